From an optimization exercise on the open Yosys and OpenROAD flow, aimed at small area, a short achievable clock period and few clock cycles; shortcuts taken in it are not production practice.
At most, simulation tests tie the RTL to the original design; equivalence was not proved.
Order is by start time. A run may have started before the one above it ended, and the first run may already hold edits.
Some runs may be left out. An edit can pass the tests and still lose a function that they never use.
No functional check of the RTL was part of runs 3 to 13 and 18.
Power is estimated from default activity; no workload was simulated.

==> design.v <==
module MyDesign(
      output reg        dut_busy                   ,
      input  wire       dut_run                    , 
      input  wire       reset_b                    ,  
      input  wire       clk                        ,
      output            input_sram_write_enable    ,
      output     [11:0] input_sram_write_addresss  ,
      output     [15:0] input_sram_write_data      ,
      output     [11:0] input_sram_read_address    ,
      input wire [15:0] input_sram_read_data       ,
      output reg        output_sram_write_enable    ,
      output reg [11:0] output_sram_write_addresss  ,
      output reg [15:0] output_sram_write_data      ,
      output     [11:0] output_sram_read_address    ,
      input wire [15:0] output_sram_read_data       ,
      output            scratchpad_sram_write_enable    ,
      output     [11:0] scratchpad_sram_write_addresss  ,
      output     [15:0] scratchpad_sram_write_data      ,
      output     [11:0] scratchpad_sram_read_address    ,
      input wire [15:0] scratchpad_sram_read_data       ,
      output            weights_sram_write_enable    ,
      output     [11:0] weights_sram_write_addresss  ,
      output     [15:0] weights_sram_write_data      ,
      output reg [11:0] weights_sram_read_address    ,
      input wire [15:0] weights_sram_read_data       
);
  localparam reset_state              = 'd0;
  localparam pre_data_fetch_state     = 'd1;
  localparam initial_data_fetch_state = 'd2;
  localparam inter_conv1_state        = 'd3;
  localparam inter_conv2_state        = 'd4;
  localparam inter_conv3_state        = 'd5;
  localparam inter_conv4_state        = 'd6;
  localparam inter_conv5_state        = 'd7;
  localparam inter_conv6_state        = 'd8;
  localparam conv_compare_state       = 'd9;
  localparam max_pool1_state          = 'd10;
  localparam max_pool2_state          = 'd11;
  localparam write_to_output_sram     = 'd12;
  localparam next_data_fetch_state    = 'd13;
  localparam stop_state               = 'd14;
  reg               ip_end_reg, 
                    even_max_pool_valid_bit, 
                    odd_max_pool_valid_bit;
  reg        [3:0]  current_state;
  reg        [3:0]  kernel_counter;
  reg        [7:0]  current_size_reg;
  reg        [5:0]  input_row_index;
  reg        [5:0]  input_col_index;
  reg        [5:0]  conv_row_index;
  reg        [5:0]  conv_even_col_index;
  reg        [5:0]  conv_odd_col_index;
  reg        [5:0]  max_pool_reg_write_ind;
  reg        [5:0]  max_pool_reg_read_ind;
  reg signed [7:0]  temp_even_max_pool_reg;
  reg signed [7:0]  temp_odd_max_pool_reg;
  reg signed [7:0]  k_reg_array             [9:0];  
  reg signed [7:0]  temp_max_pool_reg_array [30:0];  
  reg        [11:0] static_base_addr;
  reg        [11:0] output_sram_addr;
  reg        [11:0] dynamic_base_addr;
  reg signed [15:0] multiplier_1_reg;
  reg signed [15:0] multiplier_2_reg;
  reg signed [15:0] multiplier_3_reg;
  reg signed [15:0] multiplier_4_reg;
  reg signed [19:0] mac0_reg;
  reg signed [19:0] mac1_reg;
  reg signed [19:0] temp_conv_mac0_output;
  reg signed [19:0] temp_conv_mac1_output;
  wire status_k_fetch_complete, status_last_index_arrived;
  wire signed [7:0]  temp_even_max_pool_out;
  wire signed [7:0]  temp_odd_max_pool_out;
  wire signed [7:0]  max_pool_out;
  wire signed [7:0]  ip_sram_read_msb_out;
  wire signed [7:0]  ip_sram_read_lsb_out;
  wire signed [7:0]  relued_max_out;
  wire signed [7:0]  temp_max_out;
  wire signed [19:0] max_feature_out;
  assign input_sram_write_enable = 1'd0;
  assign scratchpad_sram_write_enable = 1'd0;
  assign input_sram_write_addresss      = 12'd0;
  assign input_sram_write_data          = 16'd0;
  assign output_sram_read_address       = 12'd0;
  assign scratchpad_sram_write_addresss = 12'd0;
  assign scratchpad_sram_write_data     = 16'd0;
  assign scratchpad_sram_read_address   = 12'd0;
  assign weights_sram_write_enable      = 1'd0;
  assign weights_sram_write_addresss    = 12'd0;
  assign weights_sram_write_data        = 16'd0;
  assign input_sram_read_address = ( (current_state == inter_conv6_state) && 
                                    (conv_row_index == current_size_reg - 3) && 
                                    (conv_odd_col_index == current_size_reg - 3) ) ? static_base_addr : dynamic_base_addr ;
  assign ip_sram_read_lsb_out = input_sram_read_data[7:0];
  assign ip_sram_read_msb_out = input_sram_read_data[15:8];
  assign status_k_fetch_complete = kernel_counter[3];
  assign status_last_index_arrived = (input_row_index == current_size_reg - 1 && input_col_index    == current_size_reg - 2);
  assign max_feature_out   = (mac0_reg > mac1_reg)      ? mac0_reg : mac1_reg;
  assign max_pool_out      = temp_max_pool_reg_array[max_pool_reg_read_ind];
  assign temp_max_out      = (max_feature_out < 0)      ? 'd0      : max_feature_out;
  assign relued_max_out    = (max_feature_out > 'sd127) ? 'd127    : temp_max_out;
  assign temp_odd_max_pool_out  = (max_pool_out > relued_max_out) ? max_pool_out : relued_max_out;
  assign temp_even_max_pool_out = (max_pool_out > relued_max_out) ? max_pool_out : relued_max_out;
  always @(posedge clk) begin
    if(!reset_b) begin
      current_state <= 'd0;
    end
    else begin
      casex(current_state)
        reset_state: begin
          if(dut_run == 1)
            current_state <=  pre_data_fetch_state;
          else
            current_state <=  reset_state;
        end
        pre_data_fetch_state: begin
          current_state <=  initial_data_fetch_state;
        end
        initial_data_fetch_state: begin
          if(status_k_fetch_complete == 1'd1)
            current_state <=  inter_conv1_state;
          else
            current_state <=  initial_data_fetch_state;
        end
        inter_conv1_state: begin
          if(current_size_reg != 'hff)
            current_state <=  inter_conv2_state;
          else
            current_state <=  stop_state;
        end
        inter_conv2_state: begin
          current_state <=  inter_conv3_state;
        end
        inter_conv3_state: begin
          current_state <=  inter_conv4_state;
        end
        inter_conv4_state: begin
          current_state <=  inter_conv5_state;
        end
        inter_conv5_state: begin
          current_state <=  inter_conv6_state;
        end
        inter_conv6_state: begin
          if(conv_row_index[0] == 0)
            current_state <=  conv_compare_state;
          else if(even_max_pool_valid_bit == 1'd0)
            current_state <=  max_pool1_state;
          else if(even_max_pool_valid_bit == 1'd1) 
            current_state <=  max_pool2_state;
        end
        conv_compare_state: begin
          current_state <=  inter_conv1_state;
        end
        max_pool1_state: begin
          if(conv_row_index == current_size_reg - 3 && conv_odd_col_index == current_size_reg - 3)
            current_state <=  write_to_output_sram;
          else
            current_state <=  inter_conv1_state;
        end
        max_pool2_state: begin
          current_state <=  write_to_output_sram;
        end
        write_to_output_sram: begin
          if(ip_end_reg == 1'd1)
            current_state <=  next_data_fetch_state;
          else
            current_state <=  inter_conv1_state;
        end
        next_data_fetch_state: begin
          if(current_size_reg != 'd63) 
            current_state <=  inter_conv1_state;
          else
            current_state <=  stop_state;
        end
        stop_state: begin
          if(dut_run == 1'd0)
            current_state <=  reset_state;
          else
            current_state <=  stop_state;
        end
        default: begin
            current_state <=  reset_state;
        end
      endcase
    end
  end
  always @(posedge clk) begin
    casex(current_state)
      reset_state: begin
        weights_sram_read_address   <= 'd0;
        kernel_counter              <= 'd0;
        mac0_reg                    <= 'd0;
        mac1_reg                    <= 'd0;
        static_base_addr            <= 'd0;
        conv_row_index              <= 'd0;
        conv_even_col_index         <= 'd0;
        conv_odd_col_index          <= 'd1;
        max_pool_reg_write_ind      <= 'd0;
        max_pool_reg_read_ind       <= 'd0;
        output_sram_addr            <= 'd0;
        dut_busy                    <= 'd0;
        even_max_pool_valid_bit     <= 'd0;
        odd_max_pool_valid_bit      <= 'd0;
      end
      pre_data_fetch_state: begin
        weights_sram_read_address <= weights_sram_read_address + 1'd1;
      end
      initial_data_fetch_state: begin
        k_reg_array[kernel_counter     ] <= weights_sram_read_data[15:8];
        k_reg_array[kernel_counter + 1 ] <= weights_sram_read_data[7:0];
        kernel_counter <= kernel_counter + 2;
        current_size_reg <= input_sram_read_data[7:0];
        dut_busy <= 'd1;
        if (kernel_counter <= 8) begin
          weights_sram_read_address <= weights_sram_read_address + 1'd1;
        end
      end
      inter_conv1_state,
      inter_conv2_state,
      inter_conv3_state,
      inter_conv4_state,
      inter_conv6_state: begin 
        mac1_reg <= temp_conv_mac1_output;
        mac0_reg <= temp_conv_mac0_output;
      end
      inter_conv5_state: begin
        mac1_reg <= temp_conv_mac1_output;
        mac0_reg <= temp_conv_mac0_output;
        if(status_last_index_arrived == 1) begin
          static_base_addr <= dynamic_base_addr + 1'd1;
        end
      end
      conv_compare_state: begin
        temp_max_pool_reg_array[max_pool_reg_write_ind] <= relued_max_out; 
        if(max_pool_reg_write_ind == 'd30) begin
          max_pool_reg_write_ind <= 'd0;
        end
        else begin
          max_pool_reg_write_ind <= max_pool_reg_write_ind + 1'd1;
        end
        if (conv_odd_col_index == current_size_reg - 3) begin
          conv_row_index <= conv_row_index + 1'd1;
          conv_even_col_index <= 'd0;
          conv_odd_col_index <= 'd1;
        end
        else begin
          conv_row_index <= conv_row_index;
          conv_even_col_index <= conv_even_col_index + 'd2;
          conv_odd_col_index <= conv_odd_col_index + 'd2;
        end
      end
      max_pool1_state: begin
        temp_even_max_pool_reg <= temp_even_max_pool_out;
        even_max_pool_valid_bit <= 1'd1;
        ip_end_reg <= (conv_row_index  == current_size_reg - 3 && conv_odd_col_index == current_size_reg - 3);  
        if(max_pool_reg_read_ind == 'd30) begin
          max_pool_reg_read_ind <= 'd0;
        end
        else begin
          max_pool_reg_read_ind <= max_pool_reg_read_ind + 1'd1;
        end
        if(conv_row_index == current_size_reg - 3 && conv_odd_col_index == current_size_reg -3) begin
          current_size_reg <= input_sram_read_data[07:00];
        end
        if(conv_row_index != current_size_reg - 2 && conv_odd_col_index != current_size_reg - 2) begin
          if (conv_odd_col_index == current_size_reg - 3) begin
            conv_row_index <= conv_row_index + 1'd1;
            conv_even_col_index <= 'd0;
            conv_odd_col_index <= 'd1;
          end
          else begin
            conv_row_index <= conv_row_index;
            conv_even_col_index <= conv_even_col_index + 'd2;
            conv_odd_col_index <= conv_odd_col_index + 'd2;
          end
        end
      end
      max_pool2_state: begin
        temp_odd_max_pool_reg <= temp_odd_max_pool_out;
        odd_max_pool_valid_bit <= 1'd1;
        if(max_pool_reg_read_ind == 'd30) begin  
          max_pool_reg_read_ind <= 'd0;
        end
        else begin
          max_pool_reg_read_ind <= max_pool_reg_read_ind + 1'd1;
        end
      end
      write_to_output_sram: begin
        output_sram_write_addresss <= output_sram_addr;
        output_sram_addr <= output_sram_addr + 1'd1;
        output_sram_write_data <= { 
                                    (even_max_pool_valid_bit ? (temp_even_max_pool_reg) : 8'd0), 
                                    (odd_max_pool_valid_bit  ? (temp_odd_max_pool_reg ) : 8'd0) 
                                  };
        if(conv_row_index != current_size_reg - 2 && conv_odd_col_index != current_size_reg - 2) begin
          if(conv_odd_col_index == current_size_reg - 3) begin
            conv_row_index <= conv_row_index + 1'd1;
            conv_even_col_index <= 'd0;
            conv_odd_col_index <= 'd1;
          end
          else begin
            conv_row_index <= conv_row_index;
            conv_even_col_index <= conv_even_col_index + 'd2;
            conv_odd_col_index <= conv_odd_col_index + 'd2;
          end
        end
        if(ip_end_reg == 1'd1) begin
          conv_row_index <= 1'd0;
          conv_even_col_index <= 1'd0;
          conv_odd_col_index <= 1'd1;
        end
        even_max_pool_valid_bit <= 'd0;
        odd_max_pool_valid_bit <= 'd0;
      end
      next_data_fetch_state: begin
        max_pool_reg_write_ind <= 'd0;
        max_pool_reg_read_ind <= 'd0;
        ip_end_reg <= 0;
      end
      stop_state: begin
        dut_busy <= 'd0;
      end
    endcase
  end
  always @(posedge clk) begin
    output_sram_write_enable <= (current_state == write_to_output_sram);
  end
  always@(*) begin
    casex(current_state)
      inter_conv1_state: begin
        input_row_index = conv_row_index;
        input_col_index = conv_even_col_index + 2;
      end
      inter_conv2_state: begin
        input_row_index = conv_row_index + 1;
        input_col_index = conv_even_col_index;
      end
      inter_conv3_state: begin
        input_row_index = conv_row_index + 1;
        input_col_index = conv_even_col_index + 2;
      end
      inter_conv4_state: begin
        input_row_index = conv_row_index + 2;
        input_col_index = conv_even_col_index;
      end
      inter_conv5_state: begin
        input_row_index = conv_row_index  + 2;
        input_col_index = conv_even_col_index + 2;    
      end
      inter_conv6_state: begin
        if (conv_odd_col_index == current_size_reg - 3)
          begin
            input_row_index = conv_row_index + 1; 
            input_col_index = 0;
          end
        else
          begin
            input_row_index = conv_row_index;
            input_col_index = conv_odd_col_index + 1;
          end
      end
      conv_compare_state: begin
        if (conv_odd_col_index == current_size_reg - 3)
          begin
            input_row_index = conv_row_index + 1; 
            input_col_index = 0;
          end
        else
          begin
            input_row_index = conv_row_index;
            input_col_index = conv_odd_col_index + 1;
          end
      end
      default: begin
        input_row_index = conv_row_index;
        input_col_index = conv_even_col_index;
      end
    endcase
  end
  always @(*) begin
    casex(current_state)
      reset_state: begin
        dynamic_base_addr = 'd0;
      end
      pre_data_fetch_state: begin
        dynamic_base_addr = 'd0;
      end
      initial_data_fetch_state: begin
        if(status_k_fetch_complete)
          dynamic_base_addr = 'd1;
        else
          dynamic_base_addr = 'd0;
      end
      inter_conv1_state,
      inter_conv2_state,
      inter_conv3_state,
      inter_conv4_state,
      inter_conv5_state: begin
        dynamic_base_addr   = static_base_addr + (((input_row_index*current_size_reg) + input_col_index ) >> 1 ) + 1;
      end
      inter_conv6_state,
      conv_compare_state,
      max_pool2_state,
      write_to_output_sram: begin 
        if(conv_odd_col_index == current_size_reg - 3)
          dynamic_base_addr = static_base_addr + (((conv_row_index+1)*current_size_reg)>>1) + 1'd1;
        else
          dynamic_base_addr = static_base_addr + ((conv_row_index*current_size_reg + conv_odd_col_index + 1'd1)>>1) + 1'd1;
      end
      max_pool1_state: begin
        if(conv_row_index == current_size_reg - 3 && conv_odd_col_index == current_size_reg - 3)
          dynamic_base_addr = static_base_addr + 1'd1;
        else begin
          if(conv_odd_col_index == current_size_reg - 3)
            dynamic_base_addr = static_base_addr + (((conv_row_index+1)*current_size_reg)>>1) + 1'd1;
          else
            dynamic_base_addr = static_base_addr + ((conv_row_index*current_size_reg + conv_odd_col_index + 1'd1)>>1) + 1'd1;
        end
      end
      next_data_fetch_state: begin
        dynamic_base_addr = static_base_addr + 1'd1;
      end
      stop_state: begin
        dynamic_base_addr = 'd0;
      end
      default: begin
        dynamic_base_addr = 'd0;
      end
    endcase
  end
  always@(*) begin
    casex(current_state)
    inter_conv2_state: begin
      multiplier_1_reg = (k_reg_array[2] * ip_sram_read_msb_out);
      multiplier_2_reg = 0;
      multiplier_3_reg = (k_reg_array[1] * ip_sram_read_msb_out);
      multiplier_4_reg = (k_reg_array[2] * ip_sram_read_lsb_out);
    end
    inter_conv3_state: begin
      multiplier_1_reg = (k_reg_array[3] * ip_sram_read_msb_out);
      multiplier_2_reg = (k_reg_array[4] * ip_sram_read_lsb_out);
      multiplier_3_reg = 0;
      multiplier_4_reg = (k_reg_array[3] * ip_sram_read_lsb_out);
    end
    inter_conv4_state: begin
      multiplier_1_reg = (k_reg_array[5] * ip_sram_read_msb_out);
      multiplier_2_reg = 0;
      multiplier_3_reg = (k_reg_array[4] * ip_sram_read_msb_out);
      multiplier_4_reg = (k_reg_array[5] * ip_sram_read_lsb_out);
    end
    inter_conv5_state: begin
      multiplier_1_reg = (k_reg_array[6] * ip_sram_read_msb_out);
      multiplier_2_reg = (k_reg_array[7] * ip_sram_read_lsb_out);
      multiplier_3_reg = 0;
      multiplier_4_reg = (k_reg_array[6] * ip_sram_read_lsb_out);
    end
    inter_conv6_state: begin
      multiplier_1_reg = (k_reg_array[8] * ip_sram_read_msb_out);
      multiplier_2_reg = 0;
      multiplier_3_reg = (k_reg_array[7] * ip_sram_read_msb_out);
      multiplier_4_reg = (k_reg_array[8] * ip_sram_read_lsb_out);
    end
    default: begin
        multiplier_1_reg = (k_reg_array[0] * ip_sram_read_msb_out);
        multiplier_2_reg = (k_reg_array[1] * ip_sram_read_lsb_out);
        multiplier_3_reg = 0;
        multiplier_4_reg = (k_reg_array[0] * ip_sram_read_lsb_out);
    end
    endcase
  end
  always @(*) begin
    if((current_state == reset_state) ||
      (current_state == pre_data_fetch_state) ||
      (current_state == initial_data_fetch_state))  begin
      temp_conv_mac0_output = 0;
      temp_conv_mac1_output = 0;
    end
    else if (current_state == inter_conv1_state)  begin
      temp_conv_mac0_output = multiplier_1_reg + multiplier_2_reg;
      temp_conv_mac1_output = multiplier_3_reg + multiplier_4_reg;
    end
    else begin
      temp_conv_mac0_output = mac0_reg + multiplier_1_reg + multiplier_2_reg;
      temp_conv_mac1_output = mac1_reg + multiplier_3_reg + multiplier_4_reg;
    end
  end
endmodule
==> run.sh <==
#!/bin/bash
# synth_recipe.tcl (not shown) runs the flow's synth.tcl, then flattens the netlist and writes it again
# the make line also repeats each setting of config.mk as NAME=value (left out here)
make -C /OpenROAD-flow-scripts/flow DESIGN_CONFIG=/design/flow/config.mk WORK_HOME=/design/flow/orfs CLKGATE_MAP_FILE= SYNTH_SCRIPT=/design/flow/synth_recipe.tcl finish
==> config.mk <==
export PLATFORM = sky130hd
export DESIGN_NAME = MyDesign
export DESIGN_NICKNAME = MyDesign
export VERILOG_FILES = /design/flow/design.v
export SDC_FILE = /design/flow/constraint.sdc
export NUM_CORES = 4
export LEC_CHECK = 0
export CAP_MARGIN = 20
export CORE_MARGIN = 2
export CORE_UTILIZATION = 40
export SLEW_MARGIN = 20
==> constraint.sdc <==
create_clock -name core_clock -period 13.0 [get_ports {clk}]
set_input_delay 2.6000 -clock core_clock [delete_from_list [all_inputs] [get_ports {clk}]]
set_output_delay 2.6000 -clock core_clock [all_outputs]
set_load 0.01 [all_outputs]
==> run summary, run 1 <==
status=timing/DRC/antenna clean; CTS buffer count=57; ys async rst share=0; Final Hold Fails=0; placed insts=10300; CTS root buf=clkbuf_16; Tot GR Track Use=0.216; total number of vias=54600; Reg2Reg Depth=31; crit start category=register; top cells by count, synth=inv_1 (1444), fa_1 (1118), ha_1 (759), and2_1 (724), nand2_1 (617); top cell type by total area after synthesis=fa_1; RSZ-0062 raised after global routing=false; Final HPWL DP=163000 um; Pins Over Slew Limit=0; Residual DRC=0; reg2reg setup slack=4.05 ns; Die W=445 um; P_leak=37.0 nW; crit path DAT=9.67 ns; Final Instance Count excl. Fillers=10500; setup violators final=0; clock latency on the worst-skew pair=0.67 ns; area grow syn2layout=6.64%; max-cap viol count=0; setup repair bufs after CTS=0; initial antenna violation count=16; clock buffer depth=3; Synth Register Bits=495; Crit. path cell count=30; mapped cell area=0.0779 mm^2; Worst Path Required=10.40 ns; via/cell ratio=5.23; hold path start=output_sram_addr[11]; Worst VDD drop=0.000360 V; worst-margin pin slew=1.20 ns; number of flip-flops in the largest register=248; top-count cell post-synth=inv_1; total negative slack=0 ns; minimum clock period=12.27 ns; final WL=212000 um; vias in the first global route=56600; Area contributors post-synth=fa_1 (29%), edfxtp_1 (19%), ha_1 (12%), inv_1 (7.0%), and2_1 (5.8%); grt ovf=0; worst r2r dst=mac0_reg[19]; synth unique cells=95; Crit path max-delay family=compound AO/OA/AOI/OAI gates; drt wl/cell=20.3 um; synth warn=1; Setup crit end kind=output port; fin nets=9815; CTS tree=done; worst path buffer plus inverter count=2; DRT antenna net count=0; port buffer count=88; Worst-path clk slew=0.06 ns; Crit-path slowest cell=or2_1; die area=0.198 mm^2; hold path endpoint=output_sram_write_addresss[11]; Slew headroom=0.190; hold crit path type=reg2reg; Die H=445 um; Post-synth EDFFs=485; drt pass-1 iters=6; clk_skew=0.0381 ns; Largest Register=temp_max_pool_reg_array; Initial Util=0.403; CTS H-tree lvls=2; power density over the cells=194 mW/mm^2; synthesized instance count=7926; syn avg cell area=9.82 um^2; RePlAce Congestion=0.901; R2R Path Start=k_reg_array[2][7]; layout filler cell count=18400; most used flip-flop cell after synthesis=edfxtp_1; first-pass GRT wire length=333000 um; Hold Path Depth=0; Tcrit/Tclk final=0.944; largest net degree at the start of global routing=74; CP max stage delay=0.75 ns; crit path kind=reg2out; top flop regs=temp_max_pool_reg_array (248), k_reg_array (72); row cnt=161; cts repair resizes=0; I/O pin count=232; Max Fanout on Critical Path=17; ratio of cells with drive above 1 in the final layout=0.0467; FMAX=81.5 MHz; Core Area=0.193 mm^2; post-synthesis sequential area ratio=0.190; hold_buf cts=0; CTS Sinks=495; Iter 0 DRT Violations=3782; Yosys top cell area share=0.287
==> final cells by class <==
type                            instances  area (um^2)  area share
Antenna cell                            6         15.0    0.000181
Sequential cell                       495        14800       0.178
Clock buffer                           64         1450      0.0175
Multi-Input combinational cell       5694        56200       0.677
Timing Repair Buffer                  177         1530      0.0184
Inverter                             1446         5430      0.0654
Tap cell                             2526         3160      0.0381
Clock inverter                         43          483     0.00582
==> cell usage in the layout (no fill, tap or decap), drive strengths merged, types with 171 or more instances in the layout <==
master / netlist / final
nand2b: 171 / 171
nor2: 306 / 306
fa: 1118 / 1118
ha: 759 / 759
inv: 1444 / 1453
o21ai: 197 / 197
and2: 725 / 725
nand2: 618 / 618
xnor2: 383 / 383
a21oi: 261 / 261
edfxtp: 485 / 485
==> where the power goes <==
group	switching, mW	internal [mW]	leakage, nW	total (mW)
sequential	0.208	2.21	4.66	2.42
clock	0.728	0.956	0.939	1.68
combinational	7.03	4.97	31.4	12.0
==> logic make-up after synthesis <==
family          Yosys count  synth area share
mux                     139            0.0309
flops                   495             0.190
buf+inv                1878            0.0965
fa+ha+maj              1877             0.409
compound gates          901            0.0749
other cells               2         0.0000965
simple gates           2110             0.140
xor+xnor                524            0.0589
==> worst max-delay path by stage <==
stage,start,slack [ns],end
floorplan,current_size_reg[1],2.95,input_sram_read_address[10]
detailed placement,input_sram_read_data[8],1.35,mac0_reg[19]
CTS,current_size_reg[1],0.69,input_sram_read_address[11]
global route,current_size_reg[1],0.22,input_sram_read_address[11]
global placement,input_sram_read_data[8],1.46,mac0_reg[19]
finish,current_size_reg[1],0.73,input_sram_read_address[11]
==> per-stage QoR <==
step           hold slack (ns)   util  cell area, um^2  total power [mW]  setup WS (ns)
6_report                 0.479  0.430            83000              16.1          0.725
5_1_grt                  0.492  0.430            83000              17.7          0.218
4_1_cts                  0.479  0.430            83000              16.1          0.689
3_5_place_dp             0.462  0.420            81100              14.4           1.35
3_3_place_gp             0.457  0.420            81100              14.1           1.46
2_1_floorplan            0.448      -            78400              11.3           2.95
==> per-layer routing <==
metal / GRT usage / wire length (um)
met1: 0.295 / 91800
met3: 0.0357 / 14600
met4: 0.0592 / 6170
met2: 0.355 / 99400
met5: 0 / 39
Testbench counts, summed over its fixed seeds: cycles 246,724.
## Run 2: large edit since run 1, in outline
design.v: 486 -> 2113 lines; modules unchanged: 0
  MyDesign: edited, 486 -> 204 lines
  conv_tree: new, 1909 lines, shown in part
==> module MyDesign as of run 2 <==
module MyDesign(
      output reg        dut_busy                   ,
      input  wire       dut_run                    ,
      input  wire       reset_b                    ,
      input  wire       clk                        ,
      output            input_sram_write_enable    ,
      output     [11:0] input_sram_write_addresss  ,
      output     [15:0] input_sram_write_data      ,
      output     [11:0] input_sram_read_address    ,
      input wire [15:0] input_sram_read_data       ,
      output reg        output_sram_write_enable    ,
      output reg [11:0] output_sram_write_addresss  ,
      output reg [15:0] output_sram_write_data      ,
      output     [11:0] output_sram_read_address    ,
      input wire [15:0] output_sram_read_data       ,
      output            scratchpad_sram_write_enable    ,
      output     [11:0] scratchpad_sram_write_addresss  ,
      output     [15:0] scratchpad_sram_write_data      ,
      output     [11:0] scratchpad_sram_read_address    ,
      input wire [15:0] scratchpad_sram_read_data       ,
      output            weights_sram_write_enable    ,
      output     [11:0] weights_sram_write_addresss  ,
      output     [15:0] weights_sram_write_data      ,
      output reg [11:0] weights_sram_read_address    ,
      input wire [15:0] weights_sram_read_data
);
  assign input_sram_write_enable        = 1'b0;
  assign input_sram_write_addresss      = 12'd0;
  assign input_sram_write_data          = 16'd0;
  assign output_sram_read_address       = 12'd0;
  assign scratchpad_sram_write_enable   = 1'b0;
  assign scratchpad_sram_write_addresss = 12'd0;
  assign scratchpad_sram_write_data     = 16'd0;
  assign scratchpad_sram_read_address   = 12'd0;
  assign weights_sram_write_enable      = 1'b0;
  assign weights_sram_write_addresss    = 12'd0;
  assign weights_sram_write_data        = 16'd0;
  localparam S_IDLE = 3'd0,    
             S_HDR  = 3'd1,    
             S_RUN  = 3'd2,    
             S_HW   = 3'd3,    
             S_DONE = 3'd4;    
  reg  [2:0]  state;
  reg  [11:0] addr;            
  reg  [11:0] cb;              
  reg  [5:0]  half;            
  reg  [1:0]  j;               
  reg  [4:0]  s;               
  reg  [4:0]  a;               
  reg  [2:0]  dcnt;            
  wire last_s = (s == half[4:0] - 5'd1);
  wire last_a = (a == half[4:0] - 5'd2);
  wire hdr_end = (input_sram_read_data[7:0] == 8'hFF);
  wire        use_cb  = (j == 2'd3) && !(last_s && last_a);
  wire [11:0] abase   = use_cb ? cb : addr;
  wire [5:0]  ainc    = (j != 2'd3) ? half : 6'd0;
  wire        acin    = (j == 2'd3);
  wire [5:0]  ainc2   = (j == 2'd3 && last_s && !last_a) ? half : ainc;
  wire [11:0] addr_nx = abase + {6'd0, ainc2} + {11'd0, acin};
  always @(posedge clk) begin
    if (!reset_b) begin
      state <= S_IDLE;
      addr  <= 12'd0;
      dut_busy <= 1'b0;
      j <= 2'd0; s <= 5'd0; a <= 5'd0;
      dcnt <= 3'd0;
    end else begin
      case (state)
        S_IDLE: begin
          addr <= 12'd0;
          if (dut_run) begin
            state    <= S_HDR;
            dut_busy <= 1'b1;
          end
        end
        S_HDR: begin
          half <= input_sram_read_data[6:1];
          j <= 2'd0; s <= 5'd0; a <= 5'd0;
          addr <= addr + 12'd1;
          cb   <= addr + 12'd1;
          dcnt <= 3'd0;
          state <= hdr_end ? S_DONE : S_RUN;
        end
        S_RUN: begin
          addr <= addr_nx;
          j <= j + 2'd1;
          if (j == 2'd3) begin
            cb <= addr_nx;
            if (last_s) begin
              s <= 5'd0;
              a <= a + 5'd1;
              if (last_a) state <= S_HW;
            end else begin
              s <= s + 5'd1;
            end
          end
        end
        S_HW: begin
          state <= S_HDR;
        end
        S_DONE: begin
          dcnt <= dcnt + 3'd1;
          if (dcnt == 3'd5) begin
            dut_busy <= 1'b0;
            state    <= S_IDLE;
            addr     <= 12'd0;
          end
        end
        default: state <= S_IDLE;
      endcase
    end
  end
  assign input_sram_read_address = addr;
  reg  [2:0]  waddr;
  reg  [7:0]  kr [0:8];
  always @(posedge clk) begin
    if (!reset_b) begin
      waddr <= 3'd0;
    end else if (state == S_IDLE && dut_run) begin
      waddr <= 3'd1;
    end else if (waddr != 3'd0) begin
      waddr <= (waddr == 3'd5) ? 3'd0 : waddr + 3'd1;
    end
    case (waddr)
      3'd1: begin kr[0] <= weights_sram_read_data[15:8]; kr[1] <= weights_sram_read_data[7:0]; end
      3'd2: begin kr[2] <= weights_sram_read_data[15:8]; kr[3] <= weights_sram_read_data[7:0]; end
      3'd3: begin kr[4] <= weights_sram_read_data[15:8]; kr[5] <= weights_sram_read_data[7:0]; end
      3'd4: begin kr[6] <= weights_sram_read_data[15:8]; kr[7] <= weights_sram_read_data[7:0]; end
      3'd5: begin kr[8] <= weights_sram_read_data[15:8]; end
      default: ;
    endcase
  end
  always @(*) weights_sram_read_address = {9'd0, waddr};
  reg [15:0] sr0, sr1, sr2, sr3, sr4, sr5, sr6;
  reg [7:0]  sr7, sr8;        
  always @(posedge clk) begin
    sr0 <= input_sram_read_data;
    sr1 <= sr0; sr2 <= sr1; sr3 <= sr2; sr4 <= sr3; sr5 <= sr4; sr6 <= sr5;
    sr7 <= sr6[7:0]; sr8 <= sr7;
  end
  wire tag_start = (state == S_RUN) && (j == 2'd2) && (s != 5'd0);
  wire tag_last  = tag_start && last_s && last_a;
  reg  [8:1] tg, lt;
  reg        sel_a;
  always @(posedge clk) begin
    if (!reset_b) begin
      tg <= 8'd0; lt <= 8'd0; sel_a <= 1'b0;
    end else begin
      tg <= {tg[7:1], tag_start};
      lt <= {lt[7:1], tag_last};
      sel_a <= tg[1] | tg[2];
    end
  end
  wire [7:0] x00 = sel_a ? sr6[15:8] : sr8;
  wire [7:0] x01 = sel_a ? sr6[7:0]  : sr4[15:8];
  wire [7:0] x02 = sel_a ? sr2[15:8] : sr4[7:0];
  wire [7:0] x10 = sel_a ? sr5[15:8] : sr7;
  wire [7:0] x11 = sel_a ? sr5[7:0]  : sr3[15:8];
  wire [7:0] x12 = sel_a ? sr1[15:8] : sr3[7:0];
  wire [7:0] x20 = sel_a ? sr4[15:8] : sr6[7:0];
  wire [7:0] x21 = sel_a ? sr4[7:0]  : sr2[15:8];
  wire [7:0] x22 = sel_a ? sr0[15:8] : sr2[7:0];
  wire [18:0] ra, rb;
  conv_tree u_tree (
    .clk(clk),
    .k({kr[8], kr[7], kr[6], kr[5], kr[4], kr[3], kr[2], kr[1], kr[0]}),
    .x({x22, x21, x20, x12, x11, x10, x02, x01, x00}),
    .ra(ra), .rb(rb)
  );
  wire [18:0] conv = ra + rb;
  wire [6:0]  cl   = conv[18] ? 7'd0 : ((|conv[17:7]) ? 7'd127 : conv[6:0]);
  reg  [6:0]  pool;
  always @(posedge clk) begin
    if (tg[4] || cl > pool) pool <= cl;
  end
  reg hi_full;
  always @(posedge clk) begin
    if (!reset_b) begin
      output_sram_write_enable <= 1'b0;
      output_sram_write_addresss <= 12'd0;
      hi_full <= 1'b0;
    end else begin
      output_sram_write_enable <= 1'b0;
      if (output_sram_write_enable)
        output_sram_write_addresss <= output_sram_write_addresss + 12'd1;
      if (state == S_IDLE) begin
        output_sram_write_addresss <= 12'd0;
        hi_full <= 1'b0;
      end
      if (tg[8]) begin
        if (!hi_full) begin
          output_sram_write_data[15:8] <= {1'b0, pool};
          output_sram_write_data[7:0]  <= 8'd0;
          if (lt[8]) output_sram_write_enable <= 1'b1;
          else       hi_full <= 1'b1;
        end else begin
          output_sram_write_data[7:0] <= {1'b0, pool};
          output_sram_write_enable <= 1'b1;
          hi_full <= 1'b0;
        end
      end
    end
  end
endmodule
==> module conv_tree as of run 2, first 65 of 1909 lines <==
module conv_tree(input clk, input [71:0] k, input [71:0] x, output reg [18:0] ra, output reg [18:0] rb);
  reg [195:0] mid;
  wire p1 = x[0] & k[0];
  wire p2 = x[0] & k[1];
  wire p3 = x[0] & k[2];
  wire p4 = x[0] & k[3];
  wire p5 = x[0] & k[4];
  wire p6 = x[0] & k[5];
  wire p7 = x[0] & k[6];
  wire p8 = ~(x[0] & k[7]);
  wire p9 = x[1] & k[0];
  wire p10 = x[1] & k[1];
  wire p11 = x[1] & k[2];
  wire p12 = x[1] & k[3];
  wire p13 = x[1] & k[4];
  wire p14 = x[1] & k[5];
  wire p15 = x[1] & k[6];
  wire p16 = ~(x[1] & k[7]);
  wire p17 = x[2] & k[0];
  wire p18 = x[2] & k[1];
  wire p19 = x[2] & k[2];
  wire p20 = x[2] & k[3];
  wire p21 = x[2] & k[4];
  wire p22 = x[2] & k[5];
  wire p23 = x[2] & k[6];
  wire p24 = ~(x[2] & k[7]);
  wire p25 = x[3] & k[0];
  wire p26 = x[3] & k[1];
  wire p27 = x[3] & k[2];
  wire p28 = x[3] & k[3];
  wire p29 = x[3] & k[4];
  wire p30 = x[3] & k[5];
  wire p31 = x[3] & k[6];
  wire p32 = ~(x[3] & k[7]);
  wire p33 = x[4] & k[0];
  wire p34 = x[4] & k[1];
  wire p35 = x[4] & k[2];
  wire p36 = x[4] & k[3];
  wire p37 = x[4] & k[4];
  wire p38 = x[4] & k[5];
  wire p39 = x[4] & k[6];
  wire p40 = ~(x[4] & k[7]);
  wire p41 = x[5] & k[0];
  wire p42 = x[5] & k[1];
  wire p43 = x[5] & k[2];
  wire p44 = x[5] & k[3];
  wire p45 = x[5] & k[4];
  wire p46 = x[5] & k[5];
  wire p47 = x[5] & k[6];
  wire p48 = ~(x[5] & k[7]);
  wire p49 = x[6] & k[0];
  wire p50 = x[6] & k[1];
  wire p51 = x[6] & k[2];
  wire p52 = x[6] & k[3];
  wire p53 = x[6] & k[4];
  wire p54 = x[6] & k[5];
  wire p55 = x[6] & k[6];
  wire p56 = ~(x[6] & k[7]);
  wire p57 = ~(x[7] & k[0]);
  wire p58 = ~(x[7] & k[1]);
  wire p59 = ~(x[7] & k[2]);
  wire p60 = ~(x[7] & k[3]);
  wire p61 = ~(x[7] & k[4]);
  wire p62 = ~(x[7] & k[5]);
  wire p63 = ~(x[7] & k[6]);
==> run summary, run 2 <==
Die H=293 um (-34%); Crit path max-delay family=compound AO/OA/AOI/OAI gates; power density over the cells=241 mW/mm^2 (+24%); CTS Sinks=538 (+8.7%); drt wl/cell=21.3 um (+4.9%); grt ovf=0 (unchanged); CP max stage delay=0.60 ns (-0.15 ns); number of flip-flops in the largest register=196 (-21%); CTS H-tree lvls=2 (unchanged); I/O pin count=232 (unchanged); area grow syn2layout=11.0%; worst-margin pin slew=1.18 ns (-0.0182 ns); synthesized instance count=2971 (-63%); Reg2Reg Depth=19 (-39%); reg2reg setup slack=7.56 ns (+3.51 ns); synth warn=3 (+2); Worst VDD drop=0.000370 V (+2.8%); total number of vias=20100 (-63%); RePlAce Congestion=0.991 (+10%); worst path buffer plus inverter count=0 (-2); cts repair resizes=0 (unchanged); Max Fanout on Critical Path=8 (-9); synth unique cells=64 (-33%); minimum clock period=5.44 ns (-6.83 ns); Antenna Cells=0 (-6); Crit-path slowest cell=or4_1; via/cell ratio=4.78 (-8.6%); crit path setup slack, layout=7.56 ns (+6.83 ns); RSZ-0062 raised after global routing=false; CTS tree=done; total negative slack=0 ns (unchanged); R2R Path Start=u_tree.ra[0]; drt pass-1 iters=5 (-1); CP Cell Sequence=ha_1 -> fa_1 -> a211oi_1 -> o21ai_1 -> a211o_1 -> o32ai_1 -> a31oi_1 -> or4_1 -> or4_1 -> o31a_1 -> ha_1 -> nor2b_1 -> o21a_1 -> o21a_1 -> o21a_1 -> o21ai_0 -> nand2b_1 -> a21oi_1 -> o21bai_1; Final Instance Count excl. Fillers=4218 (-60%); FMAX=184 MHz (+130%); Final Hold Fails=0 (unchanged); Largest Register=u_tree.mid; Post-synth EDFFs=111 (-77%); status=timing/DRC/antenna clean; crit path kind=reg2reg; CP startpoint=u_tree.ra[0]; initial antenna violation count=3 (-13); Yosys top cell area share=0.325 (+0.0371); max-cap viol count=0 (unchanged); Core Area=0.0833 mm^2 (-57%); DRT antenna net count=0 (unchanged); Tot GR Track Use=0.215 (-0.00139); top cell type by total area after synthesis=fa_1; Residual DRC=0 (unchanged); top flop regs=u_tree.mid (196), kr (72); final WL=89800 um (-58%); placed insts=4112 (-60%); Final HPWL DP=70700 um (-57%); commonest cells after routing, fill and taps aside=fa_1 (543), inv_1 (533), dfxtp_1 (426), nand2_1 (278), and2_1 (253); post-synthesis sequential area ratio=0.355 (+0.165); setup violators final=0 (unchanged); top-count cell post-synth=fa_1; Total Power=8.95 mW (-44%); worst r2r dst=pool[5]; Worst-path clk slew=0.06 ns (about the same); vias in the first global route=21400 (-62%); most used flip-flop cell after synthesis=dfxtp_1; pre-CTS setup slack=7.54 ns (+6.19 ns); crit path DAT=5.70 ns (-3.97 ns); Initial Util=0.402 (-0.00138); Iter 0 DRT Violations=1367 (-64%); ratio of cells with drive above 1 in the final layout=0.0625 (+0.0157); row cnt=106 (-34%); Worst Path Required=13.26 ns (+2.86 ns); fin nets=3768 (-62%); largest net degree at the start of global routing=63 (-15%); clock latency on the worst-skew pair=0.65 ns (-0.02 ns); Slew headroom=0.187 (-0.00200); clk_skew=0.0387 ns (+0.000583 ns); CTS root buf=clkbuf_16; top cells by count, synth=fa_1 (543), inv_1 (533), dfxtp_1 (427), nand2_1 (278), and2_1 (253); CTS buffer count=58 (+1.8%); crit start category=register; Pins Over Slew Limit=0 (unchanged); CP most frequent cell=o21a_1; Crit. path cell count=19 (-37%); Worst setup endpoint=pool[5]; Area contributors post-synth=fa_1 (32%), dfxtp_1 (26%), edfxtp_1 (10%), inv_1 (6.0%), and2_1 (4.7%); port buffer count=77 (-13%); Tcrit/Tclk final=0.419 (-0.526); setup repair bufs after CTS=0 (unchanged); syn avg cell area=11.3 um^2 (+15%); Setup crit end kind=register; P_leak=16.4 nW (-56%); hold_buf cts=0 (unchanged); Die W=293 um (-34%); mapped cell area=0.0335 mm^2 (-57%); die area=0.0861 mm^2 (-57%); first-pass GRT wire length=134000 um (-60%); commonest non-fill, non-tap cell in the layout=fa_1; hold crit path type=reg2reg; ys async rst share=0 (unchanged); Synth Register Bits=538 (+8.7%); clock buffer depth=3 (unchanged)
==> run 2: changes by cell type after synthesis, sizes merged, moves of 110 or more <==
cell,change
a21oi,-220
and2,-472
clkbuf,-264
dfxtp,+417
edfxtp,-374
fa,-575
ha,-693
inv,-911
nand2,-340
nand2b,-133
nor2,-244
o21ai,-157
xnor2,-351
xor2,-110
==> run 2: area by class of cell <==
| cell class | instances | area [um^2] |
|---|---|---|
| clock buffers | 84 | 1710 |
| clock inverters | 22 | 245 |
| fillers | 7774 | 46100 |
| inverters | 533 | 2000 |
| multi-input cells | 1862 | 19000 |
| flip-flops and latches | 538 | 11900 |
| well taps | 1080 | 1350 |
| repair buffers | 99 | 936 |
==> run 2: worst min path at each step <==
stage / startpoint / to / slack (ns) / depth (start not counted)
finish: sr1[2] / sr2[2] / 0.32 / 0
global route: sr0[2] / sr1[2] / 0.33 / 0
CTS: sr1[2] / sr2[2] / 0.32 / 0
detailed placement: sr1[0] / sr2[0] / 0.31 / 0
global placement: sr0[0] / sr1[0] / 0.31 / 0
floorplan: sr0[0] / sr1[0] / 0.31 / 0
==> run 2: layer usage <==
metal | vias to the layer above | part of all wire | track usage
li1 | 9046 | - | -
met1 | 10200 | 0.40 | 0.273
met2 | 739 | 0.46 | 0.349
met3 | 174 | 0.081 | 0.0506
met4 | 0 | 0.051 | 0.0974
met5 | - | 0 | 0
==> run 2: logic make-up (layout without fill, tap and decap cells) <==
| group | Yosys count | in the layout | synth area share |
|---|---|---|---|
| compound gates | 170 | 170 | 0.0339 |
| xor+xnor | 63 | 63 | 0.0165 |
| fa+ha+maj | 609 | 609 | 0.349 |
| buf+inv | 692 | 738 | 0.0914 |
| flops | 538 | 538 | 0.355 |
| mux | 88 | 88 | 0.0287 |
| other cells | 1 | 122 | 0.000112 |
| simple gates | 810 | 810 | 0.125 |
==> run 2: power by group <==
part           leakage, nW  internal [mW]  total [mW]  switching, mW
logic                 10.8           2.07        4.96           2.89
registers             4.60           2.15        2.32          0.176
clock network        0.953          0.963        1.66          0.701
==> run 2: per-stage QoR <==
step                      instance area, um^2  hold WS [ns]  utilization
after global routing                    37200         0.328        0.446
after floorplan                         33900         0.310            -
final                                   37200         0.323        0.446
after detailed placement                35200         0.312        0.423
after CTS                               37200         0.322        0.446
after global placement                  35200         0.313        0.423
Testbench counts for the RTL of run 2, summed over its fixed seeds: cycles 72,122.
==> run 3: changes to the inputs <==
--- a/design.v
+++ b/design.v
@@ -48,8 +48,11 @@
   reg  [4:0]  s;               
   reg  [4:0]  a;               
   reg  [2:0]  dcnt;            
-  wire last_s = (s == half[4:0] - 5'd1);
-  wire last_a = (a == half[4:0] - 5'd2);
+  reg  last_s, last_a;
+  always @(posedge clk) begin
+    last_s <= (s == half[4:0] - 5'd1);
+    last_a <= (a == half[4:0] - 5'd2);
+  end
   wire hdr_end = (input_sram_read_data[7:0] == 8'hFF);
   wire        use_cb  = (j == 2'd3) && !(last_s && last_a);
   wire [11:0] abase   = use_cb ? cb : addr;
@@ -100,7 +103,7 @@
         end
         S_DONE: begin
           dcnt <= dcnt + 3'd1;
-          if (dcnt == 3'd5) begin
+          if (dcnt == 3'd6) begin
             dut_busy <= 1'b0;
             state    <= S_IDLE;
             addr     <= 12'd0;
@@ -140,26 +143,27 @@
   end
   wire tag_start = (state == S_RUN) && (j == 2'd2) && (s != 5'd0);
   wire tag_last  = tag_start && last_s && last_a;
-  reg  [8:1] tg, lt;
-  reg        sel_a;
+  reg  [9:1] tg, lt;
+  reg        sel_a, sel_b;
   always @(posedge clk) begin
     if (!reset_b) begin
-      tg <= 8'd0; lt <= 8'd0; sel_a <= 1'b0;
+      tg <= 9'd0; lt <= 9'd0; sel_a <= 1'b0; sel_b <= 1'b0;
     end else begin
-      tg <= {tg[7:1], tag_start};
-      lt <= {lt[7:1], tag_last};
+      tg <= {tg[8:1], tag_start};
+      lt <= {lt[8:1], tag_last};
       sel_a <= tg[1] | tg[2];
+      sel_b <= tg[3] | tg[4];
     end
   end
   wire [7:0] x00 = sel_a ? sr6[15:8] : sr8;
   wire [7:0] x01 = sel_a ? sr6[7:0]  : sr4[15:8];
   wire [7:0] x02 = sel_a ? sr2[15:8] : sr4[7:0];
-  wire [7:0] x10 = sel_a ? sr5[15:8] : sr7;
-  wire [7:0] x11 = sel_a ? sr5[7:0]  : sr3[15:8];
-  wire [7:0] x12 = sel_a ? sr1[15:8] : sr3[7:0];
-  wire [7:0] x20 = sel_a ? sr4[15:8] : sr6[7:0];
-  wire [7:0] x21 = sel_a ? sr4[7:0]  : sr2[15:8];
-  wire [7:0] x22 = sel_a ? sr0[15:8] : sr2[7:0];
+  wire [7:0] x10 = sel_b ? sr7 : sr5[15:8];
+  wire [7:0] x11 = sel_b ? sr3[15:8] : sr5[7:0];
+  wire [7:0] x12 = sel_b ? sr3[7:0] : sr1[15:8];
+  wire [7:0] x20 = sel_b ? sr6[7:0] : sr4[15:8];
+  wire [7:0] x21 = sel_b ? sr2[15:8] : sr4[7:0];
+  wire [7:0] x22 = sel_b ? sr2[7:0] : sr0[15:8];
   wire [18:0] ra, rb;
   conv_tree u_tree (
     .clk(clk),
@@ -169,9 +173,11 @@
   );
   wire [18:0] conv = ra + rb;
   wire [6:0]  cl   = conv[18] ? 7'd0 : ((|conv[17:7]) ? 7'd127 : conv[6:0]);
+  reg  [6:0]  clr;
   reg  [6:0]  pool;
   always @(posedge clk) begin
-    if (tg[4] || cl > pool) pool <= cl;
+    clr <= cl;
+    if (tg[5] || clr > pool) pool <= clr;
   end
   reg hi_full;
   always @(posedge clk) begin
@@ -187,11 +193,11 @@
         output_sram_write_addresss <= 12'd0;
         hi_full <= 1'b0;
       end
-      if (tg[8]) begin
+      if (tg[9]) begin
         if (!hi_full) begin
           output_sram_write_data[15:8] <= {1'b0, pool};
           output_sram_write_data[7:0]  <= 8'd0;
-          if (lt[8]) output_sram_write_enable <= 1'b1;
+          if (lt[9]) output_sram_write_enable <= 1'b1;
           else       hi_full <= 1'b1;
         end else begin
           output_sram_write_data[7:0] <= {1'b0, pool};
==> run summary, run 3 <==
CP startpoint=sel_b; Worst VDD drop=0.000305 V (-18%); Slew headroom=0.155 (-0.0321); first-pass GRT wire length=137000 um (+2.0%); port buffer count=77 (unchanged); Tcrit/Tclk final=0.359 (-0.0598); FMAX=214 MHz (+17%); initial antenna violation count=4 (+1); P_leak=16.8 nW (+2.5%); CTS H-tree lvls=2 (unchanged); Area contributors post-synth=fa_1 (32%), dfxtp_1 (26%), edfxtp_1 (9.9%), inv_1 (6.4%), and2_1 (4.3%); top flop regs=u_tree.mid (196), kr (72); ys async rst share=0 (unchanged); CP Cell Sequence=buf_4 -> mux2i_1 -> nor2b_1 -> fa_1 -> inv_1 -> fa_1 -> inv_1 -> fa_1 -> fa_1; synth warn=3 (unchanged); top-count cell post-synth=inv_1; Setup crit end kind=register; status=timing/DRC/antenna clean; I/O pin count=232 (unchanged); final WL=91200 um (+1.6%); placed insts=4254 (+3.5%); sequential cell fraction of total power=0.267 (+0.007); Worst setup endpoint=u_tree.mid[89]; RSZ-0062 raised after global routing=false; die area=0.0869 mm^2 (+1.0%); mapped cell area=0.0338 mm^2 (+1.0%); Net Sw Power=3.69 mW (-2.0%); commonest cells after routing, fill and taps aside=inv_1 (579), fa_1 (543), dfxtp_1 (438), nand2_1 (316), and2_1 (234); Synth Register Bits=550 (+2.2%); minimum clock period=4.66 ns (-0.778 ns); synthesized instance count=3050 (+2.7%); Die H=295 um (+0.51%); Max Fanout on Critical Path=48 (+40); reg2reg setup slack=8.34 ns (+0.78 ns); Residual DRC=0 (unchanged); top cell type by total area after synthesis=fa_1; crit path DAT=5.14 ns (-0.56 ns); setup violators final=0 (unchanged); ratio of cells with drive above 1 in the final layout=0.0620 (-0.000483); placed cell area=0.0357 mm^2 (+1.3%); DRT antenna net count=0 (unchanged); max-cap viol count=0 (unchanged); Pins Over Slew Limit=0 (unchanged); cts repair resizes=0 (unchanged); hold_buf cts=0 (unchanged); crit start category=register; CTS tree=done; layout filler cell count=7875 (+1.3%); total number of vias=20700 (+2.9%); grt ovf=0 (unchanged); internal power=5.06 mW (-2.4%); Final Util=0.450 (+0.00398); clk_skew=0.0608 ns (+0.0221 ns); setup repair bufs after CTS=0 (unchanged); CP max stage delay=1.07 ns (+0.47 ns); crit path kind=reg2reg; Core Area=0.0837 mm^2 (+0.48%); CTS buffer count=58 (unchanged); Final Hold Fails=0 (unchanged); top cells by count, synth=inv_1 (579), fa_1 (543), dfxtp_1 (439), nand2_1 (316), and2_1 (234); Clk pwr share=0.195 (+0.009); clock latency on the worst-skew pair=0.66 ns (about the same); power density over the cells=232 mW/mm^2 (-3.5%); post-synthesis sequential area ratio=0.358 (+0.00343); worst r2r dst=u_tree.mid[89]; Reg2Reg Depth=9 (-10); vias in the first global route=21900 (+2.4%); Iter 0 DRT Violations=1510 (+10%); clock buffer depth=3 (unchanged); syn avg cell area=11.1 um^2 (-1.6%); Final HPWL DP=71600 um (+1.4%); Initial Util=0.404 (+0.00227); via/cell ratio=4.75 (-0.51%); number of flip-flops in the largest register=196 (unchanged); largest net degree at the start of global routing=49 (-22%); CTS root buf=clkbuf_16; drt pass-1 iters=5 (unchanged); Post-synth EDFFs=111 (unchanged); CTS Sinks=550 (+2.2%); RePlAce Congestion=0.972 (-1.9%); Total Power=8.75 mW (-2.2%); fin nets=3856 (+2.3%); Worst Path Required=13.48 ns (+0.22 ns); commonest non-fill, non-tap cell in the layout=inv_1; most used flip-flop cell after synthesis=dfxtp_1; worst-margin pin slew=1.23 ns (+0.0468 ns); synth unique cells=65 (+1.6%); Final Cell Area=0.0377 mm^2 (+1.4%); Tot GR Track Use=0.218 (+0.00296); Largest Register=u_tree.mid; total negative slack=0 ns (unchanged); combinational share of power=0.539 (-0.015); hold crit path type=reg2reg; area grow syn2layout=11.3%; Worst-path clk slew=0.06 ns (about the same); Final Instance Count excl. Fillers=4364 (+3.5%); CP most frequent cell=fa_1; switch share=0.422 (+0.000977); area of the multi-input gates=0.0190 mm^2 (-0.23%); Die W=295 um (+0.51%); sequential cell area=0.0121 mm^2 (+2.0%); drt wl/cell=20.9 um (-1.8%); Yosys top cell area share=0.321 (-0.00336); R2R Path Start=sel_b; Crit-path slowest cell=mux2i_1; row cnt=106 (unchanged)
run 3: changes by cell type in the layout (fill, tap and decap cells not counted), sizes merged, moves of 9 or more:
cell   before  now
nand2     278  316
dfxtp     427  439
nand3      13   24
nor2b     106  125
and2      253  234
xnor2      32   22
inv       541  585
nor2       62   86
xor2       31   40
run 3: how the worst min path moves through the flow:
stage,from,to,cells after the start
after floorplan,sr0[0],sr1[0],0
after global placement,sr1[0],sr2[0],0
after global routing,sr1[5],sr2[5],0
final,sr1[0],sr2[0],0
after detailed placement,sr1[0],sr2[0],0
after CTS,sr1[3],sr2[3],0
run 3: logic make-up after synthesis:
kind of cell / Yosys count / synth area share
xor gates and xnor gates: 62 / 0.0160
muxes: 82 / 0.0264
other: 1 / 0.000111
DFF: 550 / 0.358
and+or+nand+nor: 864 / 0.130
AOI/OAI and AO/OA: 149 / 0.0291
adders and majority gates: 609 / 0.346
buffers and inverters: 733 / 0.0950
run 3: final cells by class:
class,count,area share
inverter,579,0.0577
sequential,550,0.322
clock buffer,81,0.0451
multi-input combinational,1888,0.504
clock inverter,26,0.00800
tap,1134,0.0377
antenna,3,0.000199
timing repair buffer,103,0.0255
run 3: power by group through the flow:
stage | sequential (mW) | clock [mW] | combinational, mW
after CTS | 2.34 | 1.75 | 4.88
after floorplan | 2.31 | 0 | 3.09
after detailed placement | 2.38 | 0 | 4.86
after global routing | 2.37 | 1.81 | 5.53
final | 2.33 | 1.70 | 4.72
after global placement | 2.37 | 0 | 4.74
run 3: through the flow:
| stage | hold WS [ns] | setup slack, ns |
|---|---|---|
| 4_1_cts | 0.326 | 8.40 |
| 6_report | 0.327 | 8.34 |
| 2_1_floorplan | 0.310 | 9.05 |
| 3_5_place_dp | 0.312 | 8.44 |
| 3_3_place_gp | 0.314 | 8.48 |
| 5_1_grt | 0.331 | 8.25 |
run 3: per-layer routing:
layer / part of all wire / vias to the layer above / GRT usage
li1: - / 9220 / -
met3: 0.079 / 199 / 0.0483
met4: 0.047 / 0 / 0.0887
met2: 0.47 / 776 / 0.358
met5: 0 / - / 0
met1: 0.41 / 10500 / 0.279
run 3: worst max-delay path: cells and delay by family, from the launching register on:
kind                     cells  cell delay [ns]
AND/OR/NAND/NOR              1             0.17
buffers and inverters        3             0.70
multiplexers                 1             1.07
flip-flops                   1             0.31
adder cells (fa/ha/maj)      4             2.15
==> run 4: changes to the inputs <==
--- a/design.v
+++ b/design.v
@@ -54,12 +54,14 @@
     last_a <= (a == half[4:0] - 5'd2);
   end
   wire hdr_end = (input_sram_read_data[7:0] == 8'hFF);
-  wire        use_cb  = (j == 2'd3) && !(last_s && last_a);
+  reg         use_cb, inc_half, inc_one;
   wire [11:0] abase   = use_cb ? cb : addr;
-  wire [5:0]  ainc    = (j != 2'd3) ? half : 6'd0;
-  wire        acin    = (j == 2'd3);
-  wire [5:0]  ainc2   = (j == 2'd3 && last_s && !last_a) ? half : ainc;
-  wire [11:0] addr_nx = abase + {6'd0, ainc2} + {11'd0, acin};
+  wire [11:0] addr_nx = abase + {6'd0, inc_half ? half : 6'd0} + {11'd0, inc_one};
+  always @(posedge clk) begin
+    use_cb   <= (j == 2'd2) && !(last_s && last_a);
+    inc_half <= (j != 2'd2) || (last_s && !last_a);
+    inc_one  <= (j == 2'd2);
+  end
   always @(posedge clk) begin
     if (!reset_b) begin
       state <= S_IDLE;
@@ -103,7 +105,7 @@
         end
         S_DONE: begin
           dcnt <= dcnt + 3'd1;
-          if (dcnt == 3'd6) begin
+          if (dcnt == 3'd5) begin
             dut_busy <= 1'b0;
             state    <= S_IDLE;
             addr     <= 12'd0;
@@ -143,14 +145,14 @@
   end
   wire tag_start = (state == S_RUN) && (j == 2'd2) && (s != 5'd0);
   wire tag_last  = tag_start && last_s && last_a;
-  reg  [9:1] tg, lt;
+  reg  [8:1] tg, lt;
   reg        sel_a, sel_b;
   always @(posedge clk) begin
     if (!reset_b) begin
-      tg <= 9'd0; lt <= 9'd0; sel_a <= 1'b0; sel_b <= 1'b0;
+      tg <= 8'd0; lt <= 8'd0; sel_a <= 1'b0; sel_b <= 1'b0;
     end else begin
-      tg <= {tg[8:1], tag_start};
-      lt <= {lt[8:1], tag_last};
+      tg <= {tg[7:1], tag_start};
+      lt <= {lt[7:1], tag_last};
       sel_a <= tg[1] | tg[2];
       sel_b <= tg[3] | tg[4];
     end
@@ -164,20 +166,17 @@
   wire [7:0] x20 = sel_b ? sr6[7:0] : sr4[15:8];
   wire [7:0] x21 = sel_b ? sr2[15:8] : sr4[7:0];
   wire [7:0] x22 = sel_b ? sr2[7:0] : sr0[15:8];
-  wire [18:0] ra, rb;
+  wire [18:0] conv;
   conv_tree u_tree (
     .clk(clk),
     .k({kr[8], kr[7], kr[6], kr[5], kr[4], kr[3], kr[2], kr[1], kr[0]}),
     .x({x22, x21, x20, x12, x11, x10, x02, x01, x00}),
-    .ra(ra), .rb(rb)
+    .conv(conv)
   );
-  wire [18:0] conv = ra + rb;
   wire [6:0]  cl   = conv[18] ? 7'd0 : ((|conv[17:7]) ? 7'd127 : conv[6:0]);
-  reg  [6:0]  clr;
   reg  [6:0]  pool;
   always @(posedge clk) begin
-    clr <= cl;
-    if (tg[5] || clr > pool) pool <= clr;
+    if (tg[4] || cl > pool) pool <= cl;
   end
   reg hi_full;
   always @(posedge clk) begin
@@ -193,11 +192,11 @@
         output_sram_write_addresss <= 12'd0;
         hi_full <= 1'b0;
       end
-      if (tg[9]) begin
+      if (tg[8]) begin
         if (!hi_full) begin
           output_sram_write_data[15:8] <= {1'b0, pool};
           output_sram_write_data[7:0]  <= 8'd0;
-          if (lt[9]) output_sram_write_enable <= 1'b1;
+          if (lt[8]) output_sram_write_enable <= 1'b1;
           else       hi_full <= 1'b1;
         end else begin
           output_sram_write_data[7:0] <= {1'b0, pool};
@@ -208,8 +207,8 @@
     end
   end
 endmodule
-module conv_tree(input clk, input [71:0] k, input [71:0] x, output reg [18:0] ra, output reg [18:0] rb);
-  reg [195:0] mid;
+module conv_tree(input clk, input [71:0] k, input [71:0] x, output reg [18:0] conv);
+  reg [144:0] mid;
   wire p1 = x[0] & k[0];
   wire p2 = x[0] & k[1];
   wire p3 = x[0] & k[2];
@@ -1576,212 +1575,212 @@
   wire c1364 = (c1194 & c1196) | (c1194 & c1198) | (c1196 & c1198);
   wire s1365 = c1200 ^ c1202 ^ c1204;
   wire c1366 = (c1200 & c1202) | (c1200 & c1204) | (c1202 & c1204);
-  wire s1367 = mid[9] ^ mid[10] ^ mid[11];
-  wire c1368 = (mid[9] & mid[10]) | (mid[9] & mid[11]) | (mid[10] & mid[11]);
-  wire s1369 = mid[12] ^ mid[13] ^ mid[14];
-  wire c1370 = (mid[12] & mid[13]) | (mid[12] & mid[14]) | (mid[13] & mid[14]);
-  wire s1371 = mid[22] ^ mid[23] ^ mid[24];
-  wire c1372 = (mid[22] & mid[23]) | (mid[22] & mid[24]) | (mid[23] & mid[24]);
-  wire s1373 = mid[25] ^ mid[26] ^ mid[27];
-  wire c1374 = (mid[25] & mid[26]) | (mid[25] & mid[27]) | (mid[26] & mid[27]);
-  wire s1375 = mid[28] ^ mid[29] ^ mid[30];
-  wire c1376 = (mid[28] & mid[29]) | (mid[28] & mid[30]) | (mid[29] & mid[30]);
-  wire s1377 = mid[35] ^ mid[36] ^ mid[37];
-  wire c1378 = (mid[35] & mid[36]) | (mid[35] & mid[37]) | (mid[36] & mid[37]);
-  wire s1379 = mid[38] ^ mid[39] ^ mid[40];
-  wire c1380 = (mid[38] & mid[39]) | (mid[38] & mid[40]) | (mid[39] & mid[40]);
-  wire s1381 = mid[41] ^ mid[42] ^ mid[43];
-  wire c1382 = (mid[41] & mid[42]) | (mid[41] & mid[43]) | (mid[42] & mid[43]);
-  wire s1383 = mid[44] ^ mid[45];
-  wire c1384 = mid[44] & mid[45];
-  wire s1385 = mid[48] ^ mid[49] ^ mid[50];
-  wire c1386 = (mid[48] & mid[49]) | (mid[48] & mid[50]) | (mid[49] & mid[50]);
-  wire s1387 = mid[51] ^ mid[52] ^ mid[53];
-  wire c1388 = (mid[51] & mid[52]) | (mid[51] & mid[53]) | (mid[52] & mid[53]);
-  wire s1389 = mid[54] ^ mid[55] ^ mid[56];
-  wire c1390 = (mid[54] & mid[55]) | (mid[54] & mid[56]) | (mid[55] & mid[56]);
-  wire s1391 = mid[57] ^ mid[58] ^ mid[59];
-  wire c1392 = (mid[57] & mid[58]) | (mid[57] & mid[59]) | (mid[58] & mid[59]);
-  wire s1393 = mid[61] ^ mid[62] ^ mid[63];
-  wire c1394 = (mid[61] & mid[62]) | (mid[61] & mid[63]) | (mid[62] & mid[63]);
-  wire s1395 = mid[64] ^ mid[65] ^ mid[66];
-  wire c1396 = (mid[64] & mid[65]) | (mid[64] & mid[66]) | (mid[65] & mid[66]);
-  wire s1397 = mid[67] ^ mid[68] ^ mid[69];
-  wire c1398 = (mid[67] & mid[68]) | (mid[67] & mid[69]) | (mid[68] & mid[69]);
-  wire s1399 = mid[70] ^ mid[71] ^ mid[72];
-  wire c1400 = (mid[70] & mid[71]) | (mid[70] & mid[72]) | (mid[71] & mid[72]);
-  wire s1401 = mid[74] ^ mid[75] ^ mid[76];
-  wire c1402 = (mid[74] & mid[75]) | (mid[74] & mid[76]) | (mid[75] & mid[76]);
-  wire s1403 = mid[77] ^ mid[78] ^ mid[79];
-  wire c1404 = (mid[77] & mid[78]) | (mid[77] & mid[79]) | (mid[78] & mid[79]);
-  wire s1405 = mid[80] ^ mid[81] ^ mid[82];
-  wire c1406 = (mid[80] & mid[81]) | (mid[80] & mid[82]) | (mid[81] & mid[82]);
-  wire s1407 = mid[83] ^ mid[84] ^ mid[85];
-  wire c1408 = (mid[83] & mid[84]) | (mid[83] & mid[85]) | (mid[84] & mid[85]);
-  wire s1409 = mid[87] ^ mid[88] ^ mid[89];
-  wire c1410 = (mid[87] & mid[88]) | (mid[87] & mid[89]) | (mid[88] & mid[89]);
-  wire s1411 = mid[90] ^ mid[91] ^ mid[92];
-  wire c1412 = (mid[90] & mid[91]) | (mid[90] & mid[92]) | (mid[91] & mid[92]);
-  wire s1413 = mid[93] ^ mid[94] ^ mid[95];
-  wire c1414 = (mid[93] & mid[94]) | (mid[93] & mid[95]) | (mid[94] & mid[95]);
-  wire s1415 = mid[96] ^ mid[97] ^ mid[98];
-  wire c1416 = (mid[96] & mid[97]) | (mid[96] & mid[98]) | (mid[97] & mid[98]);
-  wire s1417 = mid[100] ^ mid[101] ^ mid[102];
-  wire c1418 = (mid[100] & mid[101]) | (mid[100] & mid[102]) | (mid[101] & mid[102]);
-  wire s1419 = mid[103] ^ mid[104] ^ mid[105];
-  wire c1420 = (mid[103] & mid[104]) | (mid[103] & mid[105]) | (mid[104] & mid[105]);
-  wire s1421 = mid[106] ^ mid[107] ^ mid[108];
-  wire c1422 = (mid[106] & mid[107]) | (mid[106] & mid[108]) | (mid[107] & mid[108]);
-  wire s1423 = mid[109] ^ mid[110] ^ mid[111];
-  wire c1424 = (mid[109] & mid[110]) | (mid[109] & mid[111]) | (mid[110] & mid[111]);
-  wire s1425 = mid[113] ^ mid[114] ^ mid[115];
-  wire c1426 = (mid[113] & mid[114]) | (mid[113] & mid[115]) | (mid[114] & mid[115]);
-  wire s1427 = mid[116] ^ mid[117] ^ mid[118];
-  wire c1428 = (mid[116] & mid[117]) | (mid[116] & mid[118]) | (mid[117] & mid[118]);
-  wire s1429 = mid[119] ^ mid[120] ^ mid[121];
-  wire c1430 = (mid[119] & mid[120]) | (mid[119] & mid[121]) | (mid[120] & mid[121]);
-  wire s1431 = mid[122] ^ mid[123] ^ mid[124];
-  wire c1432 = (mid[122] & mid[123]) | (mid[122] & mid[124]) | (mid[123] & mid[124]);
-  wire s1433 = mid[126] ^ mid[127] ^ mid[128];
-  wire c1434 = (mid[126] & mid[127]) | (mid[126] & mid[128]) | (mid[127] & mid[128]);
-  wire s1435 = mid[129] ^ mid[130] ^ mid[131];
-  wire c1436 = (mid[129] & mid[130]) | (mid[129] & mid[131]) | (mid[130] & mid[131]);
-  wire s1437 = mid[132] ^ mid[133] ^ mid[134];
-  wire c1438 = (mid[132] & mid[133]) | (mid[132] & mid[134]) | (mid[133] & mid[134]);
-  wire s1439 = mid[135] ^ mid[136] ^ mid[137];
-  wire c1440 = (mid[135] & mid[136]) | (mid[135] & mid[137]) | (mid[136] & mid[137]);
-  wire s1441 = mid[139] ^ mid[140] ^ mid[141];
-  wire c1442 = (mid[139] & mid[140]) | (mid[139] & mid[141]) | (mid[140] & mid[141]);
-  wire s1443 = mid[142] ^ mid[143] ^ mid[144];
-  wire c1444 = (mid[142] & mid[143]) | (mid[142] & mid[144]) | (mid[143] & mid[144]);
-  wire s1445 = mid[145] ^ mid[146] ^ mid[147];
-  wire c1446 = (mid[145] & mid[146]) | (mid[145] & mid[147]) | (mid[146] & mid[147]);
-  wire s1447 = mid[148] ^ mid[149] ^ mid[150];
-  wire c1448 = (mid[148] & mid[149]) | (mid[148] & mid[150]) | (mid[149] & mid[150]);
-  wire s1449 = mid[152] ^ mid[153] ^ mid[154];
-  wire c1450 = (mid[152] & mid[153]) | (mid[152] & mid[154]) | (mid[153] & mid[154]);
-  wire s1451 = mid[155] ^ mid[156] ^ mid[157];
-  wire c1452 = (mid[155] & mid[156]) | (mid[155] & mid[157]) | (mid[156] & mid[157]);
-  wire s1453 = mid[158] ^ mid[159] ^ mid[160];
-  wire c1454 = (mid[158] & mid[159]) | (mid[158] & mid[160]) | (mid[159] & mid[160]);
-  wire s1455 = mid[161] ^ mid[162] ^ mid[163];
-  wire c1456 = (mid[161] & mid[162]) | (mid[161] & mid[163]) | (mid[162] & mid[163]);
-  wire s1457 = mid[165] ^ mid[166] ^ mid[167];
-  wire c1458 = (mid[165] & mid[166]) | (mid[165] & mid[167]) | (mid[166] & mid[167]);
-  wire s1459 = mid[168] ^ mid[169] ^ mid[170];
-  wire c1460 = (mid[168] & mid[169]) | (mid[168] & mid[170]) | (mid[169] & mid[170]);
-  wire s1461 = mid[171] ^ mid[172] ^ mid[173];
-  wire c1462 = (mid[171] & mid[172]) | (mid[171] & mid[173]) | (mid[172] & mid[173]);
-  wire s1463 = mid[174] ^ mid[175] ^ mid[176];
-  wire c1464 = (mid[174] & mid[175]) | (mid[174] & mid[176]) | (mid[175] & mid[176]);
-  wire s1465 = mid[178] ^ mid[179] ^ mid[180];
-  wire c1466 = (mid[178] & mid[179]) | (mid[178] & mid[180]) | (mid[179] & mid[180]);
-  wire s1467 = mid[181] ^ mid[182] ^ mid[183];
-  wire c1468 = (mid[181] & mid[182]) | (mid[181] & mid[183]) | (mid[182] & mid[183]);
-  wire s1469 = mid[184] ^ mid[185] ^ mid[186];
-  wire c1470 = (mid[184] & mid[185]) | (mid[184] & mid[186]) | (mid[185] & mid[186]);
-  wire s1471 = mid[187] ^ mid[188] ^ mid[189];
-  wire c1472 = (mid[187] & mid[188]) | (mid[187] & mid[189]) | (mid[188] & mid[189]);
-  wire s1473 = 1'b1 ^ mid[191];
-  wire c1474 = 1'b1 & mid[191];
+  wire s1367 = p258 ^ p265 ^ p322;
+  wire c1368 = (p258 & p265) | (p258 & p322) | (p265 & p322);
+  wire s1369 = p329 ^ p386 ^ p393;
+  wire c1370 = (p329 & p386) | (p329 & p393) | (p386 & p393);
+  wire s1371 = p529 ^ s1011 ^ s1013;
+  wire c1372 = (p529 & s1011) | (p529 & s1013) | (s1011 & s1013);
+  wire s1373 = s1015 ^ s1017 ^ s1215;
+  wire c1374 = (s1015 & s1017) | (s1015 & s1215) | (s1017 & s1215);
+  wire s1375 = s1217 ^ s1219 ^ s1221;
+  wire c1376 = (s1217 & s1219) | (s1217 & s1221) | (s1219 & s1221);
+  wire s1377 = c1016 ^ c1018 ^ s1225;
+  wire c1378 = (c1016 & c1018) | (c1016 & s1225) | (c1018 & s1225);
+  wire s1379 = s1227 ^ s1229 ^ s1231;
+  wire c1380 = (s1227 & s1229) | (s1227 & s1231) | (s1229 & s1231);
+  wire s1381 = s1233 ^ s1235 ^ c1216;
+  wire c1382 = (s1233 & s1235) | (s1233 & c1216) | (s1235 & c1216);
+  wire s1383 = c1218 ^ c1220;
+  wire c1384 = c1218 & c1220;
+  wire s1385 = c1032 ^ s1237 ^ s1239;
+  wire c1386 = (c1032 & s1237) | (c1032 & s1239) | (s1237 & s1239);
+  wire s1387 = s1241 ^ s1243 ^ s1245;
+  wire c1388 = (s1241 & s1243) | (s1241 & s1245) | (s1243 & s1245);
+  wire s1389 = s1247 ^ c1226 ^ c1228;
+  wire c1390 = (s1247 & c1226) | (s1247 & c1228) | (c1226 & c1228);
+  wire s1391 = c1230 ^ c1232 ^ c1234;
+  wire c1392 = (c1230 & c1232) | (c1230 & c1234) | (c1232 & c1234);
+  wire s1393 = c1048 ^ s1249 ^ s1251;
+  wire c1394 = (c1048 & s1249) | (c1048 & s1251) | (s1249 & s1251);
+  wire s1395 = s1253 ^ s1255 ^ s1257;
+  wire c1396 = (s1253 & s1255) | (s1253 & s1257) | (s1255 & s1257);
+  wire s1397 = s1259 ^ c1238 ^ c1240;
+  wire c1398 = (s1259 & c1238) | (s1259 & c1240) | (c1238 & c1240);
+  wire s1399 = c1242 ^ c1244 ^ c1246;
+  wire c1400 = (c1242 & c1244) | (c1242 & c1246) | (c1244 & c1246);
+  wire s1401 = c1066 ^ s1261 ^ s1263;
+  wire c1402 = (c1066 & s1261) | (c1066 & s1263) | (s1261 & s1263);
+  wire s1403 = s1265 ^ s1267 ^ s1269;
+  wire c1404 = (s1265 & s1267) | (s1265 & s1269) | (s1267 & s1269);
+  wire s1405 = s1271 ^ c1250 ^ c1252;
+  wire c1406 = (s1271 & c1250) | (s1271 & c1252) | (c1250 & c1252);
+  wire s1407 = c1254 ^ c1256 ^ c1258;
+  wire c1408 = (c1254 & c1256) | (c1254 & c1258) | (c1256 & c1258);
+  wire s1409 = c1084 ^ s1273 ^ s1275;
+  wire c1410 = (c1084 & s1273) | (c1084 & s1275) | (s1273 & s1275);
+  wire s1411 = s1277 ^ s1279 ^ s1281;
+  wire c1412 = (s1277 & s1279) | (s1277 & s1281) | (s1279 & s1281);
+  wire s1413 = s1283 ^ c1262 ^ c1264;
+  wire c1414 = (s1283 & c1262) | (s1283 & c1264) | (c1262 & c1264);
+  wire s1415 = c1266 ^ c1268 ^ c1270;
+  wire c1416 = (c1266 & c1268) | (c1266 & c1270) | (c1268 & c1270);
+  wire s1417 = c1102 ^ s1285 ^ s1287;
+  wire c1418 = (c1102 & s1285) | (c1102 & s1287) | (s1285 & s1287);
+  wire s1419 = s1289 ^ s1291 ^ s1293;
+  wire c1420 = (s1289 & s1291) | (s1289 & s1293) | (s1291 & s1293);
+  wire s1421 = s1295 ^ c1274 ^ c1276;
+  wire c1422 = (s1295 & c1274) | (s1295 & c1276) | (c1274 & c1276);
+  wire s1423 = c1278 ^ c1280 ^ c1282;
+  wire c1424 = (c1278 & c1280) | (c1278 & c1282) | (c1280 & c1282);
+  wire s1425 = c1120 ^ s1297 ^ s1299;
+  wire c1426 = (c1120 & s1297) | (c1120 & s1299) | (s1297 & s1299);
+  wire s1427 = s1301 ^ s1303 ^ s1305;
+  wire c1428 = (s1301 & s1303) | (s1301 & s1305) | (s1303 & s1305);
+  wire s1429 = s1307 ^ c1286 ^ c1288;
+  wire c1430 = (s1307 & c1286) | (s1307 & c1288) | (c1286 & c1288);
+  wire s1431 = c1290 ^ c1292 ^ c1294;
+  wire c1432 = (c1290 & c1292) | (c1290 & c1294) | (c1292 & c1294);
+  wire s1433 = c1138 ^ s1309 ^ s1311;
+  wire c1434 = (c1138 & s1309) | (c1138 & s1311) | (s1309 & s1311);
+  wire s1435 = s1313 ^ s1315 ^ s1317;
+  wire c1436 = (s1313 & s1315) | (s1313 & s1317) | (s1315 & s1317);
+  wire s1437 = s1319 ^ c1298 ^ c1300;
+  wire c1438 = (s1319 & c1298) | (s1319 & c1300) | (c1298 & c1300);
+  wire s1439 = c1302 ^ c1304 ^ c1306;
+  wire c1440 = (c1302 & c1304) | (c1302 & c1306) | (c1304 & c1306);
+  wire s1441 = c1156 ^ s1321 ^ s1323;
+  wire c1442 = (c1156 & s1321) | (c1156 & s1323) | (s1321 & s1323);
+  wire s1443 = s1325 ^ s1327 ^ s1329;
+  wire c1444 = (s1325 & s1327) | (s1325 & s1329) | (s1327 & s1329);
+  wire s1445 = s1331 ^ c1310 ^ c1312;
+  wire c1446 = (s1331 & c1310) | (s1331 & c1312) | (c1310 & c1312);
+  wire s1447 = c1314 ^ c1316 ^ c1318;
+  wire c1448 = (c1314 & c1316) | (c1314 & c1318) | (c1316 & c1318);
+  wire s1449 = c1174 ^ s1333 ^ s1335;
+  wire c1450 = (c1174 & s1333) | (c1174 & s1335) | (s1333 & s1335);
+  wire s1451 = s1337 ^ s1339 ^ s1341;
+  wire c1452 = (s1337 & s1339) | (s1337 & s1341) | (s1339 & s1341);
+  wire s1453 = s1343 ^ c1322 ^ c1324;
+  wire c1454 = (s1343 & c1322) | (s1343 & c1324) | (c1322 & c1324);
+  wire s1455 = c1326 ^ c1328 ^ c1330;
+  wire c1456 = (c1326 & c1328) | (c1326 & c1330) | (c1328 & c1330);
+  wire s1457 = c1192 ^ s1345 ^ s1347;
+  wire c1458 = (c1192 & s1345) | (c1192 & s1347) | (s1345 & s1347);
+  wire s1459 = s1349 ^ s1351 ^ s1353;
+  wire c1460 = (s1349 & s1351) | (s1349 & s1353) | (s1351 & s1353);
+  wire s1461 = s1355 ^ c1334 ^ c1336;
+  wire c1462 = (s1355 & c1334) | (s1355 & c1336) | (c1334 & c1336);
+  wire s1463 = c1338 ^ c1340 ^ c1342;
+  wire c1464 = (c1338 & c1340) | (c1338 & c1342) | (c1340 & c1342);
+  wire s1465 = c1206 ^ c1208 ^ s1357;
+  wire c1466 = (c1206 & c1208) | (c1206 & s1357) | (c1208 & s1357);
+  wire s1467 = s1359 ^ s1361 ^ s1363;
+  wire c1468 = (s1359 & s1361) | (s1359 & s1363) | (s1361 & s1363);
+  wire s1469 = s1365 ^ c1346 ^ c1348;
+  wire c1470 = (s1365 & c1346) | (s1365 & c1348) | (c1346 & c1348);
+  wire s1471 = c1350 ^ c1352 ^ c1354;
+  wire c1472 = (c1350 & c1352) | (c1350 & c1354) | (c1352 & c1354);
+  wire s1473 = 1'b1 ^ c1358;
+  wire c1474 = 1'b1 & c1358;
   wire s1475 = mid[0] ^ mid[1] ^ mid[2];
   wire c1476 = (mid[0] & mid[1]) | (mid[0] & mid[2]) | (mid[1] & mid[2]);
   wire s1477 = mid[3] ^ mid[4];
   wire c1478 = mid[3] & mid[4];
-  wire s1479 = mid[15] ^ mid[16] ^ mid[17];
-  wire c1480 = (mid[15] & mid[16]) | (mid[15] & mid[17]) | (mid[16] & mid[17]);
-  wire s1481 = mid[18] ^ mid[19] ^ mid[20];
-  wire c1482 = (mid[18] & mid[19]) | (mid[18] & mid[20]) | (mid[19] & mid[20]);
-  wire s1483 = mid[21] ^ s1367;
-  wire c1484 = mid[21] & s1367;
-  wire s1485 = mid[31] ^ mid[32] ^ mid[33];
-  wire c1486 = (mid[31] & mid[32]) | (mid[31] & mid[33]) | (mid[32] & mid[33]);
-  wire s1487 = mid[34] ^ s1371 ^ s1373;
-  wire c1488 = (mid[34] & s1371) | (mid[34] & s1373) | (s1371 & s1373);
-  wire s1489 = s1375 ^ c1368 ^ c1370;
-  wire c1490 = (s1375 & c1368) | (s1375 & c1370) | (c1368 & c1370);
-  wire s1491 = mid[46] ^ mid[47] ^ s1377;
-  wire c1492 = (mid[46] & mid[47]) | (mid[46] & s1377) | (mid[47] & s1377);
-  wire s1493 = s1379 ^ s1381 ^ s1383;
-  wire c1494 = (s1379 & s1381) | (s1379 & s1383) | (s1381 & s1383);
-  wire s1495 = c1372 ^ c1374 ^ c1376;
-  wire c1496 = (c1372 & c1374) | (c1372 & c1376) | (c1374 & c1376);
-  wire s1497 = mid[60] ^ s1385 ^ s1387;
-  wire c1498 = (mid[60] & s1385) | (mid[60] & s1387) | (s1385 & s1387);
-  wire s1499 = s1389 ^ s1391 ^ c1378;
-  wire c1500 = (s1389 & s1391) | (s1389 & c1378) | (s1391 & c1378);
-  wire s1501 = c1380 ^ c1382 ^ c1384;
-  wire c1502 = (c1380 & c1382) | (c1380 & c1384) | (c1382 & c1384);
-  wire s1503 = mid[73] ^ s1393 ^ s1395;
-  wire c1504 = (mid[73] & s1393) | (mid[73] & s1395) | (s1393 & s1395);
-  wire s1505 = s1397 ^ s1399 ^ c1386;
-  wire c1506 = (s1397 & s1399) | (s1397 & c1386) | (s1399 & c1386);
-  wire s1507 = c1388 ^ c1390 ^ c1392;
-  wire c1508 = (c1388 & c1390) | (c1388 & c1392) | (c1390 & c1392);
-  wire s1509 = mid[86] ^ s1401 ^ s1403;
-  wire c1510 = (mid[86] & s1401) | (mid[86] & s1403) | (s1401 & s1403);
-  wire s1511 = s1405 ^ s1407 ^ c1394;
-  wire c1512 = (s1405 & s1407) | (s1405 & c1394) | (s1407 & c1394);
-  wire s1513 = c1396 ^ c1398 ^ c1400;
-  wire c1514 = (c1396 & c1398) | (c1396 & c1400) | (c1398 & c1400);
-  wire s1515 = mid[99] ^ s1409 ^ s1411;
-  wire c1516 = (mid[99] & s1409) | (mid[99] & s1411) | (s1409 & s1411);
-  wire s1517 = s1413 ^ s1415 ^ c1402;
-  wire c1518 = (s1413 & s1415) | (s1413 & c1402) | (s1415 & c1402);
-  wire s1519 = c1404 ^ c1406 ^ c1408;
-  wire c1520 = (c1404 & c1406) | (c1404 & c1408) | (c1406 & c1408);
-  wire s1521 = mid[112] ^ s1417 ^ s1419;
-  wire c1522 = (mid[112] & s1417) | (mid[112] & s1419) | (s1417 & s1419);
-  wire s1523 = s1421 ^ s1423 ^ c1410;
-  wire c1524 = (s1421 & s1423) | (s1421 & c1410) | (s1423 & c1410);
-  wire s1525 = c1412 ^ c1414 ^ c1416;
-  wire c1526 = (c1412 & c1414) | (c1412 & c1416) | (c1414 & c1416);
-  wire s1527 = mid[125] ^ s1425 ^ s1427;
-  wire c1528 = (mid[125] & s1425) | (mid[125] & s1427) | (s1425 & s1427);
-  wire s1529 = s1429 ^ s1431 ^ c1418;
-  wire c1530 = (s1429 & s1431) | (s1429 & c1418) | (s1431 & c1418);
-  wire s1531 = c1420 ^ c1422 ^ c1424;
-  wire c1532 = (c1420 & c1422) | (c1420 & c1424) | (c1422 & c1424);
-  wire s1533 = mid[138] ^ s1433 ^ s1435;
-  wire c1534 = (mid[138] & s1433) | (mid[138] & s1435) | (s1433 & s1435);
-  wire s1535 = s1437 ^ s1439 ^ c1426;
-  wire c1536 = (s1437 & s1439) | (s1437 & c1426) | (s1439 & c1426);
-  wire s1537 = c1428 ^ c1430 ^ c1432;
-  wire c1538 = (c1428 & c1430) | (c1428 & c1432) | (c1430 & c1432);
-  wire s1539 = mid[151] ^ s1441 ^ s1443;
-  wire c1540 = (mid[151] & s1441) | (mid[151] & s1443) | (s1441 & s1443);
-  wire s1541 = s1445 ^ s1447 ^ c1434;
-  wire c1542 = (s1445 & s1447) | (s1445 & c1434) | (s1447 & c1434);
-  wire s1543 = c1436 ^ c1438 ^ c1440;
-  wire c1544 = (c1436 & c1438) | (c1436 & c1440) | (c1438 & c1440);
-  wire s1545 = mid[164] ^ s1449 ^ s1451;
-  wire c1546 = (mid[164] & s1449) | (mid[164] & s1451) | (s1449 & s1451);
-  wire s1547 = s1453 ^ s1455 ^ c1442;
-  wire c1548 = (s1453 & s1455) | (s1453 & c1442) | (s1455 & c1442);
-  wire s1549 = c1444 ^ c1446 ^ c1448;
-  wire c1550 = (c1444 & c1446) | (c1444 & c1448) | (c1446 & c1448);
-  wire s1551 = mid[177] ^ s1457 ^ s1459;
-  wire c1552 = (mid[177] & s1457) | (mid[177] & s1459) | (s1457 & s1459);
-  wire s1553 = s1461 ^ s1463 ^ c1450;
-  wire c1554 = (s1461 & s1463) | (s1461 & c1450) | (s1463 & c1450);
-  wire s1555 = c1452 ^ c1454 ^ c1456;
-  wire c1556 = (c1452 & c1454) | (c1452 & c1456) | (c1454 & c1456);
-  wire s1557 = mid[190] ^ s1465 ^ s1467;
-  wire c1558 = (mid[190] & s1465) | (mid[190] & s1467) | (s1465 & s1467);
-  wire s1559 = s1469 ^ s1471 ^ c1458;
-  wire c1560 = (s1469 & s1471) | (s1469 & c1458) | (s1471 & c1458);
-  wire s1561 = c1460 ^ c1462 ^ c1464;
-  wire c1562 = (c1460 & c1462) | (c1460 & c1464) | (c1462 & c1464);
-  wire s1563 = mid[192] ^ mid[193] ^ mid[194];
-  wire c1564 = (mid[192] & mid[193]) | (mid[192] & mid[194]) | (mid[193] & mid[194]);
-  wire s1565 = mid[195] ^ s1473 ^ c1466;
-  wire c1566 = (mid[195] & s1473) | (mid[195] & c1466) | (s1473 & c1466);
-  wire s1567 = c1468 ^ c1470 ^ c1472;
-  wire c1568 = (c1468 & c1470) | (c1468 & c1472) | (c1470 & c1472);
+  wire s1479 = mid[9] ^ mid[10] ^ mid[11];
+  wire c1480 = (mid[9] & mid[10]) | (mid[9] & mid[11]) | (mid[10] & mid[11]);
+  wire s1481 = mid[12] ^ mid[13] ^ mid[14];
+  wire c1482 = (mid[12] & mid[13]) | (mid[12] & mid[14]) | (mid[13] & mid[14]);
+  wire s1483 = mid[15] ^ mid[16];
+  wire c1484 = mid[15] & mid[16];
+  wire s1485 = mid[18] ^ mid[19] ^ mid[20];
+  wire c1486 = (mid[18] & mid[19]) | (mid[18] & mid[20]) | (mid[19] & mid[20]);
+  wire s1487 = mid[21] ^ mid[22] ^ mid[23];
+  wire c1488 = (mid[21] & mid[22]) | (mid[21] & mid[23]) | (mid[22] & mid[23]);
+  wire s1489 = mid[24] ^ mid[25] ^ mid[26];
+  wire c1490 = (mid[24] & mid[25]) | (mid[24] & mid[26]) | (mid[25] & mid[26]);
+  wire s1491 = mid[27] ^ mid[28] ^ mid[29];
+  wire c1492 = (mid[27] & mid[28]) | (mid[27] & mid[29]) | (mid[28] & mid[29]);
+  wire s1493 = mid[30] ^ mid[31] ^ mid[32];
+  wire c1494 = (mid[30] & mid[31]) | (mid[30] & mid[32]) | (mid[31] & mid[32]);
+  wire s1495 = mid[33] ^ mid[34] ^ mid[35];
+  wire c1496 = (mid[33] & mid[34]) | (mid[33] & mid[35]) | (mid[34] & mid[35]);
+  wire s1497 = mid[36] ^ mid[37] ^ mid[38];
+  wire c1498 = (mid[36] & mid[37]) | (mid[36] & mid[38]) | (mid[37] & mid[38]);
+  wire s1499 = mid[39] ^ mid[40] ^ mid[41];
+  wire c1500 = (mid[39] & mid[40]) | (mid[39] & mid[41]) | (mid[40] & mid[41]);
+  wire s1501 = mid[42] ^ mid[43] ^ mid[44];
+  wire c1502 = (mid[42] & mid[43]) | (mid[42] & mid[44]) | (mid[43] & mid[44]);
+  wire s1503 = mid[45] ^ mid[46] ^ mid[47];
+  wire c1504 = (mid[45] & mid[46]) | (mid[45] & mid[47]) | (mid[46] & mid[47]);
+  wire s1505 = mid[48] ^ mid[49] ^ mid[50];
+  wire c1506 = (mid[48] & mid[49]) | (mid[48] & mid[50]) | (mid[49] & mid[50]);
+  wire s1507 = mid[51] ^ mid[52] ^ mid[53];
+  wire c1508 = (mid[51] & mid[52]) | (mid[51] & mid[53]) | (mid[52] & mid[53]);
+  wire s1509 = mid[54] ^ mid[55] ^ mid[56];
+  wire c1510 = (mid[54] & mid[55]) | (mid[54] & mid[56]) | (mid[55] & mid[56]);
+  wire s1511 = mid[57] ^ mid[58] ^ mid[59];
+  wire c1512 = (mid[57] & mid[58]) | (mid[57] & mid[59]) | (mid[58] & mid[59]);
+  wire s1513 = mid[60] ^ mid[61] ^ mid[62];
+  wire c1514 = (mid[60] & mid[61]) | (mid[60] & mid[62]) | (mid[61] & mid[62]);
+  wire s1515 = mid[63] ^ mid[64] ^ mid[65];
+  wire c1516 = (mid[63] & mid[64]) | (mid[63] & mid[65]) | (mid[64] & mid[65]);
+  wire s1517 = mid[66] ^ mid[67] ^ mid[68];
+  wire c1518 = (mid[66] & mid[67]) | (mid[66] & mid[68]) | (mid[67] & mid[68]);
+  wire s1519 = mid[69] ^ mid[70] ^ mid[71];
+  wire c1520 = (mid[69] & mid[70]) | (mid[69] & mid[71]) | (mid[70] & mid[71]);
+  wire s1521 = mid[72] ^ mid[73] ^ mid[74];
+  wire c1522 = (mid[72] & mid[73]) | (mid[72] & mid[74]) | (mid[73] & mid[74]);
+  wire s1523 = mid[75] ^ mid[76] ^ mid[77];
+  wire c1524 = (mid[75] & mid[76]) | (mid[75] & mid[77]) | (mid[76] & mid[77]);
+  wire s1525 = mid[78] ^ mid[79] ^ mid[80];
+  wire c1526 = (mid[78] & mid[79]) | (mid[78] & mid[80]) | (mid[79] & mid[80]);
+  wire s1527 = mid[81] ^ mid[82] ^ mid[83];
+  wire c1528 = (mid[81] & mid[82]) | (mid[81] & mid[83]) | (mid[82] & mid[83]);
+  wire s1529 = mid[84] ^ mid[85] ^ mid[86];
+  wire c1530 = (mid[84] & mid[85]) | (mid[84] & mid[86]) | (mid[85] & mid[86]);
+  wire s1531 = mid[87] ^ mid[88] ^ mid[89];
+  wire c1532 = (mid[87] & mid[88]) | (mid[87] & mid[89]) | (mid[88] & mid[89]);
+  wire s1533 = mid[90] ^ mid[91] ^ mid[92];
+  wire c1534 = (mid[90] & mid[91]) | (mid[90] & mid[92]) | (mid[91] & mid[92]);
+  wire s1535 = mid[93] ^ mid[94] ^ mid[95];
+  wire c1536 = (mid[93] & mid[94]) | (mid[93] & mid[95]) | (mid[94] & mid[95]);
+  wire s1537 = mid[96] ^ mid[97] ^ mid[98];
+  wire c1538 = (mid[96] & mid[97]) | (mid[96] & mid[98]) | (mid[97] & mid[98]);
+  wire s1539 = mid[99] ^ mid[100] ^ mid[101];
+  wire c1540 = (mid[99] & mid[100]) | (mid[99] & mid[101]) | (mid[100] & mid[101]);
+  wire s1541 = mid[102] ^ mid[103] ^ mid[104];
+  wire c1542 = (mid[102] & mid[103]) | (mid[102] & mid[104]) | (mid[103] & mid[104]);
+  wire s1543 = mid[105] ^ mid[106] ^ mid[107];
+  wire c1544 = (mid[105] & mid[106]) | (mid[105] & mid[107]) | (mid[106] & mid[107]);
+  wire s1545 = mid[108] ^ mid[109] ^ mid[110];
+  wire c1546 = (mid[108] & mid[109]) | (mid[108] & mid[110]) | (mid[109] & mid[110]);
+  wire s1547 = mid[111] ^ mid[112] ^ mid[113];
+  wire c1548 = (mid[111] & mid[112]) | (mid[111] & mid[113]) | (mid[112] & mid[113]);
+  wire s1549 = mid[114] ^ mid[115] ^ mid[116];
+  wire c1550 = (mid[114] & mid[115]) | (mid[114] & mid[116]) | (mid[115] & mid[116]);
+  wire s1551 = mid[117] ^ mid[118] ^ mid[119];
+  wire c1552 = (mid[117] & mid[118]) | (mid[117] & mid[119]) | (mid[118] & mid[119]);
+  wire s1553 = mid[120] ^ mid[121] ^ mid[122];
+  wire c1554 = (mid[120] & mid[121]) | (mid[120] & mid[122]) | (mid[121] & mid[122]);
+  wire s1555 = mid[123] ^ mid[124] ^ mid[125];
+  wire c1556 = (mid[123] & mid[124]) | (mid[123] & mid[125]) | (mid[124] & mid[125]);
+  wire s1557 = mid[126] ^ mid[127] ^ mid[128];
+  wire c1558 = (mid[126] & mid[127]) | (mid[126] & mid[128]) | (mid[127] & mid[128]);
+  wire s1559 = mid[129] ^ mid[130] ^ mid[131];
+  wire c1560 = (mid[129] & mid[130]) | (mid[129] & mid[131]) | (mid[130] & mid[131]);
+  wire s1561 = mid[132] ^ mid[133] ^ mid[134];
+  wire c1562 = (mid[132] & mid[133]) | (mid[132] & mid[134]) | (mid[133] & mid[134]);
+  wire s1563 = mid[135] ^ mid[136] ^ mid[137];
+  wire c1564 = (mid[135] & mid[136]) | (mid[135] & mid[137]) | (mid[136] & mid[137]);
+  wire s1565 = mid[138] ^ mid[139] ^ mid[140];
+  wire c1566 = (mid[138] & mid[139]) | (mid[138] & mid[140]) | (mid[139] & mid[140]);
+  wire s1567 = mid[141] ^ mid[142] ^ mid[143];
+  wire c1568 = (mid[141] & mid[142]) | (mid[141] & mid[143]) | (mid[142] & mid[143]);
   wire s1569 = mid[5] ^ mid[6] ^ mid[7];
   wire c1570 = (mid[5] & mid[6]) | (mid[5] & mid[7]) | (mid[6] & mid[7]);
-  wire s1571 = s1369 ^ s1479 ^ s1481;
-  wire c1572 = (s1369 & s1479) | (s1369 & s1481) | (s1479 & s1481);
+  wire s1571 = mid[17] ^ s1479 ^ s1481;
+  wire c1572 = (mid[17] & s1479) | (mid[17] & s1481) | (s1479 & s1481);
   wire s1573 = s1483 ^ c1476;
   wire c1574 = s1483 & c1476;
   wire s1575 = s1485 ^ s1487 ^ s1489;
@@ -1840,8 +1839,8 @@
   wire c1628 = (s1563 & s1565) | (s1563 & s1567) | (s1565 & s1567);
   wire s1629 = c1558 ^ c1560 ^ c1562;
   wire c1630 = (c1558 & c1560) | (c1558 & c1562) | (c1560 & c1562);
-  wire s1631 = 1'b1 ^ c1474 ^ c1564;
-  wire c1632 = (1'b1 & c1474) | (1'b1 & c1564) | (c1474 & c1564);
+  wire s1631 = 1'b1 ^ mid[144] ^ c1564;
+  wire c1632 = (1'b1 & mid[144]) | (1'b1 & c1564) | (mid[144] & c1564);
   wire s1633 = c1566 ^ c1568;
   wire c1634 = c1566 & c1568;
   wire s1635 = mid[8] ^ s1475;
@@ -1926,194 +1925,142 @@
     mid[6] <= p385;
     mid[7] <= p449;
     mid[8] <= p513;
-    mid[9] <= p258;
-    mid[10] <= p265;
-    mid[11] <= p322;
-    mid[12] <= p329;
-    mid[13] <= p386;
-    mid[14] <= p393;
-    mid[15] <= p450;
-    mid[16] <= p457;
-    mid[17] <= p514;
-    mid[18] <= p521;
-    mid[19] <= s1209;
-    mid[20] <= s1211;
-    mid[21] <= s1213;
-    mid[22] <= p529;
-    mid[23] <= s1011;
-    mid[24] <= s1013;
-    mid[25] <= s1015;
-    mid[26] <= s1017;
-    mid[27] <= s1215;
-    mid[28] <= s1217;
-    mid[29] <= s1219;
-    mid[30] <= s1221;
-    mid[31] <= s1223;
-    mid[32] <= c1210;
-    mid[33] <= c1212;
-    mid[34] <= c1214;
-    mid[35] <= c1016;
-    mid[36] <= c1018;
-    mid[37] <= s1225;
-    mid[38] <= s1227;
-    mid[39] <= s1229;
-    mid[40] <= s1231;
-    mid[41] <= s1233;
-    mid[42] <= s1235;
-    mid[43] <= c1216;
-    mid[44] <= c1218;
-    mid[45] <= c1220;
-    mid[46] <= c1222;
-    mid[47] <= c1224;
-    mid[48] <= c1032;
-    mid[49] <= s1237;
-    mid[50] <= s1239;
-    mid[51] <= s1241;
-    mid[52] <= s1243;
-    mid[53] <= s1245;
-    mid[54] <= s1247;
-    mid[55] <= c1226;
-    mid[56] <= c1228;
-    mid[57] <= c1230;
-    mid[58] <= c1232;
-    mid[59] <= c1234;
-    mid[60] <= c1236;
-    mid[61] <= c1048;
-    mid[62] <= s1249;
-    mid[63] <= s1251;
-    mid[64] <= s1253;
-    mid[65] <= s1255;
-    mid[66] <= s1257;
-    mid[67] <= s1259;
-    mid[68] <= c1238;
-    mid[69] <= c1240;
-    mid[70] <= c1242;
-    mid[71] <= c1244;
-    mid[72] <= c1246;
-    mid[73] <= c1248;
-    mid[74] <= c1066;
-    mid[75] <= s1261;
-    mid[76] <= s1263;
-    mid[77] <= s1265;
-    mid[78] <= s1267;
-    mid[79] <= s1269;
-    mid[80] <= s1271;
-    mid[81] <= c1250;
-    mid[82] <= c1252;
-    mid[83] <= c1254;
-    mid[84] <= c1256;
-    mid[85] <= c1258;
-    mid[86] <= c1260;
-    mid[87] <= c1084;
-    mid[88] <= s1273;
-    mid[89] <= s1275;
-    mid[90] <= s1277;
-    mid[91] <= s1279;
-    mid[92] <= s1281;
-    mid[93] <= s1283;
-    mid[94] <= c1262;
-    mid[95] <= c1264;
-    mid[96] <= c1266;
-    mid[97] <= c1268;
-    mid[98] <= c1270;
-    mid[99] <= c1272;
-    mid[100] <= c1102;
-    mid[101] <= s1285;
-    mid[102] <= s1287;
-    mid[103] <= s1289;
-    mid[104] <= s1291;
-    mid[105] <= s1293;
-    mid[106] <= s1295;
-    mid[107] <= c1274;
-    mid[108] <= c1276;
-    mid[109] <= c1278;
-    mid[110] <= c1280;
-    mid[111] <= c1282;
-    mid[112] <= c1284;
-    mid[113] <= c1120;
-    mid[114] <= s1297;
-    mid[115] <= s1299;
-    mid[116] <= s1301;
-    mid[117] <= s1303;
-    mid[118] <= s1305;
-    mid[119] <= s1307;
-    mid[120] <= c1286;
-    mid[121] <= c1288;
-    mid[122] <= c1290;
-    mid[123] <= c1292;
-    mid[124] <= c1294;
-    mid[125] <= c1296;
-    mid[126] <= c1138;
-    mid[127] <= s1309;
-    mid[128] <= s1311;
-    mid[129] <= s1313;
-    mid[130] <= s1315;
-    mid[131] <= s1317;
-    mid[132] <= s1319;
-    mid[133] <= c1298;
-    mid[134] <= c1300;
-    mid[135] <= c1302;
-    mid[136] <= c1304;
-    mid[137] <= c1306;
-    mid[138] <= c1308;
-    mid[139] <= c1156;
-    mid[140] <= s1321;
-    mid[141] <= s1323;
-    mid[142] <= s1325;
-    mid[143] <= s1327;
-    mid[144] <= s1329;
-    mid[145] <= s1331;
-    mid[146] <= c1310;
-    mid[147] <= c1312;
-    mid[148] <= c1314;
-    mid[149] <= c1316;
-    mid[150] <= c1318;
-    mid[151] <= c1320;
-    mid[152] <= c1174;
-    mid[153] <= s1333;
-    mid[154] <= s1335;
-    mid[155] <= s1337;
-    mid[156] <= s1339;
-    mid[157] <= s1341;
-    mid[158] <= s1343;
-    mid[159] <= c1322;
-    mid[160] <= c1324;
-    mid[161] <= c1326;
-    mid[162] <= c1328;
-    mid[163] <= c1330;
-    mid[164] <= c1332;
-    mid[165] <= c1192;
-    mid[166] <= s1345;
-    mid[167] <= s1347;
-    mid[168] <= s1349;
-    mid[169] <= s1351;
-    mid[170] <= s1353;
-    mid[171] <= s1355;
-    mid[172] <= c1334;
-    mid[173] <= c1336;
-    mid[174] <= c1338;
-    mid[175] <= c1340;
-    mid[176] <= c1342;
-    mid[177] <= c1344;
-    mid[178] <= c1206;
-    mid[179] <= c1208;
-    mid[180] <= s1357;
-    mid[181] <= s1359;
-    mid[182] <= s1361;
-    mid[183] <= s1363;
-    mid[184] <= s1365;
-    mid[185] <= c1346;
-    mid[186] <= c1348;
-    mid[187] <= c1350;
-    mid[188] <= c1352;
-    mid[189] <= c1354;
-    mid[190] <= c1356;
-    mid[191] <= c1358;
-    mid[192] <= c1360;
-    mid[193] <= c1362;
-    mid[194] <= c1364;
-    mid[195] <= c1366;
-    ra <= {c1670, s1705, s1703, s1701, s1699, s1697, s1695, s1693, s1691, s1689, s1687, s1685, s1683, s1681, s1679, s1677, s1675, s1673, s1635};
-    rb <= {c1706, c1704, c1702, c1700, c1698, c1696, c1694, c1692, c1690, c1688, c1686, c1684, c1682, c1680, c1678, c1676, c1674, c1672, s1671};
+    mid[9] <= p450;
+    mid[10] <= p457;
+    mid[11] <= p514;
+    mid[12] <= p521;
+    mid[13] <= s1209;
+    mid[14] <= s1211;
+    mid[15] <= s1213;
+    mid[16] <= s1367;
+    mid[17] <= s1369;
+    mid[18] <= s1223;
+    mid[19] <= c1210;
+    mid[20] <= c1212;
+    mid[21] <= c1214;
+    mid[22] <= s1371;
+    mid[23] <= s1373;
+    mid[24] <= s1375;
+    mid[25] <= c1368;
+    mid[26] <= c1370;
+    mid[27] <= c1222;
+    mid[28] <= c1224;
+    mid[29] <= s1377;
+    mid[30] <= s1379;
+    mid[31] <= s1381;
+    mid[32] <= s1383;
+    mid[33] <= c1372;
+    mid[34] <= c1374;
+    mid[35] <= c1376;
+    mid[36] <= c1236;
+    mid[37] <= s1385;
+    mid[38] <= s1387;
+    mid[39] <= s1389;
+    mid[40] <= s1391;
+    mid[41] <= c1378;
+    mid[42] <= c1380;
+    mid[43] <= c1382;
+    mid[44] <= c1384;
+    mid[45] <= c1248;
+    mid[46] <= s1393;
+    mid[47] <= s1395;
+    mid[48] <= s1397;
+    mid[49] <= s1399;
+    mid[50] <= c1386;
+    mid[51] <= c1388;
+    mid[52] <= c1390;
+    mid[53] <= c1392;
+    mid[54] <= c1260;
+    mid[55] <= s1401;
+    mid[56] <= s1403;
+    mid[57] <= s1405;
+    mid[58] <= s1407;
+    mid[59] <= c1394;
+    mid[60] <= c1396;
+    mid[61] <= c1398;
+    mid[62] <= c1400;
+    mid[63] <= c1272;
+    mid[64] <= s1409;
+    mid[65] <= s1411;
+    mid[66] <= s1413;
+    mid[67] <= s1415;
+    mid[68] <= c1402;
+    mid[69] <= c1404;
+    mid[70] <= c1406;
+    mid[71] <= c1408;
+    mid[72] <= c1284;
+    mid[73] <= s1417;
+    mid[74] <= s1419;
+    mid[75] <= s1421;
+    mid[76] <= s1423;
+    mid[77] <= c1410;
+    mid[78] <= c1412;
+    mid[79] <= c1414;
+    mid[80] <= c1416;
+    mid[81] <= c1296;
+    mid[82] <= s1425;
+    mid[83] <= s1427;
+    mid[84] <= s1429;
+    mid[85] <= s1431;
+    mid[86] <= c1418;
+    mid[87] <= c1420;
+    mid[88] <= c1422;
+    mid[89] <= c1424;
+    mid[90] <= c1308;
+    mid[91] <= s1433;
+    mid[92] <= s1435;
+    mid[93] <= s1437;
+    mid[94] <= s1439;
+    mid[95] <= c1426;
+    mid[96] <= c1428;
+    mid[97] <= c1430;
+    mid[98] <= c1432;
+    mid[99] <= c1320;
+    mid[100] <= s1441;
+    mid[101] <= s1443;
+    mid[102] <= s1445;
+    mid[103] <= s1447;
+    mid[104] <= c1434;
+    mid[105] <= c1436;
+    mid[106] <= c1438;
+    mid[107] <= c1440;
+    mid[108] <= c1332;
+    mid[109] <= s1449;
+    mid[110] <= s1451;
+    mid[111] <= s1453;
+    mid[112] <= s1455;
+    mid[113] <= c1442;
+    mid[114] <= c1444;
+    mid[115] <= c1446;
+    mid[116] <= c1448;
+    mid[117] <= c1344;
+    mid[118] <= s1457;
+    mid[119] <= s1459;
+    mid[120] <= s1461;
+    mid[121] <= s1463;
+    mid[122] <= c1450;
+    mid[123] <= c1452;
+    mid[124] <= c1454;
+    mid[125] <= c1456;
+    mid[126] <= c1356;
+    mid[127] <= s1465;
+    mid[128] <= s1467;
+    mid[129] <= s1469;
+    mid[130] <= s1471;
+    mid[131] <= c1458;
+    mid[132] <= c1460;
+    mid[133] <= c1462;
+    mid[134] <= c1464;
+    mid[135] <= c1360;
+    mid[136] <= c1362;
+    mid[137] <= c1364;
+    mid[138] <= c1366;
+    mid[139] <= s1473;
+    mid[140] <= c1466;
+    mid[141] <= c1468;
+    mid[142] <= c1470;
+    mid[143] <= c1472;
+    mid[144] <= c1474;
+    conv <= {c1670, s1705, s1703, s1701, s1699, s1697, s1695, s1693, s1691, s1689, s1687, s1685, s1683, s1681, s1679, s1677, s1675, s1673, s1635} + {c1706, c1704, c1702, c1700, c1698, c1696, c1694, c1692, c1690, c1688, c1686, c1684, c1682, c1680, c1678, c1676, c1674, c1672, s1671};
   end
 endmodule
==> run summary, run 4 <==
status=timing/DRC/antenna clean; hold_buf cts=0 (unchanged); clock latency on the worst-skew pair=0.65 ns (about the same); Max Fanout on Critical Path=48 (unchanged); hold path endpoint=sr2[0]; max-cap viol count=0 (unchanged); CTS buffer count=50 (-14%); port buffer count=77 (unchanged); initial antenna violation count=2 (-2); ys async rst share=0 (unchanged); clk_skew=0.0714 ns (+0.0106 ns); post-synthesis sequential area ratio=0.327 (-0.0314); Die W=289 um (-2.1%); drt wl/cell=21.4 um (+2.3%); Residual DRC=0 (unchanged); crit start category=register; commonest cells after routing, fill and taps aside=inv_1 (554), fa_1 (543), dfxtp_1 (362), nand2_1 (208), nor2b_1 (205); CTS root buf=clkbuf_16; final WL=88800 um (-2.6%); CTS H-tree lvls=2 (unchanged); row cnt=104 (-1.9%); Largest Register=u_tree.mid; total negative slack=0 ns (unchanged); Initial Util=0.403 (-0.00101); Final HPWL DP=70900 um (-1.0%); fin nets=3727 (-3.3%); top cells by count, synth=inv_1 (554), fa_1 (543), dfxtp_1 (363), nand2_1 (208), nor2b_1 (205); via/cell ratio=4.77 (+0.44%); drt pass-1 iters=5 (unchanged); DRT antenna net count=0 (unchanged); largest net degree at the start of global routing=49 (unchanged); total number of vias=19800 (-4.4%); ratio of cells with drive above 1 in the final layout=0.0640 (+0.00206); Setup crit end kind=register; Reg2Reg Depth=9 (unchanged); synth warn=3 (unchanged); Iter 0 DRT Violations=1331 (-12%); synthesized instance count=2919 (-4.3%); mapped cell area=0.0324 mm^2 (-4.1%); grt ovf=0 (unchanged); number of flip-flops in the largest register=145 (-26%); commonest non-fill, non-tap cell in the layout=inv_1; Die H=289 um (-2.1%); setup violators final=0 (unchanged); CTS tree=done; RePlAce Congestion=0.967 (-0.51%); Tcrit/Tclk final=0.390 (+0.0308); hold crit path type=reg2reg; clock buffer depth=3 (unchanged); R2R Path Start=sel_b; reg2reg setup slack=7.94 ns (-0.40 ns); crit path DAT=5.51 ns (+0.37 ns); top-count cell post-synth=inv_1; setup repair bufs after CTS=0 (unchanged); crit path kind=reg2reg; cts repair resizes=0 (unchanged); Area contributors post-synth=fa_1 (34%), dfxtp_1 (22%), edfxtp_1 (10%), inv_1 (6.4%), nor2b_1 (4.0%); Yosys top cell area share=0.335 (+0.0139); Synth Register Bits=474 (-14%); syn avg cell area=11.1 um^2 (+0.15%); RSZ-0062 raised after global routing=false; Tot GR Track Use=0.223 (+0.00502); Pins Over Slew Limit=0 (unchanged); Worst-path clk slew=0.06 ns (about the same); minimum clock period=5.06 ns (+0.400 ns); die area=0.0834 mm^2 (-4.1%); top cell type by total area after synthesis=fa_1; synth unique cells=76 (+17%); Core Area=0.0804 mm^2 (-3.9%); top flop regs=u_tree.mid (145), kr (72), u_tree.conv (19); worst r2r dst=u_tree.mid[91]; worst-margin pin slew=1.17 ns (-0.0658 ns); CTS Sinks=474 (-14%); Post-synth EDFFs=111 (unchanged); first-pass GRT wire length=134000 um (-1.7%); vias in the first global route=21500 (-1.6%); Worst Path Required=13.45 ns (-0.03 ns); Final Hold Fails=0 (unchanged); Hold Path Depth=0 (unchanged); Slew headroom=0.207 (+0.0520); area grow syn2layout=10.6%; hold path start=sr1[0]; most used flip-flop cell after synthesis=dfxtp_1; I/O pin count=232 (unchanged); FMAX=197 MHz (-7.9%)
## run 4: cell count changes in the layout (fill, tap and decap cells not counted), sizes merged, moves of 13 or more
cell    before  now
and2       234  196
a21oi       36   65
nor2b      125  205
xor2        40   26
clkbuf      81   62
mux2i       27   40
inv        585  560
o21ai       44   29
dfxtp      439  363
nand2      316  208
nor2        86   63
nand2b      37   58
## run 4: kinds of logic after synthesis
logic type / count (synthesis) / share of synthesized area
other: 1 / 0.000116
DFF: 474 / 0.327
AOI/OAI and AO/OA: 164 / 0.0323
buffers and inverters: 709 / 0.0971
adders and majority gates: 609 / 0.361
xor gates and xnor gates: 60 / 0.0162
muxes: 88 / 0.0294
and+or+nand+nor: 814 / 0.138
## run 4: how the worst max path moves through the flow
stage	cells past startpoint	start	endpoint	slack, ns
after global routing	9	sel_b	u_tree.mid[91]	7.76
after global placement	10	sel_b	u_tree.mid[73]	8.00
final	9	sel_b	u_tree.mid[91]	7.94
after floorplan	14	sel_a	u_tree.mid[73]	8.70
after CTS	9	sel_b	u_tree.mid[91]	7.94
after detailed placement	10	sel_b	u_tree.mid[55]	8.00
## run 4: routing by layer
metal,share of wire,GRT usage
met2,0.47,0.364
met4,0.047,0.0927
met5,0,0
met1,0.40,0.282
met3,0.087,0.0573
## run 4: worst max-delay path, stage by stage, from the launching register on
cell and delay (ns):
dfxtp_2 0.31, buf_4 0.60, mux2i_1 0.95, nor2b_1 0.19, fa_1 0.55, fa_1 0.59
fa_1 0.55, fa_1 0.57, inv_1 0.06, fa_1 0.45
## run 4: area by class of cell
type,count,area [um^2]
well taps,1060,1330
multi-input cells,1857,19200
fillers,7721,44600
flip-flops and latches,474,10600
diodes,1,2.50
clock buffers,62,1320
clock inverters,31,315
inverters,555,2080
repair buffers,113,1040
## run 4: stage by stage
stage / setup WS, ns / std cells / cell area, um^2 / util / hold slack (ns)
after floorplan: 8.70 / 3040 / 32900 / - / 0.310
after global placement: 8.00 / 4059 / 34200 / 0.426 / 0.312
after detailed placement: 8.00 / 4059 / 34200 / 0.426 / 0.313
after CTS: 7.94 / 4152 / 35900 / 0.446 / 0.328
after global routing: 7.76 / 4152 / 35900 / 0.446 / 0.333
final: 7.94 / 4153 / 35900 / 0.446 / 0.327
Power of run 4 is not shown: the default activity estimate is doubtful for this run.
==> run 5: changes to the inputs <==
--- a/design.v
+++ b/design.v
@@ -105,7 +105,7 @@
         end
         S_DONE: begin
           dcnt <= dcnt + 3'd1;
-          if (dcnt == 3'd5) begin
+          if (dcnt == 3'd6) begin
             dut_busy <= 1'b0;
             state    <= S_IDLE;
             addr     <= 12'd0;
@@ -136,47 +136,51 @@
     endcase
   end
   always @(*) weights_sram_read_address = {9'd0, waddr};
-  reg [15:0] sr0, sr1, sr2, sr3, sr4, sr5, sr6;
-  reg [7:0]  sr7, sr8;        
+  reg [15:0] sr0, sr1, sr2, sr3, sr4, sr5;
+  reg [7:0]  sr6, sr7;        
   always @(posedge clk) begin
     sr0 <= input_sram_read_data;
-    sr1 <= sr0; sr2 <= sr1; sr3 <= sr2; sr4 <= sr3; sr5 <= sr4; sr6 <= sr5;
-    sr7 <= sr6[7:0]; sr8 <= sr7;
+    sr1 <= sr0; sr2 <= sr1; sr3 <= sr2; sr4 <= sr3; sr5 <= sr4;
+    sr6 <= sr5[7:0]; sr7 <= sr6;
   end
   wire tag_start = (state == S_RUN) && (j == 2'd2) && (s != 5'd0);
   wire tag_last  = tag_start && last_s && last_a;
-  reg  [8:1] tg, lt;
-  reg        sel_a, sel_b;
+  reg  [9:1] tg, lt;
   always @(posedge clk) begin
     if (!reset_b) begin
-      tg <= 8'd0; lt <= 8'd0; sel_a <= 1'b0; sel_b <= 1'b0;
+      tg <= 9'd0; lt <= 9'd0;
     end else begin
-      tg <= {tg[7:1], tag_start};
-      lt <= {lt[7:1], tag_last};
-      sel_a <= tg[1] | tg[2];
-      sel_b <= tg[3] | tg[4];
+      tg <= {tg[8:1], tag_start};
+      lt <= {lt[8:1], tag_last};
     end
   end
-  wire [7:0] x00 = sel_a ? sr6[15:8] : sr8;
-  wire [7:0] x01 = sel_a ? sr6[7:0]  : sr4[15:8];
-  wire [7:0] x02 = sel_a ? sr2[15:8] : sr4[7:0];
-  wire [7:0] x10 = sel_b ? sr7 : sr5[15:8];
-  wire [7:0] x11 = sel_b ? sr3[15:8] : sr5[7:0];
-  wire [7:0] x12 = sel_b ? sr3[7:0] : sr1[15:8];
-  wire [7:0] x20 = sel_b ? sr6[7:0] : sr4[15:8];
-  wire [7:0] x21 = sel_b ? sr2[15:8] : sr4[7:0];
-  wire [7:0] x22 = sel_b ? sr2[7:0] : sr0[15:8];
-  wire [18:0] conv;
+  wire sel_a = tg[1] | tg[2];
+  reg  [7:0] x00, x01, x02, x10, x11, x12, x20, x21, x22;
+  always @(posedge clk) begin
+    x00 <= sel_a ? sr5[15:8] : sr7;
+    x01 <= sel_a ? sr5[7:0]  : sr3[15:8];
+    x02 <= sel_a ? sr1[15:8] : sr3[7:0];
+    x10 <= sel_a ? sr4[15:8] : sr6;
+    x11 <= sel_a ? sr4[7:0]  : sr2[15:8];
+    x12 <= sel_a ? sr0[15:8] : sr2[7:0];
+    x20 <= sel_a ? sr3[15:8] : sr5[7:0];
+    x21 <= sel_a ? sr3[7:0]  : sr1[15:8];
+    x22 <= sel_a ? input_sram_read_data[15:8] : sr1[7:0];
+  end
+  wire [18:0] ra, rb;
   conv_tree u_tree (
     .clk(clk),
     .k({kr[8], kr[7], kr[6], kr[5], kr[4], kr[3], kr[2], kr[1], kr[0]}),
     .x({x22, x21, x20, x12, x11, x10, x02, x01, x00}),
-    .conv(conv)
+    .ra(ra), .rb(rb)
   );
+  wire [18:0] conv = ra + rb;
   wire [6:0]  cl   = conv[18] ? 7'd0 : ((|conv[17:7]) ? 7'd127 : conv[6:0]);
+  reg  [6:0]  clr;
   reg  [6:0]  pool;
   always @(posedge clk) begin
-    if (tg[4] || cl > pool) pool <= cl;
+    clr <= cl;
+    if (tg[5] || clr > pool) pool <= clr;
   end
   reg hi_full;
   always @(posedge clk) begin
@@ -192,11 +196,11 @@
         output_sram_write_addresss <= 12'd0;
         hi_full <= 1'b0;
       end
-      if (tg[8]) begin
+      if (tg[9]) begin
         if (!hi_full) begin
           output_sram_write_data[15:8] <= {1'b0, pool};
           output_sram_write_data[7:0]  <= 8'd0;
-          if (lt[8]) output_sram_write_enable <= 1'b1;
+          if (lt[9]) output_sram_write_enable <= 1'b1;
           else       hi_full <= 1'b1;
         end else begin
           output_sram_write_data[7:0] <= {1'b0, pool};
@@ -207,7 +211,7 @@
     end
   end
 endmodule
-module conv_tree(input clk, input [71:0] k, input [71:0] x, output reg [18:0] conv);
+module conv_tree(input clk, input [71:0] k, input [71:0] x, output reg [18:0] ra, output reg [18:0] rb);
   reg [144:0] mid;
   wire p1 = x[0] & k[0];
   wire p2 = x[0] & k[1];
@@ -2061,6 +2065,7 @@
     mid[142] <= c1470;
     mid[143] <= c1472;
     mid[144] <= c1474;
-    conv <= {c1670, s1705, s1703, s1701, s1699, s1697, s1695, s1693, s1691, s1689, s1687, s1685, s1683, s1681, s1679, s1677, s1675, s1673, s1635} + {c1706, c1704, c1702, c1700, c1698, c1696, c1694, c1692, c1690, c1688, c1686, c1684, c1682, c1680, c1678, c1676, c1674, c1672, s1671};
+    ra <= {c1670, s1705, s1703, s1701, s1699, s1697, s1695, s1693, s1691, s1689, s1687, s1685, s1683, s1681, s1679, s1677, s1675, s1673, s1635};
+    rb <= {c1706, c1704, c1702, c1700, c1698, c1696, c1694, c1692, c1690, c1688, c1686, c1684, c1682, c1680, c1678, c1676, c1674, c1672, s1671};
   end
 endmodule
==> run summary, run 5 <==
top cells by count, synth=fa_1 (543), inv_1 (533), dfxtp_1 (445), and2_1 (379), nand2_1 (282); Die W=294 um (+1.9%); CTS Sinks=556 (+17%); Worst VDD drop=0.000214 V; Adder-Cell Fraction of Synth Area=0.347 (-0.0135); setup violators final=0 (unchanged); clk_skew=0.0636 ns (-0.00781 ns); Crit path max-delay family=buffers and inverters; worst path buffer plus inverter count=1 (-1); clock buffer depth=3 (unchanged); CTS H-tree lvls=2 (unchanged); placed insts=4115 (+1.4%); minimum clock period=4.35 ns (-0.715 ns); Final Cell Area=0.0374 mm^2 (+4.3%); layout filler cell count=7847 (+1.6%); commonest cells after routing, fill and taps aside=fa_1 (543), inv_1 (533), dfxtp_1 (445), and2_1 (379), nand2_1 (282); synthesized instance count=2976 (+2.0%); port buffer count=77 (unchanged); mapped cell area=0.0337 mm^2 (+3.9%); Total Power=7.68 mW; DRT antenna net count=0 (unchanged); Final HPWL DP=69100 um (-2.5%); largest family of logic cells by synthesized area=adder cells; CP max stage delay=0.61 ns (-0.34 ns); Post-synth EDFFs=111 (unchanged); Final Hold Fails=0 (unchanged); RePlAce Congestion=0.956 (-1.2%); commonest non-fill, non-tap cell in the layout=fa_1; FMAX=230 MHz (+16%); Slew headroom=0.305 (+0.0978); post-synthesis sequential area ratio=0.363 (+0.0364); Crit-path slowest cell=clkdlybuf4s50_1; Area contributors post-synth=fa_1 (32%), dfxtp_1 (26%), edfxtp_1 (9.9%), and2_1 (7.0%), inv_1 (5.9%); xor-xnor portion of the synthesized cell area=0.0164 (+0.000171); Worst-path clk slew=0.06 ns (about the same); initial antenna violation count=3 (+1); power density over the cells=205 mW/mm^2; drt wl/cell=20.6 um (-3.6%); synth unique cells=53 (-30%); final WL=87200 um (-1.9%); Max Fanout on Critical Path=8 (-83%); crit path kind=reg2out; Simple-Gate Fraction of Synth Area=0.125 (-0.0121); Largest Register=u_tree.mid; area grow syn2layout=11.0%; first-pass GRT wire length=132000 um (-2.1%); worst-margin pin slew=1.04 ns (-0.124 ns); via/cell ratio=4.80 (+0.48%); P_leak=16.6 nW; cts repair resizes=0 (unchanged); top flop regs=u_tree.mid (145), kr (72); Initial Util=0.403 (about the same); mux cell area share after synthesis=0.0293 (-0.0000649); drt pass-1 iters=6 (+1); Tot GR Track Use=0.208 (-0.0151); Final Instance Count excl. Fillers=4228 (+1.8%); die area=0.0866 mm^2 (+3.8%); ratio of cells with drive above 1 in the final layout=0.0637 (-0.000342); setup repair bufs after CTS=0 (unchanged); placed cell area=0.0354 mm^2 (+3.4%); sequential cell area=0.0122 mm^2 (+15%); total number of vias=20300 (+2.3%); Die H=294 um (+1.9%); status=timing/DRC/antenna clean; top-count cell post-synth=fa_1; vias in the first global route=21300 (-1.3%); Tcrit/Tclk final=0.335 (-0.0550); WHS=0.327 ns (+0.000239 ns); crit start category=register; row cnt=106 (+1.9%); Setup crit end kind=output port; CTS tree=done; fin nets=3770 (+1.2%); crit path setup slack, layout=8.65 ns (+0.715 ns); Pins Over Slew Limit=0 (unchanged); RSZ-0062 raised after global routing=false; Yosys top cell area share=0.323 (-0.0126); synth warn=3 (unchanged); CP Cell Sequence=clkdlybuf4s50_1; max-cap viol count=0 (unchanged); pre-CTS setup slack=8.45 ns (+0.449 ns); Synth Register Bits=556 (+17%); clock latency on the worst-skew pair=0.64 ns (about the same); largest net degree at the start of global routing=73 (+49%); syn avg cell area=11.3 um^2 (+1.9%); most used flip-flop cell after synthesis=dfxtp_1; Residual DRC=0 (unchanged); Final Util=0.448 (+0.00167); area of the multi-input gates=0.0189 mm^2 (-1.5%); total negative slack=0 ns (unchanged); Worst Path Required=10.40 ns (-3.05 ns); hold crit path type=reg2reg; Iter 0 DRT Violations=1398 (+5.0%); I/O pin count=232 (unchanged); top cell type by total area after synthesis=fa_1; CTS buffer count=57 (+14%); hold_buf cts=0 (unchanged); grt ovf=0 (unchanged); Core Area=0.0836 mm^2 (+3.9%); crit path DAT=1.75 ns (-3.76 ns); Synth Area in Compound Gates=0.0281 (-0.00418); number of flip-flops in the largest register=145 (unchanged); CTS root buf=clkbuf_16; ys async rst share=0 (unchanged)
run 5: changes by cell type after synthesis, sizes merged, moves of 29 or more:
cell    change
mux2       +30
dfxtp      +82
nand2      +74
and2      +183
nor2b     -199
mux2i      -29
nand2b     -53
run 5: cells by family after synthesis:
group                      after synthesis
and+or+nand+nor                        819
buffers and inverters                  689
adders and majority gates              609
DFF                                    556
AOI/OAI and AO/OA                      150
muxes                                   89
xor gates and xnor gates                63
other                                    1
run 5: cell type report:
class,instances,area share
clock inverter,32,0.0105
antenna,8,0.000535
multi-input combinational,1852,0.505
inverter,533,0.0535
clock buffer,73,0.0430
timing repair buffer,94,0.0240
sequential,556,0.327
tap,1080,0.0361
run 5: final timing paths:
path | from | endpoint | slack [ns] | depth (start not counted)
max | addr[6] | input_sram_read_address[6] | 8.65 | 1
min | sr0[2] | sr1[2] | 0.33 | 0
max reg2reg | kr[0][4] | u_tree.mid[73] | 8.92 | 11
min reg2reg | sr0[2] | sr1[2] | 0.33 | 0
run 5: per-layer routing:
layer	track usage	vias to the layer above	share of wire
li1	-	9006	-
met1	0.274	10300	0.42
met2	0.340	740	0.47
met3	0.0362	184	0.071
met4	0.0836	0	0.043
met5	0	-	0
run 5: where the power goes:
part	switching [mW]	internal, mW
combinational	2.12	1.52
sequential	0.184	2.14
clock	0.707	1.00
==> run 6: changes to the inputs <==
--- a/config.mk
+++ b/config.mk
@@ -7,5 +7,7 @@
 export LEC_CHECK = 0
 export CAP_MARGIN = 20
 export CORE_MARGIN = 2
-export CORE_UTILIZATION = 40
+export CORE_UTILIZATION = 60
+export CTS_BUF_LIST = sky130_fd_sc_hd__clkbuf_4 sky130_fd_sc_hd__clkbuf_8
+export PLACE_DENSITY = 0.75
 export SLEW_MARGIN = 20
==> run summary, run 6 <==
die area=0.0581 mm^2 (-33%); total number of vias=20900 (+3.2%); total negative slack=0 ns (unchanged); CTS Sinks=556 (unchanged); RSZ-0062 raised after global routing=false; Worst Path Required=10.40 ns (about the same); hold_buf cts=0 (unchanged); setup violators final=0 (unchanged); top flop regs=u_tree.mid (145), kr (72); sequential cell fraction of total power=0.304 (about the same); Core Area=0.0553 mm^2 (-34%); largest net degree at the start of global routing=73 (unchanged); final WL=90800 um (+4.2%); clk_skew=0.0268 ns (-0.0369 ns); Slew headroom=0.262 (-0.0432); Area contributors post-synth=fa_1 (32%), dfxtp_1 (26%), edfxtp_1 (9.9%), and2_1 (7.0%), inv_1 (5.9%); Die H=241 um (-18%); worst r2r dst=u_tree.mid[73]; row cnt=86 (-19%); top cells by count, synth=fa_1 (543), inv_1 (533), dfxtp_1 (445), and2_1 (379), nand2_1 (282); largest family of logic cells by synthesized area=adder cells; Worst-path clk slew=0.06 ns (about the same); met2 Usage GRT=0.539 (+0.198); layout filler cell count=4233 (-46%); synth unique cells=53 (unchanged); number of flip-flops in the largest register=145 (unchanged); Iter 0 DRT Violations=1721 (+23%); fin nets=3790 (+0.53%); minimum clock period=4.41 ns (+0.0582 ns); Tot GR Track Use=0.329 (+0.121); clock latency on the worst-skew pair=0.70 ns (+0.06 ns); hold crit path type=reg2reg; drt wl/cell=23.1 um (+12%); placed insts=3774 (-8.3%); Initial Util=0.609 (+0.206); CP max stage delay=0.61 ns (about the same); grt met3 use=0.0750 (+0.0388); Worst VDD drop=0.000315 V (+47%); mux cell area share after synthesis=0.0293 (unchanged); initial antenna violation count=5 (+2); commonest cells after routing, fill and taps aside=fa_1 (543), inv_1 (533), dfxtp_1 (445), and2_1 (379), nand2_1 (282); Max Fanout on Critical Path=8 (unchanged); CTS buffer count=86 (+51%); area grow syn2layout=8.94%; Tcrit/Tclk final=0.339 (+0.00448); Clk pwr share=0.195 (-0.028); Crit. path cell count=1 (unchanged); top-count cell post-synth=fa_1; status=timing/DRC/antenna clean; I/O pin count=232 (unchanged); reg2reg setup slack=8.89 ns (-0.03 ns); Post-synth EDFFs=111 (unchanged); ys async rst share=0 (unchanged); most used flip-flop cell after synthesis=dfxtp_1; worst-margin pin slew=1.11 ns (+0.0647 ns); Largest Register=u_tree.mid; mapped cell area=0.0337 mm^2 (unchanged); worst path buffer plus inverter count=1 (unchanged); xor-xnor portion of the synthesized cell area=0.0164 (unchanged); Yosys top cell area share=0.323 (unchanged); CTS tree=done; P_leak=16.6 nW (-0.44%); Crit path max-delay family=buffers and inverters; Die W=241 um (-18%); R2R Path Start=kr[0][3]; synth warn=3 (unchanged); top cell type by total area after synthesis=fa_1; Setup crit end kind=output port; Synth Area in Compound Gates=0.0281 (unchanged); cts repair resizes=0 (unchanged); internal power=4.54 mW (-2.7%); Reg2Reg Depth=11 (unchanged); clock buffer depth=3 (unchanged); crit path kind=reg2out; CTS root buf=clkbuf_8; ratio of cells with drive above 1 in the final layout=0.0771 (+0.0134); Crit-path slowest cell=clkdlybuf4s50_1; Adder-Cell Fraction of Synth Area=0.347 (unchanged); CTS H-tree lvls=3 (+1); Final Hold Fails=0 (unchanged); synthesized instance count=2976 (unchanged); post-synthesis sequential area ratio=0.363 (unchanged); Worst setup endpoint=input_sram_read_address[8]; RePlAce Congestion=1.01 (+6.1%); setup repair bufs after CTS=0 (unchanged); vias in the first global route=22700 (+6.7%); crit start category=register; drt pass-1 iters=5 (-1); Pins Over Slew Limit=0 (unchanged); commonest non-fill, non-tap cell in the layout=fa_1; Final HPWL DP=71900 um (+4.0%); DRT antenna net count=0 (unchanged); combinational share of power=0.501 (+0.027); Synth Register Bits=556 (unchanged); crit path DAT=1.81 ns (+0.06 ns); grt ovf=0 (unchanged); Simple-Gate Fraction of Synth Area=0.125 (unchanged); grt peak-use layer=met2; via/cell ratio=5.32 (+11%); Total Power=7.71 mW (+0.51%); power density over the cells=210 mW/mm^2 (+2.4%); CP startpoint=addr[8]; Final Instance Count excl. Fillers=3932 (-7.0%); met1 usage=0.413 (+0.139); max-cap viol count=0 (unchanged); first-pass GRT wire length=136000 um (+3.3%); CP Cell Sequence=clkdlybuf4s50_1; Residual DRC=0 (unchanged); FMAX=227 MHz (-1.3%); port buffer count=77 (unchanged); switch share=0.411 (+0.0193); syn avg cell area=11.3 um^2 (unchanged); Net Sw Power=3.17 mW (+5.4%)
## run 6: changes by cell type in the layout (fill, tap and decap cells not counted), moves of 2 or more
| cell | change |
|---|---|
| inv_4 | -4 |
| bufinv_16 | -6 |
| clkbuf_16 | -58 |
| clkbuf_8 | +94 |
| clkbuf_1 | -5 |
| inv_12 | +2 |
| inv_8 | -2 |
| clkbuf_4 | +33 |
| diode_2 | -3 |
| buf_4 | -9 |
## run 6: cell families after synthesis
family	after synthesis
muxes	89
buffers and inverters	689
other	1
AOI/OAI and AO/OA	150
adders and majority gates	609
and+or+nand+nor	819
xor gates and xnor gates	63
DFF	556
## run 6: power by group through the flow
| stage | Combinational (mW) | Clock (mW) | Sequential (mW) |
|---|---|---|---|
| 3_5_place_dp | 3.91 | 0 | 2.38 |
| 6_report | 3.86 | 1.50 | 2.35 |
| 3_3_place_gp | 3.77 | 0 | 2.37 |
| 4_1_cts | 3.93 | 1.54 | 2.34 |
| 5_1_grt | 4.41 | 1.61 | 2.37 |
| 2_1_floorplan | 2.37 | 0 | 2.29 |
## run 6: worst min path at each step
stage | slack (ns) | depth (start not counted) | from | endpoint
after floorplan | 0.31 | 0 | sr0[0] | sr1[0]
after global placement | 0.31 | 0 | sr0[3] | sr1[3]
after detailed placement | 0.31 | 0 | sr0[2] | sr1[2]
after CTS | 0.33 | 0 | sr0[4] | sr1[4]
after global routing | 0.34 | 0 | sr0[1] | sr1[1]
final | 0.33 | 0 | sr0[4] | sr1[4]
## run 6: final cells by class
type / instances / area, um^2 / share of cell area
repair buffers: 85 / 831 / 0.0226
diodes: 5 / 12.5 / 0.000341
flip-flops and latches: 556 / 12200 / 0.333
inverters: 533 / 2000 / 0.0545
multi-input cells: 1852 / 18900 / 0.515
clock buffers: 137 / 1680 / 0.0457
clock inverters: 16 / 123 / 0.00334
well taps: 748 / 936 / 0.0255
## run 6: stage by stage
stage | hold slack [ns] | setup slack, ns | util | area (um^2)
finish | 0.325 | 8.59 | 0.664 | 36700
global route | 0.339 | 8.52 | 0.664 | 36700
CTS | 0.329 | 8.54 | 0.664 | 36700
detailed placement | 0.313 | 8.11 | 0.631 | 34900
global placement | 0.313 | 7.76 | 0.631 | 34900
floorplan | 0.310 | 8.91 | - | 34200
## run 6: routing by layer
metal / up-vias / wire, um
met3: 268 / 7510
li1: 9046 / -
met4: 0 / 5130
met1: 10600 / 35100
met2: 954 / 43100
met5: - / 0
==> run 7: changes to the inputs <==
==> flow/run.sh (new file) <==
#!/bin/bash
# Own layout flow: the standard flow (standard.sh) with two changes.
#  1. After the standard synthesis, fa_polarity.py chooses each full adder's polarity (a full
#     adder is self-dual) and swaps simple gates for their complements, so that most of the
#     inverters Yosys leaves between the adders of the multiplier tree go away. Registers and
#     their cells are untouched; the netlist computes the same function.
#  2. Ports are buffered with sky130_fd_sc_hd__buf_4 (one buffer per port, as the standard
#     flow does) instead of the buffer buffer_ports picks by itself.
# Each step's full output goes to a log file in the work folder.
set -euo pipefail
W=$PWD
RES=$W/orfs/results/${FLOW_PLATFORM}/MyDesign/base
bash standard.sh synth > 1_std_synth.log 2>&1
cp "$RES/1_2_yosys.v" 1_2_yosys.standard.v
python3 flow/fa_polarity.py 1_2_yosys.standard.v 1_2_yosys.polarity.v > 2_fa_polarity.log 2>&1
cp 1_2_yosys.polarity.v "$RES/1_2_yosys.v"
rm -f "$RES/1_synth.odb" "$RES/1_synth.sdc"
bash standard.sh synth > 3_std_synth_odb.log 2>&1
bash standard.sh "BUFFER_PORTS_ARGS=-buffer_cell sky130_fd_sc_hd__buf_4" finish > 4_std_layout.log 2>&1
==> flow/fa_polarity.py (new file) <==
#!/usr/bin/env python3
"""Remove inverters around full adders in a Yosys/ORFS gate netlist by choosing each full
adder's polarity. A full adder is self-dual: FA(~a, ~b, ~c) = (~sum, ~cout), so an FA cell may
compute on complemented inputs and produce complemented outputs. This picks, per FA cell, the
polarity that needs the fewest inverters, then rebuilds the inverters: for each signal at most one
inverter feeds every pin that needs its complement. Flip-flops and all other cells keep their
connections and function; nets connected to ports are left as they are.

usage: fa_polarity.py in.v out.v
"""
import re
import sys
import random

src = open(sys.argv[1]).read()
cell_re = re.compile(r'^(\s*)(sky130_fd_sc_hd__\w+)\s+(\S+)\s*\((.*?)\);\n', re.S | re.M)
pin_re = re.compile(r'\.(\w+)\(\s*(.*?)\s*\)\s*(?:,|$)', re.S)

cells = []          # [type, name, {pin: net}, order]
spans = []
for m in cell_re.finditer(src):
    typ, name, body = m.group(2), m.group(3), m.group(4)
    pins = [(p, n.strip()) for p, n in pin_re.findall(body)]
    cells.append([typ, name, dict(pins), [p for p, _ in pins]])
    spans.append((m.start(), m.end()))

OUTPINS = {'X', 'Y', 'Q', 'Q_N', 'SUM', 'COUT', 'HI', 'LO'}
# complement pairs with the same inputs: (cell, output pin, area)
PAIRS = [("and2_1", "X", 6.256, "nand2_1", "Y", 3.7536), ("and2_0", "X", 6.256, "nand2_1", "Y", 3.7536),
         ("or2_1", "X", 6.256, "nor2_1", "Y", 3.7536), ("xor2_1", "X", 8.7584, "xnor2_1", "Y", 8.7584),
         ("or2b_1", "X", 7.5072, "nor2b_1", "Y", 6.256), ("and2b_1", "X", 7.5072, "nand2b_1", "Y", 6.256),
         ("a21o_1", "X", 7.5072, "a21oi_1", "Y", 5.0048), ("o21a_1", "X", 7.5072, "o21ai_0", "Y", 5.0048),
         ("a22o_1", "X", 8.7584, "a22oi_1", "Y", 7.5072), ("o22a_1", "X", 8.7584, "o22ai_1", "Y", 6.256),
         ("mux2_1", "X", 11.2608, "mux2i_1", "Y", 10.0096), ("and3_1", "X", 6.256, "nand3_1", "Y", 5.0048),
         ("or3_1", "X", 6.256, "nor3_1", "Y", 5.0048), ("a211o_1", "X", 8.7584, "a211oi_1", "Y", 7.5072),
         ("o211a_1", "X", 10.0096, "o211ai_1", "Y", 7.5072), ("a31o_1", "X", 8.7584, "a31oi_1", "Y", 6.256),
         ("o31a_1", "X", 8.7584, "o31ai_1", "Y", 7.5072), ("or3b_1", "X", 8.7584, "nor3b_1", "Y", 7.5072),
         ("and3b_1", "X", 8.7584, "nand3b_1", "Y", 7.5072), ("xor3_1", "X", 23.7728, "xnor3_1", "X", 22.5216),
         ("a2bb2o_1", "X", 10.0096, "a2bb2oi_1", "Y", 8.7584), ("o2bb2a_1", "X", 10.0096, "o2bb2ai_1", "Y", 8.7584),
         ("a32o_1", "X", 10.0096, "a32oi_1", "Y", 8.7584), ("and4_1", "X", 8.7584, "nand4_1", "Y", 6.256),
         ("or4_1", "X", 7.5072, "nor4_1", "Y", 6.256), ("a21bo_1", "X", 10.0096, "a21boi_0", "Y", 7.5072),
         ("o21ba_1", "X", 10.0096, "o21bai_1", "Y", 7.5072)]
COMP = {}
for a, ap, aa, b, bp, ba in PAIRS:
    COMP["sky130_fd_sc_hd__" + a] = ("sky130_fd_sc_hd__" + b, ap, bp, ba - aa)
    if "sky130_fd_sc_hd__" + b not in COMP:
        COMP["sky130_fd_sc_hd__" + b] = ("sky130_fd_sc_hd__" + a, bp, ap, aa - ba)
INV_AREA = 3.7536
def is_inv(t): return re.search(r'__(clk)?inv_\d+$', t) is not None
def is_fa(t): return re.search(r'__fa_\d+$', t) is not None

# port nets: anything declared input/output (bus bits written as name[i])
ports = set()
for m in re.finditer(r'^\s*(input|output)\s+(\[(\d+):(\d+)\]\s+)?(\S+?)\s*;', src, re.M):
    nm = m.group(5)
    if m.group(2):
        hi, lo = int(m.group(3)), int(m.group(4))
        for i in range(min(hi, lo), max(hi, lo) + 1):
            ports.add(f"{nm}[{i}]")
    ports.add(nm)

driver = {}
loads = {}
for ci, (typ, name, pins, order) in enumerate(cells):
    for p, n in pins.items():
        if p in OUTPINS:
            driver[n] = (ci, p)
        else:
            loads.setdefault(n, []).append((ci, p))

# root and parity through inverter chains
def root_of(n):
    par = 0
    seen = 0
    while n in driver and is_inv(cells[driver[n][0]][0]) and seen < 50:
        n = cells[driver[n][0]][2]['A']
        par ^= 1
        seen += 1
    return n, par

inv_cells = [ci for ci, c in enumerate(cells) if is_inv(c[0])]
fa_cells = [ci for ci, c in enumerate(cells) if is_fa(c[0])]
gate_cells = [ci for ci, c in enumerate(cells) if c[0] in COMP]
fa_index = {ci: k for k, ci in enumerate(fa_cells)}

# terminal loads of each root: (cell, pin, parity), over the root's inverter tree
term = {}
tree_nets = {}
def collect(r):
    res = []
    nets = []
    stack = [(r, 0)]
    while stack:
        n, par = stack.pop()
        nets.append(n)
        for (ci, p) in loads.get(n, []):
            if is_inv(cells[ci][0]):
                stack.append((cells[ci][2]['Y'], par ^ 1))
            else:
                res.append((ci, p, par))
    return res, nets

roots = set()
for ci in inv_cells:
    roots.add(root_of(cells[ci][2]['A'])[0])
for ci in fa_cells:
    for p in ('COUT', 'SUM'):
        roots.add(cells[ci][2][p])
    for p in ('A', 'B', 'CIN'):
        roots.add(root_of(cells[ci][2][p])[0])
for ci in gate_cells:
    roots.add(cells[ci][2][COMP[cells[ci][0]][1]])
frozen = set()
for r in roots:
    t, nets = collect(r)
    term[r] = t
    tree_nets[r] = nets
    if any(n in ports for n in nets) or r.startswith("1'"):
        frozen.add(r)

src_fa = {}
for ci in fa_cells:
    for p in ('COUT', 'SUM'):
        src_fa[cells[ci][2][p]] = fa_index[ci]
NF = len(fa_cells)
gate_var = {}
for k, ci in enumerate(gate_cells):
    gate_var[ci] = NF + k
    src_fa[cells[ci][2][COMP[cells[ci][0]][1]]] = NF + k
var_cell = fa_cells + gate_cells
fixed = set()
for r in frozen:
    if r in src_fa:
        fixed.add(src_fa[r])

# roots touched by each FA (its output roots and the roots feeding its inputs)
fa_roots = [set() for _ in var_cell]
for r in roots:
    if r in src_fa:
        fa_roots[src_fa[r]].add(r)
    for (ci, p, par) in term[r]:
        if ci in fa_index:
            fa_roots[fa_index[ci]].add(r)

pol = [0] * len(var_cell)
def var_cost(k):
    if k < NF or not pol[k]:
        return 0.0
    return COMP[cells[var_cell[k]][0]][3]

def cost_root(r):
    if r in frozen:
        return INV_AREA if any(par for (ci, p, par) in term[r]) else 0.0
    ps = pol[src_fa[r]] if r in src_fa else 0
    need = False
    for (ci, p, par) in term[r]:
        pl = pol[fa_index[ci]] if ci in fa_index else 0
        if par ^ pl ^ ps:
            need = True
            break
    return INV_AREA if need else 0.0

def total():
    return sum(cost_root(r) for r in roots) + sum(var_cost(k) for k in range(len(var_cell)))

before = sum(1 for _ in inv_cells)
start = total()
improved = True
it = 0
order = list(range(len(var_cell)))
rng = random.Random(1)
while improved and it < 50:
    improved = False
    it += 1
    rng.shuffle(order)
    for k in order:
        if k in fixed:
            continue
        rs = fa_roots[k]
        c0 = sum(cost_root(r) for r in rs) + var_cost(k)
        pol[k] ^= 1
        c1 = sum(cost_root(r) for r in rs) + var_cost(k)
        if c1 < c0 - 1e-9:
            improved = True
        else:
            pol[k] ^= 1
# simulated annealing on top of the greedy result
import math
cur = total()
best = cur
best_pol = pol[:]
free = [k for k in range(len(var_cell)) if k not in fixed]
T0, T1, STEPS = 4.0, 0.05, 400000
for step in range(STEPS):
    T = T0 * (T1 / T0) ** (step / STEPS)
    k = free[rng.randrange(len(free))]
    rs = fa_roots[k]
    c0 = sum(cost_root(r) for r in rs) + var_cost(k)
    pol[k] ^= 1
    c1 = sum(cost_root(r) for r in rs) + var_cost(k)
    d = c1 - c0
    if d <= 0 or rng.random() < math.exp(-d / T):
        cur += d
        if cur < best - 1e-9:
            best = cur
            best_pol = pol[:]
    else:
        pol[k] ^= 1
pol = best_pol
end = total()
sys.stderr.write(f"inverters before {before}, cost (um2) before {start:.1f}, after {end:.1f}, "
                 f"fa {len(fa_cells)} flipped {sum(pol[:NF])}, gates {len(gate_cells)} flipped {sum(pol[NF:])}, iterations {it}\n")

# rebuild: drop tree inverters of non-frozen roots, add one inverter per root that needs it
drop = set()
newcells = []
newwires = []
k = 0
for r in roots:
    if r in frozen:
        continue
    tr = term[r]
    ps = pol[src_fa[r]] if r in src_fa else 0
    for n in tree_nets[r]:
        if n in driver and is_inv(cells[driver[n][0]][0]):
            drop.add(driver[n][0])
    inv_net = None
    for (ci, p, par) in tr:
        pl = pol[fa_index[ci]] if ci in fa_index else 0
        if par ^ pl ^ ps:
            if inv_net is None:
                inv_net = f"_polfix_n{k}_"
                newwires.append(inv_net)
                newcells.append(("sky130_fd_sc_hd__inv_1", f"_polfix_i{k}_", {'A': r, 'Y': inv_net}, ['A', 'Y']))
                k += 1
            cells[ci][2][p] = inv_net
        else:
            cells[ci][2][p] = r

for ci, k in gate_var.items():
    if pol[k]:
        typ, name, pins, order = cells[ci]
        nt, op, np_, _ = COMP[typ]
        pins[np_] = pins.pop(op)
        cells[ci] = [nt, name, pins, [np_ if q == op else q for q in order]]
out = []
pos = 0
first = spans[0][0] if spans else len(src)
head = src[:first]
# declare new wires after the last wire declaration of the header
idx = head.rfind('\n  wire ')
idx = head.index('\n', idx + 1) + 1 if idx >= 0 else len(head)
head = head[:idx] + ''.join(f"  wire {w};\n" for w in newwires) + head[idx:]
out.append(head)
def fmt(typ, name, pins, order):
    body = ",\n".join(f"    .{p}({pins[p]}{' ' if pins[p].startswith(chr(92)) else ''})" for p in order)
    return f"  {typ} {name} (\n{body}\n  );\n"
for ci, (typ, name, pins, order) in enumerate(cells):
    if ci in drop:
        continue
    out.append(fmt(typ, name, pins, order))
for c in newcells:
    out.append(fmt(*c))
out.append(src[spans[-1][1]:] if spans else "")
open(sys.argv[2], 'w').write(''.join(out))
sys.stderr.write(f"dropped {len(drop)} inverters, added {len(newcells)}\n")
==> standard.sh (new file) <==
#!/bin/bash
# synth_recipe.tcl (not shown) runs the flow's synth.tcl, then flattens the netlist and writes it again
# the make line also repeats each setting of config.mk as NAME=value (left out here)
make -C /OpenROAD-flow-scripts/flow DESIGN_CONFIG=/design/flow/config.mk WORK_HOME=/design/flow/orfs CLKGATE_MAP_FILE= SYNTH_SCRIPT=/design/flow/synth_recipe.tcl "${@:-finish}"
--- a/config.mk
+++ b/config.mk
@@ -7,7 +7,5 @@
 export LEC_CHECK = 0
 export CAP_MARGIN = 20
 export CORE_MARGIN = 2
-export CORE_UTILIZATION = 60
-export CTS_BUF_LIST = sky130_fd_sc_hd__clkbuf_4 sky130_fd_sc_hd__clkbuf_8
-export PLACE_DENSITY = 0.75
+export CORE_UTILIZATION = 40
 export SLEW_MARGIN = 20
removed: run.sh
==> run summary, run 7 <==
status=timing/DRC/antenna clean; clock buffer depth=3 (unchanged); port buffer count=77 (unchanged); final WL=92200 um (+1.6%); RSZ-0062 raised after global routing=false; hold_buf cts=0 (unchanged); Hold Path Depth=0 (unchanged); Reg2Reg Depth=8 (-3); CP max stage delay=0.93 ns (+0.32 ns); Total Power=7.65 mW (-0.88%); Tot GR Track Use=0.230 (-0.0982); reg2reg setup slack=8.84 ns (-0.05 ns); area grow syn2layout=10.4%; die area=0.0824 mm^2 (+42%); vias in the first global route=20900 (-7.8%); Tcrit/Tclk final=0.320 (-0.0190); max-cap viol count=0 (unchanged); Residual DRC=0 (unchanged); crit path setup slack, layout=8.84 ns (+0.248 ns); clock latency on the worst-skew pair=0.63 ns (-0.07 ns); hold crit path type=reg2reg; Core Area=0.0791 mm^2 (+43%); clk_skew=0.0522 ns (+0.0255 ns); DRT antenna net count=0 (unchanged); Initial Util=0.405 (-0.204); via/cell ratio=5.03 (-5.5%); Iter 0 DRT Violations=1313 (-24%); setup violators final=0 (unchanged); CTS H-tree lvls=2 (-1); CTS root buf=clkbuf_16; drt wl/cell=24.5 um (+6.0%); commonest cells after routing, fill and taps aside=fa_1 (543), dfxtp_1 (445), and2_1 (342), nand2_1 (319), conb_1 (122); CTS buffer count=55 (-36%); syn avg cell area=12.5 um^2 (+11%); R2R Path Start=x00[4]; hold path start=sr0[3]; layout filler cell count=7261 (+72%); total negative slack=0 ns (unchanged); WHS=0.326 ns (+0.000763 ns); FMAX=240 MHz (+6.0%); Largest Register=u_tree.mid; Die H=287 um (+19%); initial antenna violation count=5 (unchanged); largest net degree at the start of global routing=73 (unchanged); cts repair resizes=0 (unchanged); first-pass GRT wire length=137000 um (+0.65%); top flop regs=u_tree.mid (145), kr (72); mapped cell area=0.0321 mm^2 (-4.9%); crit path DAT=4.62 ns (+2.81 ns); setup repair bufs after CTS=0 (unchanged); crit path kind=reg2reg; CTS tree=done; grt ovf=0 (unchanged); CP Cell Sequence=nand2_1 -> fa_1 -> ha_1 -> inv_1 -> fa_1 -> fa_1 -> fa_1 -> fa_1; crit start category=register; fin nets=3349 (-12%); P_leak=14.6 nW (-12%); Crit-path slowest cell=dfxtp_1; Worst VDD drop=0.000345 V (+9.6%); Setup crit end kind=register; worst r2r dst=u_tree.mid[73]; commonest non-fill, non-tap cell in the layout=fa_1; synth warn=3 (unchanged); I/O pin count=232 (unchanged); power density over the cells=216 mW/mm^2 (+2.9%); drt pass-1 iters=5 (unchanged); row cnt=103 (+20%); Final Hold Fails=0 (unchanged); Worst Path Required=13.46 ns (+3.06 ns); Die W=287 um (+19%); CTS Sinks=556 (unchanged); Max Fanout on Critical Path=8 (unchanged); Worst-path clk slew=0.06 ns (about the same); synthesized instance count=2561 (-14%); minimum clock period=4.16 ns (-0.248 ns); ratio of cells with drive above 1 in the final layout=0.0990 (+0.0219); pre-CTS setup slack=8.76 ns (+0.652 ns); worst-margin pin slew=0.981 ns (-0.126 ns); CP most frequent cell=fa_1; Final HPWL DP=73700 um (+2.6%); Pins Over Slew Limit=0 (unchanged); total number of vias=18900 (-9.4%); Slew headroom=0.345 (+0.0831); RePlAce Congestion=0.938 (-7.6%); hold path endpoint=sr1[3]; number of flip-flops in the largest register=145 (unchanged)
run 7: how the worst max path moves through the flow:
| stage | from | end | slack, ns | cells after the start |
|---|---|---|---|---|
| finish | x00[4] | u_tree.mid[73] | 8.84 | 8 |
| global route | x00[4] | u_tree.mid[73] | 8.85 | 8 |
| detailed placement | reset_b | cb[4] | 8.76 | 4 |
| floorplan | reset_b | cb[0] | 8.91 | 4 |
| CTS | kr[0][3] | u_tree.mid[73] | 8.88 | 8 |
| global placement | reset_b | cb[11] | 8.41 | 4 |
run 7: power by group:
group          internal (mW)  switching, mW
Combinational           1.60           2.06
Sequential              2.14          0.210
Clock                  0.949          0.684
run 7: worst max-delay path: cells and delay by family (launching register included):
family / cells / cell delay [ns]
adder cells (fa/ha/maj): 6 / 2.84
flip-flops: 1 / 0.93
AND/OR/NAND/NOR: 1 / 0.19
buffers and inverters: 1 / 0.05
run 7: area by class of cell:
type	instances	area, um^2	area share
multi-input cells	1852	18800	0.532
flip-flops and latches	556	12200	0.346
clock buffers	68	1550	0.0438
well taps	1050	1310	0.0371
repair buffers	90	683	0.0193
inverters	118	443	0.0125
clock inverters	34	339	0.00959
diodes	1	2.50	0.0000707
run 7: through the flow:
step           utilization  std cells  cell area (um^2)
2_1_floorplan            -       2682             32500
3_3_place_gp         0.423       3665             33500
5_1_grt              0.447       3768             35400
6_report             0.447       3769             35400
3_5_place_dp         0.423       3665             33500
4_1_cts              0.447       3767             35400
run 7: layer usage:
| layer | part of all wire | track usage | vias to the layer above |
|---|---|---|---|
| met5 | 0 | 0 | - |
| met4 | 0.047 | 0.0961 | 0 |
| met2 | 0.48 | 0.382 | 669 |
| met3 | 0.064 | 0.0409 | 205 |
| met1 | 0.41 | 0.299 | 9915 |
| li1 | - | - | 8153 |
==> run 8: changes to the inputs <==
--- a/config.mk
+++ b/config.mk
@@ -5,7 +5,7 @@
 export SDC_FILE = /design/flow/constraint.sdc
 export NUM_CORES = 4
 export LEC_CHECK = 0
-export CAP_MARGIN = 20
+export CAP_MARGIN = 60
 export CORE_MARGIN = 2
 export CORE_UTILIZATION = 40
-export SLEW_MARGIN = 20
+export SLEW_MARGIN = 60
==> run summary, run 8 <==
Final HPWL DP=75300 um (+2.1%); initial antenna violation count=6 (+1); port buffer count=77 (unchanged); mapped cell area=0.0321 mm^2 (unchanged); RSZ-0062 raised after global routing=false; Residual DRC=0 (unchanged); CP Cell Sequence=buf_4; minimum clock period=3.94 ns (-0.225 ns); top flop regs=u_tree.mid (145), kr (72); Iter 0 DRT Violations=1569 (+19%); commonest cells after routing, fill and taps aside=fa_1 (543), dfxtp_1 (419), and2_1 (341), nand2_1 (318), conb_1 (122); crit start category=register; synthesized instance count=2561 (unchanged); power density over the cells=218 mW/mm^2 (+0.87%); sequential cell area=0.0123 mm^2 (+0.27%); commonest non-fill, non-tap cell in the layout=fa_1; Setup crit end kind=output port; row cnt=103 (unchanged); vias in the first global route=21000 (+0.49%); fin nets=3360 (+0.33%); CP max stage delay=0.52 ns (-0.41 ns); CTS H-tree lvls=2 (unchanged); clock buffer depth=3 (unchanged); Tot GR Track Use=0.233 (+0.00223); RePlAce Congestion=0.970 (+3.5%); clk_skew=0.0348 ns (-0.0174 ns); DRT antenna net count=0 (unchanged); die area=0.0824 mm^2 (unchanged); crit path DAT=1.34 ns (-3.28 ns); largest net degree at the start of global routing=73 (unchanged); CTS root buf=clkbuf_16; P_leak=14.7 nW (+0.48%); Slew headroom=0.578 (+0.233); worst-margin pin slew=0.632 ns (-0.349 ns); layout filler cell count=7254 (-0.096%); synth warn=3 (unchanged); CTS Sinks=556 (unchanged); setup repair bufs after CTS=0 (unchanged); Tcrit/Tclk final=0.303 (-0.0173); placed insts=3673 (+0.22%); max-cap viol count=0 (unchanged); ratio of cells with drive above 1 in the final layout=0.115 (+0.0164); area grow syn2layout=11.1%; Crit path max-delay family=flip-flops; drt wl/cell=24.6 um (+0.56%); total number of vias=19100 (+0.79%); Max Fanout on Critical Path=8 (unchanged); Initial Util=0.405 (unchanged); Largest Register=u_tree.mid; Final Instance Count excl. Fillers=3785 (+0.42%); worst path buffer plus inverter count=1 (unchanged); I/O pin count=232 (unchanged); syn avg cell area=12.5 um^2 (unchanged); Worst VDD drop=0.000315 V (-8.6%); Worst-path clk slew=0.06 ns (about the same); area of the multi-input gates=0.0189 mm^2 (+0.31%); hold crit path type=reg2reg; Crit-path slowest cell=dfxtp_1; grt ovf=0 (unchanged); total negative slack=0 ns (unchanged); cts repair resizes=0 (unchanged); FMAX=254 MHz (+5.7%); crit path kind=reg2out; drt pass-1 iters=7 (+2); clock latency on the worst-skew pair=0.63 ns (about the same); number of flip-flops in the largest register=145 (unchanged); Pins Over Slew Limit=0 (unchanged); Die W=287 um (unchanged); Core Area=0.0791 mm^2 (unchanged); status=timing/DRC/antenna clean; CTS tree=done; setup violators final=0 (unchanged); CTS buffer count=56 (+1.8%); Die H=287 um (unchanged); via/cell ratio=5.04 (+0.36%); Final Hold Fails=0 (unchanged); final WL=93200 um (+0.99%); Worst Path Required=10.40 ns (-3.06 ns); hold_buf cts=0 (unchanged); first-pass GRT wire length=138000 um (+0.97%)
[run 8: cell types whose count changed in the layout (fill, tap and decap cells not counted), moves of 2 or more]
cell,change
diode_2,+3
inv_8,+2
clkinv_2,-3
clkbuf_1,+4
dfxtp_2,+26
clkinvlp_4,+5
clkbuf_8,-4
buf_4,+6
buf_6,+3
inv_6,-3
dfxtp_1,-26
[run 8: report_power, final]
group	internal, mW	leakage [nW]	total (mW)	switching (mW)
Clock	0.968	0.934	1.67	0.703
Sequential	2.15	4.72	2.35	0.208
Combinational	1.63	9.04	3.74	2.11
Total	4.75	14.7	7.77	3.02
[run 8: cell type report]
cell class / count / share of cell area
multi-input cells: 1852 / 0.529
flip-flops and latches: 556 / 0.345
repair buffers: 100 / 0.0220
well taps: 1050 / 0.0369
inverters: 118 / 0.0124
clock inverters: 36 / 0.0113
diodes: 4 / 0.000281
clock buffers: 69 / 0.0431
[run 8: layer usage]
layer | global-route usage | routed length (um)
met4 | 0.0883 | 3770
met5 | 0 | 11
met1 | 0.306 | 38100
met3 | 0.0417 | 6590
met2 | 0.384 | 44700
[run 8: worst reg2reg max path: cells and delay by family (launching register included)]
kind / cells / cell delay, ns
buffers and inverters: 2 / 0.32
and+or+nand+nor: 1 / 0.11
DFF: 1 / 0.54
adders and majority gates: 6 / 2.80
[run 8: worst paths after layout]
check	startpoint	endpoint	slack [ns]	cells past startpoint
hold reg to reg	sr0[4]	sr1[4]	0.32	0
setup / recovery	addr[7]	input_sram_read_address[7]	9.06	1
setup reg to reg	kr[0][3]	u_tree.mid[73]	9.09	9
hold / removal	sr0[4]	sr1[4]	0.32	0
[run 8: metrics by stage]
| step | utilization | worst slack [ns] | power, mW | hold slack [ns] | cell area, um^2 |
|---|---|---|---|---|---|
| 6_report | 0.450 | 9.06 | 7.77 | 0.318 | 35600 |
| 5_1_grt | 0.450 | 9.00 | 8.36 | 0.321 | 35600 |
| 4_1_cts | 0.449 | 9.03 | 7.91 | 0.313 | 35600 |
| 3_5_place_dp | 0.425 | 8.98 | 6.22 | 0.312 | 33600 |
| 3_3_place_gp | 0.422 | 8.42 | 6.05 | 0.311 | 33400 |
| 2_1_floorplan | - | 8.91 | 4.55 | 0.310 | 32500 |
==> run 9: changes to the inputs <==
--- a/config.mk
+++ b/config.mk
@@ -8,4 +8,5 @@
 export CAP_MARGIN = 60
 export CORE_MARGIN = 2
 export CORE_UTILIZATION = 40
+export CTS_BUF_LIST = sky130_fd_sc_hd__clkbuf_8
 export SLEW_MARGIN = 60
==> run summary, run 9 <==
P_leak=14.9 nW (+1.1%); WHS=0.320 ns (+0.00133 ns); Die W=287 um (unchanged); Max Fanout on Critical Path=8 (unchanged); FMAX=248 MHz (-2.5%); CTS H-tree lvls=3 (+1); Largest Register=u_tree.mid; hold path endpoint=sr1[2]; I/O pin count=232 (unchanged); initial antenna violation count=5 (-1); port buffer count=77 (unchanged); ratio of cells with drive above 1 in the final layout=0.129 (+0.0136); clk_skew=0.0495 ns (+0.0146 ns); CP max stage delay=0.52 ns (about the same); status=timing/DRC/antenna clean; crit path kind=reg2out; hold path start=sr0[2]; Die H=287 um (unchanged); syn avg cell area=12.5 um^2 (unchanged); commonest cells after routing, fill and taps aside=fa_1 (543), dfxtp_1 (423), and2_1 (341), nand2_1 (318), inv_1 (142); CTS tree=done; largest net degree at the start of global routing=73 (unchanged); power density over the cells=214 mW/mm^2 (-1.7%); crit path DAT=1.44 ns (+0.10 ns); minimum clock period=4.04 ns (+0.102 ns); fin nets=3398 (+1.1%); CTS buffer count=88 (+57%); drt pass-1 iters=6 (-1); RSZ-0062 raised after global routing=false; Crit-path slowest cell=dfxtp_1; Crit path max-delay family=flip-flops; Residual DRC=0 (unchanged); Slew headroom=0.564 (-0.0142); met3 WL=6580 um (-0.15%); mapped cell area=0.0321 mm^2 (unchanged); synth warn=3 (unchanged); crit start category=register; hold_buf cts=0 (unchanged); layout filler cell count=7375 (+1.7%); clock buffer depth=3 (unchanged); cts repair resizes=0 (unchanged); DRT antenna net count=0 (unchanged); top flop regs=u_tree.mid (145), kr (72); CTS root buf=clkbuf_8; hold crit path type=reg2reg; Core Area=0.0791 mm^2 (unchanged); total number of vias=19300 (+1.3%); worst path buffer plus inverter count=1 (unchanged); CTS Sinks=556 (unchanged); drt wl/cell=24.6 um (about the same); Final Hold Fails=0 (unchanged); synthesized instance count=2561 (unchanged); Tcrit/Tclk final=0.311 (+0.00785); Initial Util=0.405 (unchanged); total negative slack=0 ns (unchanged); die area=0.0824 mm^2 (unchanged); Final HPWL DP=75700 um (+0.60%); reg2reg setup slack=9.16 ns (+0.07 ns); area grow syn2layout=11.1% (about the same); CP Cell Sequence=buf_4; first-pass GRT wire length=139000 um (+0.42%); Worst VDD drop=0.000333 V (+5.8%); Worst Path Required=10.40 ns (about the same); Tot GR Track Use=0.236 (+0.00295); Top Layer Used=met5; commonest non-fill, non-tap cell in the layout=fa_1; Worst-path clk slew=0.07 ns (about the same); metal2 WL=45400 um (+1.5%); Hold Path Depth=0 (unchanged); Reg2Reg Depth=7 (-2); M1 WL=38900 um (+2.1%); RePlAce Congestion=0.952 (-1.9%); via/cell ratio=5.03 (-0.25%); Pins Over Slew Limit=0 (unchanged); final WL=94700 um (+1.7%); worst r2r dst=u_tree.mid[73]; clock latency on the worst-skew pair=0.72 ns (+0.09 ns); setup repair bufs after CTS=0 (unchanged); vias in the first global route=21300 (+1.2%); grt ovf=0 (unchanged); Setup crit end kind=output port; row cnt=103 (unchanged); max-cap viol count=0 (unchanged); Iter 0 DRT Violations=1274 (-19%); number of flip-flops in the largest register=145 (unchanged); R2R Path Start=x01[1]; setup violators final=0 (unchanged); worst-margin pin slew=0.654 ns (+0.0213 ns)
run 9: cell count changes in the layout (fill, tap and decap cells not counted), moves of 5 or more:
cell	previous run	this run
clkbuf_8	2	109
clkbuf_16	59	0
inv_1	117	142
clkbuf_1	8	0
clkinvlp_4	7	1
buf_4	95	100
clkinv_1	5	0
run 9: per-stage QoR:
step	utilization	instance area [um^2]	total power [mW]	std cells	worst slack, ns
3_3_place_gp	0.423	33500	5.99	3665	8.42
6_report	0.450	35600	7.64	3845	8.96
5_1_grt	0.450	35600	8.26	3842	8.90
2_1_floorplan	-	32500	4.55	2682	8.91
4_1_cts	0.449	35500	7.74	3836	8.90
3_5_place_dp	0.425	33600	6.17	3677	9.00
run 9: worst max-delay path by stage:
stage / from / end / slack (ns) / cells past startpoint
after detailed placement: reset_b / half[4] / 9.00 / 4
after floorplan: reset_b / cb[0] / 8.91 / 4
final: addr[6] / input_sram_read_address[6] / 8.96 / 1
after global routing: addr[7] / input_sram_read_address[7] / 8.90 / 1
after global placement: reset_b / cb[4] / 8.42 / 4
after CTS: addr[6] / input_sram_read_address[6] / 8.90 / 1
run 9: cell type report:
| cell class | instances | area [um^2] | area share |
|---|---|---|---|
| Multi-Input combinational cell | 1852 | 18900 | 0.530 |
| Sequential cell | 556 | 12300 | 0.344 |
| Clock buffer | 109 | 1500 | 0.0421 |
| Tap cell | 1050 | 1310 | 0.0369 |
| Timing Repair Buffer | 106 | 831 | 0.0233 |
| Inverter | 118 | 443 | 0.0124 |
| Clock inverter | 50 | 378 | 0.0106 |
| Antenna cell | 4 | 10.0 | 0.000281 |
run 9: layer usage:
metal  track usage  vias up
met1         0.301    10100
met2         0.390      745
li1              -     8276
met3        0.0514      186
met4        0.0936        2
met5             0        -
run 9: power by group:
part / internal, mW / leakage, nW / switching (mW)
Clock: 0.832 / 1.07 / 0.717
Combinational: 1.62 / 9.08 / 2.12
Sequential: 2.15 / 4.72 / 0.206
Total: 4.60 / 14.9 / 3.04
==> run 10: changes to the inputs <==
--- a/flow/run.sh
+++ b/flow/run.sh
@@ -12,7 +12,7 @@
 RES=$W/orfs/results/${FLOW_PLATFORM}/MyDesign/base
 bash standard.sh synth > 1_std_synth.log 2>&1
 cp "$RES/1_2_yosys.v" 1_2_yosys.standard.v
-python3 flow/fa_polarity.py 1_2_yosys.standard.v 1_2_yosys.polarity.v > 2_fa_polarity.log 2>&1
+python3 flow/fa_polarity.py 1_2_yosys.standard.v 1_2_yosys.polarity.v --size '^\\x[0-2][0-2]\[=sky130_fd_sc_hd__dfxtp_2' '^\\(addr|output_sram_write|dut_busy)=sky130_fd_sc_hd__dfxtp_2' > 2_fa_polarity.log 2>&1
 cp 1_2_yosys.polarity.v "$RES/1_2_yosys.v"
 rm -f "$RES/1_synth.odb" "$RES/1_synth.sdc"
 bash standard.sh synth > 3_std_synth_odb.log 2>&1
--- a/flow/fa_polarity.py
+++ b/flow/fa_polarity.py
@@ -6,13 +6,22 @@
 inverter feeds every pin that needs its complement. Flip-flops and all other cells keep their
 connections and function; nets connected to ports are left as they are.
 
-usage: fa_polarity.py in.v out.v
+Optionally also changes the drive strength of the cells whose instance names match a regular
+expression (--size REGEX=CELL, e.g. to give registers that drive many loads a stronger cell).
+
+usage: fa_polarity.py in.v out.v [--size REGEX=CELL ...]
 """
 import re
 import sys
 import random
 
 src = open(sys.argv[1]).read()
+SIZES = []
+for a in sys.argv[3:]:
+    if a.startswith('--size'):
+        continue
+    rx, cell = a.rsplit('=', 1)
+    SIZES.append((re.compile(rx), cell))
 cell_re = re.compile(r'^(\s*)(sky130_fd_sc_hd__\w+)\s+(\S+)\s*\((.*?)\);\n', re.S | re.M)
 pin_re = re.compile(r'\.(\w+)\(\s*(.*?)\s*\)\s*(?:,|$)', re.S)
 
@@ -255,10 +264,17 @@
 def fmt(typ, name, pins, order):
     body = ",\n".join(f"    .{p}({pins[p]}{' ' if pins[p].startswith(chr(92)) else ''})" for p in order)
     return f"  {typ} {name} (\n{body}\n  );\n"
+nsized = 0
 for ci, (typ, name, pins, order) in enumerate(cells):
     if ci in drop:
         continue
+    for rx, cell in SIZES:
+        if rx.search(name) and re.sub(r'_\d+$', '', typ) == re.sub(r'_\d+$', '', cell):
+            typ = cell
+            nsized += 1
+            break
     out.append(fmt(typ, name, pins, order))
+sys.stderr.write(f"resized {nsized} cells\n")
 for c in newcells:
     out.append(fmt(*c))
 out.append(src[spans[-1][1]:] if spans else "")
--- a/config.mk
+++ b/config.mk
@@ -8,5 +8,4 @@
 export CAP_MARGIN = 60
 export CORE_MARGIN = 2
 export CORE_UTILIZATION = 40
-export CTS_BUF_LIST = sky130_fd_sc_hd__clkbuf_8
 export SLEW_MARGIN = 60
==> run summary, run 10 <==
Pins Over Slew Limit=0 (unchanged); crit path DAT=4.37 ns (+2.93 ns); first-pass GRT wire length=135000 um (-2.4%); FMAX=256 MHz (+3.5%); hold_buf cts=0 (unchanged); Core Area=0.0800 mm^2 (+1.1%); port buffer count=77 (unchanged); drt pass-1 iters=5 (-1); Worst Path Required=13.47 ns (+3.07 ns); Max Fanout on Critical Path=8 (unchanged); mapped cell area=0.0322 mm^2 (+0.38%); Final HPWL DP=73600 um (-2.8%); via/cell ratio=5.02 (-0.28%); Reg2Reg Depth=8 (+1); largest net degree at the start of global routing=73 (unchanged); Die H=288 um (+0.19%); commonest non-fill, non-tap cell in the layout=fa_1; CTS buffer count=56 (-36%); Slew headroom=0.582 (+0.0184); ratio of cells with drive above 1 in the final layout=0.140 (+0.0110); CTS root buf=clkbuf_16; vias in the first global route=20900 (-1.8%); layout filler cell count=7247 (-1.7%); row cnt=104 (+0.97%); Tcrit/Tclk final=0.300 (-0.0105); Iter 0 DRT Violations=1396 (+9.6%); clock buffer depth=3 (unchanged); DRT antenna net count=0 (unchanged); synthesized instance count=2561 (unchanged); max-cap viol count=0 (unchanged); power density over the cells=216 mW/mm^2 (+0.67%); status=timing/DRC/antenna clean; area grow syn2layout=10.6%; initial antenna violation count=4 (-1); area of the multi-input gates=0.0189 mm^2 (-0.12%); Tot GR Track Use=0.227 (-0.00846); die area=0.0827 mm^2 (+0.38%); Hold Path Depth=0 (unchanged); Final Util=0.445 (-0.00538); total number of vias=19000 (-1.8%); synth warn=3 (unchanged); P_leak=14.6 nW (-1.6%); clock latency on the worst-skew pair=0.64 ns (-0.08 ns); I/O pin count=232 (unchanged); final WL=91000 um (-3.9%); reg2reg setup slack=9.10 ns (-0.06 ns); hold path start=sr0[12]; RSZ-0062 raised after global routing=false; setup violators final=0 (unchanged); grt ovf=0 (unchanged); commonest cells after routing, fill and taps aside=fa_1 (543), dfxtp_1 (346), and2_1 (341), nand2_1 (318), conb_1 (122); minimum clock period=3.90 ns (-0.137 ns); Worst-path clk slew=0.06 ns (about the same); syn avg cell area=12.6 um^2 (+0.38%); Final Cell Area=0.0356 mm^2 (about the same); worst-margin pin slew=0.627 ns (-0.0266 ns); clk_skew=0.0494 ns (-0.0000793 ns); Total Power=7.68 mW (+0.60%); worst r2r dst=u_tree.mid[73]; sequential cell area=0.0124 mm^2 (+0.78%); Largest Register=u_tree.mid; Die W=288 um (+0.19%); placed cell area=0.0337 mm^2 (about the same); crit path kind=reg2reg; Residual DRC=0 (unchanged); Worst VDD drop=0.000355 V (+6.3%); total negative slack=0 ns (unchanged); hold crit path type=reg2reg; setup repair bufs after CTS=0 (unchanged); RePlAce Congestion=0.951 (about the same); CTS H-tree lvls=2 (-1); fin nets=3351 (-1.4%); Final Hold Fails=0 (unchanged); crit start category=register; Setup crit end kind=register; top flop regs=u_tree.mid (145), kr (72); drt wl/cell=24.0 um (-2.4%); CTS tree=done; number of flip-flops in the largest register=145 (unchanged); hold path endpoint=sr1[12]; Initial Util=0.402 (-0.00301); R2R Path Start=kr[0][4]; cts repair resizes=0 (unchanged); CTS Sinks=556 (unchanged)
[run 10: layer usage]
layer  up-vias  global-route usage  part of all wire
met4         2              0.0939             0.044
met3       203              0.0444             0.066
met2       731               0.378              0.48
met5         -                   0           0.00016
li1       8177                   -                 -
met1      9883               0.290              0.41
[run 10: where the power goes]
group,leakage (nW),total (mW),switching [mW],internal (mW)
registers,4.73,2.36,0.212,2.15
clock network,0.908,1.64,0.711,0.927
logic,8.99,3.69,2.07,1.62
[run 10: worst max-delay path by stage]
stage                                    to      from  slack (ns)  depth (start not counted)
4_1_cts        weights_sram_read_address[0]  waddr[0]        9.07                          1
3_5_place_dp                         cb[10]   reset_b        8.95                          4
6_report                     u_tree.mid[73]  kr[0][4]        9.10                          8
5_1_grt        weights_sram_read_address[0]  waddr[0]        9.03                          1
2_1_floorplan                         cb[0]   reset_b        8.91                          4
3_3_place_gp                         cb[10]   reset_b        8.74                          4
[run 10: area by class of cell]
type | instances | area share
clock buffer | 70 | 0.0429
clock inverter | 35 | 0.0106
multi-input combinational | 1852 | 0.530
tap | 1060 | 0.0373
sequential | 556 | 0.347
antenna | 4 | 0.000281
inverter | 118 | 0.0124
timing repair buffer | 91 | 0.0194
[run 10: critical path, cell delays in order, from the launching register on]
cell and delay (ns):
edfxtp_1 0.69, nand2_1 0.16, fa_1 0.51, ha_1 0.29, inv_1 0.05, fa_1 0.54
fa_1 0.45, fa_1 0.62, fa_1 0.43
[run 10: through the flow]
step / hold slack, ns / worst slack (ns) / instances
5_1_grt: 0.325 / 9.03 / 3782
2_1_floorplan: 0.310 / 8.91 / 2682
3_3_place_gp: 0.311 / 8.74 / 3668
3_5_place_dp: 0.312 / 8.95 / 3674
4_1_cts: 0.325 / 9.07 / 3779
6_report: 0.325 / 9.10 / 3786
==> run 11: changes to the inputs <==
--- a/config.mk
+++ b/config.mk
@@ -5,7 +5,7 @@
 export SDC_FILE = /design/flow/constraint.sdc
 export NUM_CORES = 4
 export LEC_CHECK = 0
-export CAP_MARGIN = 60
+export CAP_MARGIN = 80
 export CORE_MARGIN = 2
 export CORE_UTILIZATION = 40
-export SLEW_MARGIN = 60
+export SLEW_MARGIN = 80
==> run summary, run 11 <==
status=timing/DRC/antenna clean; Final HPWL DP=76100 um (+3.4%); worst r2r dst=u_tree.mid[73]; cts repair resizes=0 (unchanged); FMAX=241 MHz (-6.0%); synthesized instance count=2561 (unchanged); total number of vias=19200 (+1.3%); Clk pwr share=0.223 (+0.010); grt peak-use layer=met2; Core Area=0.0800 mm^2 (unchanged); row cnt=104 (unchanged); first-pass GRT wire length=137000 um (+0.89%); via/cell ratio=4.90 (-2.3%); area of the multi-input gates=0.0191 mm^2 (+1.3%); grt met3 use=0.0422 (-0.00222); initial antenna violation count=2 (-2); Net Sw Power=2.99 mW (-0.15%); CTS buffer count=58 (+3.6%); Die W=288 um (unchanged); syn avg cell area=12.6 um^2 (unchanged); Initial Util=0.402 (unchanged); Die H=288 um (unchanged); CTS root buf=clkbuf_16; I/O pin count=232 (unchanged); Setup crit end kind=register; clock buffer depth=3 (unchanged); final WL=91400 um (+0.36%); met1 usage=0.290 (about the same); WHS=0.326 ns (+0.000457 ns); crit path kind=reg2reg; P_leak=15.4 nW (+5.4%); switch share=0.381 (-0.00806); number of flip-flops in the largest register=145 (unchanged); layout filler cell count=7227 (-0.28%); Final Hold Fails=0 (unchanged); clk_skew=0.0378 ns (-0.0116 ns); commonest non-fill, non-tap cell in the layout=fa_1; sequential cell fraction of total power=0.299 (-0.008); fin nets=3492 (+4.2%); DRT antenna net count=0 (unchanged); power density over the cells=210 mW/mm^2 (-2.5%); RePlAce Congestion=0.932 (-2.0%); ratio of cells with drive above 1 in the final layout=0.195 (+0.0551); top flop regs=u_tree.mid (145), kr (72); R2R Path Start=kr[0][2]; CTS Sinks=556 (unchanged); Iter 0 DRT Violations=1212 (-13%); die area=0.0827 mm^2 (unchanged); Max Fanout on Critical Path=4 (-4); Worst-path clk slew=0.06 ns (about the same); RSZ-0062 raised after global routing=false; drt pass-1 iters=8 (+3); max-cap viol count=0 (unchanged); hold_buf cts=0 (unchanged); internal power=4.85 mW (+3.3%); clock latency on the worst-skew pair=0.63 ns (about the same); largest net degree at the start of global routing=28 (-62%); hold path endpoint=sr7[4]; crit path DAT=4.61 ns (+0.24 ns); vias in the first global route=21500 (+2.9%); crit start category=register; setup repair bufs after CTS=0 (unchanged); reg2reg setup slack=8.85 ns (-0.25 ns); hold path start=sr6[4]; Tot GR Track Use=0.227 (about the same); port buffer count=77 (unchanged); Worst VDD drop=0.000222 V (-37%); hold crit path type=reg2reg; Reg2Reg Depth=11 (+3); Tcrit/Tclk final=0.319 (+0.0193); synth warn=3 (unchanged); Hold Path Depth=0 (unchanged); setup violators final=0 (unchanged); commonest cells after routing, fill and taps aside=fa_1 (541), and2_1 (341), dfxtp_1 (340), nand2_1 (317), conb_1 (122); Worst Path Required=13.46 ns (about the same); minimum clock period=4.15 ns (+0.250 ns); area grow syn2layout=15.7%; CTS H-tree lvls=2 (unchanged); grt ovf=0 (unchanged); combinational share of power=0.479 (about the same); sequential cell area=0.0125 mm^2 (+0.79%); total negative slack=0 ns (unchanged); mapped cell area=0.0322 mm^2 (unchanged); Pins Over Slew Limit=0 (unchanged); CTS tree=done; Residual DRC=0 (unchanged); met2 Usage GRT=0.380 (+0.00210); drt wl/cell=23.3 um (-3.2%); Largest Register=u_tree.mid
[run 11: how the worst max path moves through the flow]
stage,from,to,cells past startpoint
final,kr[0][2],u_tree.mid[73],11
after global routing,kr[0][7],u_tree.mid[73],10
after CTS,kr[0][2],u_tree.mid[73],11
after detailed placement,reset_b,cb[0],6
after global placement,reset_b,cb[0],4
after floorplan,reset_b,cb[0],4
[run 11: layer usage]
metal | vias up | part of all wire | wire length [um]
met5 | - | 0 | 0
met4 | 0 | 0.046 | 4210
met3 | 177 | 0.055 | 5060
met2 | 620 | 0.48 | 44000
met1 | 9992 | 0.42 | 38100
li1 | 8453 | - | -
[run 11: per-stage QoR]
stage                     total power, mW  cells  worst slack (ns)   util  cell area [um^2]
after floorplan                      4.55   2682              8.91      -             32600
after global placement               6.01   3670              8.46  0.419             33600
after detailed placement             6.20   3814              8.90  0.438             35100
after CTS                            7.96   3924              8.87  0.464             37100
after global routing                 8.44   3926              8.77  0.465             37200
final                                7.83   3927              8.85  0.465             37200
[run 11: cell type report]
| type | count | area share |
|---|---|---|
| Antenna cell | 1 | 0.0000672 |
| Clock buffer | 79 | 0.0446 |
| Clock inverter | 31 | 0.0106 |
| Inverter | 118 | 0.0120 |
| Multi-Input combinational cell | 1852 | 0.513 |
| Sequential cell | 556 | 0.335 |
| Tap cell | 1060 | 0.0356 |
| Timing Repair Buffer | 230 | 0.0494 |
[run 11: worst max-delay path, stage by stage (launching register included)]
cell and delay, ns:
edfxtp_1 0.33, buf_2 0.19, clkdlybuf4s18_2 0.28, clkdlybuf4s15_2 0.28
nand2_1 0.08, fa_1 0.44, ha_1 0.28, inv_1 0.05
fa_1 0.54, fa_1 0.45, fa_1 0.60, fa_1 0.46
[run 11: power groups by stage]
stage	Combinational, mW	Sequential [mW]	Clock [mW]
global placement	3.62	2.39	0
detailed placement	3.83	2.38	0
CTS	3.83	2.34	1.79
floorplan	2.25	2.30	0
finish	3.75	2.34	1.75
global route	4.21	2.37	1.86
==> run 12: changes to the inputs <==
--- a/design.v
+++ b/design.v
@@ -212,7 +212,7 @@
   end
 endmodule
 module conv_tree(input clk, input [71:0] k, input [71:0] x, output reg [18:0] ra, output reg [18:0] rb);
-  reg [144:0] mid;
+  reg [195:0] mid;
   wire p1 = x[0] & k[0];
   wire p2 = x[0] & k[1];
   wire p3 = x[0] & k[2];
@@ -1579,212 +1579,212 @@
   wire c1364 = (c1194 & c1196) | (c1194 & c1198) | (c1196 & c1198);
   wire s1365 = c1200 ^ c1202 ^ c1204;
   wire c1366 = (c1200 & c1202) | (c1200 & c1204) | (c1202 & c1204);
-  wire s1367 = p258 ^ p265 ^ p322;
-  wire c1368 = (p258 & p265) | (p258 & p322) | (p265 & p322);
-  wire s1369 = p329 ^ p386 ^ p393;
-  wire c1370 = (p329 & p386) | (p329 & p393) | (p386 & p393);
-  wire s1371 = p529 ^ s1011 ^ s1013;
-  wire c1372 = (p529 & s1011) | (p529 & s1013) | (s1011 & s1013);
-  wire s1373 = s1015 ^ s1017 ^ s1215;
-  wire c1374 = (s1015 & s1017) | (s1015 & s1215) | (s1017 & s1215);
-  wire s1375 = s1217 ^ s1219 ^ s1221;
-  wire c1376 = (s1217 & s1219) | (s1217 & s1221) | (s1219 & s1221);
-  wire s1377 = c1016 ^ c1018 ^ s1225;
-  wire c1378 = (c1016 & c1018) | (c1016 & s1225) | (c1018 & s1225);
-  wire s1379 = s1227 ^ s1229 ^ s1231;
-  wire c1380 = (s1227 & s1229) | (s1227 & s1231) | (s1229 & s1231);
-  wire s1381 = s1233 ^ s1235 ^ c1216;
-  wire c1382 = (s1233 & s1235) | (s1233 & c1216) | (s1235 & c1216);
-  wire s1383 = c1218 ^ c1220;
-  wire c1384 = c1218 & c1220;
-  wire s1385 = c1032 ^ s1237 ^ s1239;
-  wire c1386 = (c1032 & s1237) | (c1032 & s1239) | (s1237 & s1239);
-  wire s1387 = s1241 ^ s1243 ^ s1245;
-  wire c1388 = (s1241 & s1243) | (s1241 & s1245) | (s1243 & s1245);
-  wire s1389 = s1247 ^ c1226 ^ c1228;
-  wire c1390 = (s1247 & c1226) | (s1247 & c1228) | (c1226 & c1228);
-  wire s1391 = c1230 ^ c1232 ^ c1234;
-  wire c1392 = (c1230 & c1232) | (c1230 & c1234) | (c1232 & c1234);
-  wire s1393 = c1048 ^ s1249 ^ s1251;
-  wire c1394 = (c1048 & s1249) | (c1048 & s1251) | (s1249 & s1251);
-  wire s1395 = s1253 ^ s1255 ^ s1257;
-  wire c1396 = (s1253 & s1255) | (s1253 & s1257) | (s1255 & s1257);
-  wire s1397 = s1259 ^ c1238 ^ c1240;
-  wire c1398 = (s1259 & c1238) | (s1259 & c1240) | (c1238 & c1240);
-  wire s1399 = c1242 ^ c1244 ^ c1246;
-  wire c1400 = (c1242 & c1244) | (c1242 & c1246) | (c1244 & c1246);
-  wire s1401 = c1066 ^ s1261 ^ s1263;
-  wire c1402 = (c1066 & s1261) | (c1066 & s1263) | (s1261 & s1263);
-  wire s1403 = s1265 ^ s1267 ^ s1269;
-  wire c1404 = (s1265 & s1267) | (s1265 & s1269) | (s1267 & s1269);
-  wire s1405 = s1271 ^ c1250 ^ c1252;
-  wire c1406 = (s1271 & c1250) | (s1271 & c1252) | (c1250 & c1252);
-  wire s1407 = c1254 ^ c1256 ^ c1258;
-  wire c1408 = (c1254 & c1256) | (c1254 & c1258) | (c1256 & c1258);
-  wire s1409 = c1084 ^ s1273 ^ s1275;
-  wire c1410 = (c1084 & s1273) | (c1084 & s1275) | (s1273 & s1275);
-  wire s1411 = s1277 ^ s1279 ^ s1281;
-  wire c1412 = (s1277 & s1279) | (s1277 & s1281) | (s1279 & s1281);
-  wire s1413 = s1283 ^ c1262 ^ c1264;
-  wire c1414 = (s1283 & c1262) | (s1283 & c1264) | (c1262 & c1264);
-  wire s1415 = c1266 ^ c1268 ^ c1270;
-  wire c1416 = (c1266 & c1268) | (c1266 & c1270) | (c1268 & c1270);
-  wire s1417 = c1102 ^ s1285 ^ s1287;
-  wire c1418 = (c1102 & s1285) | (c1102 & s1287) | (s1285 & s1287);
-  wire s1419 = s1289 ^ s1291 ^ s1293;
-  wire c1420 = (s1289 & s1291) | (s1289 & s1293) | (s1291 & s1293);
-  wire s1421 = s1295 ^ c1274 ^ c1276;
-  wire c1422 = (s1295 & c1274) | (s1295 & c1276) | (c1274 & c1276);
-  wire s1423 = c1278 ^ c1280 ^ c1282;
-  wire c1424 = (c1278 & c1280) | (c1278 & c1282) | (c1280 & c1282);
-  wire s1425 = c1120 ^ s1297 ^ s1299;
-  wire c1426 = (c1120 & s1297) | (c1120 & s1299) | (s1297 & s1299);
-  wire s1427 = s1301 ^ s1303 ^ s1305;
-  wire c1428 = (s1301 & s1303) | (s1301 & s1305) | (s1303 & s1305);
-  wire s1429 = s1307 ^ c1286 ^ c1288;
-  wire c1430 = (s1307 & c1286) | (s1307 & c1288) | (c1286 & c1288);
-  wire s1431 = c1290 ^ c1292 ^ c1294;
-  wire c1432 = (c1290 & c1292) | (c1290 & c1294) | (c1292 & c1294);
-  wire s1433 = c1138 ^ s1309 ^ s1311;
-  wire c1434 = (c1138 & s1309) | (c1138 & s1311) | (s1309 & s1311);
-  wire s1435 = s1313 ^ s1315 ^ s1317;
-  wire c1436 = (s1313 & s1315) | (s1313 & s1317) | (s1315 & s1317);
-  wire s1437 = s1319 ^ c1298 ^ c1300;
-  wire c1438 = (s1319 & c1298) | (s1319 & c1300) | (c1298 & c1300);
-  wire s1439 = c1302 ^ c1304 ^ c1306;
-  wire c1440 = (c1302 & c1304) | (c1302 & c1306) | (c1304 & c1306);
-  wire s1441 = c1156 ^ s1321 ^ s1323;
-  wire c1442 = (c1156 & s1321) | (c1156 & s1323) | (s1321 & s1323);
-  wire s1443 = s1325 ^ s1327 ^ s1329;
-  wire c1444 = (s1325 & s1327) | (s1325 & s1329) | (s1327 & s1329);
-  wire s1445 = s1331 ^ c1310 ^ c1312;
-  wire c1446 = (s1331 & c1310) | (s1331 & c1312) | (c1310 & c1312);
-  wire s1447 = c1314 ^ c1316 ^ c1318;
-  wire c1448 = (c1314 & c1316) | (c1314 & c1318) | (c1316 & c1318);
-  wire s1449 = c1174 ^ s1333 ^ s1335;
-  wire c1450 = (c1174 & s1333) | (c1174 & s1335) | (s1333 & s1335);
-  wire s1451 = s1337 ^ s1339 ^ s1341;
-  wire c1452 = (s1337 & s1339) | (s1337 & s1341) | (s1339 & s1341);
-  wire s1453 = s1343 ^ c1322 ^ c1324;
-  wire c1454 = (s1343 & c1322) | (s1343 & c1324) | (c1322 & c1324);
-  wire s1455 = c1326 ^ c1328 ^ c1330;
-  wire c1456 = (c1326 & c1328) | (c1326 & c1330) | (c1328 & c1330);
-  wire s1457 = c1192 ^ s1345 ^ s1347;
-  wire c1458 = (c1192 & s1345) | (c1192 & s1347) | (s1345 & s1347);
-  wire s1459 = s1349 ^ s1351 ^ s1353;
-  wire c1460 = (s1349 & s1351) | (s1349 & s1353) | (s1351 & s1353);
-  wire s1461 = s1355 ^ c1334 ^ c1336;
-  wire c1462 = (s1355 & c1334) | (s1355 & c1336) | (c1334 & c1336);
-  wire s1463 = c1338 ^ c1340 ^ c1342;
-  wire c1464 = (c1338 & c1340) | (c1338 & c1342) | (c1340 & c1342);
-  wire s1465 = c1206 ^ c1208 ^ s1357;
-  wire c1466 = (c1206 & c1208) | (c1206 & s1357) | (c1208 & s1357);
-  wire s1467 = s1359 ^ s1361 ^ s1363;
-  wire c1468 = (s1359 & s1361) | (s1359 & s1363) | (s1361 & s1363);
-  wire s1469 = s1365 ^ c1346 ^ c1348;
-  wire c1470 = (s1365 & c1346) | (s1365 & c1348) | (c1346 & c1348);
-  wire s1471 = c1350 ^ c1352 ^ c1354;
-  wire c1472 = (c1350 & c1352) | (c1350 & c1354) | (c1352 & c1354);
-  wire s1473 = 1'b1 ^ c1358;
-  wire c1474 = 1'b1 & c1358;
+  wire s1367 = mid[9] ^ mid[10] ^ mid[11];
+  wire c1368 = (mid[9] & mid[10]) | (mid[9] & mid[11]) | (mid[10] & mid[11]);
+  wire s1369 = mid[12] ^ mid[13] ^ mid[14];
+  wire c1370 = (mid[12] & mid[13]) | (mid[12] & mid[14]) | (mid[13] & mid[14]);
+  wire s1371 = mid[22] ^ mid[23] ^ mid[24];
+  wire c1372 = (mid[22] & mid[23]) | (mid[22] & mid[24]) | (mid[23] & mid[24]);
+  wire s1373 = mid[25] ^ mid[26] ^ mid[27];
+  wire c1374 = (mid[25] & mid[26]) | (mid[25] & mid[27]) | (mid[26] & mid[27]);
+  wire s1375 = mid[28] ^ mid[29] ^ mid[30];
+  wire c1376 = (mid[28] & mid[29]) | (mid[28] & mid[30]) | (mid[29] & mid[30]);
+  wire s1377 = mid[35] ^ mid[36] ^ mid[37];
+  wire c1378 = (mid[35] & mid[36]) | (mid[35] & mid[37]) | (mid[36] & mid[37]);
+  wire s1379 = mid[38] ^ mid[39] ^ mid[40];
+  wire c1380 = (mid[38] & mid[39]) | (mid[38] & mid[40]) | (mid[39] & mid[40]);
+  wire s1381 = mid[41] ^ mid[42] ^ mid[43];
+  wire c1382 = (mid[41] & mid[42]) | (mid[41] & mid[43]) | (mid[42] & mid[43]);
+  wire s1383 = mid[44] ^ mid[45];
+  wire c1384 = mid[44] & mid[45];
+  wire s1385 = mid[48] ^ mid[49] ^ mid[50];
+  wire c1386 = (mid[48] & mid[49]) | (mid[48] & mid[50]) | (mid[49] & mid[50]);
+  wire s1387 = mid[51] ^ mid[52] ^ mid[53];
+  wire c1388 = (mid[51] & mid[52]) | (mid[51] & mid[53]) | (mid[52] & mid[53]);
+  wire s1389 = mid[54] ^ mid[55] ^ mid[56];
+  wire c1390 = (mid[54] & mid[55]) | (mid[54] & mid[56]) | (mid[55] & mid[56]);
+  wire s1391 = mid[57] ^ mid[58] ^ mid[59];
+  wire c1392 = (mid[57] & mid[58]) | (mid[57] & mid[59]) | (mid[58] & mid[59]);
+  wire s1393 = mid[61] ^ mid[62] ^ mid[63];
+  wire c1394 = (mid[61] & mid[62]) | (mid[61] & mid[63]) | (mid[62] & mid[63]);
+  wire s1395 = mid[64] ^ mid[65] ^ mid[66];
+  wire c1396 = (mid[64] & mid[65]) | (mid[64] & mid[66]) | (mid[65] & mid[66]);
+  wire s1397 = mid[67] ^ mid[68] ^ mid[69];
+  wire c1398 = (mid[67] & mid[68]) | (mid[67] & mid[69]) | (mid[68] & mid[69]);
+  wire s1399 = mid[70] ^ mid[71] ^ mid[72];
+  wire c1400 = (mid[70] & mid[71]) | (mid[70] & mid[72]) | (mid[71] & mid[72]);
+  wire s1401 = mid[74] ^ mid[75] ^ mid[76];
+  wire c1402 = (mid[74] & mid[75]) | (mid[74] & mid[76]) | (mid[75] & mid[76]);
+  wire s1403 = mid[77] ^ mid[78] ^ mid[79];
+  wire c1404 = (mid[77] & mid[78]) | (mid[77] & mid[79]) | (mid[78] & mid[79]);
+  wire s1405 = mid[80] ^ mid[81] ^ mid[82];
+  wire c1406 = (mid[80] & mid[81]) | (mid[80] & mid[82]) | (mid[81] & mid[82]);
+  wire s1407 = mid[83] ^ mid[84] ^ mid[85];
+  wire c1408 = (mid[83] & mid[84]) | (mid[83] & mid[85]) | (mid[84] & mid[85]);
+  wire s1409 = mid[87] ^ mid[88] ^ mid[89];
+  wire c1410 = (mid[87] & mid[88]) | (mid[87] & mid[89]) | (mid[88] & mid[89]);
+  wire s1411 = mid[90] ^ mid[91] ^ mid[92];
+  wire c1412 = (mid[90] & mid[91]) | (mid[90] & mid[92]) | (mid[91] & mid[92]);
+  wire s1413 = mid[93] ^ mid[94] ^ mid[95];
+  wire c1414 = (mid[93] & mid[94]) | (mid[93] & mid[95]) | (mid[94] & mid[95]);
+  wire s1415 = mid[96] ^ mid[97] ^ mid[98];
+  wire c1416 = (mid[96] & mid[97]) | (mid[96] & mid[98]) | (mid[97] & mid[98]);
+  wire s1417 = mid[100] ^ mid[101] ^ mid[102];
+  wire c1418 = (mid[100] & mid[101]) | (mid[100] & mid[102]) | (mid[101] & mid[102]);
+  wire s1419 = mid[103] ^ mid[104] ^ mid[105];
+  wire c1420 = (mid[103] & mid[104]) | (mid[103] & mid[105]) | (mid[104] & mid[105]);
+  wire s1421 = mid[106] ^ mid[107] ^ mid[108];
+  wire c1422 = (mid[106] & mid[107]) | (mid[106] & mid[108]) | (mid[107] & mid[108]);
+  wire s1423 = mid[109] ^ mid[110] ^ mid[111];
+  wire c1424 = (mid[109] & mid[110]) | (mid[109] & mid[111]) | (mid[110] & mid[111]);
+  wire s1425 = mid[113] ^ mid[114] ^ mid[115];
+  wire c1426 = (mid[113] & mid[114]) | (mid[113] & mid[115]) | (mid[114] & mid[115]);
+  wire s1427 = mid[116] ^ mid[117] ^ mid[118];
+  wire c1428 = (mid[116] & mid[117]) | (mid[116] & mid[118]) | (mid[117] & mid[118]);
+  wire s1429 = mid[119] ^ mid[120] ^ mid[121];
+  wire c1430 = (mid[119] & mid[120]) | (mid[119] & mid[121]) | (mid[120] & mid[121]);
+  wire s1431 = mid[122] ^ mid[123] ^ mid[124];
+  wire c1432 = (mid[122] & mid[123]) | (mid[122] & mid[124]) | (mid[123] & mid[124]);
+  wire s1433 = mid[126] ^ mid[127] ^ mid[128];
+  wire c1434 = (mid[126] & mid[127]) | (mid[126] & mid[128]) | (mid[127] & mid[128]);
+  wire s1435 = mid[129] ^ mid[130] ^ mid[131];
+  wire c1436 = (mid[129] & mid[130]) | (mid[129] & mid[131]) | (mid[130] & mid[131]);
+  wire s1437 = mid[132] ^ mid[133] ^ mid[134];
+  wire c1438 = (mid[132] & mid[133]) | (mid[132] & mid[134]) | (mid[133] & mid[134]);
+  wire s1439 = mid[135] ^ mid[136] ^ mid[137];
+  wire c1440 = (mid[135] & mid[136]) | (mid[135] & mid[137]) | (mid[136] & mid[137]);
+  wire s1441 = mid[139] ^ mid[140] ^ mid[141];
+  wire c1442 = (mid[139] & mid[140]) | (mid[139] & mid[141]) | (mid[140] & mid[141]);
+  wire s1443 = mid[142] ^ mid[143] ^ mid[144];
+  wire c1444 = (mid[142] & mid[143]) | (mid[142] & mid[144]) | (mid[143] & mid[144]);
+  wire s1445 = mid[145] ^ mid[146] ^ mid[147];
+  wire c1446 = (mid[145] & mid[146]) | (mid[145] & mid[147]) | (mid[146] & mid[147]);
+  wire s1447 = mid[148] ^ mid[149] ^ mid[150];
+  wire c1448 = (mid[148] & mid[149]) | (mid[148] & mid[150]) | (mid[149] & mid[150]);
+  wire s1449 = mid[152] ^ mid[153] ^ mid[154];
+  wire c1450 = (mid[152] & mid[153]) | (mid[152] & mid[154]) | (mid[153] & mid[154]);
+  wire s1451 = mid[155] ^ mid[156] ^ mid[157];
+  wire c1452 = (mid[155] & mid[156]) | (mid[155] & mid[157]) | (mid[156] & mid[157]);
+  wire s1453 = mid[158] ^ mid[159] ^ mid[160];
+  wire c1454 = (mid[158] & mid[159]) | (mid[158] & mid[160]) | (mid[159] & mid[160]);
+  wire s1455 = mid[161] ^ mid[162] ^ mid[163];
+  wire c1456 = (mid[161] & mid[162]) | (mid[161] & mid[163]) | (mid[162] & mid[163]);
+  wire s1457 = mid[165] ^ mid[166] ^ mid[167];
+  wire c1458 = (mid[165] & mid[166]) | (mid[165] & mid[167]) | (mid[166] & mid[167]);
+  wire s1459 = mid[168] ^ mid[169] ^ mid[170];
+  wire c1460 = (mid[168] & mid[169]) | (mid[168] & mid[170]) | (mid[169] & mid[170]);
+  wire s1461 = mid[171] ^ mid[172] ^ mid[173];
+  wire c1462 = (mid[171] & mid[172]) | (mid[171] & mid[173]) | (mid[172] & mid[173]);
+  wire s1463 = mid[174] ^ mid[175] ^ mid[176];
+  wire c1464 = (mid[174] & mid[175]) | (mid[174] & mid[176]) | (mid[175] & mid[176]);
+  wire s1465 = mid[178] ^ mid[179] ^ mid[180];
+  wire c1466 = (mid[178] & mid[179]) | (mid[178] & mid[180]) | (mid[179] & mid[180]);
+  wire s1467 = mid[181] ^ mid[182] ^ mid[183];
+  wire c1468 = (mid[181] & mid[182]) | (mid[181] & mid[183]) | (mid[182] & mid[183]);
+  wire s1469 = mid[184] ^ mid[185] ^ mid[186];
+  wire c1470 = (mid[184] & mid[185]) | (mid[184] & mid[186]) | (mid[185] & mid[186]);
+  wire s1471 = mid[187] ^ mid[188] ^ mid[189];
+  wire c1472 = (mid[187] & mid[188]) | (mid[187] & mid[189]) | (mid[188] & mid[189]);
+  wire s1473 = 1'b1 ^ mid[191];
+  wire c1474 = 1'b1 & mid[191];
   wire s1475 = mid[0] ^ mid[1] ^ mid[2];
   wire c1476 = (mid[0] & mid[1]) | (mid[0] & mid[2]) | (mid[1] & mid[2]);
   wire s1477 = mid[3] ^ mid[4];
   wire c1478 = mid[3] & mid[4];
-  wire s1479 = mid[9] ^ mid[10] ^ mid[11];
-  wire c1480 = (mid[9] & mid[10]) | (mid[9] & mid[11]) | (mid[10] & mid[11]);
-  wire s1481 = mid[12] ^ mid[13] ^ mid[14];
-  wire c1482 = (mid[12] & mid[13]) | (mid[12] & mid[14]) | (mid[13] & mid[14]);
-  wire s1483 = mid[15] ^ mid[16];
-  wire c1484 = mid[15] & mid[16];
-  wire s1485 = mid[18] ^ mid[19] ^ mid[20];
-  wire c1486 = (mid[18] & mid[19]) | (mid[18] & mid[20]) | (mid[19] & mid[20]);
-  wire s1487 = mid[21] ^ mid[22] ^ mid[23];
-  wire c1488 = (mid[21] & mid[22]) | (mid[21] & mid[23]) | (mid[22] & mid[23]);
-  wire s1489 = mid[24] ^ mid[25] ^ mid[26];
-  wire c1490 = (mid[24] & mid[25]) | (mid[24] & mid[26]) | (mid[25] & mid[26]);
-  wire s1491 = mid[27] ^ mid[28] ^ mid[29];
-  wire c1492 = (mid[27] & mid[28]) | (mid[27] & mid[29]) | (mid[28] & mid[29]);
-  wire s1493 = mid[30] ^ mid[31] ^ mid[32];
-  wire c1494 = (mid[30] & mid[31]) | (mid[30] & mid[32]) | (mid[31] & mid[32]);
-  wire s1495 = mid[33] ^ mid[34] ^ mid[35];
-  wire c1496 = (mid[33] & mid[34]) | (mid[33] & mid[35]) | (mid[34] & mid[35]);
-  wire s1497 = mid[36] ^ mid[37] ^ mid[38];
-  wire c1498 = (mid[36] & mid[37]) | (mid[36] & mid[38]) | (mid[37] & mid[38]);
-  wire s1499 = mid[39] ^ mid[40] ^ mid[41];
-  wire c1500 = (mid[39] & mid[40]) | (mid[39] & mid[41]) | (mid[40] & mid[41]);
-  wire s1501 = mid[42] ^ mid[43] ^ mid[44];
-  wire c1502 = (mid[42] & mid[43]) | (mid[42] & mid[44]) | (mid[43] & mid[44]);
-  wire s1503 = mid[45] ^ mid[46] ^ mid[47];
-  wire c1504 = (mid[45] & mid[46]) | (mid[45] & mid[47]) | (mid[46] & mid[47]);
-  wire s1505 = mid[48] ^ mid[49] ^ mid[50];
-  wire c1506 = (mid[48] & mid[49]) | (mid[48] & mid[50]) | (mid[49] & mid[50]);
-  wire s1507 = mid[51] ^ mid[52] ^ mid[53];
-  wire c1508 = (mid[51] & mid[52]) | (mid[51] & mid[53]) | (mid[52] & mid[53]);
-  wire s1509 = mid[54] ^ mid[55] ^ mid[56];
-  wire c1510 = (mid[54] & mid[55]) | (mid[54] & mid[56]) | (mid[55] & mid[56]);
-  wire s1511 = mid[57] ^ mid[58] ^ mid[59];
-  wire c1512 = (mid[57] & mid[58]) | (mid[57] & mid[59]) | (mid[58] & mid[59]);
-  wire s1513 = mid[60] ^ mid[61] ^ mid[62];
-  wire c1514 = (mid[60] & mid[61]) | (mid[60] & mid[62]) | (mid[61] & mid[62]);
-  wire s1515 = mid[63] ^ mid[64] ^ mid[65];
-  wire c1516 = (mid[63] & mid[64]) | (mid[63] & mid[65]) | (mid[64] & mid[65]);
-  wire s1517 = mid[66] ^ mid[67] ^ mid[68];
-  wire c1518 = (mid[66] & mid[67]) | (mid[66] & mid[68]) | (mid[67] & mid[68]);
-  wire s1519 = mid[69] ^ mid[70] ^ mid[71];
-  wire c1520 = (mid[69] & mid[70]) | (mid[69] & mid[71]) | (mid[70] & mid[71]);
-  wire s1521 = mid[72] ^ mid[73] ^ mid[74];
-  wire c1522 = (mid[72] & mid[73]) | (mid[72] & mid[74]) | (mid[73] & mid[74]);
-  wire s1523 = mid[75] ^ mid[76] ^ mid[77];
-  wire c1524 = (mid[75] & mid[76]) | (mid[75] & mid[77]) | (mid[76] & mid[77]);
-  wire s1525 = mid[78] ^ mid[79] ^ mid[80];
-  wire c1526 = (mid[78] & mid[79]) | (mid[78] & mid[80]) | (mid[79] & mid[80]);
-  wire s1527 = mid[81] ^ mid[82] ^ mid[83];
-  wire c1528 = (mid[81] & mid[82]) | (mid[81] & mid[83]) | (mid[82] & mid[83]);
-  wire s1529 = mid[84] ^ mid[85] ^ mid[86];
-  wire c1530 = (mid[84] & mid[85]) | (mid[84] & mid[86]) | (mid[85] & mid[86]);
-  wire s1531 = mid[87] ^ mid[88] ^ mid[89];
-  wire c1532 = (mid[87] & mid[88]) | (mid[87] & mid[89]) | (mid[88] & mid[89]);
-  wire s1533 = mid[90] ^ mid[91] ^ mid[92];
-  wire c1534 = (mid[90] & mid[91]) | (mid[90] & mid[92]) | (mid[91] & mid[92]);
-  wire s1535 = mid[93] ^ mid[94] ^ mid[95];
-  wire c1536 = (mid[93] & mid[94]) | (mid[93] & mid[95]) | (mid[94] & mid[95]);
-  wire s1537 = mid[96] ^ mid[97] ^ mid[98];
-  wire c1538 = (mid[96] & mid[97]) | (mid[96] & mid[98]) | (mid[97] & mid[98]);
-  wire s1539 = mid[99] ^ mid[100] ^ mid[101];
-  wire c1540 = (mid[99] & mid[100]) | (mid[99] & mid[101]) | (mid[100] & mid[101]);
-  wire s1541 = mid[102] ^ mid[103] ^ mid[104];
-  wire c1542 = (mid[102] & mid[103]) | (mid[102] & mid[104]) | (mid[103] & mid[104]);
-  wire s1543 = mid[105] ^ mid[106] ^ mid[107];
-  wire c1544 = (mid[105] & mid[106]) | (mid[105] & mid[107]) | (mid[106] & mid[107]);
-  wire s1545 = mid[108] ^ mid[109] ^ mid[110];
-  wire c1546 = (mid[108] & mid[109]) | (mid[108] & mid[110]) | (mid[109] & mid[110]);
-  wire s1547 = mid[111] ^ mid[112] ^ mid[113];
-  wire c1548 = (mid[111] & mid[112]) | (mid[111] & mid[113]) | (mid[112] & mid[113]);
-  wire s1549 = mid[114] ^ mid[115] ^ mid[116];
-  wire c1550 = (mid[114] & mid[115]) | (mid[114] & mid[116]) | (mid[115] & mid[116]);
-  wire s1551 = mid[117] ^ mid[118] ^ mid[119];
-  wire c1552 = (mid[117] & mid[118]) | (mid[117] & mid[119]) | (mid[118] & mid[119]);
-  wire s1553 = mid[120] ^ mid[121] ^ mid[122];
-  wire c1554 = (mid[120] & mid[121]) | (mid[120] & mid[122]) | (mid[121] & mid[122]);
-  wire s1555 = mid[123] ^ mid[124] ^ mid[125];
-  wire c1556 = (mid[123] & mid[124]) | (mid[123] & mid[125]) | (mid[124] & mid[125]);
-  wire s1557 = mid[126] ^ mid[127] ^ mid[128];
-  wire c1558 = (mid[126] & mid[127]) | (mid[126] & mid[128]) | (mid[127] & mid[128]);
-  wire s1559 = mid[129] ^ mid[130] ^ mid[131];
-  wire c1560 = (mid[129] & mid[130]) | (mid[129] & mid[131]) | (mid[130] & mid[131]);
-  wire s1561 = mid[132] ^ mid[133] ^ mid[134];
-  wire c1562 = (mid[132] & mid[133]) | (mid[132] & mid[134]) | (mid[133] & mid[134]);
-  wire s1563 = mid[135] ^ mid[136] ^ mid[137];
-  wire c1564 = (mid[135] & mid[136]) | (mid[135] & mid[137]) | (mid[136] & mid[137]);
-  wire s1565 = mid[138] ^ mid[139] ^ mid[140];
-  wire c1566 = (mid[138] & mid[139]) | (mid[138] & mid[140]) | (mid[139] & mid[140]);
-  wire s1567 = mid[141] ^ mid[142] ^ mid[143];
-  wire c1568 = (mid[141] & mid[142]) | (mid[141] & mid[143]) | (mid[142] & mid[143]);
+  wire s1479 = mid[15] ^ mid[16] ^ mid[17];
+  wire c1480 = (mid[15] & mid[16]) | (mid[15] & mid[17]) | (mid[16] & mid[17]);
+  wire s1481 = mid[18] ^ mid[19] ^ mid[20];
+  wire c1482 = (mid[18] & mid[19]) | (mid[18] & mid[20]) | (mid[19] & mid[20]);
+  wire s1483 = mid[21] ^ s1367;
+  wire c1484 = mid[21] & s1367;
+  wire s1485 = mid[31] ^ mid[32] ^ mid[33];
+  wire c1486 = (mid[31] & mid[32]) | (mid[31] & mid[33]) | (mid[32] & mid[33]);
+  wire s1487 = mid[34] ^ s1371 ^ s1373;
+  wire c1488 = (mid[34] & s1371) | (mid[34] & s1373) | (s1371 & s1373);
+  wire s1489 = s1375 ^ c1368 ^ c1370;
+  wire c1490 = (s1375 & c1368) | (s1375 & c1370) | (c1368 & c1370);
+  wire s1491 = mid[46] ^ mid[47] ^ s1377;
+  wire c1492 = (mid[46] & mid[47]) | (mid[46] & s1377) | (mid[47] & s1377);
+  wire s1493 = s1379 ^ s1381 ^ s1383;
+  wire c1494 = (s1379 & s1381) | (s1379 & s1383) | (s1381 & s1383);
+  wire s1495 = c1372 ^ c1374 ^ c1376;
+  wire c1496 = (c1372 & c1374) | (c1372 & c1376) | (c1374 & c1376);
+  wire s1497 = mid[60] ^ s1385 ^ s1387;
+  wire c1498 = (mid[60] & s1385) | (mid[60] & s1387) | (s1385 & s1387);
+  wire s1499 = s1389 ^ s1391 ^ c1378;
+  wire c1500 = (s1389 & s1391) | (s1389 & c1378) | (s1391 & c1378);
+  wire s1501 = c1380 ^ c1382 ^ c1384;
+  wire c1502 = (c1380 & c1382) | (c1380 & c1384) | (c1382 & c1384);
+  wire s1503 = mid[73] ^ s1393 ^ s1395;
+  wire c1504 = (mid[73] & s1393) | (mid[73] & s1395) | (s1393 & s1395);
+  wire s1505 = s1397 ^ s1399 ^ c1386;
+  wire c1506 = (s1397 & s1399) | (s1397 & c1386) | (s1399 & c1386);
+  wire s1507 = c1388 ^ c1390 ^ c1392;
+  wire c1508 = (c1388 & c1390) | (c1388 & c1392) | (c1390 & c1392);
+  wire s1509 = mid[86] ^ s1401 ^ s1403;
+  wire c1510 = (mid[86] & s1401) | (mid[86] & s1403) | (s1401 & s1403);
+  wire s1511 = s1405 ^ s1407 ^ c1394;
+  wire c1512 = (s1405 & s1407) | (s1405 & c1394) | (s1407 & c1394);
+  wire s1513 = c1396 ^ c1398 ^ c1400;
+  wire c1514 = (c1396 & c1398) | (c1396 & c1400) | (c1398 & c1400);
+  wire s1515 = mid[99] ^ s1409 ^ s1411;
+  wire c1516 = (mid[99] & s1409) | (mid[99] & s1411) | (s1409 & s1411);
+  wire s1517 = s1413 ^ s1415 ^ c1402;
+  wire c1518 = (s1413 & s1415) | (s1413 & c1402) | (s1415 & c1402);
+  wire s1519 = c1404 ^ c1406 ^ c1408;
+  wire c1520 = (c1404 & c1406) | (c1404 & c1408) | (c1406 & c1408);
+  wire s1521 = mid[112] ^ s1417 ^ s1419;
+  wire c1522 = (mid[112] & s1417) | (mid[112] & s1419) | (s1417 & s1419);
+  wire s1523 = s1421 ^ s1423 ^ c1410;
+  wire c1524 = (s1421 & s1423) | (s1421 & c1410) | (s1423 & c1410);
+  wire s1525 = c1412 ^ c1414 ^ c1416;
+  wire c1526 = (c1412 & c1414) | (c1412 & c1416) | (c1414 & c1416);
+  wire s1527 = mid[125] ^ s1425 ^ s1427;
+  wire c1528 = (mid[125] & s1425) | (mid[125] & s1427) | (s1425 & s1427);
+  wire s1529 = s1429 ^ s1431 ^ c1418;
+  wire c1530 = (s1429 & s1431) | (s1429 & c1418) | (s1431 & c1418);
+  wire s1531 = c1420 ^ c1422 ^ c1424;
+  wire c1532 = (c1420 & c1422) | (c1420 & c1424) | (c1422 & c1424);
+  wire s1533 = mid[138] ^ s1433 ^ s1435;
+  wire c1534 = (mid[138] & s1433) | (mid[138] & s1435) | (s1433 & s1435);
+  wire s1535 = s1437 ^ s1439 ^ c1426;
+  wire c1536 = (s1437 & s1439) | (s1437 & c1426) | (s1439 & c1426);
+  wire s1537 = c1428 ^ c1430 ^ c1432;
+  wire c1538 = (c1428 & c1430) | (c1428 & c1432) | (c1430 & c1432);
+  wire s1539 = mid[151] ^ s1441 ^ s1443;
+  wire c1540 = (mid[151] & s1441) | (mid[151] & s1443) | (s1441 & s1443);
+  wire s1541 = s1445 ^ s1447 ^ c1434;
+  wire c1542 = (s1445 & s1447) | (s1445 & c1434) | (s1447 & c1434);
+  wire s1543 = c1436 ^ c1438 ^ c1440;
+  wire c1544 = (c1436 & c1438) | (c1436 & c1440) | (c1438 & c1440);
+  wire s1545 = mid[164] ^ s1449 ^ s1451;
+  wire c1546 = (mid[164] & s1449) | (mid[164] & s1451) | (s1449 & s1451);
+  wire s1547 = s1453 ^ s1455 ^ c1442;
+  wire c1548 = (s1453 & s1455) | (s1453 & c1442) | (s1455 & c1442);
+  wire s1549 = c1444 ^ c1446 ^ c1448;
+  wire c1550 = (c1444 & c1446) | (c1444 & c1448) | (c1446 & c1448);
+  wire s1551 = mid[177] ^ s1457 ^ s1459;
+  wire c1552 = (mid[177] & s1457) | (mid[177] & s1459) | (s1457 & s1459);
+  wire s1553 = s1461 ^ s1463 ^ c1450;
+  wire c1554 = (s1461 & s1463) | (s1461 & c1450) | (s1463 & c1450);
+  wire s1555 = c1452 ^ c1454 ^ c1456;
+  wire c1556 = (c1452 & c1454) | (c1452 & c1456) | (c1454 & c1456);
+  wire s1557 = mid[190] ^ s1465 ^ s1467;
+  wire c1558 = (mid[190] & s1465) | (mid[190] & s1467) | (s1465 & s1467);
+  wire s1559 = s1469 ^ s1471 ^ c1458;
+  wire c1560 = (s1469 & s1471) | (s1469 & c1458) | (s1471 & c1458);
+  wire s1561 = c1460 ^ c1462 ^ c1464;
+  wire c1562 = (c1460 & c1462) | (c1460 & c1464) | (c1462 & c1464);
+  wire s1563 = mid[192] ^ mid[193] ^ mid[194];
+  wire c1564 = (mid[192] & mid[193]) | (mid[192] & mid[194]) | (mid[193] & mid[194]);
+  wire s1565 = mid[195] ^ s1473 ^ c1466;
+  wire c1566 = (mid[195] & s1473) | (mid[195] & c1466) | (s1473 & c1466);
+  wire s1567 = c1468 ^ c1470 ^ c1472;
+  wire c1568 = (c1468 & c1470) | (c1468 & c1472) | (c1470 & c1472);
   wire s1569 = mid[5] ^ mid[6] ^ mid[7];
   wire c1570 = (mid[5] & mid[6]) | (mid[5] & mid[7]) | (mid[6] & mid[7]);
-  wire s1571 = mid[17] ^ s1479 ^ s1481;
-  wire c1572 = (mid[17] & s1479) | (mid[17] & s1481) | (s1479 & s1481);
+  wire s1571 = s1369 ^ s1479 ^ s1481;
+  wire c1572 = (s1369 & s1479) | (s1369 & s1481) | (s1479 & s1481);
   wire s1573 = s1483 ^ c1476;
   wire c1574 = s1483 & c1476;
   wire s1575 = s1485 ^ s1487 ^ s1489;
@@ -1843,8 +1843,8 @@
   wire c1628 = (s1563 & s1565) | (s1563 & s1567) | (s1565 & s1567);
   wire s1629 = c1558 ^ c1560 ^ c1562;
   wire c1630 = (c1558 & c1560) | (c1558 & c1562) | (c1560 & c1562);
-  wire s1631 = 1'b1 ^ mid[144] ^ c1564;
-  wire c1632 = (1'b1 & mid[144]) | (1'b1 & c1564) | (mid[144] & c1564);
+  wire s1631 = 1'b1 ^ c1474 ^ c1564;
+  wire c1632 = (1'b1 & c1474) | (1'b1 & c1564) | (c1474 & c1564);
   wire s1633 = c1566 ^ c1568;
   wire c1634 = c1566 & c1568;
   wire s1635 = mid[8] ^ s1475;
@@ -1929,142 +1929,193 @@
     mid[6] <= p385;
     mid[7] <= p449;
     mid[8] <= p513;
-    mid[9] <= p450;
-    mid[10] <= p457;
-    mid[11] <= p514;
-    mid[12] <= p521;
-    mid[13] <= s1209;
-    mid[14] <= s1211;
-    mid[15] <= s1213;
-    mid[16] <= s1367;
-    mid[17] <= s1369;
-    mid[18] <= s1223;
-    mid[19] <= c1210;
-    mid[20] <= c1212;
-    mid[21] <= c1214;
-    mid[22] <= s1371;
-    mid[23] <= s1373;
-    mid[24] <= s1375;
-    mid[25] <= c1368;
-    mid[26] <= c1370;
-    mid[27] <= c1222;
-    mid[28] <= c1224;
-    mid[29] <= s1377;
-    mid[30] <= s1379;
-    mid[31] <= s1381;
-    mid[32] <= s1383;
-    mid[33] <= c1372;
-    mid[34] <= c1374;
-    mid[35] <= c1376;
-    mid[36] <= c1236;
-    mid[37] <= s1385;
-    mid[38] <= s1387;
-    mid[39] <= s1389;
-    mid[40] <= s1391;
-    mid[41] <= c1378;
-    mid[42] <= c1380;
-    mid[43] <= c1382;
-    mid[44] <= c1384;
-    mid[45] <= c1248;
-    mid[46] <= s1393;
-    mid[47] <= s1395;
-    mid[48] <= s1397;
-    mid[49] <= s1399;
-    mid[50] <= c1386;
-    mid[51] <= c1388;
-    mid[52] <= c1390;
-    mid[53] <= c1392;
-    mid[54] <= c1260;
-    mid[55] <= s1401;
-    mid[56] <= s1403;
-    mid[57] <= s1405;
-    mid[58] <= s1407;
-    mid[59] <= c1394;
-    mid[60] <= c1396;
-    mid[61] <= c1398;
-    mid[62] <= c1400;
-    mid[63] <= c1272;
-    mid[64] <= s1409;
-    mid[65] <= s1411;
-    mid[66] <= s1413;
-    mid[67] <= s1415;
-    mid[68] <= c1402;
-    mid[69] <= c1404;
-    mid[70] <= c1406;
-    mid[71] <= c1408;
-    mid[72] <= c1284;
-    mid[73] <= s1417;
-    mid[74] <= s1419;
-    mid[75] <= s1421;
-    mid[76] <= s1423;
-    mid[77] <= c1410;
-    mid[78] <= c1412;
-    mid[79] <= c1414;
-    mid[80] <= c1416;
-    mid[81] <= c1296;
-    mid[82] <= s1425;
-    mid[83] <= s1427;
-    mid[84] <= s1429;
-    mid[85] <= s1431;
-    mid[86] <= c1418;
-    mid[87] <= c1420;
-    mid[88] <= c1422;
-    mid[89] <= c1424;
-    mid[90] <= c1308;
-    mid[91] <= s1433;
-    mid[92] <= s1435;
-    mid[93] <= s1437;
-    mid[94] <= s1439;
-    mid[95] <= c1426;
-    mid[96] <= c1428;
-    mid[97] <= c1430;
-    mid[98] <= c1432;
-    mid[99] <= c1320;
-    mid[100] <= s1441;
-    mid[101] <= s1443;
-    mid[102] <= s1445;
-    mid[103] <= s1447;
-    mid[104] <= c1434;
-    mid[105] <= c1436;
-    mid[106] <= c1438;
-    mid[107] <= c1440;
-    mid[108] <= c1332;
-    mid[109] <= s1449;
-    mid[110] <= s1451;
-    mid[111] <= s1453;
-    mid[112] <= s1455;
-    mid[113] <= c1442;
-    mid[114] <= c1444;
-    mid[115] <= c1446;
-    mid[116] <= c1448;
-    mid[117] <= c1344;
-    mid[118] <= s1457;
-    mid[119] <= s1459;
-    mid[120] <= s1461;
-    mid[121] <= s1463;
-    mid[122] <= c1450;
-    mid[123] <= c1452;
-    mid[124] <= c1454;
-    mid[125] <= c1456;
-    mid[126] <= c1356;
-    mid[127] <= s1465;
-    mid[128] <= s1467;
-    mid[129] <= s1469;
-    mid[130] <= s1471;
-    mid[131] <= c1458;
-    mid[132] <= c1460;
-    mid[133] <= c1462;
-    mid[134] <= c1464;
-    mid[135] <= c1360;
-    mid[136] <= c1362;
-    mid[137] <= c1364;
-    mid[138] <= c1366;
-    mid[139] <= s1473;
-    mid[140] <= c1466;
-    mid[141] <= c1468;
-    mid[142] <= c1470;
-    mid[143] <= c1472;
-    mid[144] <= c1474;
+    mid[9] <= p258;
+    mid[10] <= p265;
+    mid[11] <= p322;
+    mid[12] <= p329;
+    mid[13] <= p386;
+    mid[14] <= p393;
+    mid[15] <= p450;
+    mid[16] <= p457;
+    mid[17] <= p514;
+    mid[18] <= p521;
+    mid[19] <= s1209;
+    mid[20] <= s1211;
+    mid[21] <= s1213;
+    mid[22] <= p529;
+    mid[23] <= s1011;
+    mid[24] <= s1013;
+    mid[25] <= s1015;
+    mid[26] <= s1017;
+    mid[27] <= s1215;
+    mid[28] <= s1217;
+    mid[29] <= s1219;
+    mid[30] <= s1221;
+    mid[31] <= s1223;
+    mid[32] <= c1210;
+    mid[33] <= c1212;
+    mid[34] <= c1214;
+    mid[35] <= c1016;
+    mid[36] <= c1018;
+    mid[37] <= s1225;
+    mid[38] <= s1227;
+    mid[39] <= s1229;
+    mid[40] <= s1231;
+    mid[41] <= s1233;
+    mid[42] <= s1235;
+    mid[43] <= c1216;
+    mid[44] <= c1218;
+    mid[45] <= c1220;
+    mid[46] <= c1222;
+    mid[47] <= c1224;
+    mid[48] <= c1032;
+    mid[49] <= s1237;
+    mid[50] <= s1239;
+    mid[51] <= s1241;
+    mid[52] <= s1243;
+    mid[53] <= s1245;
+    mid[54] <= s1247;
+    mid[55] <= c1226;
+    mid[56] <= c1228;
+    mid[57] <= c1230;
+    mid[58] <= c1232;
+    mid[59] <= c1234;
+    mid[60] <= c1236;
+    mid[61] <= c1048;
+    mid[62] <= s1249;
+    mid[63] <= s1251;
+    mid[64] <= s1253;
+    mid[65] <= s1255;
+    mid[66] <= s1257;
+    mid[67] <= s1259;
+    mid[68] <= c1238;
+    mid[69] <= c1240;
+    mid[70] <= c1242;
+    mid[71] <= c1244;
+    mid[72] <= c1246;
+    mid[73] <= c1248;
+    mid[74] <= c1066;
+    mid[75] <= s1261;
+    mid[76] <= s1263;
+    mid[77] <= s1265;
+    mid[78] <= s1267;
+    mid[79] <= s1269;
+    mid[80] <= s1271;
+    mid[81] <= c1250;
+    mid[82] <= c1252;
+    mid[83] <= c1254;
+    mid[84] <= c1256;
+    mid[85] <= c1258;
+    mid[86] <= c1260;
+    mid[87] <= c1084;
+    mid[88] <= s1273;
+    mid[89] <= s1275;
+    mid[90] <= s1277;
+    mid[91] <= s1279;
+    mid[92] <= s1281;
+    mid[93] <= s1283;
+    mid[94] <= c1262;
+    mid[95] <= c1264;
+    mid[96] <= c1266;
+    mid[97] <= c1268;
+    mid[98] <= c1270;
+    mid[99] <= c1272;
+    mid[100] <= c1102;
+    mid[101] <= s1285;
+    mid[102] <= s1287;
+    mid[103] <= s1289;
+    mid[104] <= s1291;
+    mid[105] <= s1293;
+    mid[106] <= s1295;
+    mid[107] <= c1274;
+    mid[108] <= c1276;
+    mid[109] <= c1278;
+    mid[110] <= c1280;
+    mid[111] <= c1282;
+    mid[112] <= c1284;
+    mid[113] <= c1120;
+    mid[114] <= s1297;
+    mid[115] <= s1299;
+    mid[116] <= s1301;
+    mid[117] <= s1303;
+    mid[118] <= s1305;
+    mid[119] <= s1307;
+    mid[120] <= c1286;
+    mid[121] <= c1288;
+    mid[122] <= c1290;
+    mid[123] <= c1292;
+    mid[124] <= c1294;
+    mid[125] <= c1296;
+    mid[126] <= c1138;
+    mid[127] <= s1309;
+    mid[128] <= s1311;
+    mid[129] <= s1313;
+    mid[130] <= s1315;
+    mid[131] <= s1317;
+    mid[132] <= s1319;
+    mid[133] <= c1298;
+    mid[134] <= c1300;
+    mid[135] <= c1302;
+    mid[136] <= c1304;
+    mid[137] <= c1306;
+    mid[138] <= c1308;
+    mid[139] <= c1156;
+    mid[140] <= s1321;
+    mid[141] <= s1323;
+    mid[142] <= s1325;
+    mid[143] <= s1327;
+    mid[144] <= s1329;
+    mid[145] <= s1331;
+    mid[146] <= c1310;
+    mid[147] <= c1312;
+    mid[148] <= c1314;
+    mid[149] <= c1316;
+    mid[150] <= c1318;
+    mid[151] <= c1320;
+    mid[152] <= c1174;
+    mid[153] <= s1333;
+    mid[154] <= s1335;
+    mid[155] <= s1337;
+    mid[156] <= s1339;
+    mid[157] <= s1341;
+    mid[158] <= s1343;
+    mid[159] <= c1322;
+    mid[160] <= c1324;
+    mid[161] <= c1326;
+    mid[162] <= c1328;
+    mid[163] <= c1330;
+    mid[164] <= c1332;
+    mid[165] <= c1192;
+    mid[166] <= s1345;
+    mid[167] <= s1347;
+    mid[168] <= s1349;
+    mid[169] <= s1351;
+    mid[170] <= s1353;
+    mid[171] <= s1355;
+    mid[172] <= c1334;
+    mid[173] <= c1336;
+    mid[174] <= c1338;
+    mid[175] <= c1340;
+    mid[176] <= c1342;
+    mid[177] <= c1344;
+    mid[178] <= c1206;
+    mid[179] <= c1208;
+    mid[180] <= s1357;
+    mid[181] <= s1359;
+    mid[182] <= s1361;
+    mid[183] <= s1363;
+    mid[184] <= s1365;
+    mid[185] <= c1346;
+    mid[186] <= c1348;
+    mid[187] <= c1350;
+    mid[188] <= c1352;
+    mid[189] <= c1354;
+    mid[190] <= c1356;
+    mid[191] <= c1358;
+    mid[192] <= c1360;
+    mid[193] <= c1362;
+    mid[194] <= c1364;
+    mid[195] <= c1366;
     ra <= {c1670, s1705, s1703, s1701, s1699, s1697, s1695, s1693, s1691, s1689, s1687, s1685, s1683, s1681, s1679, s1677, s1675, s1673, s1635};
     rb <= {c1706, c1704, c1702, c1700, c1698, c1696, c1694, c1692, c1690, c1688, c1686, c1684, c1682, c1680, c1678, c1676, c1674, c1672, s1671};
   end
--- a/flow/run.sh
+++ b/flow/run.sh
@@ -12,7 +12,7 @@
 RES=$W/orfs/results/${FLOW_PLATFORM}/MyDesign/base
 bash standard.sh synth > 1_std_synth.log 2>&1
 cp "$RES/1_2_yosys.v" 1_2_yosys.standard.v
-python3 flow/fa_polarity.py 1_2_yosys.standard.v 1_2_yosys.polarity.v --size '^\\x[0-2][0-2]\[=sky130_fd_sc_hd__dfxtp_2' '^\\(addr|output_sram_write|dut_busy)=sky130_fd_sc_hd__dfxtp_2' > 2_fa_polarity.log 2>&1
+python3 flow/fa_polarity.py 1_2_yosys.standard.v 1_2_yosys.polarity.v --size '^\\x[0-2][0-2]\[=sky130_fd_sc_hd__dfxtp_2' '^\\(addr|waddr|output_sram_write|dut_busy)=sky130_fd_sc_hd__dfxtp_2' > 2_fa_polarity.log 2>&1
 cp 1_2_yosys.polarity.v "$RES/1_2_yosys.v"
 rm -f "$RES/1_synth.odb" "$RES/1_synth.sdc"
 bash standard.sh synth > 3_std_synth_odb.log 2>&1
--- a/config.mk
+++ b/config.mk
@@ -5,7 +5,7 @@
 export SDC_FILE = /design/flow/constraint.sdc
 export NUM_CORES = 4
 export LEC_CHECK = 0
-export CAP_MARGIN = 80
+export CAP_MARGIN = 60
 export CORE_MARGIN = 2
 export CORE_UTILIZATION = 40
-export SLEW_MARGIN = 80
+export SLEW_MARGIN = 60
==> run summary, run 12 <==
cts repair resizes=0 (unchanged); setup violators final=0 (unchanged); clock latency on the worst-skew pair=0.63 ns (about the same); grt ovf=0 (unchanged); Max Fanout on Critical Path=8 (+4); Worst-path clk slew=0.06 ns (about the same); sequential cell fraction of total power=0.278 (-0.021); top flop regs=u_tree.mid (196), kr (72); clock buffer depth=3 (unchanged); Die H=292 um (+1.7%); Pins Over Slew Limit=0 (unchanged); max-cap viol count=0 (unchanged); status=timing/DRC/antenna clean; FMAX=263 MHz (+9.4%); Net Sw Power=3.68 mW (+23%); area grow syn2layout=11.5%; total negative slack=0 ns (unchanged); synth warn=3 (unchanged); clk_skew=0.0497 ns (+0.0119 ns); worst-margin pin slew=0.663 ns; Largest Register=u_tree.mid; Initial Util=0.405 (+0.00271); die area=0.0855 mm^2 (+3.4%); drt wl/cell=24.9 um (+7.2%); vias in the first global route=21300 (-0.93%); combinational share of power=0.514 (+0.035); Final Hold Fails=0 (unchanged); Final Util=0.451 (-0.0139); Final Instance Count excl. Fillers=3876 (-1.3%); RSZ-0062 raised after global routing=false; CTS tree=done; commonest non-fill, non-tap cell in the layout=fa_1; Final Cell Area=0.0371 mm^2 (-0.30%); first-pass GRT wire length=142000 um (+3.8%); Clk pwr share=0.207 (-0.016); CTS root buf=clkbuf_16; Die W=292 um (+1.7%); crit path kind=reg2out; Residual DRC=0 (unchanged); Setup crit end kind=output port; DRT antenna net count=0 (unchanged); Tot GR Track Use=0.231 (+0.00372); initial antenna violation count=2 (unchanged); hold_buf cts=0 (unchanged); ratio of cells with drive above 1 in the final layout=0.147 (-0.0477); Worst VDD drop=0.000347 V (+56%); Slew headroom=0.558; internal power=5.56 mW (+15%); CTS buffer count=66 (+14%); Worst Path Required=10.40 ns (-3.06 ns); setup repair bufs after CTS=0 (unchanged); number of flip-flops in the largest register=196 (+35%); Crit path max-delay family=flip-flops; Final HPWL DP=76800 um (+0.94%); Core Area=0.0822 mm^2 (+2.8%); CP max stage delay=0.41 ns (-0.19 ns); Iter 0 DRT Violations=1351 (+11%); I/O pin count=232 (unchanged); Tcrit/Tclk final=0.292 (-0.0273); largest net degree at the start of global routing=55 (+96%); drt pass-1 iters=5 (-3); row cnt=105 (+0.96%); reg2reg setup slack=9.62 ns (+0.77 ns); final WL=96600 um (+5.8%); syn avg cell area=12.7 um^2 (+1.2%); worst path buffer plus inverter count=1 (-3); mapped cell area=0.0333 mm^2 (+3.5%); hold crit path type=reg2reg; crit start category=register; port buffer count=77 (unchanged); Crit-path slowest cell=dfxtp_2; power density over the cells=249 mW/mm^2 (+18%); pre-CTS setup slack=8.95 ns (+0.0556 ns); via/cell ratio=5.05 (+3.0%); RePlAce Congestion=0.938 (+0.68%); synthesized instance count=2618 (+2.2%); fin nets=3427 (-1.9%); CP Cell Sequence=buf_4; P_leak=15.3 nW (-0.87%); CTS Sinks=607 (+9.2%); minimum clock period=3.80 ns (-0.355 ns); placed insts=3750 (-1.7%); placed cell area=0.0348 mm^2 (-0.77%); commonest cells after routing, fill and taps aside=fa_1 (543), dfxtp_1 (394), and2_1 (343), nand2_1 (316), inv_1 (123); crit path DAT=1.20 ns (-3.41 ns); crit path setup slack, layout=9.20 ns (+0.355 ns); CTS H-tree lvls=3 (+1); switch share=0.399 (+0.0174); total number of vias=19600 (+1.6%)
-- run 12: routing by layer --
metal	GRT usage	up-vias	wire, um
li1	-	8385	-
met1	0.301	10200	40000
met2	0.375	788	45500
met3	0.0486	195	7050
met4	0.0976	2	4060
met5	0	-	12
-- run 12: cell type report --
class,count,area (um^2)
antenna,4,10.0
fill,7478,45100
sequential,607,13400
tap,1070,1340
clock inverter,24,373
multi-input combinational,1853,18900
inverter,124,465
clock buffer,95,1880
timing repair buffer,99,754
-- run 12: final timing paths --
check	cells after the start	from	to
setup / recovery	1	addr[6]	input_sram_read_address[6]
hold / removal	0	sr0[3]	sr1[3]
setup reg to reg	7	kr[0][4]	u_tree.mid[102]
hold reg to reg	0	sr0[3]	sr1[3]
-- run 12: power by group through the flow --
| stage | logic (mW) | clock network, mW | registers, mW |
|---|---|---|---|
| 3_3_place_gp | 4.75 | 0 | 2.60 |
| 5_1_grt | 5.38 | 2.04 | 2.60 |
| 2_1_floorplan | 2.96 | 0 | 2.52 |
| 6_report | 4.76 | 1.92 | 2.57 |
| 3_5_place_dp | 4.89 | 0 | 2.61 |
| 4_1_cts | 4.89 | 1.96 | 2.57 |
-- run 12: stage by stage --
step                hold WS [ns]  power, mW
detailed placement         0.314       7.50
finish                     0.324       9.24
CTS                        0.326       9.43
floorplan                  0.310       5.48
global route               0.337       10.0
global placement           0.314       7.35
==> run 13: changes to the inputs <==
==> design.v: back to that of run 5 <==
--- a/config.mk
+++ b/config.mk
@@ -8,4 +8,6 @@
 export CAP_MARGIN = 60
 export CORE_MARGIN = 2
 export CORE_UTILIZATION = 40
+export CTS_CLUSTER_DIAMETER = 100
+export CTS_CLUSTER_SIZE = 30
 export SLEW_MARGIN = 60
==> run summary, run 13 <==
CTS root buf=clkbuf_16; number of flip-flops in the largest register=145 (-26%); CP max stage delay=0.61 ns (+0.20 ns); P_leak=14.1 nW (-7.4%); Core Area=0.0800 mm^2 (-2.7%); setup violators final=0 (unchanged); Crit. path cell count=9 (+8); Worst VDD drop=0.000282 V (-18%); sequential cell area=0.0124 mm^2 (-7.6%); RSZ-0062 raised after global routing=false; area grow syn2layout=7.34%; Setup crit end kind=register; Die H=288 um (-1.7%); CTS Sinks=556 (-8.4%); Max Fanout on Critical Path=6 (-2); clk_skew=0.0527 ns (+0.00295 ns); port buffer count=77 (unchanged); metal2 WL=43100 um (-5.3%); final WL=90500 um (-6.3%); CP most frequent cell=fa_1; cts repair resizes=0 (unchanged); CP Cell Sequence=buf_4 -> nand2_1 -> fa_1 -> ha_1 -> inv_1 -> fa_1 -> fa_1 -> fa_1 -> fa_1; Final Util=0.432 (-0.0198); Slew headroom=0.596 (+0.0377); Die W=288 um (-1.7%); Tcrit/Tclk final=0.302 (+0.0104); hold crit path type=reg2reg; Tot GR Track Use=0.225 (-0.00609); Crit path max-delay family=adder cells; Crit-path slowest cell=fa_1; Reg2Reg Depth=9 (+2); synthesized instance count=2561 (-2.2%); crit start category=register; via/cell ratio=4.99 (-1.0%); CTS buffer count=24 (-64%); row cnt=104 (-0.95%); R2R Path Start=kr[0][4]; syn avg cell area=12.6 um^2 (-1.2%); clock buffer depth=3 (unchanged); crit path DAT=4.43 ns (+3.23 ns); Iter 0 DRT Violations=1259 (-6.8%); layout filler cell count=7361 (-1.6%); placed cell area=0.0337 mm^2 (-3.2%); max-cap viol count=0 (unchanged); synth warn=3 (unchanged); M1 WL=38600 um (-3.4%); top flop regs=u_tree.mid (145), kr (72); first-pass GRT wire length=135000 um (-4.8%); drt pass-1 iters=5 (unchanged); clock latency on the worst-skew pair=0.63 ns (about the same); total number of vias=18600 (-4.8%); total negative slack=0 ns (unchanged); status=timing/DRC/antenna clean; RePlAce Congestion=0.951 (+1.3%); Initial Util=0.402 (-0.00267); CP startpoint=kr[0][4]; power density over the cells=203 mW/mm^2 (-18%); worst-margin pin slew=0.607 ns (-0.0566 ns); Worst Path Required=13.50 ns (+3.10 ns); hold_buf cts=0 (unchanged); crit path kind=reg2reg; FMAX=254 MHz (-3.4%); die area=0.0827 mm^2 (-3.3%); grt ovf=0 (unchanged); setup repair bufs after CTS=0 (unchanged); ratio of cells with drive above 1 in the final layout=0.124 (-0.0230); commonest cells after routing, fill and taps aside=fa_1 (543), dfxtp_1 (343), and2_1 (341), nand2_1 (318), conb_1 (122); Residual DRC=0 (unchanged); DRT antenna net count=0 (unchanged); Final HPWL DP=74400 um (-3.2%); CTS tree=done; Pins Over Slew Limit=0 (unchanged); CTS H-tree lvls=1 (-2); drt wl/cell=24.3 um (-2.6%); Worst-path clk slew=0.11 ns (+0.05 ns); largest net degree at the start of global routing=73 (+33%); Largest Register=u_tree.mid; Top Layer Used=met4; worst r2r dst=u_tree.mid[73]; initial antenna violation count=5 (+3); minimum clock period=3.93 ns (+0.135 ns); area of the multi-input gates=0.0189 mm^2 (-0.24%); met3 WL=5020 um (-29%); Final Cell Area=0.0345 mm^2 (-7.0%); Final Hold Fails=0 (unchanged); I/O pin count=232 (unchanged); fin nets=3327 (-2.9%); mapped cell area=0.0322 mm^2 (-3.3%); Worst setup endpoint=u_tree.mid[73]; vias in the first global route=20500 (-3.6%); reg2reg setup slack=9.07 ns (-0.55 ns); commonest non-fill, non-tap cell in the layout=fa_1; worst path buffer plus inverter count=2 (+1)
-- run 13: how the worst min path moves through the flow --
| stage | start | to | slack (ns) | depth (start not counted) |
|---|---|---|---|---|
| after floorplan | sr0[0] | sr1[0] | 0.31 | 0 |
| after global placement | sr0[2] | sr1[2] | 0.31 | 0 |
| after detailed placement | sr0[4] | sr1[4] | 0.31 | 0 |
| after CTS | sr0[4] | sr1[4] | 0.34 | 0 |
| after global routing | sr0[5] | sr1[5] | 0.34 | 0 |
| final | sr0[12] | sr1[12] | 0.33 | 0 |
-- run 13: final cells by class --
cell class,count,area share
multi-input cells,1852,0.546
flip-flops and latches,556,0.358
well taps,1060,0.0384
repair buffers,99,0.0224
clock buffers,33,0.0184
inverters,118,0.0128
clock inverters,10,0.00359
diodes,2,0.000145
-- run 13: per-stage QoR --
step | worst slack (ns) | instances | hold slack [ns] | power (mW)
final | 9.07 | 3730 | 0.333 | 7.01
after global routing | 9.00 | 3728 | 0.343 | 7.56
after CTS | 9.11 | 3724 | 0.338 | 7.11
after detailed placement | 8.94 | 3681 | 0.312 | 6.20
after global placement | 8.99 | 3671 | 0.310 | 6.06
after floorplan | 8.91 | 2682 | 0.310 | 4.55
-- run 13: routing by layer --
layer / up-vias / GRT usage
li1: 8082 / -
met1: 9816 / 0.301
met2: 579 / 0.372
met3: 148 / 0.0290
met4: 0 / 0.0870
met5: - / 0
-- run 13: power by group --
group	switching [mW]	internal [mW]	total, mW
clock network	0.560	0.365	0.925
registers	0.206	2.14	2.35
logic	2.11	1.63	3.74
total	2.88	4.14	7.01
--- run 14: outline of the changes from run 13 ---
design.v: 2071 -> 1990 lines; modules unchanged: 1
  conv_tree: edited, 1858 -> 1777 lines, shown in part
==> module conv_tree as of run 14, first 65 of 1777 lines <==
module conv_tree(input clk, input [71:0] k, input [71:0] x, output reg [18:0] ra, output reg [18:0] rb);
  reg [87:0] mid;
  wire p1 = x[0] & k[0];
  wire p2 = x[0] & k[1];
  wire p3 = x[0] & k[2];
  wire p4 = x[0] & k[3];
  wire p5 = x[0] & k[4];
  wire p6 = x[0] & k[5];
  wire p7 = x[0] & k[6];
  wire p8 = ~(x[0] & k[7]);
  wire p9 = x[1] & k[0];
  wire p10 = x[1] & k[1];
  wire p11 = x[1] & k[2];
  wire p12 = x[1] & k[3];
  wire p13 = x[1] & k[4];
  wire p14 = x[1] & k[5];
  wire p15 = x[1] & k[6];
  wire p16 = ~(x[1] & k[7]);
  wire p17 = x[2] & k[0];
  wire p18 = x[2] & k[1];
  wire p19 = x[2] & k[2];
  wire p20 = x[2] & k[3];
  wire p21 = x[2] & k[4];
  wire p22 = x[2] & k[5];
  wire p23 = x[2] & k[6];
  wire p24 = ~(x[2] & k[7]);
  wire p25 = x[3] & k[0];
  wire p26 = x[3] & k[1];
  wire p27 = x[3] & k[2];
  wire p28 = x[3] & k[3];
  wire p29 = x[3] & k[4];
  wire p30 = x[3] & k[5];
  wire p31 = x[3] & k[6];
  wire p32 = ~(x[3] & k[7]);
  wire p33 = x[4] & k[0];
  wire p34 = x[4] & k[1];
  wire p35 = x[4] & k[2];
  wire p36 = x[4] & k[3];
  wire p37 = x[4] & k[4];
  wire p38 = x[4] & k[5];
  wire p39 = x[4] & k[6];
  wire p40 = ~(x[4] & k[7]);
  wire p41 = x[5] & k[0];
  wire p42 = x[5] & k[1];
  wire p43 = x[5] & k[2];
  wire p44 = x[5] & k[3];
  wire p45 = x[5] & k[4];
  wire p46 = x[5] & k[5];
  wire p47 = x[5] & k[6];
  wire p48 = ~(x[5] & k[7]);
  wire p49 = x[6] & k[0];
  wire p50 = x[6] & k[1];
  wire p51 = x[6] & k[2];
  wire p52 = x[6] & k[3];
  wire p53 = x[6] & k[4];
  wire p54 = x[6] & k[5];
  wire p55 = x[6] & k[6];
  wire p56 = ~(x[6] & k[7]);
  wire p57 = ~(x[7] & k[0]);
  wire p58 = ~(x[7] & k[1]);
  wire p59 = ~(x[7] & k[2]);
  wire p60 = ~(x[7] & k[3]);
  wire p61 = ~(x[7] & k[4]);
  wire p62 = ~(x[7] & k[5]);
  wire p63 = ~(x[7] & k[6]);
--- a/config.mk
+++ b/config.mk
@@ -9,5 +9,5 @@
 export CORE_MARGIN = 2
 export CORE_UTILIZATION = 40
 export CTS_CLUSTER_DIAMETER = 100
-export CTS_CLUSTER_SIZE = 30
+export CTS_CLUSTER_SIZE = 25
 export SLEW_MARGIN = 60
==> run summary, run 14 <==
status=timing/DRC/antenna clean; Max Fanout on Critical Path=10 (+4); synthesized instance count=2463 (-3.8%); commonest cells after routing, fill and taps aside=fa_1 (550), nand2_1 (446), dfxtp_1 (277), and2_1 (218), inv_1 (151); initial antenna violation count=4 (-1); setup violators final=0 (unchanged); grt ovf=0 (unchanged); CTS root buf=clkbuf_16; clock latency on the worst-skew pair=0.62 ns (about the same); worst-margin pin slew=0.638 ns (+0.0314 ns); Pins Over Slew Limit=0 (unchanged); port buffer count=77 (unchanged); minimum clock period=3.81 ns (-0.121 ns); top flop regs=u_tree.mid (88), kr (72), u_tree.ra (19); Tot GR Track Use=0.232 (+0.00758); I/O pin count=232 (unchanged); fin nets=3217 (-3.3%); CP Cell Sequence=buf_4; total negative slack=0 ns (unchanged); via/cell ratio=5.10 (+2.1%); commonest non-fill, non-tap cell in the layout=fa_1; FMAX=263 MHz (+3.2%); Net Sw Power=2.36 mW (-18%); CP max stage delay=0.45 ns (-0.16 ns); Crit-path slowest cell=dfxtp_2; internal power=3.56 mW (-14%); WHS=0.323 ns (-0.00940 ns); Clk pwr share=0.144 (+0.012); clk_skew=0.0372 ns (-0.0155 ns); RePlAce Congestion=0.974 (+2.5%); Crit path max-delay family=flip-flops; RSZ-0062 raised after global routing=false; crit path setup slack, layout=9.19 ns (+0.121 ns); Worst VDD drop=0.000163 V (-42%); hold crit path type=reg2reg; crit start category=register; DRT antenna net count=0 (unchanged); crit path kind=reg2out; sequential cell fraction of total power=0.359 (+0.024); Core Area=0.0747 mm^2 (-6.7%); CTS buffer count=24 (unchanged); combinational share of power=0.497 (-0.036); Total Power=5.92 mW (-16%); final WL=88200 um (-2.6%); Tcrit/Tclk final=0.293 (-0.00934); CTS tree=done; cts repair resizes=0 (unchanged); mapped cell area=0.0303 mm^2 (-5.8%); crit path DAT=1.21 ns (-3.22 ns); worst path buffer plus inverter count=1 (-1); Largest Register=u_tree.mid; pre-CTS setup slack=8.88 ns (-0.0567 ns); area grow syn2layout=7.38% (about the same); Setup crit end kind=output port; ratio of cells with drive above 1 in the final layout=0.133 (+0.00861); Slew headroom=0.575 (-0.0209); setup repair bufs after CTS=0 (unchanged); P_leak=13.0 nW (-7.9%); Die H=279 um (-2.9%); Die W=279 um (-2.9%); CTS H-tree lvls=1 (unchanged); row cnt=100 (-3.8%); drt wl/cell=24.9 um (+2.4%); drt pass-1 iters=5 (unchanged); number of flip-flops in the largest register=88 (-39%); vias in the first global route=20000 (-2.6%); CTS Sinks=489 (-12%); synth warn=3 (unchanged); Initial Util=0.406 (+0.00363); largest net degree at the start of global routing=64 (-12%); Worst-path clk slew=0.10 ns (about the same); total number of vias=18100 (-2.9%); Final Hold Fails=0 (unchanged); syn avg cell area=12.3 um^2 (-2.1%); first-pass GRT wire length=131000 um (-2.8%); Residual DRC=0 (unchanged); hold_buf cts=0 (unchanged); Final Util=0.436 (+0.00406); Final HPWL DP=72300 um (-2.9%); die area=0.0780 mm^2 (-5.7%); switch share=0.398 (-0.0117); clock buffer depth=3 (unchanged); layout filler cell count=6899 (-6.3%); Iter 0 DRT Violations=1394 (+11%); max-cap viol count=0 (unchanged); Worst Path Required=10.40 ns (-3.10 ns); power density over the cells=182 mW/mm^2 (-10%)
## run 14: changes by cell type in the layout (fill, tap and decap cells not counted), sizes merged, moves of 27 or more
cell,previous run,this run
inv,123,154
nor2,80,48
and2,342,219
nand2,319,446
dfxtp,445,378
ha,66,39
## run 14: area by class of cell
cell class                      instances  area (um^2)  share of cell area
Tap cell                              969         1210              0.0373
Multi-Input combinational cell       1789        18200               0.559
Timing Repair Buffer                  105          810              0.0249
Sequential cell                       489        11000               0.339
Clock buffer                           39          667              0.0205
Clock inverter                          4         70.1             0.00215
Antenna cell                            2         5.00            0.000154
Inverter                              152          571              0.0175
## run 14: metrics by stage
step | std cells | area (um^2)
final | 3549 | 32500
after global routing | 3549 | 32500
after CTS | 3547 | 32500
after detailed placement | 3504 | 31800
after global placement | 3483 | 31600
after floorplan | 2584 | 30800
## run 14: final timing paths
check             cells past startpoint  slack, ns     start                          to
setup / recovery                      1       9.19   addr[7]  input_sram_read_address[7]
hold / removal                        0       0.32    sr0[3]                      sr1[3]
setup reg to reg                      7       9.24  kr[7][3]              u_tree.mid[31]
hold reg to reg                       0       0.32    sr0[3]                      sr1[3]
## run 14: power by group through the flow
stage	logic [mW]	registers (mW)	clock network [mW]
3_5_place_dp	3.06	2.16	0
5_1_grt	3.37	2.15	0.945
4_1_cts	3.06	2.13	0.886
2_1_floorplan	1.89	2.06	0
6_report	2.94	2.12	0.854
3_3_place_gp	2.95	2.16	0
## run 14: routing by layer
metal / part of all wire / track usage
met1: 0.41 / 0.306
met4: 0.048 / 0.0962
met5: 0 / 0
met2: 0.47 / 0.382
met3: 0.071 / 0.0383
Testbench counts for the RTL of run 14, summed over its fixed seeds: cycles 72,146.
==> run 15: changes to the inputs <==
--- a/config.mk
+++ b/config.mk
@@ -8,6 +8,7 @@
 export CAP_MARGIN = 60
 export CORE_MARGIN = 2
 export CORE_UTILIZATION = 40
-export CTS_CLUSTER_DIAMETER = 100
-export CTS_CLUSTER_SIZE = 25
+export CTS_BUF_LIST = sky130_fd_sc_hd__clkbuf_16 sky130_fd_sc_hd__clkbuf_8
+export CTS_CLUSTER_DIAMETER = 60
+export CTS_CLUSTER_SIZE = 40
 export SLEW_MARGIN = 60
==> run summary, run 15 <==
Die H=279 um (unchanged); Max Fanout on Critical Path=10 (unchanged); Slew headroom=0.577 (+0.00193); Crit path max-delay family=flip-flops; Tot GR Track Use=0.229 (-0.00351); Crit-path slowest cell=dfxtp_2; power density over the cells=188 mW/mm^2 (+3.2%); clk_skew=0.0239 ns (-0.0133 ns); hold crit path type=reg2reg; vias in the first global route=20100 (+0.27%); max-cap viol count=0 (unchanged); Die W=279 um (unchanged); CP startpoint=addr[7]; largest net degree at the start of global routing=73 (+14%); switch share=0.400 (+0.00108); port buffer count=77 (unchanged); crit start category=register; layout filler cell count=6782 (-1.7%); via/cell ratio=5.12 (+0.48%); combinational share of power=0.471 (-0.026); minimum clock period=3.86 ns (+0.0535 ns); Residual DRC=0 (unchanged); commonest cells after routing, fill and taps aside=fa_1 (550), nand2_1 (446), dfxtp_1 (275), and2_1 (218), inv_1 (154); clock latency on the worst-skew pair=0.66 ns (+0.04 ns); Core Area=0.0747 mm^2 (unchanged); Setup crit end kind=output port; drt wl/cell=24.3 um (-2.0%); RSZ-0062 raised after global routing=false; top flop regs=u_tree.mid (88), kr (72), u_tree.ra (19); Reg2Reg Depth=7 (unchanged); number of flip-flops in the largest register=88 (unchanged); worst-margin pin slew=0.635 ns (-0.00290 ns); initial antenna violation count=0 (-4); setup repair bufs after CTS=0 (unchanged); status=timing/DRC/antenna clean; CP max stage delay=0.46 ns (about the same); FMAX=259 MHz (-1.4%); hold path start=sr0[4]; CP Cell Sequence=buf_4; worst path buffer plus inverter count=1 (unchanged); RePlAce Congestion=1.00 (+2.7%); commonest non-fill, non-tap cell in the layout=fa_1; Tcrit/Tclk final=0.297 (+0.00412); hold_buf cts=0 (unchanged); clock buffer depth=3 (unchanged); Initial Util=0.406 (unchanged); CTS buffer count=31 (+29%); syn avg cell area=12.3 um^2 (unchanged); fin nets=3226 (+0.28%); Worst VDD drop=0.000215 V (+32%); Final Hold Fails=0 (unchanged); final WL=86800 um (-1.6%); total number of vias=18300 (+0.96%); die area=0.0780 mm^2 (unchanged); Pins Over Slew Limit=0 (unchanged); synth warn=3 (unchanged); area grow syn2layout=9.21%; DRT antenna net count=0 (unchanged); Largest Register=u_tree.mid; crit path kind=reg2out; hold path endpoint=sr1[4]; R2R Path Start=kr[8][5]; mapped cell area=0.0303 mm^2 (unchanged); P_leak=13.3 nW (+2.1%); Hold Path Depth=0 (unchanged); total negative slack=0 ns (unchanged); grt ovf=0 (unchanged); Net Sw Power=2.48 mW (+5.3%); Final HPWL DP=70500 um (-2.5%); reg2reg setup slack=9.30 ns (+0.06 ns); row cnt=100 (unchanged); Worst Path Required=10.40 ns (about the same); internal power=3.73 mW (+4.8%); I/O pin count=232 (unchanged); crit path DAT=1.26 ns (+0.05 ns); Iter 0 DRT Violations=1379 (-1.1%); Crit. path cell count=1 (unchanged); CTS tree=done; setup violators final=0 (unchanged); synthesized instance count=2463 (unchanged); Total Power=6.22 mW (+5.0%); drt pass-1 iters=5 (unchanged); ratio of cells with drive above 1 in the final layout=0.144 (+0.0107); worst r2r dst=u_tree.mid[31]; CTS root buf=clkbuf_16; Worst-path clk slew=0.10 ns (about the same); CTS Sinks=489 (unchanged); CTS H-tree lvls=1 (unchanged); first-pass GRT wire length=130000 um (-0.92%); cts repair resizes=0 (unchanged); Clk pwr share=0.188 (+0.044); sequential cell fraction of total power=0.341 (-0.018)
## run 15: how the worst max path moves through the flow
stage / end / slack, ns
after floorplan: output_sram_write_data[10] / 9.10
after CTS: input_sram_read_address[7] / 9.10
final: input_sram_read_address[7] / 9.14
after detailed placement: half[4] / 8.88
after global placement: cb[3] / 8.93
after global routing: input_sram_read_address[7] / 9.09
## run 15: power by group through the flow
stage,Sequential [mW],Combinational (mW),Clock [mW]
finish,2.12,2.93,1.17
global route,2.15,3.35,1.26
CTS,2.12,3.02,1.20
detailed placement,2.16,3.00,0
global placement,2.15,2.92,0
floorplan,2.06,1.89,0
## run 15: layer usage
metal	share of wire	global-route usage	routed length [um]	vias to the layer above
li1	-	-	-	7757
met1	0.40	0.295	35000	9500
met2	0.47	0.379	41000	820
met3	0.073	0.0391	6340	186
met4	0.051	0.103	4440	0
met5	0	0	0	-
## run 15: cell type report
cell class	count	area [um^2]	area share
Multi-Input combinational cell	1789	18200	0.550
Tap cell	969	1210	0.0366
Antenna cell	2	5.00	0.000151
Sequential cell	489	11000	0.333
Timing Repair Buffer	107	850	0.0257
Clock inverter	25	428	0.0129
Clock buffer	33	815	0.0246
Inverter	152	571	0.0172
## run 15: per-stage QoR
step | std cells | utilization | area, um^2 | setup WS (ns) | hold slack (ns)
global placement | 3482 | 0.423 | 31600 | 8.93 | 0.310
CTS | 3561 | 0.442 | 33000 | 9.10 | 0.336
finish | 3566 | 0.443 | 33100 | 9.14 | 0.335
floorplan | 2584 | - | 30800 | 9.10 | 0.310
detailed placement | 3503 | 0.425 | 31800 | 8.88 | 0.312
global route | 3564 | 0.443 | 33100 | 9.09 | 0.341
==> run 16: changes to the inputs <==
==> config.mk (replaced) <==
export PLATFORM = sky130hd
export DESIGN_NAME = MyDesign
export DESIGN_NICKNAME = MyDesign
export VERILOG_FILES = /design/flow/design.v
export SDC_FILE = /design/flow/constraint.sdc
export NUM_CORES = 4
export LEC_CHECK = 0
export CAP_MARGIN = 60
export CORE_MARGIN = 2
export CORE_UTILIZATION = 55
export CTS_CLUSTER_DIAMETER = 100
export CTS_CLUSTER_SIZE = 25
export PLACE_DENSITY = 0.7
export SLEW_MARGIN = 60
==> run summary, run 16 <==
status=timing/DRC/antenna clean; number of flip-flops in the largest register=88 (unchanged); CTS tree=done; final WL=84700 um (-2.4%); setup repair bufs after CTS=0 (unchanged); FMAX=263 MHz (+1.8%); clock buffer depth=3 (unchanged); worst path buffer plus inverter count=1 (unchanged); port buffer count=77 (unchanged); first-pass GRT wire length=127000 um (-2.2%); Core Area=0.0548 mm^2 (-27%); RSZ-0062 raised after global routing=false; CTS Sinks=489 (unchanged); drt wl/cell=25.8 um (+6.0%); synthesized instance count=2463 (unchanged); synth warn=3 (unchanged); Initial Util=0.553 (+0.148); grt ovf=0 (unchanged); CP max stage delay=0.45 ns (about the same); hold crit path type=reg2reg; crit path DAT=1.20 ns (-0.06 ns); via/cell ratio=5.57 (+8.9%); Crit path max-delay family=flip-flops; commonest non-fill, non-tap cell in the layout=fa_1; Worst VDD drop=0.000246 V (+14%); Residual DRC=0 (unchanged); pre-CTS setup slack=8.94 ns (+0.0617 ns); commonest cells after routing, fill and taps aside=fa_1 (550), nand2_1 (446), dfxtp_1 (276), and2_1 (218), inv_1 (151); Net Sw Power=2.39 mW (-3.8%); internal power=3.60 mW (-3.6%); max-cap viol count=0 (unchanged); ratio of cells with drive above 1 in the final layout=0.133 (-0.0102); initial antenna violation count=2 (+2); RePlAce Congestion=1.00 (+0.37%); drt pass-1 iters=8 (+3); Max Fanout on Critical Path=10 (unchanged); die area=0.0570 mm^2 (-27%); Slew headroom=0.576 (about the same); Die W=239 um (-15%); worst-margin pin slew=0.636 ns (+0.000603 ns); vias in the first global route=19900 (-0.79%); row cnt=86 (-14%); P_leak=13.0 nW (-1.9%); clk_skew=0.0395 ns (+0.0157 ns); total number of vias=18300 (+0.19%); I/O pin count=232 (unchanged); Iter 0 DRT Violations=1440 (+4.4%); setup violators final=0 (unchanged); cts repair resizes=0 (unchanged); Clk pwr share=0.143 (-0.045); CTS root buf=clkbuf_16; DRT antenna net count=0 (unchanged); crit path setup slack, layout=9.20 ns (+0.0667 ns); mapped cell area=0.0303 mm^2 (unchanged); clock latency on the worst-skew pair=0.62 ns (-0.04 ns); Final Hold Fails=0 (unchanged); largest net degree at the start of global routing=73 (unchanged); Worst-path clk slew=0.09 ns (about the same); Largest Register=u_tree.mid; power density over the cells=186 mW/mm^2 (-1.1%); Pins Over Slew Limit=0 (unchanged); Die H=239 um (-15%); sequential cell fraction of total power=0.355 (+0.014); Tot GR Track Use=0.310 (+0.0814); crit start category=register; syn avg cell area=12.3 um^2 (unchanged); minimum clock period=3.80 ns (-0.0667 ns); Worst Path Required=10.40 ns (about the same); hold_buf cts=0 (unchanged); switch share=0.399 (-0.000498); Final HPWL DP=67900 um (-3.7%); crit path kind=reg2out; CTS buffer count=23 (-26%); top flop regs=u_tree.mid (88), kr (72), u_tree.ra (19); fin nets=3217 (-0.28%); Crit-path slowest cell=dfxtp_2; Tcrit/Tclk final=0.292 (-0.00513); combinational share of power=0.502 (+0.031); layout filler cell count=4425 (-35%); total negative slack=0 ns (unchanged); CP Cell Sequence=buf_4; Setup crit end kind=output port; CTS H-tree lvls=1 (unchanged); area grow syn2layout=6.36%
## run 16: cell type report
cell class,instances,area (um^2),share of cell area
Clock buffer,38,642,0.0199
Sequential cell,489,11000,0.342
Inverter,152,571,0.0177
Clock inverter,3,80.1,0.00248
Antenna cell,1,2.50,0.0000776
Timing Repair Buffer,106,842,0.0261
Tap cell,704,881,0.0273
Multi-Input combinational cell,1789,18200,0.564
## run 16: worst reg2reg max path, cell delays in order (launching register included)
cell	delay [ns]
dfxtp_1	0.33
fa_1	0.57
fa_1	0.43
fa_1	0.40
fa_1	0.42
fa_1	0.40
fa_1	0.40
fa_1	0.66
## run 16: worst paths after layout
check	depth (start not counted)	from	slack [ns]	end
worst max-delay path	1	addr[7]	9.20	input_sram_read_address[7]
worst min-delay path	0	u_tree.mid[1]	0.34	u_tree.ra[1]
worst max register to register	7	u_tree.mid[70]	9.28	u_tree.ra[17]
worst min register to register	0	u_tree.mid[1]	0.34	u_tree.ra[1]
## run 16: stage by stage
stage | instance area (um^2) | total power [mW] | hold slack, ns | instances | util
2_1_floorplan | 30800 | 3.95 | 0.310 | 2584 | -
3_3_place_gp | 31200 | 5.04 | 0.311 | 3217 | 0.570
3_5_place_dp | 31400 | 5.19 | 0.312 | 3234 | 0.574
4_1_cts | 32100 | 6.04 | 0.335 | 3275 | 0.587
5_1_grt | 32200 | 6.47 | 0.340 | 3281 | 0.588
6_report | 32200 | 5.99 | 0.335 | 3282 | 0.589
## run 16: power groups by stage
stage / Sequential [mW] / Combinational (mW) / Clock [mW]
2_1_floorplan: 2.06 / 1.89 / 0
3_3_place_gp: 2.15 / 2.88 / 0
3_5_place_dp: 2.16 / 3.03 / 0
4_1_cts: 2.12 / 3.04 / 0.875
5_1_grt: 2.15 / 3.39 / 0.929
6_report: 2.12 / 3.01 / 0.857
## run 16: per-layer routing
| layer | track usage | vias up | share of wire |
|---|---|---|---|
| met4 | 0.125 | 0 | 0.049 |
| li1 | - | 7722 | - |
| met5 | 0 | - | 0 |
| met2 | 0.503 | 883 | 0.47 |
| met3 | 0.0714 | 231 | 0.091 |
| met1 | 0.407 | 9461 | 0.39 |
==> run 17: changes to the inputs <==
--- a/config.mk
+++ b/config.mk
@@ -7,8 +7,8 @@
 export LEC_CHECK = 0
 export CAP_MARGIN = 60
 export CORE_MARGIN = 2
-export CORE_UTILIZATION = 55
+export CORE_UTILIZATION = 40
 export CTS_CLUSTER_DIAMETER = 100
 export CTS_CLUSTER_SIZE = 25
-export PLACE_DENSITY = 0.7
+export GPL_TIMING_DRIVEN = 1
 export SLEW_MARGIN = 60
==> run summary, run 17 <==
area grow syn2layout=7.38%; P_leak=13.0 nW (-0.14%); Final HPWL DP=69700 um (+2.7%); setup repair bufs after CTS=0 (unchanged); Net Sw Power=2.37 mW (-0.82%); commonest non-fill, non-tap cell in the layout=fa_1; syn avg cell area=12.3 um^2 (unchanged); Tcrit/Tclk final=0.294 (+0.00245); Core Area=0.0747 mm^2 (+36%); Residual DRC=0 (unchanged); total number of vias=18300 (-0.077%); largest net degree at the start of global routing=73 (unchanged); status=timing/DRC/antenna clean; Initial Util=0.406 (-0.148); port buffer count=77 (unchanged); top flop regs=u_tree.mid (88), kr (72), u_tree.ra (19); Crit path max-delay family=flip-flops; total negative slack=0 ns (unchanged); switch share=0.400 (+0.000751); Setup crit end kind=output port; ratio of cells with drive above 1 in the final layout=0.133 (-0.000285); vias in the first global route=20400 (+2.3%); Slew headroom=0.576 (-0.000632); Tot GR Track Use=0.228 (-0.0826); drt wl/cell=24.3 um (-5.7%); worst path buffer plus inverter count=1 (unchanged); clock buffer depth=3 (unchanged); initial antenna violation count=1 (-1); internal power=3.56 mW (-1.1%); Largest Register=u_tree.mid; final WL=86300 um (+1.9%); Crit-path slowest cell=dfxtp_2; max-cap viol count=0 (unchanged); CTS tree=done; via/cell ratio=5.16 (-7.5%); mapped cell area=0.0303 mm^2 (unchanged); cts repair resizes=0 (unchanged); CP Cell Sequence=buf_4; Iter 0 DRT Violations=1385 (-3.8%); I/O pin count=232 (unchanged); Worst-path clk slew=0.11 ns (+0.02 ns); Antenna Cells=0 (-1); CTS root buf=clkbuf_16; commonest cells after routing, fill and taps aside=fa_1 (550), nand2_1 (446), dfxtp_1 (275), and2_1 (218), inv_1 (151); DRT antenna net count=0 (unchanged); Final Hold Fails=0 (unchanged); RePlAce Congestion=0.983 (-2.1%); RSZ-0062 raised after global routing=false; Pins Over Slew Limit=0 (unchanged); crit path DAT=1.23 ns (+0.03 ns); worst-margin pin slew=0.637 ns (+0.000947 ns); crit start category=register; hold_buf cts=0 (unchanged); crit path kind=reg2out; grt ovf=0 (unchanged); FMAX=261 MHz (-0.83%); minimum clock period=3.83 ns (+0.0319 ns); Worst VDD drop=0.000281 V (+15%); setup violators final=0 (unchanged); Worst Path Required=10.40 ns (about the same); hold crit path type=reg2reg; fin nets=3216 (-0.031%); combinational share of power=0.499 (-0.003); die area=0.0780 mm^2 (+37%); row cnt=100 (+16%); Max Fanout on Critical Path=10 (unchanged); synth warn=3 (unchanged); synthesized instance count=2463 (unchanged); Final Util=0.436 (-0.153); clk_skew=0.0246 ns (-0.0149 ns); Die W=279 um (+17%); Die H=279 um (+17%); Clk pwr share=0.143 (about the same); number of flip-flops in the largest register=88 (unchanged); power density over the cells=182 mW/mm^2 (-1.9%); clock latency on the worst-skew pair=0.61 ns (about the same); drt pass-1 iters=5 (-3); CTS buffer count=24 (+4.3%); first-pass GRT wire length=130000 um (+2.5%); sequential cell fraction of total power=0.358 (+0.003); CP max stage delay=0.45 ns (about the same); CTS H-tree lvls=1 (unchanged); CTS Sinks=489 (unchanged)
run 17: worst paths after layout:
check	endpoint	slack [ns]	from	depth (start not counted)
max	input_sram_read_address[7]	9.17	addr[7]	1
min	u_tree.ra[2]	0.33	u_tree.mid[3]	0
max reg2reg	u_tree.mid[31]	9.30	kr[7][3]	7
min reg2reg	u_tree.ra[2]	0.33	u_tree.mid[3]	0
run 17: area by class of cell:
class                   instances  area [um^2]
flip-flops and latches        489        11000
fillers                      6846        42200
inverters                     152          571
multi-input cells            1789        18200
clock buffers                  37          649
well taps                     969         1210
clock inverters                 4         73.8
repair buffers                104          820
run 17: stage by stage:
stage | hold slack [ns] | instances | total power, mW | area, um^2 | setup WS (ns)
floorplan | 0.310 | 2584 | 3.95 | 30800 | 9.10
global placement | 0.310 | 3482 | 5.05 | 31600 | 8.95
detailed placement | 0.312 | 3500 | 5.18 | 31800 | 8.91
CTS | 0.334 | 3541 | 6.02 | 32500 | 9.15
global route | 0.341 | 3544 | 6.46 | 32500 | 9.11
finish | 0.333 | 3544 | 5.93 | 32500 | 9.17
run 17: metal layers:
layer,share of wire,track usage
met5,0,0
met2,0.47,0.377
met3,0.082,0.0407
met4,0.052,0.104
met1,0.39,0.292
run 17: power groups by stage:
| stage | registers, mW | logic (mW) | clock network [mW] |
|---|---|---|---|
| floorplan | 2.06 | 1.89 | 0 |
| global placement | 2.15 | 2.89 | 0 |
| detailed placement | 2.16 | 3.02 | 0 |
| CTS | 2.12 | 3.02 | 0.880 |
| global route | 2.15 | 3.38 | 0.930 |
| finish | 2.12 | 2.96 | 0.847 |
## Run 18: large edit since run 17, in outline
design.v: 1990 -> 2025 lines; modules unchanged: 0
  MyDesign: edited, 213 -> 212 lines
  conv_tree: edited, 1777 -> 1813 lines, shown in part
==> module MyDesign, changes in run 18 <==
@@ -136,37 +136,36 @@
     endcase
   end
   always @(*) weights_sram_read_address = {9'd0, waddr};
-  reg [15:0] sr0, sr1, sr2, sr3, sr4, sr5;
-  reg [7:0]  sr6, sr7;        
+  reg [15:0] sr0, sr1, sr2, sr3, sr4, sr5, sr6;
+  reg [7:0]  sr7, sr8;        
   always @(posedge clk) begin
     sr0 <= input_sram_read_data;
-    sr1 <= sr0; sr2 <= sr1; sr3 <= sr2; sr4 <= sr3; sr5 <= sr4;
-    sr6 <= sr5[7:0]; sr7 <= sr6;
+    sr1 <= sr0; sr2 <= sr1; sr3 <= sr2; sr4 <= sr3; sr5 <= sr4; sr6 <= sr5;
+    sr7 <= sr6[7:0]; sr8 <= sr7;
   end
   wire tag_start = (state == S_RUN) && (j == 2'd2) && (s != 5'd0);
   wire tag_last  = tag_start && last_s && last_a;
   reg  [9:1] tg, lt;
-  always @(posedge clk) begin
-    if (!reset_b) begin
-      tg <= 9'd0; lt <= 9'd0;
+  reg        sel_a, sel_b;
+  always @(posedge clk) begin
+    if (!reset_b) begin
+      tg <= 9'd0; lt <= 9'd0; sel_a <= 1'b0; sel_b <= 1'b0;
     end else begin
       tg <= {tg[8:1], tag_start};
       lt <= {lt[8:1], tag_last};
-    end
-  end
-  wire sel_a = tg[1] | tg[2];
-  reg  [7:0] x00, x01, x02, x10, x11, x12, x20, x21, x22;
-  always @(posedge clk) begin
-    x00 <= sel_a ? sr5[15:8] : sr7;
-    x01 <= sel_a ? sr5[7:0]  : sr3[15:8];
-    x02 <= sel_a ? sr1[15:8] : sr3[7:0];
-    x10 <= sel_a ? sr4[15:8] : sr6;
-    x11 <= sel_a ? sr4[7:0]  : sr2[15:8];
-    x12 <= sel_a ? sr0[15:8] : sr2[7:0];
-    x20 <= sel_a ? sr3[15:8] : sr5[7:0];
-    x21 <= sel_a ? sr3[7:0]  : sr1[15:8];
-    x22 <= sel_a ? input_sram_read_data[15:8] : sr1[7:0];
-  end
+      sel_a <= tg[1] | tg[2];
+      sel_b <= tg[3] | tg[4];
+    end
+  end
+  wire [7:0] x00 = sel_a ? sr6[15:8] : sr8;
+  wire [7:0] x01 = sel_a ? sr6[7:0]  : sr4[15:8];
+  wire [7:0] x02 = sel_a ? sr2[15:8] : sr4[7:0];
+  wire [7:0] x10 = sel_b ? sr7 : sr5[15:8];
+  wire [7:0] x11 = sel_b ? sr3[15:8] : sr5[7:0];
+  wire [7:0] x12 = sel_b ? sr3[7:0] : sr1[15:8];
+  wire [7:0] x20 = sel_b ? sr6[7:0] : sr4[15:8];
+  wire [7:0] x21 = sel_b ? sr2[15:8] : sr4[7:0];
+  wire [7:0] x22 = sel_b ? sr2[7:0] : sr0[15:8];
   wire [18:0] ra, rb;
   conv_tree u_tree (
     .clk(clk),
==> module conv_tree as of run 18, first 65 of 1813 lines <==
module conv_tree(input clk, input [71:0] k, input [71:0] x, output reg [18:0] ra, output reg [18:0] rb);
  reg [123:0] mid;
  wire p1 = x[0] & k[0];
  wire p2 = x[0] & k[1];
  wire p3 = x[0] & k[2];
  wire p4 = x[0] & k[3];
  wire p5 = x[0] & k[4];
  wire p6 = x[0] & k[5];
  wire p7 = x[0] & k[6];
  wire p8 = ~(x[0] & k[7]);
  wire p9 = x[1] & k[0];
  wire p10 = x[1] & k[1];
  wire p11 = x[1] & k[2];
  wire p12 = x[1] & k[3];
  wire p13 = x[1] & k[4];
  wire p14 = x[1] & k[5];
  wire p15 = x[1] & k[6];
  wire p16 = ~(x[1] & k[7]);
  wire p17 = x[2] & k[0];
  wire p18 = x[2] & k[1];
  wire p19 = x[2] & k[2];
  wire p20 = x[2] & k[3];
  wire p21 = x[2] & k[4];
  wire p22 = x[2] & k[5];
  wire p23 = x[2] & k[6];
  wire p24 = ~(x[2] & k[7]);
  wire p25 = x[3] & k[0];
  wire p26 = x[3] & k[1];
  wire p27 = x[3] & k[2];
  wire p28 = x[3] & k[3];
  wire p29 = x[3] & k[4];
  wire p30 = x[3] & k[5];
  wire p31 = x[3] & k[6];
  wire p32 = ~(x[3] & k[7]);
  wire p33 = x[4] & k[0];
  wire p34 = x[4] & k[1];
  wire p35 = x[4] & k[2];
  wire p36 = x[4] & k[3];
  wire p37 = x[4] & k[4];
  wire p38 = x[4] & k[5];
  wire p39 = x[4] & k[6];
  wire p40 = ~(x[4] & k[7]);
  wire p41 = x[5] & k[0];
  wire p42 = x[5] & k[1];
  wire p43 = x[5] & k[2];
  wire p44 = x[5] & k[3];
  wire p45 = x[5] & k[4];
  wire p46 = x[5] & k[5];
  wire p47 = x[5] & k[6];
  wire p48 = ~(x[5] & k[7]);
  wire p49 = x[6] & k[0];
  wire p50 = x[6] & k[1];
  wire p51 = x[6] & k[2];
  wire p52 = x[6] & k[3];
  wire p53 = x[6] & k[4];
  wire p54 = x[6] & k[5];
  wire p55 = x[6] & k[6];
  wire p56 = ~(x[6] & k[7]);
  wire p57 = ~(x[7] & k[0]);
  wire p58 = ~(x[7] & k[1]);
  wire p59 = ~(x[7] & k[2]);
  wire p60 = ~(x[7] & k[3]);
  wire p61 = ~(x[7] & k[4]);
  wire p62 = ~(x[7] & k[5]);
  wire p63 = ~(x[7] & k[6]);
--- a/flow/run.sh
+++ b/flow/run.sh
@@ -12,7 +12,7 @@
 RES=$W/orfs/results/${FLOW_PLATFORM}/MyDesign/base
 bash standard.sh synth > 1_std_synth.log 2>&1
 cp "$RES/1_2_yosys.v" 1_2_yosys.standard.v
-python3 flow/fa_polarity.py 1_2_yosys.standard.v 1_2_yosys.polarity.v --size '^\\x[0-2][0-2]\[=sky130_fd_sc_hd__dfxtp_2' '^\\(addr|waddr|output_sram_write|dut_busy)=sky130_fd_sc_hd__dfxtp_2' > 2_fa_polarity.log 2>&1
+python3 flow/fa_polarity.py 1_2_yosys.standard.v 1_2_yosys.polarity.v --size '^\\sel_[ab]\$=sky130_fd_sc_hd__dfxtp_4' '^\\(addr|waddr|output_sram_write|dut_busy)=sky130_fd_sc_hd__dfxtp_2' > 2_fa_polarity.log 2>&1
 cp 1_2_yosys.polarity.v "$RES/1_2_yosys.v"
 rm -f "$RES/1_synth.odb" "$RES/1_synth.sdc"
 bash standard.sh synth > 3_std_synth_odb.log 2>&1
--- a/config.mk
+++ b/config.mk
@@ -7,8 +7,8 @@
 export LEC_CHECK = 0
 export CAP_MARGIN = 60
 export CORE_MARGIN = 2
-export CORE_UTILIZATION = 40
+export CORE_UTILIZATION = 55
 export CTS_CLUSTER_DIAMETER = 100
 export CTS_CLUSTER_SIZE = 25
-export GPL_TIMING_DRIVEN = 1
+export PLACE_DENSITY = 0.7
 export SLEW_MARGIN = 60
==> run summary, run 18 <==
CTS Sinks=471 (-3.7%); Initial Util=0.559 (+0.153); sequential cell area=0.0106 mm^2 (-4.0%); area grow syn2layout=7.29% (about the same); Largest Register=u_tree.mid; crit path kind=reg2reg; synth warn=3 (unchanged); syn avg cell area=12.8 um^2 (+4.3%); hold_buf cts=0 (unchanged); P_leak=13.1 nW (+0.89%); CTS buffer count=22 (-8.3%); commonest cells after routing, fill and taps aside=fa_1 (550), dfxtp_1 (328), nor2b_1 (253), and2_1 (185), nand2_1 (145); ratio of cells with drive above 1 in the final layout=0.105 (-0.0278); Tot GR Track Use=0.308 (+0.0798); max-cap viol count=0 (unchanged); cts repair resizes=0 (unchanged); synthesized instance count=2357 (-4.3%); top flop regs=u_tree.mid (124), kr (72), u_tree.ra (19); vias in the first global route=19600 (-3.8%); DRT antenna net count=0 (unchanged); status=timing/DRC/antenna clean; Total Power=6.92 mW (+17%); clock latency on the worst-skew pair=0.60 ns (about the same); final WL=84300 um (-2.3%); total number of vias=18000 (-1.8%); area of the multi-input gates=0.0191 mm^2 (+5.0%); Die H=239 um (-15%); mapped cell area=0.0303 mm^2 (-0.17%); first-pass GRT wire length=125000 um (-3.8%); Hold Path Depth=0 (unchanged); clock buffer depth=3 (unchanged); setup repair bufs after CTS=0 (unchanged); number of flip-flops in the largest register=124 (+41%); port buffer count=77 (unchanged); crit path DAT=4.68 ns (+3.45 ns); RePlAce Congestion=0.985 (+0.20%); worst-margin pin slew=0.616 ns (-0.0203 ns); CTS root buf=clkbuf_16; row cnt=85 (-15%); RSZ-0062 raised after global routing=false; Die W=239 um (-15%); Iter 0 DRT Violations=1446 (+4.4%); I/O pin count=232 (unchanged); CTS H-tree lvls=1 (unchanged); largest net degree at the start of global routing=29 (-60%); total negative slack=0 ns (unchanged); Worst Path Required=13.48 ns (+3.08 ns); drt wl/cell=26.4 um (+8.5%); placed cell area=0.0318 mm^2 (about the same); Core Area=0.0541 mm^2 (-28%); Setup crit end kind=register; Reg2Reg Depth=8 (+1); Final Hold Fails=0 (unchanged); FMAX=238 MHz (-8.8%); Worst VDD drop=0.000408 V (+45%); Final Util=0.600 (+0.164); minimum clock period=4.20 ns (+0.368 ns); Antenna Cells=0 (unchanged); initial antenna violation count=10 (+9); hold crit path type=reg2reg; Final Cell Area=0.0325 mm^2 (-0.25%); setup violators final=0 (unchanged); crit start category=register; Residual DRC=0 (unchanged); grt ovf=0 (unchanged); Pins Over Slew Limit=0 (unchanged); power density over the cells=213 mW/mm^2 (+17%); Slew headroom=0.589 (+0.0135); CTS tree=done; Worst-path clk slew=0.10 ns (about the same); clk_skew=0.0174 ns (-0.00719 ns); Tcrit/Tclk final=0.323 (+0.0283); drt pass-1 iters=5 (unchanged); fin nets=3137 (-2.5%); commonest non-fill, non-tap cell in the layout=fa_1; die area=0.0569 mm^2 (-27%); layout filler cell count=4300 (-37%); via/cell ratio=5.63 (+9.1%); Final HPWL DP=68500 um (-1.8%); Max Fanout on Critical Path=1 (-9)
## run 18: report_power, final
part	internal, mW	switching (mW)
registers	1.91	0.184
clock network	0.333	0.459
logic	1.74	2.29
## run 18: path summary, 6_finish.rpt
kind / to / slack [ns] / from
max: u_tree.ra[17] / 8.80 / u_tree.mid[100]
max reg2reg: u_tree.ra[17] / 8.80 / u_tree.mid[100]
min reg2reg: sr2[2] / 0.33 / sr1[2]
min: sr2[2] / 0.33 / sr1[2]
## run 18: layout make-up
class	instances	share of cell area
multi-input combinational	1797	0.588
sequential	471	0.326
clock buffer	37	0.0193
clock inverter	1	0.000501
tap	696	0.0268
timing repair buffer	132	0.0325
inverter	57	0.00659
## run 18: routing by layer
layer,routed length (um),GRT usage,vias up
li1,-,-,7545
met1,33800,0.418,9336
met2,38800,0.480,850
met3,7430,0.0691,216
met4,4300,0.135,8
met5,50,0,-
## run 18: per-stage QoR
stage	setup slack (ns)	cells	hold slack, ns
final	8.80	3191	0.330
after global routing	8.69	3191	0.340
after CTS	8.80	3188	0.329
after detailed placement	8.82	3150	0.312
after global placement	8.65	3132	0.311
after floorplan	8.57	2478	0.310
## run 18: critical path: stages, from the launching register on
cell	delay, ns
dfxtp_1	0.33
fa_1	0.47
fa_1	0.57
fa_1	0.43
fa_1	0.41
fa_1	0.42
fa_1	0.39
fa_1	0.39
fa_1	0.68
==> run 19: changes to the inputs <==
==> design.v: back to that of run 14 <==
--- a/flow/run.sh
+++ b/flow/run.sh
@@ -12,7 +12,7 @@
 RES=$W/orfs/results/${FLOW_PLATFORM}/MyDesign/base
 bash standard.sh synth > 1_std_synth.log 2>&1
 cp "$RES/1_2_yosys.v" 1_2_yosys.standard.v
-python3 flow/fa_polarity.py 1_2_yosys.standard.v 1_2_yosys.polarity.v --size '^\\sel_[ab]\$=sky130_fd_sc_hd__dfxtp_4' '^\\(addr|waddr|output_sram_write|dut_busy)=sky130_fd_sc_hd__dfxtp_2' > 2_fa_polarity.log 2>&1
+python3 flow/fa_polarity.py 1_2_yosys.standard.v 1_2_yosys.polarity.v --size '^\\x[0-2][0-2]\[=sky130_fd_sc_hd__dfxtp_2' '^\\(addr|waddr|output_sram_write|dut_busy)=sky130_fd_sc_hd__dfxtp_2' > 2_fa_polarity.log 2>&1
 cp 1_2_yosys.polarity.v "$RES/1_2_yosys.v"
 rm -f "$RES/1_synth.odb" "$RES/1_synth.sdc"
 bash standard.sh synth > 3_std_synth_odb.log 2>&1
--- a/config.mk
+++ b/config.mk
@@ -5,10 +5,10 @@
 export SDC_FILE = /design/flow/constraint.sdc
 export NUM_CORES = 4
 export LEC_CHECK = 0
-export CAP_MARGIN = 60
+export CAP_MARGIN = 45
 export CORE_MARGIN = 2
 export CORE_UTILIZATION = 55
 export CTS_CLUSTER_DIAMETER = 100
 export CTS_CLUSTER_SIZE = 25
 export PLACE_DENSITY = 0.7
-export SLEW_MARGIN = 60
+export SLEW_MARGIN = 45
==> run summary, run 19 <==
RSZ-0062 raised after global routing=false; crit path DAT=4.32 ns (-0.36 ns); DRT antenna net count=0 (unchanged); cts repair resizes=0 (unchanged); pre-CTS setup slack=8.95 ns (+0.126 ns); commonest non-fill, non-tap cell in the layout=fa_1; hold crit path type=reg2reg; Final Hold Fails=0 (unchanged); crit start category=register; Antenna Cells=0 (unchanged); Total Power=5.93 mW (-14%); area grow syn2layout=5.45%; clock latency on the worst-skew pair=0.62 ns (+0.02 ns); CTS Sinks=489 (+3.8%); commonest cells after routing, fill and taps aside=fa_1 (550), nand2_1 (446), dfxtp_1 (277), and2_1 (219), inv_1 (151); Largest Register=u_tree.mid; Residual DRC=0 (unchanged); CTS tree=done; RePlAce Congestion=0.961 (-2.4%); fin nets=3195 (+1.8%); status=timing/DRC/antenna clean; Slew headroom=0.438 (-0.151); drt wl/cell=26.5 um (+0.45%); Tcrit/Tclk final=0.294 (-0.0286); port buffer count=77 (unchanged); drt pass-1 iters=6 (+1); Max Fanout on Critical Path=8 (+7); Pins Over Slew Limit=0 (unchanged); hold_buf cts=0 (unchanged); synthesized instance count=2463 (+4.5%); max-cap viol count=0 (unchanged); Die W=239 um (about the same); final WL=86500 um (+2.6%); crit path kind=reg2reg; Core Area=0.0548 mm^2 (+1.2%); via/cell ratio=5.62 (-0.21%); clock buffer depth=3 (unchanged); crit path setup slack, layout=9.18 ns (+0.372 ns); die area=0.0570 mm^2 (+0.16%); CTS buffer count=23 (+4.5%); syn avg cell area=12.3 um^2 (-4.1%); Initial Util=0.553 (-0.00559); P_leak=12.9 nW (-1.9%); row cnt=86 (+1.2%); FMAX=261 MHz (+9.7%); total negative slack=0 ns (unchanged); power density over the cells=185 mW/mm^2 (-13%); setup repair bufs after CTS=0 (unchanged); CTS root buf=clkbuf_16; Iter 0 DRT Violations=1556 (+7.6%); top flop regs=u_tree.mid (88), kr (72), u_tree.ra (19); Setup crit end kind=register; Worst VDD drop=0.000256 V (-37%); Final Util=0.583 (-0.0162); clk_skew=0.0471 ns (+0.0297 ns); minimum clock period=3.82 ns (-0.372 ns); Worst Path Required=13.50 ns (+0.02 ns); worst-margin pin slew=0.843 ns (+0.226 ns); CTS H-tree lvls=1 (unchanged); Final Cell Area=0.0320 mm^2 (-1.6%); Final Instance Count excl. Fillers=3259 (+2.1%); ratio of cells with drive above 1 in the final layout=0.124 (+0.0183); vias in the first global route=19900 (+1.7%); largest net degree at the start of global routing=73 (+150%); placed insts=3217 (+2.1%); Worst-path clk slew=0.09 ns (about the same); grt ovf=0 (unchanged); number of flip-flops in the largest register=88 (-29%); placed cell area=0.0313 mm^2 (-1.6%); first-pass GRT wire length=129000 um (+2.9%); initial antenna violation count=4 (-6); synth warn=3 (unchanged); Final HPWL DP=68000 um (-0.65%); setup violators final=0 (unchanged); Tot GR Track Use=0.317 (+0.00933); mapped cell area=0.0303 mm^2 (+0.17%); Die H=239 um (about the same); WHS=0.299 ns (-0.0310 ns); total number of vias=18300 (+1.9%); I/O pin count=232 (unchanged)
run 19: cell types whose count changed in the layout (fill, tap and decap cells not counted), moves of 15 or more:
cell	previous run	this run
inv_1	56	151
dfxtp_1	328	277
buf_4	120	82
mux2_2	39	80
and2_1	185	219
dfxtp_2	30	101
nand2_1	145	446
nand2b_1	29	10
mux2i_1	39	8
and2b_1	37	0
or2b_1	21	0
nor2b_1	253	7
nor2_1	61	46
run 19: metal layers:
| layer | global-route usage | routed length (um) | vias to the layer above | part of all wire |
|---|---|---|---|---|
| li1 | - | - | 7673 | - |
| met5 | 0 | 13 | - | 0.00015 |
| met3 | 0.0783 | 7790 | 251 | 0.090 |
| met2 | 0.508 | 40100 | 894 | 0.46 |
| met4 | 0.130 | 4300 | 2 | 0.050 |
| met1 | 0.416 | 34300 | 9480 | 0.40 |
run 19: final timing paths:
kind | startpoint | endpoint | slack [ns] | depth (start not counted)
worst max-delay path | kr[4][5] | u_tree.mid[49] | 9.18 | 7
worst min-delay path | sr0[6] | sr1[6] | 0.30 | 0
worst max register to register | kr[4][5] | u_tree.mid[49] | 9.18 | 7
worst min register to register | sr0[6] | sr1[6] | 0.30 | 0
run 19: critical path, stage by stage (launching register included):
cell      delay, ns
edfxtp_1       0.91
nand2_1        0.21
fa_1           0.53
fa_1           0.55
inv_1          0.05
fa_1           0.46
fa_1           0.56
fa_1           0.43
run 19: where the power goes:
| part | internal (mW) | total, mW | switching [mW] |
|---|---|---|---|
| sequential | 1.91 | 2.14 | 0.225 |
| combinational | 1.28 | 2.96 | 1.68 |
| clock | 0.347 | 0.824 | 0.477 |
| total | 3.54 | 5.93 | 2.39 |
run 19: area by class of cell:
type                    count  area, um^2
fillers                  4481       22800
multi-input cells        1789       18200
flip-flops and latches    489       11000
well taps                 704         881
clock buffers              39         647
repair buffers             84         642
inverters                 152         571
clock inverters             2        28.8
Testbench counts for the RTL of run 19, summed over its fixed seeds: cycles 72,146.

==> static timing again, ports no longer ideal <==
Ports are ideal in the flow. The routed layouts listed here were re-timed in OpenROAD. Step 1, drivers: a clkbuf_16 drives clk and a buf_2 each remaining input, both assumed. Step 2, shift: input delay + t, output delay - t, t = (earliest + latest rising clock arrival at the registers) / 2. This alone moves slack from input paths to output paths. Three values: ideal ports, drivers, drivers and shift; two values: the first two.
run | shift t [ns] | slack for setup (ns) | clock arrival spread, ns
run 1 | 0.717 | 0.725 / 0.659 / 1.237 | 0.038 / 0.038
run 2 | 0.692 | 7.558 / 7.558 / 7.558 | 0.044 / 0.044
run 3 | 0.696 | 8.336 / 8.336 / 8.336 | 0.061 / 0.061
run 4 | 0.676 | 7.936 / 7.936 / 7.936 | 0.072 / 0.071
run 5 | 0.665 | 8.651 / 8.590 / 8.511 | 0.064 / 0.064
run 6 | 0.743 | 8.592 / 8.533 / 8.113 | 0.028 / 0.028
run 7 | 0.662 | 8.840 / 8.840 / 8.804 | 0.053 / 0.053
run 8 | 0.667 | 9.065 / 9.007 / 9.054 | 0.039 / 0.039
run 9 | 0.755 | 8.963 / 8.908 / 8.992 | 0.050 / 0.050
run 10 | 0.672 | 9.099 / 9.052 / 8.959 | 0.054 / 0.055
run 11 | 0.672 | 8.849 / 8.849 / 8.849 | 0.040 / 0.040
run 12 | 0.671 | 9.204 / 9.141 / 9.047 | 0.053 / 0.053
run 13 | 0.664 | 9.069 / 9.069 / 8.944 | 0.053 / 0.053
run 14 | 0.656 | 9.191 / 9.134 / 8.916 | 0.038 / 0.038
run 15 | 0.699 | 9.137 / 9.079 / 8.900 | 0.030 / 0.029
run 16 | 0.662 | 9.204 / 9.144 / 8.952 | 0.040 / 0.040
run 17 | 0.657 | 9.172 / 9.116 / 8.924 | 0.026 / 0.027
run 18 | 0.652 | 8.804 / 8.804 / 8.804 | 0.020 / 0.020
run 19 | 0.655 | 9.176 / 9.152 / 8.933 | 0.048 / 0.047
After both steps setup and hold are still met in every run listed. The setup slack of run 6, which loses most, moves by -0.059 ns with the drivers and by -0.479 ns with both steps.
